From an optimization exercise on the open Yosys and OpenROAD flow, aimed at small area; shortcuts taken in it are not production practice. Only simulation tests tie the RTL to the original design; equivalence was not proved. Order is by start time. A run may have started before the one above it ended, and the first run may already hold edits. Some runs may be left out. An edit can pass the tests and still lose a function that they never use. Power and IR drop assume default switching activity.

==> flow/design.v <==
module button_debouncer (
    input wire clk_fast,             
    input wire reset,                
    input wire btn_raw_in,           
    output reg btn_debounced_out     
);
    localparam CLK_FREQ_HZ = 25_000_000;  
    localparam DEBOUNCE_TIME_MS = 10;     
    localparam DEBOUNCE_CYCLES_THRESHOLD = (CLK_FREQ_HZ / 1000) * DEBOUNCE_TIME_MS;
    localparam COUNTER_WIDTH = $clog2(DEBOUNCE_CYCLES_THRESHOLD);
    reg [COUNTER_WIDTH-1:0] debounce_counter_reg;  
    reg                     btn_intermediate_reg;  
    reg                     btn_sync1_reg;         
    reg                     btn_sync2_reg;         
    always @(posedge clk_fast) begin
        if (reset) begin
            btn_sync1_reg <= 1'b1;  
            btn_sync2_reg <= 1'b1;  
        end else begin
            btn_sync1_reg <= btn_raw_in;
            btn_sync2_reg <= btn_sync1_reg;
        end
    end
    always @(posedge clk_fast) begin
        if (reset) begin
            btn_intermediate_reg <= 1'b1;  
            debounce_counter_reg <= 0;
            btn_debounced_out    <= 1'b1;  
        end else begin
            if (btn_sync2_reg != btn_intermediate_reg) begin
                btn_intermediate_reg <= btn_sync2_reg;
                debounce_counter_reg <= 0;
            end
            else begin
                if (debounce_counter_reg < (DEBOUNCE_CYCLES_THRESHOLD - 1)) begin
                    debounce_counter_reg <= debounce_counter_reg + 1;
                end
                else begin
                    btn_debounced_out <= btn_intermediate_reg;
                end
            end
        end
    end
endmodule
module input_handler (
    input  wire clk_50Mhz,           
    input  wire game_tick,           
    input  wire reset,               
    input  wire p1_key_left_raw_in,
    input  wire p1_key_right_raw_in,
    input  wire p1_key_attack_raw_in,
    input  wire p1_key_confirm_raw_in,
    output wire p1_move_left_cmd_out,
    output wire p1_move_right_cmd_out,
    output wire p1_attack_cmd_out,
    output reg  p1_confirm_cmd_out
);
    wire p1_left_db_n;
    wire p1_right_db_n;
    wire p1_confirm_db_n;
    button_debouncer db_left (
        .clk_fast        (clk_50Mhz),
        .reset           (reset),
        .btn_raw_in      (p1_key_left_raw_in),
        .btn_debounced_out(p1_left_db_n)
    );
    button_debouncer db_right (
        .clk_fast        (clk_50Mhz),
        .reset           (reset),
        .btn_raw_in      (p1_key_right_raw_in),
        .btn_debounced_out(p1_right_db_n)
    );
    button_debouncer db_confirm (
        .clk_fast        (clk_50Mhz),
        .reset           (reset),
        .btn_raw_in      (p1_key_confirm_raw_in),
        .btn_debounced_out(p1_confirm_db_n)
    );
    reg p1_left_sync1, p1_left_sync2;
    reg p1_right_sync1, p1_right_sync2;
    reg p1_confirm_sync1, p1_confirm_sync2;
    always @(posedge clk_50Mhz) begin
        if (reset) begin
            p1_left_sync1     <= 1'b0;
            p1_left_sync2     <= 1'b0;
            p1_right_sync1    <= 1'b0;
            p1_right_sync2    <= 1'b0;
            p1_confirm_sync1  <= 1'b0;
            p1_confirm_sync2  <= 1'b0;
            p1_confirm_cmd_out<= 1'b0;
        end else if (game_tick) begin
            p1_left_sync1     <= ~p1_left_db_n;
            p1_left_sync2     <= p1_left_sync1;
            p1_right_sync1    <= ~p1_right_db_n;
            p1_right_sync2    <= p1_right_sync1;
            p1_confirm_sync1  <= ~p1_confirm_db_n;
            p1_confirm_sync2  <= p1_confirm_sync1;
            p1_confirm_cmd_out<= p1_confirm_sync2;
        end
    end
    assign p1_move_left_cmd_out   = p1_left_sync1;
    assign p1_move_right_cmd_out  = p1_right_sync1;
    reg p1_attack_sync1;
    always @(posedge clk_50Mhz) begin
        if (reset)
            p1_attack_sync1 <= 1'b0;
        else if (game_tick)
            p1_attack_sync1 <= ~p1_key_attack_raw_in;  
    end
    assign p1_attack_cmd_out = p1_attack_sync1;
endmodule
module game_clocks (
    input  wire clk,             
    input  wire reset_in,        
    input  wire sw1_in,          
    input  wire key_step_in,     
    input  wire frame_sync_in,   
    output wire game_tick_out    
);
    reg key_sync1, key_sync2, key_prev;
    always @(posedge clk) begin
        if (reset_in) begin
            key_sync1 <= 1'b0;
            key_sync2 <= 1'b0;
            key_prev  <= 1'b0;
        end else begin
            key_sync1 <= key_step_in;
            key_sync2 <= key_sync1;
            key_prev  <= key_sync2;
        end
    end
    assign game_tick_out = sw1_in ? (key_sync2 & ~key_prev) : frame_sync_in;
endmodule
module player_logic (
    input  wire        clk,                 
    input  wire        tick,                
    input  wire        reset,              
    input  wire        move_left_cmd_in,
    input  wire        move_right_cmd_in,
    input  wire        p1_attack_cmd_in,
    output reg  [9:0]  char_x_pos_out,      
    output wire [9:0]  char_y_pos_out,      
    output wire [9:0]  char_width_out,      
    output wire [9:0]  char_height_out,     
    output reg  [7:0]  char_color_out_332,  
output wire [1:0] attack_phase_out,
    output wire        attack_active      
);
    localparam P_SCREEN_W   = 10'd640;
    localparam P_SCREEN_H   = 10'd480;
    localparam P_CHAR_W     = 10'd32;
    localparam P_CHAR_H     = 10'd60;
    localparam P_FLOOR_OFF  = 10'd40;
    localparam P_INIT_X     = (P_SCREEN_W - P_CHAR_W) >> 1;
    localparam P_INIT_Y     = P_SCREEN_H - P_CHAR_H - P_FLOOR_OFF;
    localparam P_FWD_SPD    = 10'd3;
    localparam P_BAK_SPD    = 10'd2;
    localparam N_STARTUP = 8'd5, N_ACTIVE = 8'd2,  N_RECOV = 8'd16;
    localparam D_STARTUP = 8'd4, D_ACTIVE = 8'd3,  D_RECOV = 8'd15;
    localparam COL_IDLE    = 8'b11111110;  
    localparam COL_START   = 8'b00011111;  
    localparam COL_ACTIVE  = 8'b11100000;  
    localparam COL_RECOV   = 8'b00111000;  
    localparam S_IDLE     = 2'd0;
    localparam S_STARTUP  = 2'd1;
    localparam S_ACTIVE   = 2'd2;
    localparam S_RECOVERY = 2'd3;
    reg [1:0] state_reg;
    reg [7:0] timer_reg;
    reg       dir_latch;        
    reg       dir_attack;       
    reg       prev_attack;
	 assign attack_phase_out = (state_reg == S_IDLE)     ? 2'b00 :
                          (state_reg == S_STARTUP)  ? 2'b01 :
                          (state_reg == S_ACTIVE)   ? 2'b10 :
                          (state_reg == S_RECOVERY) ? 2'b11 :
                          2'b00; 
    wire attack_trig = p1_attack_cmd_in && !prev_attack;
    assign char_width_out   = P_CHAR_W;
    assign char_height_out  = P_CHAR_H;
    assign char_y_pos_out   = P_INIT_Y;
    assign attack_active    = (state_reg == S_ACTIVE);
    always @(posedge clk) begin
        if (reset) prev_attack <= 1'b0;
        else if (tick) prev_attack <= p1_attack_cmd_in;
    end
    always @(posedge clk) begin
        if (reset) dir_latch <= 1'b0;
        else if (tick && state_reg == S_IDLE)
            dir_latch <= move_left_cmd_in || move_right_cmd_in;
    end
    always @(posedge clk) begin
        if (reset) begin
            char_x_pos_out     <= P_INIT_X;
            char_color_out_332 <= COL_IDLE;
            state_reg          <= S_IDLE;
            timer_reg          <= 8'd0;
            dir_attack         <= 1'b0;
        end else if (tick) begin
            if (attack_trig && state_reg == S_IDLE) begin
                dir_attack         <= dir_latch;
                state_reg          <= S_STARTUP;
                timer_reg          <= dir_latch ? D_STARTUP-1 : N_STARTUP-1;
                char_color_out_332 <= COL_START;
            end else begin
                case (state_reg)
                    S_IDLE: begin
                        char_color_out_332 <= COL_IDLE;
                        if (move_left_cmd_in) begin
                            if (char_x_pos_out >= P_BAK_SPD)
                                char_x_pos_out <= char_x_pos_out - P_BAK_SPD;
                            else
                                char_x_pos_out <= 10'd0;
                        end else if (move_right_cmd_in) begin
                            if (char_x_pos_out <= P_SCREEN_W - P_CHAR_W - P_FWD_SPD)
                                char_x_pos_out <= char_x_pos_out + P_FWD_SPD;
                            else
                                char_x_pos_out <= P_SCREEN_W - P_CHAR_W;
                        end
                    end
                    S_STARTUP: begin
                        char_color_out_332 <= COL_START;
                        if (timer_reg == 0) begin
                            state_reg          <= S_ACTIVE;
                            timer_reg          <= dir_attack ? D_ACTIVE-1 : N_ACTIVE-1;
                            char_color_out_332 <= COL_ACTIVE;
                        end else
                            timer_reg <= timer_reg - 1;
                    end
                    S_ACTIVE: begin
                        char_color_out_332 <= COL_ACTIVE;
                        if (timer_reg == 0) begin
                            state_reg          <= S_RECOVERY;
                            timer_reg          <= dir_attack ? D_RECOV-1 : N_RECOV-1;
                            char_color_out_332 <= COL_RECOV;
                        end else
                            timer_reg <= timer_reg - 1;
                    end
                    S_RECOVERY: begin
                        char_color_out_332 <= COL_RECOV;
                        if (timer_reg == 0) begin
                            state_reg          <= S_IDLE;
                            char_color_out_332 <= COL_IDLE;
                        end else
                            timer_reg <= timer_reg - 1;
                    end
                    default: state_reg <= S_IDLE;
                endcase
            end
        end
    end
endmodule
module background_generator (
    input wire pixel_clk,         
    input wire reset,             
    input wire display_enable,   
    input wire [9:0] pixel_x,    
    input wire [9:0] pixel_y,    
    output reg [7:0] color_out_332 
);
    localparam COLOR_BLACK      = 8'b00000000;
    localparam BACKGROUND_COLOR = 8'b00100101; 
    always @(*) begin  
        if (display_enable) begin
            color_out_332 = BACKGROUND_COLOR;
        end else begin
            color_out_332 = COLOR_BLACK;  
        end
    end
endmodule
module character_renderer (
    input  wire        display_enable,
    input  wire [9:0]  current_pixel_x,
    input  wire [9:0]  current_pixel_y,
    input  wire [9:0]  char_x_pos_in,
    input  wire [9:0]  char_y_pos_in,
    input  wire [9:0]  char_width_in,
    input  wire [9:0]  char_height_in,
    input  wire [7:0]  char_color_in_332,
    input  wire [1:0]  attack_phase_in,
    output reg  [7:0]  char_pixel_color_out_332,
    output reg         char_is_visible_at_pixel_out
);
    wire [9:0] body_right  = char_x_pos_in + char_width_in  - 1;
    wire [9:0] body_bottom = char_y_pos_in + char_height_in - 1;
    wire        in_body_x  = (current_pixel_x >= char_x_pos_in) && (current_pixel_x <= body_right);
    wire        in_body_y  = (current_pixel_y >= char_y_pos_in) && (current_pixel_y <= body_bottom);
    localparam HITBOX_WIDTH  = 32;
    localparam HITBOX_HEIGHT = 8;
    wire [9:0] hitbox_left   = body_right + 1;
    wire [9:0] hitbox_right  = hitbox_left + HITBOX_WIDTH  - 1;
    wire [9:0] hitbox_top    = char_y_pos_in + (char_height_in >> 1) - (HITBOX_HEIGHT >> 1);
    wire [9:0] hitbox_bottom = hitbox_top   + HITBOX_HEIGHT - 1;
    wire        in_hitbox_x  = (current_pixel_x >= hitbox_left)  && (current_pixel_x <= hitbox_right);
    wire        in_hitbox_y  = (current_pixel_y >= hitbox_top)   && (current_pixel_y <= hitbox_bottom);
    always @(*) begin
        char_is_visible_at_pixel_out = 1'b0;
        char_pixel_color_out_332    = 8'b00000000;
        if (display_enable && in_body_x && in_body_y) begin
            char_is_visible_at_pixel_out = 1'b1;
            char_pixel_color_out_332     = char_color_in_332;
        end
        if (display_enable && (attack_phase_in != 2'b00) && in_hitbox_x && in_hitbox_y) begin
            char_is_visible_at_pixel_out = 1'b1;
            case (attack_phase_in)
                2'b01: char_pixel_color_out_332 = 8'b000_000_11;  
                2'b10: char_pixel_color_out_332 = 8'b111_000_00;  
                2'b11: char_pixel_color_out_332 = 8'b000_111_00;  
                default: char_pixel_color_out_332 = 8'b00000000;
            endcase
        end
    end
endmodule
module graphics_mixer (
    input  wire        display_enable,          
    input  wire [9:0]  pixel_x,                 
    input  wire [9:0]  pixel_y,                 
    input  wire [7:0]  background_color_in_332,  
    input  wire [9:0]  char_x_pos,               
    input  wire [9:0]  char_y_pos,               
    input  wire [9:0]  char_width,               
    input  wire [9:0]  char_height,              
    input  wire [7:0]  char_color_in_332,        
    input  wire [1:0]  attack_phase,             
    input  wire [2:0]  current_game_state,       
    input  wire [7:0]  menu_color_in_332,        
    input  wire        menu_pixel_visible,       
    output reg  [7:0]  final_pixel_color_out_332
);
    localparam STATE_MENU      = 3'b000;
    localparam STATE_COUNTDOWN = 3'b001;
    localparam STATE_GAMEPLAY  = 3'b010;
    localparam STATE_GAME_OVER = 3'b011;
    wire gameplay_active = (current_game_state == STATE_GAMEPLAY);
    wire [7:0] sprite_color;
    wire       sprite_visible;
    character_renderer char_inst (
        .display_enable               (display_enable),
        .current_pixel_x              (pixel_x),
        .current_pixel_y              (pixel_y),
        .char_x_pos_in                (char_x_pos),
        .char_y_pos_in                (char_y_pos),
        .char_width_in                (char_width),
        .char_height_in               (char_height),
        .char_color_in_332            (char_color_in_332),
        .attack_phase_in              (attack_phase),
        .char_pixel_color_out_332     (sprite_color),
        .char_is_visible_at_pixel_out (sprite_visible)
    );
    always @(*) begin
        if (!display_enable) begin
            final_pixel_color_out_332 = 8'b00000000;
        end else if (menu_pixel_visible) begin
            final_pixel_color_out_332 = menu_color_in_332;
        end else if (gameplay_active && sprite_visible) begin
            final_pixel_color_out_332 = sprite_color;
        end else begin
            final_pixel_color_out_332 = background_color_in_332;
        end
    end
endmodule
module vga_driver (
    input wire pixel_clk,          
    input wire reset,              
    input wire [7:0] color_in_332,  
    output wire [9:0] pixel_x,     
    output wire [9:0] pixel_y,     
    output wire display_enable,    
    output wire vga_hsync,         
    output wire vga_vsync,         
    output wire [2:0] vga_r_out,       
    output wire [2:0] vga_g_out,       
    output wire [1:0] vga_b_out,        
	 output wire frame_sync,        
    output wire vblank             
);
    localparam [9:0] H_ACTIVE_CYCLES  = 10'd640;
    localparam [9:0] H_FRONT_CYCLES   = 10'd25;
    localparam [9:0] H_PULSE_CYCLES   = 10'd96;
    localparam [9:0] H_BACK_CYCLES    = 10'd39;
    localparam [9:0] H_ACTIVE_PARAM  = H_ACTIVE_CYCLES -1; 
    localparam [9:0] H_FRONT_PARAM   = H_FRONT_CYCLES -1;  
    localparam [9:0] H_PULSE_PARAM   = H_PULSE_CYCLES -1;  
    localparam [9:0] H_BACK_PARAM    = H_BACK_CYCLES -1;   
    localparam [9:0] V_ACTIVE_LINES   = 10'd480;
    localparam [9:0] V_FRONT_LINES    = 10'd10;
    localparam [9:0] V_PULSE_LINES    = 10'd2;
    localparam [9:0] V_BACK_LINES     = 10'd33;
    localparam [9:0] V_ACTIVE_PARAM   = V_ACTIVE_LINES -1;  
    localparam [9:0] V_FRONT_PARAM    = V_FRONT_LINES -1;   
    localparam [9:0] V_PULSE_PARAM    = V_PULSE_LINES -1;   
    localparam [9:0] V_BACK_PARAM     = V_BACK_LINES -1;    
    localparam [1:0] S_H_ACTIVE    = 2'd0; 
    localparam [1:0] S_H_FRONT     = 2'd1;
    localparam [1:0] S_H_PULSE     = 2'd2;
    localparam [1:0] S_H_BACK      = 2'd3;
    localparam [1:0] S_V_ACTIVE    = 2'd0;
    localparam [1:0] S_V_FRONT     = 2'd1;
    localparam [1:0] S_V_PULSE     = 2'd2;
    localparam [1:0] S_V_BACK      = 2'd3;
    reg hsync_reg_internal;  
    reg vsync_reg_internal;  
    reg [2:0] r_reg;
    reg [2:0] g_reg;
    reg [1:0] b_reg;
    reg line_done_tick;
    reg [9:0] h_count;
    reg [9:0] v_count;
    reg [1:0] h_state_reg;
    reg [1:0] v_state_reg;
    assign display_enable = (h_state_reg == S_H_ACTIVE) && (v_state_reg == S_V_ACTIVE);
    assign pixel_x = (h_state_reg == S_H_ACTIVE) ? h_count : 10'd0;  
    assign pixel_y = (v_state_reg == S_V_ACTIVE) ? v_count : 10'd0;  
    always @(posedge pixel_clk) begin
        if (reset) begin
            h_count <= 0; v_count <= 0;
            h_state_reg <= S_H_ACTIVE; v_state_reg <= S_V_ACTIVE;
            hsync_reg_internal <= 1'b1; vsync_reg_internal <= 1'b1;
            line_done_tick <= 1'b0;
            r_reg <= 0; g_reg <= 0; b_reg <= 0;
        end else begin
            line_done_tick <= 1'b0;
            case (h_state_reg)
                S_H_ACTIVE: begin
                    hsync_reg_internal <= 1'b1;  
                    if (h_count == H_ACTIVE_PARAM) begin
                        h_count <= 0;
                        h_state_reg <= S_H_FRONT;
                    end else begin
                        h_count <= h_count + 1;
                    end
                end
                S_H_FRONT: begin
                    hsync_reg_internal <= 1'b1;
                    if (h_count == H_FRONT_PARAM) begin
                        h_count <= 0;
                        h_state_reg <= S_H_PULSE;
                    end else begin
                        h_count <= h_count + 1;
                    end
                end
                S_H_PULSE: begin
                    hsync_reg_internal <= 1'b0;  
                    if (h_count == H_PULSE_PARAM) begin
                        h_count <= 0;
                        h_state_reg <= S_H_BACK;
                    end else begin
                        h_count <= h_count + 1;
                    end
                end
                S_H_BACK: begin
                    hsync_reg_internal <= 1'b1;
                    if (h_count == H_BACK_PARAM) begin
                        h_count <= 0;
                        h_state_reg <= S_H_ACTIVE;
                        line_done_tick <= 1'b1;  
                    end else begin
                        h_count <= h_count + 1;
                    end
                end
                default: begin 
                    h_state_reg <= S_H_ACTIVE;
                    h_count <= 0;
                end
            endcase
            if (line_done_tick) begin
                case (v_state_reg)
                    S_V_ACTIVE: begin
                        vsync_reg_internal <= 1'b1;  
                        if (v_count == V_ACTIVE_PARAM) begin
                            v_count <= 0;
                            v_state_reg <= S_V_FRONT;
                        end else begin
                            v_count <= v_count + 1;
                        end
                    end
                    S_V_FRONT: begin
                        vsync_reg_internal <= 1'b1;
                        if (v_count == V_FRONT_PARAM) begin
                            v_count <= 0;
                            v_state_reg <= S_V_PULSE;
                        end else begin
                            v_count <= v_count + 1;
                        end
                    end
                    S_V_PULSE: begin
                        vsync_reg_internal <= 1'b0;  
                        if (v_count == V_PULSE_PARAM) begin
                            v_count <= 0;
                            v_state_reg <= S_V_BACK;
                        end else begin
                            v_count <= v_count + 1;
                        end
                    end
                    S_V_BACK: begin
                        vsync_reg_internal <= 1'b1;
                        if (v_count == V_BACK_PARAM) begin
                            v_count <= 0;
                            v_state_reg <= S_V_ACTIVE;
                        end else begin
                            v_count <= v_count + 1;
                        end
                    end
                    default: begin  
                        v_state_reg <= S_V_ACTIVE;
                        v_count <= 0;
                    end
                endcase
            end
            if ((h_state_reg == S_H_ACTIVE) && (v_state_reg == S_V_ACTIVE)) begin
                r_reg <= color_in_332[7:5];
                g_reg <= color_in_332[4:2];
                b_reg <= color_in_332[1:0];
            end else begin
                r_reg <= 3'b0;  
                g_reg <= 3'b0;
                b_reg <= 2'b0;
            end
        end
    end
    assign vga_hsync = hsync_reg_internal;
    assign vga_vsync = vsync_reg_internal;
    assign vga_r_out = r_reg;
    assign vga_g_out = g_reg;
    assign vga_b_out = b_reg;
	 reg frame_sync_reg;
    reg prev_vsync;
    always @(posedge pixel_clk) begin
        if (reset) begin
            frame_sync_reg <= 1'b0;
            prev_vsync <= 1'b1;
        end else begin
            prev_vsync <= vsync_reg_internal;
            frame_sync_reg <= (~prev_vsync) & vsync_reg_internal;
        end
    end
    assign frame_sync = frame_sync_reg;
    assign vblank = (v_state_reg != S_V_ACTIVE);  
endmodule
module game_state_controller (
    input wire clk,                          
    input wire tick,                         
    input wire reset,                        
    input wire p1_any_button_pressed,        
    input wire sw0_game_mode,                
    input wire game_over_condition,          
    input wire winner_p1,                    
    input wire winner_p2,
    output reg [2:0] current_game_state,     
    output reg [7:0] countdown_value,        
    output reg game_mode_1p,                 
    output reg start_gameplay,               
    output reg reset_gameplay,                
	 output reg timer_enable,                 
output reg timer_reset                 
);
    localparam STATE_MENU      = 3'b000;
    localparam STATE_COUNTDOWN = 3'b001;
    localparam STATE_GAMEPLAY  = 3'b010;
    localparam STATE_GAME_OVER = 3'b011;
    localparam COUNTDOWN_START = 8'd180;     
    localparam COUNTDOWN_2     = 8'd120;     
    localparam COUNTDOWN_1     = 8'd60;      
    localparam COUNTDOWN_START_TEXT = 8'd0;  
    reg [2:0] state_reg, state_next;
    reg [7:0] countdown_timer;
    reg prev_p1_button;
    wire p1_button_edge = p1_any_button_pressed && !prev_p1_button;
    always @(posedge clk) begin
        if (reset) begin
            state_reg <= STATE_MENU;
            countdown_timer <= 8'd0;
            prev_p1_button <= 1'b0;
            game_mode_1p <= 1'b0;
        end else if (tick) begin
            state_reg <= state_next;
            prev_p1_button <= p1_any_button_pressed;
            game_mode_1p <= sw0_game_mode;
            if (state_reg == STATE_COUNTDOWN) begin
                if (countdown_timer > 0)
                    countdown_timer <= countdown_timer - 1;
            end else if (state_next == STATE_COUNTDOWN) begin
                countdown_timer <= COUNTDOWN_START;
            end
        end
    end
    always @(*) begin
        state_next = state_reg;
        case (state_reg)
            STATE_MENU: begin
                if (p1_button_edge) begin
                    state_next = STATE_COUNTDOWN;
                end
            end
            STATE_COUNTDOWN: begin
                if (countdown_timer == 0) begin
                    state_next = STATE_GAMEPLAY;
                end
            end
            STATE_GAMEPLAY: begin
                if (game_over_condition) begin
                    state_next = STATE_GAME_OVER;
                end
            end
            STATE_GAME_OVER: begin
                if (p1_button_edge) begin
                    state_next = STATE_MENU;
                end
            end
            default: state_next = STATE_MENU;
        endcase
    end
always @(*) begin
    current_game_state = state_reg;
    start_gameplay = (state_reg == STATE_COUNTDOWN && countdown_timer == 0);
    reset_gameplay = (state_reg == STATE_MENU || state_reg == STATE_COUNTDOWN);
    timer_enable = (state_reg == STATE_GAMEPLAY);
    timer_reset = (state_reg == STATE_MENU) || (state_next == STATE_COUNTDOWN && state_reg != STATE_COUNTDOWN);
    if (state_reg == STATE_COUNTDOWN) begin
        if (countdown_timer > COUNTDOWN_2)
            countdown_value = 8'd3;            
        else if (countdown_timer > COUNTDOWN_1)
            countdown_value = 8'd2;            
        else if (countdown_timer > COUNTDOWN_START_TEXT)
            countdown_value = 8'd1;            
        else
            countdown_value = 8'd0;            
    end else begin
        countdown_value = 8'd255;              
    end
end
endmodule
module text_renderer (
    input wire pixel_clk,
    input wire reset,
    input wire display_enable,
    input wire [9:0] pixel_x,
    input wire [9:0] pixel_y,
    input wire text_enable,
    input wire [9:0] text_x_pos,         
    input wire [9:0] text_y_pos,         
    input wire [7:0] text_color_332,     
    input wire [3:0] text_id,            
    output reg [7:0] text_pixel_color_332,
    output reg text_pixel_visible
);
    localparam CHAR_WIDTH = 8;
    localparam CHAR_HEIGHT = 16;
    localparam TEXT_MENU = 4'd0;
    localparam TEXT_1_PLAYER = 4'd1;
    localparam TEXT_2_PLAYER = 4'd2;
    localparam TEXT_PRESS_BUTTON = 4'd3;
    localparam TEXT_COUNT_3 = 4'd4;
    localparam TEXT_COUNT_2 = 4'd5;
    localparam TEXT_COUNT_1 = 4'd6;
    localparam TEXT_START = 4'd7;
    wire [9:0] rel_x = pixel_x - text_x_pos;
    wire [9:0] rel_y = pixel_y - text_y_pos;
    wire [3:0] char_x = rel_x[6:3];   
    wire [2:0] pixel_in_char_x = rel_x[2:0];   
    wire [3:0] pixel_in_char_y = rel_y[3:0];   
    reg [7:0] font_data;
    wire font_pixel = font_data[7 - pixel_in_char_x];
    reg [3:0] text_width;   
    always @(*) begin
        case (text_id)
            TEXT_MENU:        text_width = 4;    
            TEXT_1_PLAYER:    text_width = 3;    
            TEXT_2_PLAYER:    text_width = 3;    
            TEXT_PRESS_BUTTON: text_width = 11;  
            TEXT_COUNT_3:     text_width = 1;    
            TEXT_COUNT_2:     text_width = 1;    
            TEXT_COUNT_1:     text_width = 1;    
            TEXT_START:       text_width = 5;    
            default:          text_width = 0;
        endcase
    end
    wire in_text_bounds = text_enable && display_enable &&
                         (pixel_x >= text_x_pos) && 
                         (pixel_x < text_x_pos + (text_width * CHAR_WIDTH)) &&
                         (pixel_y >= text_y_pos) && 
                         (pixel_y < text_y_pos + CHAR_HEIGHT);
    always @(*) begin
        font_data = 8'h00;   
        if (in_text_bounds) begin
            case (text_id)
                TEXT_START: begin
                    case (char_x)
                        0: begin   
                            case (pixel_in_char_y)
                                0:  font_data = 8'b01111110;
                                1:  font_data = 8'b11000011;
                                2:  font_data = 8'b11000000;
                                3:  font_data = 8'b11000000;
                                4:  font_data = 8'b01111110;
                                5:  font_data = 8'b00000011;
                                6:  font_data = 8'b00000011;
                                7:  font_data = 8'b00000011;
                                8:  font_data = 8'b00000011;
                                9:  font_data = 8'b00000011;
                                10: font_data = 8'b00000011;
                                11: font_data = 8'b11000011;
                                12: font_data = 8'b01111110;
                                13: font_data = 8'b00000000;
                                14: font_data = 8'b00000000;
                                15: font_data = 8'b00000000;
                                default: font_data = 8'h00;
                            endcase
                        end
                        1: begin   
                            case (pixel_in_char_y)
                                0:  font_data = 8'b11111111;
                                1:  font_data = 8'b00011000;
                                2:  font_data = 8'b00011000;
                                3:  font_data = 8'b00011000;
                                4:  font_data = 8'b00011000;
                                5:  font_data = 8'b00011000;
                                6:  font_data = 8'b00011000;
                                7:  font_data = 8'b00011000;
                                8:  font_data = 8'b00011000;
                                9:  font_data = 8'b00011000;
                                10: font_data = 8'b00011000;
                                11: font_data = 8'b00011000;
                                12: font_data = 8'b00011000;
                                13: font_data = 8'b00011000;
                                14: font_data = 8'b00011000;
                                15: font_data = 8'b00000000;
                                default: font_data = 8'h00;
                            endcase
                        end
                        2: begin   
                            case (pixel_in_char_y)
                                0:  font_data = 8'b00111100;
                                1:  font_data = 8'b01100110;
                                2:  font_data = 8'b11000011;
                                3:  font_data = 8'b11000011;
                                4:  font_data = 8'b11000011;
                                5:  font_data = 8'b11111111;
                                6:  font_data = 8'b11000011;
                                7:  font_data = 8'b11000011;
                                8:  font_data = 8'b11000011;
                                9:  font_data = 8'b11000011;
                                10: font_data = 8'b11000011;
                                11: font_data = 8'b11000011;
                                12: font_data = 8'b11000011;
                                13: font_data = 8'b11000011;
                                14: font_data = 8'b11000011;
                                15: font_data = 8'b00000000;
                                default: font_data = 8'h00;
                            endcase
                        end
                        3: begin   
                            case (pixel_in_char_y)
                                0:  font_data = 8'b11111110;
                                1:  font_data = 8'b11000011;
                                2:  font_data = 8'b11000011;
                                3:  font_data = 8'b11000011;
                                4:  font_data = 8'b11111110;
                                5:  font_data = 8'b11111000;
                                6:  font_data = 8'b11001100;
                                7:  font_data = 8'b11000110;
                                8:  font_data = 8'b11000011;
                                9:  font_data = 8'b11000011;
                                10: font_data = 8'b11000011;
                                11: font_data = 8'b11000011;
                                12: font_data = 8'b11000011;
                                13: font_data = 8'b11000011;
                                14: font_data = 8'b11000011;
                                15: font_data = 8'b00000000;
                                default: font_data = 8'h00;
                            endcase
                        end
                        4: begin   
                            case (pixel_in_char_y)
                                0:  font_data = 8'b11111111;
                                1:  font_data = 8'b00011000;
                                2:  font_data = 8'b00011000;
                                3:  font_data = 8'b00011000;
                                4:  font_data = 8'b00011000;
                                5:  font_data = 8'b00011000;
                                6:  font_data = 8'b00011000;
                                7:  font_data = 8'b00011000;
                                8:  font_data = 8'b00011000;
                                9:  font_data = 8'b00011000;
                                10: font_data = 8'b00011000;
                                11: font_data = 8'b00011000;
                                12: font_data = 8'b00011000;
                                13: font_data = 8'b00011000;
                                14: font_data = 8'b00011000;
                                15: font_data = 8'b00000000;
                                default: font_data = 8'h00;
                            endcase
                        end
                        default: font_data = 8'h00;
                    endcase
                end
                TEXT_PRESS_BUTTON: begin
                    case (char_x)
                        0: begin   
                            case (pixel_in_char_y)
                                0:  font_data = 8'b11111110;
                                1:  font_data = 8'b11000011;
                                2:  font_data = 8'b11000011;
                                3:  font_data = 8'b11000011;
                                4:  font_data = 8'b11111110;
                                5:  font_data = 8'b11000000;
                                6:  font_data = 8'b11000000;
                                7:  font_data = 8'b11000000;
                                8:  font_data = 8'b11000000;
                                9:  font_data = 8'b11000000;
                                10: font_data = 8'b11000000;
                                11: font_data = 8'b11000000;
                                12: font_data = 8'b11000000;
                                13: font_data = 8'b11000000;
                                14: font_data = 8'b11000000;
                                15: font_data = 8'b00000000;
                                default: font_data = 8'h00;
                            endcase
                        end
                        1: begin   
                            case (pixel_in_char_y)
                                0:  font_data = 8'b11111110;
                                1:  font_data = 8'b11000011;
                                2:  font_data = 8'b11000011;
                                3:  font_data = 8'b11000011;
                                4:  font_data = 8'b11111110;
                                5:  font_data = 8'b11111000;
                                6:  font_data = 8'b11001100;
                                7:  font_data = 8'b11000110;
                                8:  font_data = 8'b11000011;
                                9:  font_data = 8'b11000011;
                                10: font_data = 8'b11000011;
                                11: font_data = 8'b11000011;
                                12: font_data = 8'b11000011;
                                13: font_data = 8'b11000011;
                                14: font_data = 8'b11000011;
                                15: font_data = 8'b00000000;
                                default: font_data = 8'h00;
                            endcase
                        end
                        2: begin   
                            case (pixel_in_char_y)
                                0:  font_data = 8'b11111111;
                                1:  font_data = 8'b11000000;
                                2:  font_data = 8'b11000000;
                                3:  font_data = 8'b11000000;
                                4:  font_data = 8'b11111110;
                                5:  font_data = 8'b11000000;
                                6:  font_data = 8'b11000000;
                                7:  font_data = 8'b11000000;
                                8:  font_data = 8'b11000000;
                                9:  font_data = 8'b11000000;
                                10: font_data = 8'b11000000;
                                11: font_data = 8'b11000000;
                                12: font_data = 8'b11000000;
                                13: font_data = 8'b11000000;
                                14: font_data = 8'b11111111;
                                15: font_data = 8'b00000000;
                                default: font_data = 8'h00;
                            endcase
                        end
                        3: begin   
                            case (pixel_in_char_y)
                                0:  font_data = 8'b01111110;
                                1:  font_data = 8'b11000011;
                                2:  font_data = 8'b11000000;
                                3:  font_data = 8'b11000000;
                                4:  font_data = 8'b01111110;
                                5:  font_data = 8'b00000011;
                                6:  font_data = 8'b00000011;
                                7:  font_data = 8'b00000011;
                                8:  font_data = 8'b00000011;
                                9:  font_data = 8'b00000011;
                                10: font_data = 8'b00000011;
                                11: font_data = 8'b11000011;
                                12: font_data = 8'b01111110;
                                13: font_data = 8'b00000000;
                                14: font_data = 8'b00000000;
                                15: font_data = 8'b00000000;
                                default: font_data = 8'h00;
                            endcase
                        end
                        4: begin   
                            case (pixel_in_char_y)
                                0:  font_data = 8'b01111110;
                                1:  font_data = 8'b11000011;
                                2:  font_data = 8'b11000000;
                                3:  font_data = 8'b11000000;
                                4:  font_data = 8'b01111110;
                                5:  font_data = 8'b00000011;
                                6:  font_data = 8'b00000011;
                                7:  font_data = 8'b00000011;
                                8:  font_data = 8'b00000011;
                                9:  font_data = 8'b00000011;
                                10: font_data = 8'b00000011;
                                11: font_data = 8'b11000011;
                                12: font_data = 8'b01111110;
                                13: font_data = 8'b00000000;
                                14: font_data = 8'b00000000;
                                15: font_data = 8'b00000000;
                                default: font_data = 8'h00;
                            endcase
                        end
                        5: begin   
                            font_data = 8'h00;
                        end
                        6: begin   
                            case (pixel_in_char_y)
                                0:  font_data = 8'b01111110;
                                1:  font_data = 8'b11000011;
                                2:  font_data = 8'b11000000;
                                3:  font_data = 8'b11000000;
                                4:  font_data = 8'b01111110;
                                5:  font_data = 8'b00000011;
                                6:  font_data = 8'b00000011;
                                7:  font_data = 8'b00000011;
                                8:  font_data = 8'b00000011;
                                9:  font_data = 8'b00000011;
                                10: font_data = 8'b00000011;
                                11: font_data = 8'b11000011;
                                12: font_data = 8'b01111110;
                                13: font_data = 8'b00000000;
                                14: font_data = 8'b00000000;
                                15: font_data = 8'b00000000;
                                default: font_data = 8'h00;
                            endcase
                        end
                        7: begin   
                            case (pixel_in_char_y)
                                0:  font_data = 8'b11111111;
                                1:  font_data = 8'b00011000;
                                2:  font_data = 8'b00011000;
                                3:  font_data = 8'b00011000;
                                4:  font_data = 8'b00011000;
                                5:  font_data = 8'b00011000;
                                6:  font_data = 8'b00011000;
                                7:  font_data = 8'b00011000;
                                8:  font_data = 8'b00011000;
                                9:  font_data = 8'b00011000;
                                10: font_data = 8'b00011000;
                                11: font_data = 8'b00011000;
                                12: font_data = 8'b00011000;
                                13: font_data = 8'b00011000;
                                14: font_data = 8'b00011000;
                                15: font_data = 8'b00000000;
                                default: font_data = 8'h00;
                            endcase
                        end
                        8: begin   
                            case (pixel_in_char_y)
                                0:  font_data = 8'b00111100;
                                1:  font_data = 8'b01100110;
                                2:  font_data = 8'b11000011;
                                3:  font_data = 8'b11000011;
                                4:  font_data = 8'b11000011;
                                5:  font_data = 8'b11111111;
                                6:  font_data = 8'b11000011;
                                7:  font_data = 8'b11000011;
                                8:  font_data = 8'b11000011;
                                9:  font_data = 8'b11000011;
                                10: font_data = 8'b11000011;
                                11: font_data = 8'b11000011;
                                12: font_data = 8'b11000011;
                                13: font_data = 8'b11000011;
                                14: font_data = 8'b11000011;
                                15: font_data = 8'b00000000;
                                default: font_data = 8'h00;
                            endcase
                        end
                        9: begin   
                            case (pixel_in_char_y)
                                0:  font_data = 8'b11111110;
                                1:  font_data = 8'b11000011;
                                2:  font_data = 8'b11000011;
                                3:  font_data = 8'b11000011;
                                4:  font_data = 8'b11111110;
                                5:  font_data = 8'b11111000;
                                6:  font_data = 8'b11001100;
                                7:  font_data = 8'b11000110;
                                8:  font_data = 8'b11000011;
                                9:  font_data = 8'b11000011;
                                10: font_data = 8'b11000011;
                                11: font_data = 8'b11000011;
                                12: font_data = 8'b11000011;
                                13: font_data = 8'b11000011;
                                14: font_data = 8'b11000011;
                                15: font_data = 8'b00000000;
                                default: font_data = 8'h00;
                            endcase
                        end
                        10: begin   
                            case (pixel_in_char_y)
                                0:  font_data = 8'b11111111;
                                1:  font_data = 8'b00011000;
                                2:  font_data = 8'b00011000;
                                3:  font_data = 8'b00011000;
                                4:  font_data = 8'b00011000;
                                5:  font_data = 8'b00011000;
                                6:  font_data = 8'b00011000;
                                7:  font_data = 8'b00011000;
                                8:  font_data = 8'b00011000;
                                9:  font_data = 8'b00011000;
                                10: font_data = 8'b00011000;
                                11: font_data = 8'b00011000;
                                12: font_data = 8'b00011000;
                                13: font_data = 8'b00011000;
                                14: font_data = 8'b00011000;
                                15: font_data = 8'b00000000;
                                default: font_data = 8'h00;
                            endcase
                        end
                        default: font_data = 8'h00;
                    endcase
                end
                TEXT_MENU: begin
                    case (char_x)
                        0: begin   
                            case (pixel_in_char_y)
                                0:  font_data = 8'b11000011;
                                1:  font_data = 8'b11100111;
                                2:  font_data = 8'b11111111;
                                3:  font_data = 8'b11011011;
                                4:  font_data = 8'b11000011;
                                5:  font_data = 8'b11000011;
                                6:  font_data = 8'b11000011;
                                7:  font_data = 8'b11000011;
                                8:  font_data = 8'b11000011;
                                9:  font_data = 8'b11000011;
                                10: font_data = 8'b11000011;
                                11: font_data = 8'b11000011;
                                12: font_data = 8'b11000011;
                                13: font_data = 8'b11000011;
                                14: font_data = 8'b11000011;
                                15: font_data = 8'b00000000;
                                default: font_data = 8'h00;
                            endcase
                        end
                        1: begin   
                            case (pixel_in_char_y)
                                0:  font_data = 8'b11111111;
                                1:  font_data = 8'b11000000;
                                2:  font_data = 8'b11000000;
                                3:  font_data = 8'b11000000;
                                4:  font_data = 8'b11111110;
                                5:  font_data = 8'b11000000;
                                6:  font_data = 8'b11000000;
                                7:  font_data = 8'b11000000;
                                8:  font_data = 8'b11000000;
                                9:  font_data = 8'b11000000;
                                10: font_data = 8'b11000000;
                                11: font_data = 8'b11000000;
                                12: font_data = 8'b11000000;
                                13: font_data = 8'b11000000;
                                14: font_data = 8'b11111111;
                                15: font_data = 8'b00000000;
                                default: font_data = 8'h00;
                            endcase
                        end
                        2: begin   
                            case (pixel_in_char_y)
                                0:  font_data = 8'b11000011;
                                1:  font_data = 8'b11100011;
                                2:  font_data = 8'b11110011;
                                3:  font_data = 8'b11111011;
                                4:  font_data = 8'b11011111;
                                5:  font_data = 8'b11001111;
                                6:  font_data = 8'b11000111;
                                7:  font_data = 8'b11000011;
                                8:  font_data = 8'b11000011;
                                9:  font_data = 8'b11000011;
                                10: font_data = 8'b11000011;
                                11: font_data = 8'b11000011;
                                12: font_data = 8'b11000011;
                                13: font_data = 8'b11000011;
                                14: font_data = 8'b11000011;
                                15: font_data = 8'b00000000;
                                default: font_data = 8'h00;
                            endcase
                        end
                        3: begin   
                            case (pixel_in_char_y)
                                0:  font_data = 8'b11000011;
                                1:  font_data = 8'b11000011;
                                2:  font_data = 8'b11000011;
                                3:  font_data = 8'b11000011;
                                4:  font_data = 8'b11000011;
                                5:  font_data = 8'b11000011;
                                6:  font_data = 8'b11000011;
                                7:  font_data = 8'b11000011;
                                8:  font_data = 8'b11000011;
                                9:  font_data = 8'b11000011;
                                10: font_data = 8'b11000011;
                                11: font_data = 8'b11000011;
                                12: font_data = 8'b01100110;
                                13: font_data = 8'b00111100;
                                14: font_data = 8'b00011000;
                                15: font_data = 8'b00000000;
                                default: font_data = 8'h00;
                            endcase
                        end
                        default: font_data = 8'h00;
                    endcase
                end
                TEXT_1_PLAYER: begin
                    case (char_x)
                        0: begin   
                            case (pixel_in_char_y)
                                0:  font_data = 8'b00011000;
                                1:  font_data = 8'b00111000;
                                2:  font_data = 8'b00011000;
                                3:  font_data = 8'b00011000;
                                4:  font_data = 8'b00011000;
                                5:  font_data = 8'b00011000;
                                6:  font_data = 8'b00011000;
                                7:  font_data = 8'b00011000;
                                8:  font_data = 8'b00011000;
                                9:  font_data = 8'b00011000;
                                10: font_data = 8'b00011000;
                                11: font_data = 8'b00011000;
                                12: font_data = 8'b00011000;
                                13: font_data = 8'b00011000;
                                14: font_data = 8'b01111110;
                                15: font_data = 8'b00000000;
                                default: font_data = 8'h00;
                            endcase
                        end
                        1: begin   
                            case (pixel_in_char_y)
                                7:  font_data = 8'b11111111;
                                8:  font_data = 8'b11111111;
                                default: font_data = 8'h00;
                            endcase
                        end
                        2: begin   
                            case (pixel_in_char_y)
                                0:  font_data = 8'b11111110;
                                1:  font_data = 8'b11000011;
                                2:  font_data = 8'b11000011;
                                3:  font_data = 8'b11000011;
                                4:  font_data = 8'b11111110;
                                5:  font_data = 8'b11000000;
                                6:  font_data = 8'b11000000;
                                7:  font_data = 8'b11000000;
                                8:  font_data = 8'b11000000;
                                9:  font_data = 8'b11000000;
                                10: font_data = 8'b11000000;
                                11: font_data = 8'b11000000;
                                12: font_data = 8'b11000000;
                                13: font_data = 8'b11000000;
                                14: font_data = 8'b11000000;
                                15: font_data = 8'b00000000;
                                default: font_data = 8'h00;
                            endcase
                        end
                        default: font_data = 8'h00;
                    endcase
                end
                TEXT_2_PLAYER: begin
                    case (char_x)
                        0: begin   
                            case (pixel_in_char_y)
                                0:  font_data = 8'b01111110;
                                1:  font_data = 8'b11000011;
                                2:  font_data = 8'b00000011;
                                3:  font_data = 8'b00000011;
                                4:  font_data = 8'b00000110;
                                5:  font_data = 8'b00001100;
                                6:  font_data = 8'b00011000;
                                7:  font_data = 8'b00110000;
                                8:  font_data = 8'b01100000;
                                9:  font_data = 8'b11000000;
                                10: font_data = 8'b11000000;
                                11: font_data = 8'b11000000;
                                12: font_data = 8'b11000011;
                                13: font_data = 8'b11000011;
                                14: font_data = 8'b11111111;
                                15: font_data = 8'b00000000;
                                default: font_data = 8'h00;
                            endcase
                        end
                        1: begin   
                            case (pixel_in_char_y)
                                7:  font_data = 8'b11111111;
                                8:  font_data = 8'b11111111;
                                default: font_data = 8'h00;
                            endcase
                        end
                        2: begin   
                            case (pixel_in_char_y)
                                0:  font_data = 8'b11111110;
                                1:  font_data = 8'b11000011;
                                2:  font_data = 8'b11000011;
                                3:  font_data = 8'b11000011;
                                4:  font_data = 8'b11111110;
                                5:  font_data = 8'b11000000;
                                6:  font_data = 8'b11000000;
                                7:  font_data = 8'b11000000;
                                8:  font_data = 8'b11000000;
                                9:  font_data = 8'b11000000;
                                10: font_data = 8'b11000000;
                                11: font_data = 8'b11000000;
                                12: font_data = 8'b11000000;
                                13: font_data = 8'b11000000;
                                14: font_data = 8'b11000000;
                                15: font_data = 8'b00000000;
                                default: font_data = 8'h00;
                            endcase
                        end
                        default: font_data = 8'h00;
                    endcase
                end
                TEXT_COUNT_3: begin
                    case (pixel_in_char_y)
                        1:  font_data = 8'b01111110;
                        2:  font_data = 8'b11000011;
                        3:  font_data = 8'b00000011;
                        4:  font_data = 8'b00000011;
                        5:  font_data = 8'b00111110;
                        6:  font_data = 8'b00000011;
                        7:  font_data = 8'b00000011;
                        8:  font_data = 8'b00000011;
                        9:  font_data = 8'b00000011;
                        10: font_data = 8'b00000011;
                        11: font_data = 8'b11000011;
                        12: font_data = 8'b01111110;
                        default: font_data = 8'h00;
                    endcase
                end
                TEXT_COUNT_2: begin
                    case (pixel_in_char_y)
                        1:  font_data = 8'b01111110;
                        2:  font_data = 8'b11000011;
                        3:  font_data = 8'b00000011;
                        4:  font_data = 8'b00000110;
                        5:  font_data = 8'b00001100;
                        6:  font_data = 8'b00011000;
                        7:  font_data = 8'b00110000;
                        8:  font_data = 8'b01100000;
                        9:  font_data = 8'b11000000;
                        10: font_data = 8'b11000011;
                        11: font_data = 8'b11111111;
                        default: font_data = 8'h00;
                    endcase
                end
                TEXT_COUNT_1: begin
                    case (pixel_in_char_y)
                        1:  font_data = 8'b00011000;
                        2:  font_data = 8'b00111000;
                        3:  font_data = 8'b00011000;
                        4:  font_data = 8'b00011000;
                        5:  font_data = 8'b00011000;
                        6:  font_data = 8'b00011000;
                        7:  font_data = 8'b00011000;
                        8:  font_data = 8'b00011000;
                        9:  font_data = 8'b00011000;
                        10: font_data = 8'b00011000;
                        11: font_data = 8'b01111110;
                        default: font_data = 8'h00;
                    endcase
                end
                default: font_data = 8'h00;
            endcase
        end
    end
    always @(*) begin
        if (in_text_bounds && font_pixel) begin
            text_pixel_visible = 1'b1;
            text_pixel_color_332 = text_color_332;
        end else begin
            text_pixel_visible = 1'b0;
            text_pixel_color_332 = 8'b00000000;
        end
    end
endmodule
module menu_controller (
    input wire pixel_clk,                    
    input wire reset,
    input wire display_enable,               
    input wire [9:0] pixel_x,
    input wire [9:0] pixel_y,
    input wire menu_active,                  
    input wire countdown_active,             
    input wire [7:0] countdown_value,        
    input wire game_mode_1p,                 
    output reg [7:0] menu_color_out_332,     
    output reg menu_pixel_visible            
);
    localparam SCREEN_WIDTH = 640;
    localparam SCREEN_HEIGHT = 480;
    localparam MENU_TITLE_X = 296;           
    localparam MENU_TITLE_Y = 150;
    localparam MODE_TEXT_X = 276;            
    localparam MODE_TEXT_Y = 220;
    localparam INSTRUCTION_X = 264;          
    localparam INSTRUCTION_Y = 280;
    localparam COUNTDOWN_X = 316;            
    localparam COUNTDOWN_Y = 200;
    localparam COLOR_MENU_BG = 8'b001_001_01;       
    localparam COLOR_TITLE = 8'b111_111_11;         
    localparam COLOR_MODE_1P = 8'b000_111_00;       
    localparam COLOR_MODE_2P = 8'b111_100_00;       
    localparam COLOR_INSTRUCTION = 8'b110_110_10;    
    localparam COLOR_COUNTDOWN = 8'b111_000_00;      
    wire [7:0] title_color, mode_color, instruction_color, countdown_color;
    wire title_visible, mode_visible, instruction_visible, countdown_visible;
    text_renderer title_renderer (
        .pixel_clk(pixel_clk),
        .reset(reset),
        .display_enable(display_enable),
        .pixel_x(pixel_x),
        .pixel_y(pixel_y),
        .text_enable(menu_active),
        .text_x_pos(MENU_TITLE_X),
        .text_y_pos(MENU_TITLE_Y),
        .text_color_332(COLOR_TITLE),
        .text_id(4'd0),   
        .text_pixel_color_332(title_color),
        .text_pixel_visible(title_visible)
    );
    text_renderer mode_renderer (
        .pixel_clk(pixel_clk),
        .reset(reset),
        .display_enable(display_enable),
        .pixel_x(pixel_x),
        .pixel_y(pixel_y),
        .text_enable(menu_active),
        .text_x_pos(MODE_TEXT_X),
        .text_y_pos(MODE_TEXT_Y),
        .text_color_332(game_mode_1p ? COLOR_MODE_1P : COLOR_MODE_2P),
        .text_id(game_mode_1p ? 4'd1 : 4'd2),   
        .text_pixel_color_332(mode_color),
        .text_pixel_visible(mode_visible)
    );
    text_renderer instruction_renderer (
        .pixel_clk(pixel_clk),
        .reset(reset),
        .display_enable(display_enable),
        .pixel_x(pixel_x),
        .pixel_y(pixel_y),
        .text_enable(menu_active),
        .text_x_pos(INSTRUCTION_X),
        .text_y_pos(INSTRUCTION_Y),
        .text_color_332(COLOR_INSTRUCTION),
        .text_id(4'd3),   
        .text_pixel_color_332(instruction_color),
        .text_pixel_visible(instruction_visible)
    );
    reg [3:0] countdown_text_id;
    always @(*) begin
        case (countdown_value)
            8'd3: countdown_text_id = 4'd4;     
            8'd2: countdown_text_id = 4'd5;     
            8'd1: countdown_text_id = 4'd6;     
            8'd0: countdown_text_id = 4'd7;     
            default: countdown_text_id = 4'd4;
        endcase
    end
    text_renderer countdown_renderer (
        .pixel_clk(pixel_clk),
        .reset(reset),
        .display_enable(display_enable),
        .pixel_x(pixel_x),
        .pixel_y(pixel_y),
        .text_enable(countdown_active),
        .text_x_pos(COUNTDOWN_X),
        .text_y_pos(COUNTDOWN_Y),
        .text_color_332(COLOR_COUNTDOWN),
        .text_id(countdown_text_id),
        .text_pixel_color_332(countdown_color),
        .text_pixel_visible(countdown_visible)
    );
    always @(*) begin
        menu_pixel_visible = 1'b0;
        menu_color_out_332 = COLOR_MENU_BG;
        if (display_enable && (menu_active || countdown_active)) begin
            menu_pixel_visible = 1'b1;
            if (countdown_visible) begin
                menu_color_out_332 = countdown_color;
            end else if (title_visible) begin
                menu_color_out_332 = title_color;
            end else if (mode_visible) begin
                menu_color_out_332 = mode_color;
            end else if (instruction_visible) begin
                menu_color_out_332 = instruction_color;
            end else begin
                menu_color_out_332 = COLOR_MENU_BG;   
            end
        end
    end
endmodule
module game_timer (
    input wire clk,                          
    input wire tick,                         
    input wire reset,                        
    input wire timer_enable,                 
    input wire timer_reset,                  
    output reg [7:0] seconds_count           
);
    reg [5:0] tick_counter;   
    always @(posedge clk) begin
        if (reset) begin
            seconds_count <= 8'd0;
            tick_counter <= 6'd0;
        end else if (tick && timer_reset) begin
            seconds_count <= 8'd0;
            tick_counter <= 6'd0;
        end else if (tick && timer_enable) begin
            if (tick_counter == 6'd59) begin
                tick_counter <= 6'd0;
                if (seconds_count < 8'd99) begin
                    seconds_count <= seconds_count + 1;
                end
            end else begin
                tick_counter <= tick_counter + 1;
            end
        end
    end
endmodule
module seven_segment_controller (
    input wire clk,                          
    input wire tick,                         
    input wire reset,                        
    input wire [2:0] current_game_state,     
    input wire game_mode_1p,                 
    input wire [7:0] game_time_seconds,      
    input wire winner_p1,                    
    input wire winner_p2,                    
    input wire game_is_draw,                 
    output reg [6:0] hex0_out,               
    output reg [6:0] hex1_out,
    output reg [6:0] hex2_out,
    output reg [6:0] hex3_out,
    output reg [6:0] hex4_out,
    output reg [6:0] hex5_out                
);
    localparam STATE_MENU      = 3'b000;
    localparam STATE_COUNTDOWN = 3'b001;
    localparam STATE_GAMEPLAY  = 3'b010;
    localparam STATE_GAME_OVER = 3'b011;
    localparam SEG_0 = 7'b1000000;   
    localparam SEG_1 = 7'b1111001;   
    localparam SEG_2 = 7'b0100100;   
    localparam SEG_3 = 7'b0110000;   
    localparam SEG_4 = 7'b0011001;   
    localparam SEG_5 = 7'b0010010;   
    localparam SEG_6 = 7'b0000010;   
    localparam SEG_7 = 7'b1111000;   
    localparam SEG_8 = 7'b0000000;   
    localparam SEG_9 = 7'b0010000;   
    localparam SEG_A = 7'b0001000;   
    localparam SEG_b = 7'b0000011;   
    localparam SEG_C = 7'b1000110;   
    localparam SEG_d = 7'b0100001;   
    localparam SEG_E = 7'b0000110;   
    localparam SEG_F = 7'b0001110;   
    localparam SEG_G = 7'b1000010;   
    localparam SEG_H = 7'b0001001;   
    localparam SEG_I = 7'b1111001;   
    localparam SEG_J = 7'b1100001;   
    localparam SEG_L = 7'b1000111;   
    localparam SEG_n = 7'b0101011;   
    localparam SEG_o = 7'b0100011;   
    localparam SEG_P = 7'b0001100;   
    localparam SEG_q = 7'b0011000;   
    localparam SEG_r = 7'b0101111;   
    localparam SEG_S = 7'b0010010;   
    localparam SEG_t = 7'b0000111;   
    localparam SEG_U = 7'b1000001;   
    localparam SEG_y = 7'b0010001;   
    localparam SEG_DASH = 7'b0111111;   
    localparam SEG_BLANK = 7'b1111111;  
    function [6:0] digit_to_7seg;
        input [3:0] digit;
        begin
            case (digit)
                4'd0: digit_to_7seg = SEG_0;
                4'd1: digit_to_7seg = SEG_1;
                4'd2: digit_to_7seg = SEG_2;
                4'd3: digit_to_7seg = SEG_3;
                4'd4: digit_to_7seg = SEG_4;
                4'd5: digit_to_7seg = SEG_5;
                4'd6: digit_to_7seg = SEG_6;
                4'd7: digit_to_7seg = SEG_7;
                4'd8: digit_to_7seg = SEG_8;
                4'd9: digit_to_7seg = SEG_9;
                default: digit_to_7seg = SEG_BLANK;
            endcase
        end
    endfunction
    wire [3:0] time_tens = (game_time_seconds >= 8'd10) ? (game_time_seconds / 8'd10) : 4'd0;
    wire [3:0] time_units = game_time_seconds % 8'd10;
    always @(posedge clk) begin
        if (reset) begin
            hex0_out <= SEG_BLANK;
            hex1_out <= SEG_BLANK;
            hex2_out <= SEG_BLANK;
            hex3_out <= SEG_BLANK;
            hex4_out <= SEG_BLANK;
            hex5_out <= SEG_BLANK;
        end else if (tick) begin
            case (current_game_state)
                STATE_MENU: begin
                    if (game_mode_1p) begin
                        hex5_out <= SEG_BLANK;
                        hex4_out <= SEG_BLANK;
                        hex3_out <= SEG_BLANK;
                        hex2_out <= SEG_1;         
                        hex1_out <= SEG_P;         
                        hex0_out <= SEG_BLANK;
                    end else begin
                        hex5_out <= SEG_BLANK;
                        hex4_out <= SEG_BLANK;
                        hex3_out <= SEG_BLANK;
                        hex2_out <= SEG_2;         
                        hex1_out <= SEG_P;         
                        hex0_out <= SEG_BLANK;
                    end
                end
                STATE_COUNTDOWN, STATE_GAMEPLAY: begin
                    hex5_out <= SEG_F;             
                    hex4_out <= SEG_I;             
                    hex3_out <= SEG_G;             
                    hex2_out <= SEG_H;             
                    hex1_out <= SEG_t;             
                    hex0_out <= SEG_BLANK;
                end
                STATE_GAME_OVER: begin
                    if (game_is_draw) begin
                        hex5_out <= SEG_E;                     
                        hex4_out <= SEG_q;                     
                        hex3_out <= SEG_DASH;                  
                        hex2_out <= digit_to_7seg(time_tens);  
                        hex1_out <= digit_to_7seg(time_units); 
                        hex0_out <= SEG_DASH;                  
                    end else if (winner_p1) begin
                        hex5_out <= SEG_P;                     
                        hex4_out <= SEG_1;                     
                        hex3_out <= SEG_DASH;                  
                        hex2_out <= digit_to_7seg(time_tens);  
                        hex1_out <= digit_to_7seg(time_units); 
                        hex0_out <= SEG_DASH;                  
                    end else if (winner_p2) begin
                        hex5_out <= SEG_P;                     
                        hex4_out <= SEG_2;                     
                        hex3_out <= SEG_DASH;                  
                        hex2_out <= digit_to_7seg(time_tens);  
                        hex1_out <= digit_to_7seg(time_units); 
                        hex0_out <= SEG_DASH;                  
                    end else begin
                        hex5_out <= SEG_E;                     
                        hex4_out <= SEG_r;                     
                        hex3_out <= SEG_r;                     
                        hex2_out <= SEG_o;                     
                        hex1_out <= SEG_r;                     
                        hex0_out <= SEG_BLANK;
                    end
                end
                default: begin
                    hex5_out <= SEG_E;         
                    hex4_out <= SEG_r;         
                    hex3_out <= SEG_r;         
                    hex2_out <= SEG_BLANK;
                    hex1_out <= SEG_BLANK;
                    hex0_out <= SEG_BLANK;
                end
            endcase
        end
    end
endmodule
module EE314_GROUP38(
    input              clk,         
    input              rst,         
    output     [6:0]   HEX0,
    output     [6:0]   HEX1,
    output     [6:0]   HEX2,
    output     [6:0]   HEX3,
    output     [6:0]   HEX4,
    output     [6:0]   HEX5,
    input      [3:0]   KEY,
    input      [1:0]   SW,
    output             VGA_BLANK_N,
    output     [7:0]   VGA_B,
    output             VGA_HS,
    output     [7:0]   VGA_R,
    output     [7:0]   VGA_G,
    output             VGA_SYNC_N,
    output             VGA_VS
);
    wire [2:0] vga_r_3bit_internal;
    wire [2:0] vga_g_3bit_internal;
    wire [1:0] vga_b_2bit_internal;
    wire timer_enable;
    wire timer_reset;
    wire [7:0] game_time_seconds;
    wire winner_p1, winner_p2, game_is_draw;
    wire p1_move_left_cmd;
    wire p1_move_right_cmd;
    wire p1_attack_cmd;
    wire p1_confirm_cmd;
    wire game_tick;
    wire [9:0] current_pixel_x;
    wire [9:0] current_pixel_y;
    wire current_display_enable;
    wire [9:0] char_x_pos;
    wire [9:0] char_y_pos;
    wire [9:0] char_width;
    wire [9:0] char_height;
    wire [7:0] char_color_332;
    wire [7:0] background_pixel_color_332;
    wire [7:0] final_pixel_color_to_vga_332;
    wire [1:0] attack_phase;
    wire frame_sync;
    wire vblank;
    wire [2:0] current_game_state;
    wire [7:0] countdown_value;
    wire game_mode_1p;
    wire start_gameplay;
    wire reset_gameplay;
    wire p1_any_button_pressed;
    wire menu_active;
    wire countdown_active;
    wire [7:0] menu_color_332;
    wire menu_pixel_visible;
    game_clocks clocks_inst (
        .clk          (clk),
        .reset_in     (rst),
        .sw1_in       (SW[1]),
        .key_step_in  (KEY[0]),
        .frame_sync_in(frame_sync),
        .game_tick_out(game_tick)
    );
    input_handler player1_input_inst (
        .clk_50Mhz(clk),
        .game_tick(game_tick),
        .reset(rst),
        .p1_key_left_raw_in(KEY[1]),
        .p1_key_right_raw_in(KEY[2]),
        .p1_key_attack_raw_in(KEY[3]),
        .p1_key_confirm_raw_in(1'b0),
        .p1_move_left_cmd_out(p1_move_left_cmd),
        .p1_move_right_cmd_out(p1_move_right_cmd),
        .p1_attack_cmd_out(p1_attack_cmd),
        .p1_confirm_cmd_out(p1_confirm_cmd)
    );
    player_logic player1_logic_inst (
        .clk(clk),
        .tick(game_tick),
        .reset(rst || reset_gameplay),
        .move_left_cmd_in(p1_move_left_cmd && (current_game_state == 3'b010)),
        .move_right_cmd_in(p1_move_right_cmd && (current_game_state == 3'b010)),
        .p1_attack_cmd_in(p1_attack_cmd && (current_game_state == 3'b010)),
        .char_x_pos_out(char_x_pos),
        .char_y_pos_out(char_y_pos),
        .char_width_out(char_width),
        .char_height_out(char_height),
        .char_color_out_332(char_color_332),
        .attack_phase_out(attack_phase),
        .attack_active()
    );
    background_generator background_gen_inst (
        .pixel_clk(clk),
        .reset(rst),
        .display_enable(current_display_enable),
        .pixel_x(current_pixel_x),
        .pixel_y(current_pixel_y),
        .color_out_332(background_pixel_color_332)
    );
    graphics_mixer mixer_inst (
        .display_enable(current_display_enable),
        .pixel_x(current_pixel_x),
        .pixel_y(current_pixel_y),
        .background_color_in_332(background_pixel_color_332),
        .char_x_pos(char_x_pos),
        .char_y_pos(char_y_pos),
        .char_width(char_width),
        .char_height(char_height),
        .char_color_in_332(char_color_332),
        .attack_phase(attack_phase),
        .current_game_state(current_game_state),
        .menu_color_in_332(menu_color_332),
        .menu_pixel_visible(menu_pixel_visible),
        .final_pixel_color_out_332(final_pixel_color_to_vga_332)
    );
    vga_driver vga_controller_inst (
        .pixel_clk(clk),
        .reset(rst),
        .color_in_332(final_pixel_color_to_vga_332),
        .pixel_x(current_pixel_x),
        .pixel_y(current_pixel_y),
        .display_enable(current_display_enable),
        .vga_hsync(VGA_HS),
        .vga_vsync(VGA_VS),
        .vga_r_out(vga_r_3bit_internal),
        .vga_g_out(vga_g_3bit_internal),
        .vga_b_out(vga_b_2bit_internal),
        .frame_sync(frame_sync),
        .vblank(vblank)
    );
    assign menu_active = (current_game_state == 3'b000);       
    assign countdown_active = (current_game_state == 3'b001);  
    assign p1_any_button_pressed = p1_move_left_cmd || p1_move_right_cmd || p1_attack_cmd;
    game_state_controller game_state_ctrl (
        .clk(clk),
        .tick(game_tick),
        .reset(rst),
        .p1_any_button_pressed(p1_any_button_pressed),
        .sw0_game_mode(SW[0]),
        .game_over_condition(1'b0),
        .winner_p1(1'b0),
        .winner_p2(1'b0),
        .current_game_state(current_game_state),
        .countdown_value(countdown_value),
        .game_mode_1p(game_mode_1p),
        .start_gameplay(start_gameplay),
        .reset_gameplay(reset_gameplay),
        .timer_enable(timer_enable),
        .timer_reset(timer_reset)
    );
    menu_controller menu_ctrl (
        .pixel_clk(clk),
        .reset(rst),
        .display_enable(current_display_enable),
        .pixel_x(current_pixel_x),
        .pixel_y(current_pixel_y),
        .menu_active(menu_active),
        .countdown_active(countdown_active),
        .countdown_value(countdown_value),
        .game_mode_1p(game_mode_1p),
        .menu_color_out_332(menu_color_332),
        .menu_pixel_visible(menu_pixel_visible)
    );
    game_timer timer_inst (
        .clk(clk),
        .tick(game_tick),
        .reset(rst),
        .timer_enable(timer_enable),
        .timer_reset(timer_reset),
        .seconds_count(game_time_seconds)
    );
    seven_segment_controller seg7_ctrl (
        .clk(clk),
        .tick(game_tick),
        .reset(rst),
        .current_game_state(current_game_state),
        .game_mode_1p(game_mode_1p),
        .game_time_seconds(game_time_seconds),
        .winner_p1(winner_p1),
        .winner_p2(winner_p2),
        .game_is_draw(game_is_draw),
        .hex0_out(HEX0),
        .hex1_out(HEX1),
        .hex2_out(HEX2),
        .hex3_out(HEX3),
        .hex4_out(HEX4),
        .hex5_out(HEX5)
    );
    assign winner_p1 = 1'b0;
    assign winner_p2 = 1'b0;
    assign game_is_draw = 1'b0;
    assign VGA_BLANK_N = current_display_enable;
    assign VGA_SYNC_N  = 1'b1;
    assign VGA_R = {vga_r_3bit_internal, vga_r_3bit_internal[2:1], vga_r_3bit_internal[2:0]};
    assign VGA_G = {vga_g_3bit_internal, vga_g_3bit_internal[2:1], vga_g_3bit_internal[2:0]};
    assign VGA_B = {vga_b_2bit_internal, vga_b_2bit_internal, vga_b_2bit_internal, vga_b_2bit_internal};
endmodule
==> flow/run.sh <==
#!/bin/bash
# synth_recipe.tcl (not shown) runs the flow's synth.tcl, then flattens the netlist and writes it again
# the make line also repeats each setting of config.mk as NAME=value (left out here)
make -C /OpenROAD-flow-scripts/flow DESIGN_CONFIG=/design/flow/config.mk WORK_HOME=/design/flow/orfs CLKGATE_MAP_FILE= SYNTH_SCRIPT=/design/flow/synth_recipe.tcl finish
==> flow/config.mk <==
export PLATFORM = sky130hd
export DESIGN_NAME = EE314_GROUP38
export DESIGN_NICKNAME = EE314_GROUP38
export VERILOG_FILES = /design/flow/design.v
export SDC_FILE = /design/flow/constraint.sdc
export NUM_CORES = 4
export LEC_CHECK = 0
export CAP_MARGIN = 20
export CORE_MARGIN = 2
export CORE_UTILIZATION = 40
export PLACE_DENSITY = 0.6
export SLEW_MARGIN = 20
==> flow/constraint.sdc <==
create_clock -name core_clock -period 40.0 [get_ports {clk}]
set_input_delay 8.0000 -clock core_clock [delete_from_list [all_inputs] [get_ports {clk}]]
set_output_delay 8.0000 -clock core_clock [all_outputs]
set_load 0.01 [all_outputs]
==> implementation parameters, run 1 <==
Parameter                              Value

Run status
  Result of the run ... finished clean

Setup path
  Crit Path Class ... register to output pin
  Reg-to-reg critical path startpoint ... player1_logic_inst.char_x_pos_out[2]
  Crit. End Element ... output pin
  CP Max Fanout ... 38
  Category of the worst setup path launch point ... register
  Cell breakdown of the critical path ... inv_1 > ha_1 > buf_4 > nand2_1 > inv_1 > clkdlybuf4s50_1
  Launch point of the worst path ... vga_controller_inst.v_state_reg[0]
  Cell type with the highest occurrence count on the critical path ... inv_1
  Longest individual stage delay on the worst path ... between 0.5 and 0.6 ns
  Required time of the worst setup path ... ~32 ns
  CP Data Arrival Time ... around 2.4 ns
  Library cell contributing the largest single delay on the critical path ... clkdlybuf4s50_1

Clock tree
  Setup fix buffers added after clock tree synthesis ... 0
  Clock transition at the register clock pins on the worst setup and hold paths after CTS ... approximately 0.070 ns
  Largest buffer count on any clock path ... 2
  Clock latency reported for the late side of the worst-skew pair ... about 0.43 ns
  Sink Count ... around 140
  PostCTS Resize Cnt ... 0
  Max H-tree Level ... 4
  CTS tree ... built
  Quantity of hold-fixing buffers added after cts ... 0
  Clock root buffer ... clkbuf_16
  Clock buffer count from CTS ... 17

Die
  Die height ... approximately 170 µm
  Starting density of the core ... between 40 and 50%
  Die ar. ... roughly 30000 µm²
  X dimension of the die ... 175 µm
  Number of top-level pins ... between 70 and 80
  Floorplan row count ... between 60 and 70
  Core region area ... between 20000 and 30000 µm²

Route
  Detailed-route via count ... 11.1k
  Number of DRC violations after detailed routing ... 0
  Routed via count divided by cell count ... 5.79
  WL final ... between 30 and 40 mm
  Met2 wire length ... ~15 mm
  Top Layer Used ... met4
  Number of design-rule violations left by the first detailed-router iteration ... approximately 960
  Length of routed wiring on met1 ... approximately 16 mm
  Routed wire length on met3 ... about 2.3 mm
  DRT Pass-1 Iters ... 5
  Final ANT Viol Nets ... 0
  Wirelength per Cell ... approximately 17 µm

Synth
  Leading cell types by total area after synthesis ... dfxtp_1 24%, ha_1 11%, nor2_1 5.6%
  Number of flops mapped to enable cells by yosys ... 0
  Async set-reset flop share out of synthesis ... 0%
  Post-synthesis cell type with the largest combined area ... dfxtp_1
  Proportion of netlist area held by the largest area contributor ... about a quarter
  Number of distinct library cell variants in the gate-level netlist after synthesis ... 90
  Average cell area after synthesis ... between 7 and 8 µm²
  Seq cells post-synth ... 138
  Syn Inst Count ... between 1.5k and 2k
  Sequential cell area fraction in the yosys report ... between 20% and 30%
  Post-synth top flop ... dfxtp_1
  Yosys warning count ... 21
  Cell area after synthesis ... about 12000 µm²

Timing
  Max frequency ... approximately 96 MHz
  Max-slew violation total from the final report ... 0
  Slew at the pin closest to its max-slew limit ... ~1.2 ns
  Total count of hold-check failures in the final report ... 0
  Setup Skew ... roughly 0.012 ns
  Final sum of negative setup slack ... 0 ns
  Setup slack after layout ... between 20 and 30 ns
  Tmin final ... 10.41 ns
  Final worst-path cycle share ... between 20% and 30%
  Final number of setup-violating endpoints ... 0
  Worst hold-check slack ... just over 0.4 ns
  RSZ-0062 raised after global routing ... no
  Relative slew slack ... 20.7%

Layout
  Filler cells ... ~3k
  Total Nets Final ... 1634
  Post-route standard cell area excluding fillers ... ~13000 µm²
  Number of antenna diodes ... 0
  Relative area change from synthesis to final layout ... 9.06%
  Most common cell after layout, fill and taps aside ... nor2_1
  Most used cells in the layout excluding fill and tap cells ... 175 x nor2_1, 138 x dfxtp_1, 127 x nand2_1
  Filler-free cell count of the finished design ... about 1.9k
  Layout cell share with drive strength beyond 1 ... between 5 and 6%

GRT
  Total global routing track utilization ... 21.5%
  Number of global-route vias before repair ... ~10k
  First-pass GRT wire length ... 54.1 mm
  Remaining global-route overflow ... 0
  Largest net degree at the start of global routing ... 62
  Antenna violations before repair ... 1

Pwr
  Net switching fraction of the power ... 30.0%
  Pwr/cell area ... slightly below 30 nW/µm²
  Power share of the combinational group ... between 10% and 20%
  Share of power burned in registers ... 39.5%
  Int Pwr ... between 0.2 and 0.3 mW
  Total leakage power ... 4.75 nW
  Peak supply drop ... about 0.021 mV
  Part of the power in the clock network ... roughly 46%
  NetSw ... around 0.11 mW

Placed design
  Gp weighted congestion ... 0.931
  Post-detailed-placement cell area ... about 12000 µm²
  Post-detailed-placement half-perimeter wirelength ... approximately 24 mm
  IO Port Bufs ... 62
  Setup slack at placement ... 29.69 ns
  Cell count after placement ... 1890

Hold path
  Path class of the lowest-slack min-delay path ... register to register
  Hold Path Origin ... player1_input_inst.db_left.btn_sync1_reg

Run
  Max_cap viols ... 0
kinds of logic after synthesis:
| logic type | synth area share [%] |
|---|---|
| and+or+nand+nor | 26.1 |
| AOI/OAI and AO/OA | 23.1 |
| buffers and inverters | 9.18 |
| DFF | 23.8 |
| adders and majority gates | 10.9 |
| xor gates and xnor gates | 5.51 |
| muxes | 1.48 |
| other | 0.0322 |
critical path: cells and delay by family, from the launching register on:
kind | cells | cell delay [ns]
fa+ha+maj | 1 | 0.17
simple gates | 1 | 0.30
flops | 1 | 0.35
buf+inv | 4 | 1.15
layout make-up:
type	count	area [µm²]	share of cell area (%)
clock buffer	18	439	3.46
multi-input combinational	1221	7860	61.9
sequential	138	2760	21.8
timing repair buffer	71	683	5.39
clock inverter	14	175	1.38
tap	384	480	3.79
inverter	76	287	2.26
routing by layer:
metal / GRT usage [%] / vias to the layer above
met4: 5.03 / 0
met3: 3.59 / 40
met5: 0 / -
li1: - / 5468
met2: 34.4 / 396
met1: 30.1 / 5218
path summary, 6_finish.rpt:
path / endpoint / slack, ns / cells after the start
setup / recovery: VGA_BLANK_N / 29.59 / 6
hold / removal: player1_input_inst.db_left.btn_sync2_reg / 0.41 / 1
setup reg to reg: vga_controller_inst.g_reg[0] / 34.51 / 20
hold reg to reg: player1_input_inst.db_left.btn_sync2_reg / 0.41 / 1
cell usage after synthesis (all sizes together), types with 7 or more instances:
| library cell | count |
|---|---|
| nand2b | 36 |
| buf | 88 |
| nand3 | 46 |
| o21a | 9 |
| o221ai | 9 |
| o21ai | 88 |
| nor2b | 14 |
| a211oi | 31 |
| o211ai | 9 |
| o31ai | 8 |
| a31oi | 20 |
| and2 | 10 |
| dfxtp | 138 |
| mux2i | 15 |
| o22ai | 11 |
| o21bai | 13 |
| nor3 | 67 |
| or3 | 18 |
| a21oi | 106 |
| a22oi | 9 |
| a221oi | 7 |
| ha | 101 |
| nor4 | 22 |
| and3 | 14 |
| nand3b | 9 |
| a21o | 13 |
| xnor2 | 47 |
| nand4 | 17 |
| clkbuf | 52 |
| or2 | 15 |
| xor2 | 24 |
| nand2 | 128 |
| inv | 74 |
| a311oi | 13 |
| nor2 | 176 |
power by group through the flow:
stage / clock network [mW] / logic (mW) / registers (mW)
after floorplan: 0 / 0.0382 / 0.146
final: 0.169 / 0.0525 / 0.145
after CTS: 0.172 / 0.0518 / 0.145
after global placement: 0 / 0.0514 / 0.148
after detailed placement: 0 / 0.0516 / 0.148
after global routing: 0.178 / 0.0571 / 0.145
per-stage QoR:
step,util [%],total power [mW]
2_1_floorplan,-,0.184
3_3_place_gp,42.0,0.199
3_5_place_dp,42.0,0.199
4_1_cts,44.2,0.369
5_1_grt,44.2,0.380
6_report,44.2,0.366
==> run 2, diff against run 1 <==
==> flow/design.v (replaced) <==
module button_debouncer (
    input  wire clk,
    input  wire rst,
    input  wire btn_raw_in,
    output reg  btn_debounced_out
);
    localparam [17:0] DB_TERM = 18'h0de83;
    reg        s1, s2;
    reg [17:0] c;
    always @(posedge clk) begin
        if (rst) begin
            s1 <= 1'b1;
            s2 <= 1'b1;
            c  <= 18'd1;
            btn_debounced_out <= 1'b1;
        end else begin
            s1 <= btn_raw_in;
            s2 <= s1;
            c  <= (s1 != s2) ? 18'd0 : {c[16:0], ~(c[17] ^ c[10])};
            if (c == DB_TERM)
                btn_debounced_out <= s2;
        end
    end
endmodule
module input_handler (
    input  wire clk,
    input  wire rst,
    input  wire tick,
    input  wire key_left,
    input  wire key_right,
    input  wire key_attack,
    output reg  mv_l,
    output reg  mv_r,
    output reg  atk
);
    wire db_l, db_r;
    button_debouncer db_left  (.clk(clk), .rst(rst), .btn_raw_in(key_left),  .btn_debounced_out(db_l));
    button_debouncer db_right (.clk(clk), .rst(rst), .btn_raw_in(key_right), .btn_debounced_out(db_r));
    always @(posedge clk) begin
        if (rst) begin
            mv_l <= 1'b0; mv_r <= 1'b0; atk <= 1'b0;
        end else if (tick) begin
            mv_l <= ~db_l;
            mv_r <= ~db_r;
            atk  <= ~key_attack;
        end
    end
endmodule
module game_clocks (
    input  wire clk,
    input  wire rst,
    input  wire sw1,
    input  wire key_step,
    input  wire frame_sync,
    output wire tick
);
    reg k1, k2, kp;
    always @(posedge clk) begin
        if (rst) begin
            k1 <= 1'b0; k2 <= 1'b0; kp <= 1'b0;
        end else begin
            k1 <= key_step; k2 <= k1; kp <= k2;
        end
    end
    assign tick = sw1 ? (k2 & ~kp) : frame_sync;
endmodule
module player_logic (
    input  wire       clk,
    input  wire       rst,
    input  wire       tick,
    input  wire       mv_l,
    input  wire       mv_r,
    input  wire       atk,
    output reg  [9:0] px,
    output wire [1:0] ps
);
    reg [4:0] k;
    reg       dir_latch, dir_attack, prev_attack;
    wire idle = (k == 5'd0);
    wire k_end = (k == {4'b1011, ~dir_attack});
    assign ps = idle ? 2'd0 :
                (k <= {4'b0010, ~dir_attack}) ? 2'd1 :
                (k <= 5'd7) ? 2'd2 : 2'd3;
    wire [9:0] px_step = px + (mv_l ? 10'h3fe : 10'd3);
    wire low_clamp  = (px[9:1] == 9'd0);         
    wire high_clamp = (px > 10'd605);
    always @(posedge clk) begin
        if (rst) begin
            px <= 10'd304; k <= 5'd0;
            dir_latch <= 1'b0; dir_attack <= 1'b0; prev_attack <= 1'b0;
        end else if (tick) begin
            prev_attack <= atk;
            if (idle)
                dir_latch <= mv_l | mv_r;
            if (idle) begin
                if (atk && !prev_attack) begin
                    dir_attack <= dir_latch;
                    k <= 5'd1;
                end else if (mv_l)
                    px <= low_clamp ? 10'd0 : px_step;
                else if (mv_r)
                    px <= high_clamp ? 10'd608 : px_step;
            end else
                k <= k_end ? 5'd0 : k + 5'd1;
        end
    end
endmodule
module character_renderer (
    input  wire [9:0] H,
    input  wire [9:0] V,
    input  wire [9:0] px,
    input  wire [1:0] ps,
    output wire       body,
    output wire       hitbox
);
    wire [10:0] dx = {1'b0, H} - {1'b0, px};
    wire near_x = (dx[10:6] == 5'd0);
    assign body   = near_x && !dx[5] && (V >= 10'd380) && (V <= 10'd439);
    assign hitbox = near_x &&  dx[5] && (V >= 10'd406) && (V <= 10'd413) && (ps != 2'd0);
endmodule
module graphics_mixer (
    input  wire       st_menu,
    input  wire       st_cd,
    input  wire       mode_1p,
    input  wire       lit,
    input  wire       y_title,
    input  wire       y_mode,
    input  wire       body,
    input  wire       hitbox,
    input  wire [1:0] ps,
    output reg  [3:0] code
);
    localparam [3:0] C_BG = 4'b1001, C_WHITE = 4'b0011, C_GREEN = 4'b0010, C_ORANGE = 4'b0101, C_LGRAY = 4'b1110, C_RED = 4'b0001, C_CREAM = 4'b0111, C_START = 4'b1010, C_RECOV = 4'b1111, C_BLUE = 4'b1000;
    always @(*) begin
        code = C_BG;
        if (st_menu) begin
            if (lit) begin
                if (y_title)     code = C_WHITE;
                else if (y_mode) code = mode_1p ? C_GREEN : C_ORANGE;
                else             code = C_LGRAY;
            end
        end else if (st_cd) begin
            if (lit) code = C_RED;
        end else if (hitbox) begin
            case (ps)
                2'd1: code = C_BLUE;
                2'd2: code = C_RED;
                default: code = C_GREEN;
            endcase
        end else if (body) begin
            case (ps)
                2'd0: code = C_CREAM;
                2'd1: code = C_START;
                2'd2: code = C_RED;
                default: code = C_RECOV;
            endcase
        end
    end
endmodule
module vga_driver (
    input  wire       clk,
    input  wire       rst,
    output reg  [9:0] H,
    output reg  [9:0] V,
    output wire       de,
    output wire       hs,
    output wire       vs,
    output wire       frame_sync
);
    reg ldt;
    wire h_end = (H == 10'd799);
    always @(posedge clk) begin
        if (rst) begin
            H   <= 10'd0;
            V   <= 10'd0;
            ldt <= 1'b0;
        end else begin
            H   <= h_end ? 10'd0 : H + 10'd1;
            ldt <= h_end;
            V   <= (ldt && V == 10'd524) ? 10'd0 : V + {9'd0, ldt};
        end
    end
    assign de = (H < 10'd640) && (V < 10'd480);
    assign hs = !((H >= 10'd666) && (H <= 10'd761));
    assign vs = !((V == 10'd491) || (V == 10'd492));
    assign frame_sync = (V == 10'd493) && (H == 10'd2);
endmodule
module game_state_controller (
    input  wire       clk,
    input  wire       rst,
    input  wire       tick,
    input  wire       any_btn,
    input  wire       sw0,
    output reg  [2:0] st,
    output reg        mode_1p
);
    reg [5:0] cr;
    reg       prev_btn;
    always @(posedge clk) begin
        if (rst) begin
            st <= 3'b000; cr <= 6'd0; prev_btn <= 1'b0; mode_1p <= 1'b0;
        end else if (tick) begin
            prev_btn <= any_btn;
            mode_1p  <= sw0;
            if (st == 3'b000) begin
                if (any_btn && !prev_btn) begin
                    st <= 3'b111;
                    cr <= 6'd59;
                end
            end else if (st[2]) begin
                if (st[1:0] == 2'd0)
                    st <= 3'b001;
                else if (cr == 6'd0) begin
                    st[1:0] <= st[1:0] - 2'd1;
                    cr <= 6'd59;
                end else
                    cr <= cr - 6'd1;
            end
        end
    end
endmodule
module text_renderer (
    input  wire [9:0] H,
    input  wire [9:0] V,
    input  wire st_menu,
    input  wire st_cd,
    input  wire [1:0] cdp,
    input  wire mode_1p,
    output wire lit,
    output wire y_title,
    output wire y_mode
);
  wire new_n29, new_n30, new_n31, new_n32, new_n33, new_n34, new_n35,
    new_n36, new_n37, new_n38, new_n39, new_n40, new_n41, new_n42, new_n43,
    new_n44, new_n45, new_n46, new_n47, new_n48, new_n49, new_n51, new_n52,
    new_n53, new_n54, new_n55, new_n57, new_n58, new_n59, new_n60, new_n61,
    new_n62, new_n63, new_n64, new_n65, new_n66, new_n67, new_n68, new_n69,
    new_n70, new_n71, new_n72, new_n73, new_n74, new_n75, new_n76, new_n77,
    new_n78, new_n79, new_n80, new_n81, new_n82, new_n83, new_n84, new_n85,
    new_n86, new_n87, new_n88, new_n89, new_n90, new_n91, new_n92, new_n93,
    new_n94, new_n95, new_n96, new_n97, new_n98, new_n99, new_n100,
    new_n101, new_n102, new_n103, new_n104, new_n105, new_n106, new_n107,
    new_n108, new_n109, new_n110, new_n111, new_n112, new_n113, new_n114,
    new_n115, new_n116, new_n117, new_n118, new_n119, new_n120, new_n121,
    new_n122, new_n123, new_n124, new_n125, new_n126, new_n127, new_n128,
    new_n129, new_n130, new_n131, new_n132, new_n133, new_n134, new_n135,
    new_n136, new_n137, new_n138, new_n139, new_n140, new_n141, new_n142,
    new_n143, new_n144, new_n145, new_n146, new_n147, new_n148, new_n149,
    new_n150, new_n151, new_n152, new_n153, new_n154, new_n155, new_n156,
    new_n157, new_n158, new_n159, new_n160, new_n161, new_n162, new_n163,
    new_n164, new_n165, new_n166, new_n167, new_n168, new_n169, new_n170,
    new_n171, new_n172, new_n173, new_n174, new_n175, new_n176, new_n177,
    new_n178, new_n179, new_n180, new_n181, new_n182, new_n183, new_n184,
    new_n185, new_n186, new_n187, new_n188, new_n189, new_n190, new_n191,
    new_n192, new_n193, new_n194, new_n195, new_n196, new_n197, new_n198,
    new_n199, new_n200, new_n201, new_n202, new_n203, new_n204, new_n205,
    new_n206, new_n207, new_n208, new_n209, new_n210, new_n211, new_n212,
    new_n213, new_n214, new_n215, new_n216, new_n217, new_n218, new_n219,
    new_n220, new_n221, new_n222, new_n223, new_n224, new_n225, new_n226,
    new_n227, new_n228, new_n229, new_n230, new_n231, new_n232, new_n233,
    new_n234, new_n235, new_n236, new_n237, new_n238, new_n239, new_n240,
    new_n241, new_n242, new_n243, new_n244, new_n245, new_n246, new_n247,
    new_n248, new_n249, new_n250, new_n251, new_n252, new_n253, new_n254,
    new_n255, new_n256, new_n257, new_n258, new_n259, new_n260, new_n261,
    new_n262, new_n263, new_n264, new_n265, new_n266, new_n267, new_n268,
    new_n269, new_n270, new_n271, new_n272, new_n273, new_n274, new_n275,
    new_n276, new_n277, new_n278, new_n279, new_n280, new_n281, new_n282,
    new_n283, new_n284, new_n285, new_n286, new_n287, new_n288, new_n289,
    new_n290, new_n291, new_n292, new_n293, new_n294, new_n295, new_n296,
    new_n297, new_n298, new_n299, new_n300, new_n301, new_n302, new_n303,
    new_n304, new_n305, new_n306, new_n307, new_n308, new_n309, new_n310,
    new_n311, new_n312, new_n313, new_n314, new_n315, new_n316, new_n317,
    new_n318, new_n319, new_n320, new_n321, new_n322, new_n323, new_n324,
    new_n325, new_n326, new_n327, new_n328, new_n329, new_n330, new_n331,
    new_n332, new_n333, new_n334, new_n335, new_n336, new_n337, new_n338,
    new_n339, new_n340, new_n341, new_n342, new_n343, new_n344, new_n345,
    new_n346, new_n347, new_n348, new_n349, new_n350, new_n351;
  assign new_n29 = ~H[7] & H[8];
  assign new_n30 = ~H[9] & new_n29;
  assign new_n31 = st_cd & new_n30;
  assign new_n32 = V[4] & ~V[5];
  assign new_n33 = V[3] & new_n32;
  assign new_n34 = V[6] & V[7];
  assign new_n35 = ~V[8] & new_n34;
  assign new_n36 = V[3] & ~V[5];
  assign new_n37 = ~new_n32 & ~new_n36;
  assign new_n38 = new_n35 & ~new_n37;
  assign new_n39 = ~new_n33 & new_n38;
  assign new_n40 = new_n31 & new_n39;
  assign new_n41 = cdp[0] & new_n40;
  assign new_n42 = V[1] & V[2];
  assign new_n43 = ~V[3] & ~new_n42;
  assign new_n44 = ~new_n32 & ~new_n43;
  assign new_n45 = ~V[4] & V[5];
  assign new_n46 = new_n43 & ~new_n45;
  assign new_n47 = ~V[6] & ~V[8];
  assign new_n48 = V[7] & new_n47;
  assign new_n49 = ~new_n46 & new_n48;
  assign y_title = ~new_n44 & new_n49;
  assign new_n51 = ~new_n41 & ~y_title;
  assign new_n52 = V[2] & V[3];
  assign new_n53 = ~new_n45 & ~new_n52;
  assign new_n54 = ~new_n32 & new_n52;
  assign new_n55 = ~new_n53 & ~new_n54;
  assign y_mode = new_n35 & new_n55;
  assign new_n57 = V[1] & new_n47;
  assign new_n58 = ~y_mode & ~new_n57;
  assign new_n59 = ~V[2] & ~new_n58;
  assign new_n60 = V[2] & new_n58;
  assign new_n61 = ~new_n59 & ~new_n60;
  assign new_n62 = ~V[3] & ~new_n57;
  assign new_n63 = V[3] & new_n57;
  assign new_n64 = ~new_n62 & ~new_n63;
  assign new_n65 = V[2] & ~new_n64;
  assign new_n66 = ~V[3] & V[5];
  assign new_n67 = V[6] & new_n66;
  assign new_n68 = ~new_n36 & ~new_n67;
  assign new_n69 = ~V[2] & new_n68;
  assign new_n70 = ~new_n65 & ~new_n69;
  assign new_n71 = new_n61 & new_n70;
  assign new_n72 = ~H[2] & ~V[6];
  assign new_n73 = H[2] & V[6];
  assign new_n74 = ~new_n72 & ~new_n73;
  assign new_n75 = ~H[1] & ~new_n74;
  assign new_n76 = H[1] & new_n74;
  assign new_n77 = ~new_n75 & ~new_n76;
  assign new_n78 = ~H[0] & ~H[1];
  assign new_n79 = H[0] & H[1];
  assign new_n80 = ~new_n78 & ~new_n79;
  assign new_n81 = ~new_n77 & ~new_n80;
  assign new_n82 = V[0] & ~new_n81;
  assign new_n83 = ~V[1] & ~new_n47;
  assign new_n84 = ~new_n57 & ~new_n83;
  assign new_n85 = ~V[2] & ~new_n84;
  assign new_n86 = ~new_n82 & new_n85;
  assign new_n87 = V[0] & new_n77;
  assign new_n88 = V[2] & new_n87;
  assign new_n89 = ~V[0] & ~V[2];
  assign new_n90 = H[2] & ~new_n89;
  assign new_n91 = ~new_n77 & ~new_n90;
  assign new_n92 = new_n84 & ~new_n91;
  assign new_n93 = ~new_n88 & ~new_n92;
  assign new_n94 = ~new_n86 & new_n93;
  assign new_n95 = new_n71 & ~new_n94;
  assign new_n96 = st_menu & new_n30;
  assign new_n97 = y_title & new_n96;
  assign new_n98 = ~H[3] & H[4];
  assign new_n99 = H[3] & H[6];
  assign new_n100 = ~new_n98 & ~new_n99;
  assign new_n101 = ~new_n97 & new_n100;
  assign new_n102 = new_n97 & ~new_n100;
  assign new_n103 = ~new_n101 & ~new_n102;
  assign new_n104 = ~H[5] & ~H[6];
  assign new_n105 = y_mode & new_n96;
  assign new_n106 = new_n104 & new_n105;
  assign new_n107 = ~H[3] & ~H[5];
  assign new_n108 = H[6] & ~new_n107;
  assign new_n109 = H[3] & H[5];
  assign new_n110 = H[4] & ~new_n109;
  assign new_n111 = ~new_n108 & ~new_n110;
  assign new_n112 = new_n41 & new_n111;
  assign new_n113 = ~new_n106 & ~new_n112;
  assign new_n114 = ~new_n75 & new_n113;
  assign new_n115 = ~new_n103 & new_n114;
  assign new_n116 = ~V[0] & ~new_n84;
  assign new_n117 = new_n71 & ~new_n116;
  assign new_n118 = ~new_n115 & new_n117;
  assign new_n119 = V[1] & new_n117;
  assign new_n120 = ~V[0] & ~V[1];
  assign new_n121 = new_n76 & ~new_n120;
  assign new_n122 = ~new_n119 & new_n121;
  assign new_n123 = ~new_n118 & ~new_n122;
  assign new_n124 = ~new_n80 & ~new_n84;
  assign new_n125 = ~new_n123 & ~new_n124;
  assign new_n126 = ~V[0] & ~new_n77;
  assign new_n127 = ~new_n87 & ~new_n126;
  assign new_n128 = H[2] & ~V[0];
  assign new_n129 = ~new_n84 & ~new_n128;
  assign new_n130 = ~new_n127 & new_n129;
  assign new_n131 = new_n70 & ~new_n130;
  assign new_n132 = ~new_n125 & new_n131;
  assign new_n133 = ~new_n95 & ~new_n132;
  assign new_n134 = ~new_n51 & ~new_n133;
  assign new_n135 = ~new_n61 & new_n68;
  assign new_n136 = new_n51 & new_n70;
  assign new_n137 = new_n123 & new_n136;
  assign new_n138 = ~new_n135 & ~new_n137;
  assign new_n139 = V[0] & V[1];
  assign new_n140 = new_n75 & new_n139;
  assign new_n141 = ~V[3] & ~new_n76;
  assign new_n142 = ~new_n140 & new_n141;
  assign new_n143 = new_n138 & new_n142;
  assign new_n144 = ~cdp[0] & new_n40;
  assign new_n145 = cdp[1] & new_n144;
  assign new_n146 = H[2] & H[3];
  assign new_n147 = ~H[2] & ~H[3];
  assign new_n148 = ~new_n146 & ~new_n147;
  assign new_n149 = new_n40 & ~new_n148;
  assign new_n150 = new_n98 & new_n149;
  assign new_n151 = H[5] & ~new_n146;
  assign new_n152 = mode_1p & ~new_n146;
  assign new_n153 = H[4] & ~new_n147;
  assign new_n154 = ~new_n152 & new_n153;
  assign new_n155 = ~new_n151 & ~new_n154;
  assign new_n156 = new_n105 & ~new_n155;
  assign new_n157 = ~new_n150 & ~new_n156;
  assign new_n158 = ~new_n145 & new_n157;
  assign new_n159 = ~V[3] & new_n45;
  assign new_n160 = ~new_n33 & ~new_n159;
  assign new_n161 = ~V[6] & ~V[7];
  assign new_n162 = V[8] & new_n161;
  assign new_n163 = new_n96 & new_n162;
  assign new_n164 = ~new_n160 & new_n163;
  assign new_n165 = new_n40 & ~new_n147;
  assign new_n166 = ~new_n164 & ~new_n165;
  assign new_n167 = H[5] & ~new_n166;
  assign new_n168 = ~H[5] & new_n166;
  assign new_n169 = ~new_n167 & ~new_n168;
  assign new_n170 = new_n158 & ~new_n169;
  assign new_n171 = ~new_n81 & new_n116;
  assign new_n172 = ~new_n138 & ~new_n171;
  assign new_n173 = new_n170 & ~new_n172;
  assign new_n174 = ~new_n143 & new_n173;
  assign new_n175 = ~new_n134 & new_n174;
  assign new_n176 = V[0] & ~V[1];
  assign new_n177 = ~new_n89 & ~new_n176;
  assign new_n178 = new_n43 & new_n177;
  assign new_n179 = new_n156 & new_n178;
  assign new_n180 = new_n84 & new_n135;
  assign new_n181 = V[0] & new_n180;
  assign new_n182 = ~cdp[1] & new_n144;
  assign new_n183 = new_n113 & ~new_n182;
  assign new_n184 = H[2] & ~new_n183;
  assign new_n185 = ~new_n104 & new_n164;
  assign new_n186 = ~new_n184 & ~new_n185;
  assign new_n187 = ~new_n113 & new_n186;
  assign new_n188 = new_n97 & new_n107;
  assign new_n189 = H[6] & ~new_n164;
  assign new_n190 = ~new_n182 & new_n189;
  assign new_n191 = H[6] & new_n109;
  assign new_n192 = ~new_n98 & ~new_n191;
  assign new_n193 = ~new_n190 & new_n192;
  assign new_n194 = ~new_n188 & ~new_n193;
  assign new_n195 = ~new_n187 & new_n194;
  assign new_n196 = ~H[4] & new_n108;
  assign new_n197 = ~new_n186 & ~new_n196;
  assign new_n198 = ~H[4] & new_n186;
  assign new_n199 = ~new_n194 & ~new_n198;
  assign new_n200 = ~new_n197 & new_n199;
  assign new_n201 = ~new_n195 & ~new_n200;
  assign new_n202 = ~new_n156 & ~new_n164;
  assign new_n203 = H[6] & ~new_n147;
  assign new_n204 = new_n202 & ~new_n203;
  assign new_n205 = H[5] & ~V[6];
  assign new_n206 = ~new_n147 & ~new_n205;
  assign new_n207 = new_n111 & ~new_n206;
  assign new_n208 = ~H[6] & ~V[6];
  assign new_n209 = H[4] & ~new_n208;
  assign new_n210 = H[3] & ~new_n209;
  assign new_n211 = ~H[5] & ~new_n210;
  assign new_n212 = ~new_n207 & ~new_n211;
  assign new_n213 = ~new_n190 & ~new_n212;
  assign new_n214 = ~new_n204 & new_n213;
  assign new_n215 = ~H[4] & ~H[6];
  assign new_n216 = new_n40 & ~new_n215;
  assign new_n217 = cdp[0] & ~cdp[1];
  assign new_n218 = new_n216 & ~new_n217;
  assign new_n219 = ~new_n214 & ~new_n218;
  assign new_n220 = new_n71 & new_n116;
  assign new_n221 = new_n77 & ~new_n80;
  assign new_n222 = ~new_n220 & ~new_n221;
  assign new_n223 = H[6] & ~new_n170;
  assign new_n224 = ~new_n222 & new_n223;
  assign new_n225 = ~new_n219 & ~new_n224;
  assign new_n226 = new_n201 & new_n225;
  assign new_n227 = ~new_n181 & ~new_n226;
  assign new_n228 = ~new_n179 & ~new_n227;
  assign new_n229 = ~new_n175 & new_n228;
  assign new_n230 = new_n70 & new_n171;
  assign new_n231 = new_n115 & ~new_n230;
  assign new_n232 = ~new_n220 & new_n231;
  assign new_n233 = ~new_n84 & new_n95;
  assign new_n234 = ~H[0] & new_n233;
  assign new_n235 = new_n80 & new_n170;
  assign new_n236 = ~new_n234 & new_n235;
  assign new_n237 = ~new_n232 & ~new_n236;
  assign new_n238 = ~new_n180 & ~new_n237;
  assign new_n239 = ~new_n81 & new_n106;
  assign new_n240 = ~new_n77 & ~new_n233;
  assign new_n241 = V[0] & new_n80;
  assign new_n242 = new_n94 & ~new_n241;
  assign new_n243 = V[3] & ~new_n84;
  assign new_n244 = new_n77 & new_n243;
  assign new_n245 = ~new_n242 & new_n244;
  assign new_n246 = H[6] & ~new_n245;
  assign new_n247 = ~new_n240 & new_n246;
  assign new_n248 = H[5] & ~new_n97;
  assign new_n249 = new_n104 & ~new_n164;
  assign new_n250 = ~new_n248 & ~new_n249;
  assign new_n251 = ~new_n190 & new_n250;
  assign new_n252 = ~new_n247 & new_n251;
  assign new_n253 = ~new_n239 & ~new_n252;
  assign new_n254 = ~new_n238 & ~new_n253;
  assign new_n255 = ~new_n97 & ~new_n149;
  assign new_n256 = new_n111 & ~new_n255;
  assign new_n257 = ~new_n214 & ~new_n256;
  assign new_n258 = ~new_n254 & new_n257;
  assign new_n259 = ~V[0] & ~new_n76;
  assign new_n260 = new_n84 & ~new_n259;
  assign new_n261 = ~V[5] & ~new_n260;
  assign new_n262 = ~V[2] & ~new_n261;
  assign new_n263 = H[2] & new_n78;
  assign new_n264 = new_n120 & new_n263;
  assign new_n265 = ~H[2] & ~V[3];
  assign new_n266 = ~H[0] & new_n120;
  assign new_n267 = H[2] & V[3];
  assign new_n268 = H[1] & ~new_n267;
  assign new_n269 = ~new_n266 & new_n268;
  assign new_n270 = ~new_n265 & ~new_n269;
  assign new_n271 = ~new_n264 & new_n270;
  assign new_n272 = ~new_n262 & ~new_n271;
  assign new_n273 = ~V[2] & V[3];
  assign new_n274 = new_n84 & new_n221;
  assign new_n275 = new_n80 & new_n116;
  assign new_n276 = ~new_n87 & ~new_n275;
  assign new_n277 = ~new_n274 & new_n276;
  assign new_n278 = H[2] & ~V[1];
  assign new_n279 = ~H[2] & new_n139;
  assign new_n280 = ~new_n278 & ~new_n279;
  assign new_n281 = ~new_n277 & new_n280;
  assign new_n282 = ~new_n273 & ~new_n281;
  assign new_n283 = ~new_n58 & new_n244;
  assign new_n284 = ~new_n282 & ~new_n283;
  assign new_n285 = ~new_n61 & ~new_n284;
  assign new_n286 = ~new_n272 & ~new_n285;
  assign new_n287 = ~new_n117 & ~new_n286;
  assign new_n288 = ~new_n95 & ~new_n158;
  assign new_n289 = ~new_n287 & new_n288;
  assign new_n290 = ~H[2] & ~V[1];
  assign new_n291 = H[0] & ~new_n290;
  assign new_n292 = H[2] & ~new_n176;
  assign new_n293 = ~new_n291 & ~new_n292;
  assign new_n294 = ~new_n51 & new_n293;
  assign new_n295 = new_n117 & ~new_n294;
  assign new_n296 = new_n70 & ~new_n295;
  assign new_n297 = new_n77 & ~new_n296;
  assign new_n298 = ~new_n51 & new_n77;
  assign new_n299 = H[2] & ~new_n84;
  assign new_n300 = ~new_n116 & ~new_n128;
  assign new_n301 = H[0] & ~new_n300;
  assign new_n302 = ~new_n299 & ~new_n301;
  assign new_n303 = ~new_n61 & ~new_n302;
  assign new_n304 = new_n298 & ~new_n303;
  assign new_n305 = ~V[1] & ~new_n74;
  assign new_n306 = ~new_n75 & ~new_n266;
  assign new_n307 = ~new_n305 & new_n306;
  assign new_n308 = ~H[0] & new_n139;
  assign new_n309 = H[0] & new_n176;
  assign new_n310 = ~H[1] & ~new_n309;
  assign new_n311 = ~new_n308 & new_n310;
  assign new_n312 = new_n76 & new_n308;
  assign new_n313 = ~new_n311 & ~new_n312;
  assign new_n314 = new_n307 & new_n313;
  assign new_n315 = new_n136 & new_n314;
  assign new_n316 = ~new_n304 & ~new_n315;
  assign new_n317 = ~new_n117 & ~new_n316;
  assign new_n318 = new_n158 & ~new_n317;
  assign new_n319 = ~new_n297 & new_n318;
  assign new_n320 = ~new_n257 & ~new_n319;
  assign new_n321 = ~new_n289 & new_n320;
  assign new_n322 = ~new_n258 & ~new_n321;
  assign new_n323 = ~new_n201 & ~new_n322;
  assign new_n324 = ~new_n77 & new_n117;
  assign new_n325 = new_n231 & ~new_n324;
  assign new_n326 = new_n97 & new_n109;
  assign new_n327 = new_n202 & ~new_n326;
  assign new_n328 = new_n84 & new_n241;
  assign new_n329 = ~new_n124 & ~new_n328;
  assign new_n330 = new_n117 & new_n329;
  assign new_n331 = new_n298 & ~new_n330;
  assign new_n332 = ~new_n327 & ~new_n331;
  assign new_n333 = ~new_n325 & new_n332;
  assign new_n334 = new_n80 & ~new_n178;
  assign new_n335 = ~new_n81 & ~new_n334;
  assign new_n336 = H[1] & new_n128;
  assign new_n337 = new_n71 & new_n336;
  assign new_n338 = ~new_n335 & ~new_n337;
  assign new_n339 = ~new_n135 & new_n216;
  assign new_n340 = ~new_n220 & new_n339;
  assign new_n341 = ~new_n338 & new_n340;
  assign new_n342 = new_n77 & ~new_n135;
  assign new_n343 = new_n135 & new_n277;
  assign new_n344 = H[6] & ~new_n40;
  assign new_n345 = ~new_n343 & new_n344;
  assign new_n346 = ~new_n342 & new_n345;
  assign new_n347 = new_n219 & ~new_n346;
  assign new_n348 = ~new_n341 & new_n347;
  assign new_n349 = ~new_n333 & new_n348;
  assign new_n350 = new_n201 & new_n349;
  assign new_n351 = ~new_n323 & ~new_n350;
  assign lit = ~new_n229 & new_n351;
endmodule
module seven_segment_controller (
    input  wire       clk,
    input  wire       rst,
    input  wire       tick,
    input  wire       st_menu,
    input  wire       mode_1p,
    output wire [6:0] hex0,
    output wire [6:0] hex1,
    output wire [6:0] hex2,
    output wire [6:0] hex3,
    output wire [6:0] hex4,
    output wire [6:0] hex5
);
    reg hx, hy;
    always @(posedge clk) begin
        if (rst) begin
            hx <= 1'b0; hy <= 1'b0;
        end else if (tick) begin
            hx <= !st_menu | !mode_1p;
            hy <= !st_menu |  mode_1p;
        end
    end
    wire f  = hx & hy;
    wire m2 = hx & ~hy;
    wire m1 = ~hx & hy;
    assign hex5 = f ? 7'b0001110 : 7'b1111111;
    assign hex4 = f ? 7'b1111001 : 7'b1111111;
    assign hex3 = f ? 7'b1000010 : 7'b1111111;
    assign hex2 = f ? 7'b0001001 : m1 ? 7'b1111001 : m2 ? 7'b0100100 : 7'b1111111;
    assign hex1 = f ? 7'b0000111 : (m1 | m2) ? 7'b0001100 : 7'b1111111;
    assign hex0 = 7'b1111111;
endmodule
module EE314_GROUP38(
    input              clk,         
    input              rst,         
    output     [6:0]   HEX0,
    output     [6:0]   HEX1,
    output     [6:0]   HEX2,
    output     [6:0]   HEX3,
    output     [6:0]   HEX4,
    output     [6:0]   HEX5,
    input      [3:0]   KEY,
    input      [1:0]   SW,
    output             VGA_BLANK_N,
    output     [7:0]   VGA_B,
    output             VGA_HS,
    output     [7:0]   VGA_R,
    output     [7:0]   VGA_G,
    output             VGA_SYNC_N,
    output             VGA_VS
);
    wire [9:0] H, V;
    wire de, frame_sync, tick;
    wire mv_l, mv_r, atk;
    wire [2:0] st;
    wire mode_1p;
    wire [9:0] px;
    wire [1:0] ps;
    wire lit, y_title, y_mode, body, hitbox;
    wire [3:0] code;
    wire st_menu = (st == 3'b000);
    wire st_gp   = (st == 3'b001);
    wire st_cd   = st[2];
    vga_driver vga (.clk(clk), .rst(rst), .H(H), .V(V), .de(de), .hs(VGA_HS), .vs(VGA_VS),
                    .frame_sync(frame_sync));
    game_clocks clocks (.clk(clk), .rst(rst), .sw1(SW[1]), .key_step(KEY[0]),
                        .frame_sync(frame_sync), .tick(tick));
    input_handler inputs (.clk(clk), .rst(rst), .tick(tick), .key_left(KEY[1]), .key_right(KEY[2]),
                          .key_attack(KEY[3]), .mv_l(mv_l), .mv_r(mv_r), .atk(atk));
    game_state_controller game (.clk(clk), .rst(rst), .tick(tick), .any_btn(mv_l | mv_r | atk),
                                .sw0(SW[0]), .st(st), .mode_1p(mode_1p));
    player_logic player (.clk(clk), .rst(rst | ~st_gp), .tick(tick), .mv_l(mv_l), .mv_r(mv_r),
                         .atk(atk), .px(px), .ps(ps));
    text_renderer text (.H(H), .V(V), .st_menu(st_menu), .st_cd(st_cd), .cdp(st[1:0]),
                        .mode_1p(mode_1p), .lit(lit), .y_title(y_title), .y_mode(y_mode));
    character_renderer sprite (.H(H), .V(V), .px(px), .ps(ps), .body(body), .hitbox(hitbox));
    graphics_mixer mixer (.st_menu(st_menu), .st_cd(st_cd), .mode_1p(mode_1p), .lit(lit),
                          .y_title(y_title), .y_mode(y_mode), .body(body), .hitbox(hitbox),
                          .ps(ps), .code(code));
    reg [3:0] cc;
    always @(posedge clk) begin
        if (rst || !de) begin
            cc <= 4'd0;
        end else begin
            cc <= code;
        end
    end
    reg [7:0] rgb;
    always @(*) begin
        case (cc)
            4'b1001: rgb = 8'b001_001_01;   
            4'b0011: rgb = 8'b111_111_11;   
            4'b0010: rgb = 8'b000_111_00;   
            4'b0101: rgb = 8'b111_100_00;   
            4'b1110: rgb = 8'b110_110_10;   
            4'b0001: rgb = 8'b111_000_00;   
            4'b0111: rgb = 8'b111_111_10;   
            4'b1010: rgb = 8'b000_111_11;   
            4'b1111: rgb = 8'b001_110_00;   
            4'b1000: rgb = 8'b000_000_11;   
            default: rgb = 8'b000_000_00;
        endcase
    end
    assign VGA_R = {rgb[7:5], rgb[7:6], rgb[7:5]};
    assign VGA_G = {rgb[4:2], rgb[4:3], rgb[4:2]};
    assign VGA_B = {rgb[1:0], rgb[1:0], rgb[1:0], rgb[1:0]};
    assign VGA_BLANK_N = de;
    assign VGA_SYNC_N  = 1'b1;
    seven_segment_controller seg7 (.clk(clk), .rst(rst), .tick(tick), .st_menu(st_menu),
                                   .mode_1p(mode_1p), .hex0(HEX0), .hex1(HEX1), .hex2(HEX2),
                                   .hex3(HEX3), .hex4(HEX4), .hex5(HEX5));
endmodule
==> flow/flow/run.sh (new file) <==
#!/bin/bash
# Own layout flow: the standard flow (standard.sh) unchanged for
# synthesis, with three layout changes:
#  - after floorplanning, OpenROAD's restructure re-maps the combinational
#    logic for area (registers are not touched);
#  - ports are buffered with 1x buffers;
#  - the clock tree uses the small clock buffers listed in config.mk.
# Each make step's full output goes to a log file in the work folder.
set -euo pipefail
here=$(cd "$(dirname "${BASH_SOURCE[0]}")" && pwd)
export POST_FLOORPLAN_TCL="$here/restructure.tcl"
export BUFFER_PORTS_ARGS="-buffer_cell sky130_fd_sc_hd__buf_1"
bash standard.sh synth > synth.log 2>&1
bash standard.sh floorplan > floorplan.log 2>&1
bash standard.sh finish > layout.log 2>&1
==> flow/flow/restructure.tcl (new file) <==
# Area-oriented resynthesis of the combinational logic (registers are kept).
# restructure hands ABC a liberty file, and ABC does not know the platform's
# don't-use list, so it gets a copy of the library without those cells.
proc write_filtered_lib { src dst patterns } {
  set in [open $src r]
  set out [open $dst w]
  set skip 0
  while { [gets $in line] >= 0 } {
    if { !$skip && [regexp {^    cell \("([^"]+)"\)} $line -> name] } {
      foreach p $patterns {
        if { [string match $p $name] } { set skip 1; break }
      }
    }
    if { !$skip } {
      puts $out $line
    } elseif { $line eq "    \}" } {
      set skip 0
    }
  }
  close $in
  close $out
}

remove_buffers
set rmp_dir $::env(RESULTS_DIR)/rmp
file mkdir $rmp_dir
set rmp_lib $rmp_dir/rmp.lib
write_filtered_lib [lindex $::env(LIB_FILES) 0] $rmp_lib $::env(DONT_USE_CELLS)
restructure -target area -liberty_file $rmp_lib \
  -tielo_port sky130_fd_sc_hd__conb_1/LO -tiehi_port sky130_fd_sc_hd__conb_1/HI \
  -work_dir $rmp_dir/
file delete $rmp_lib
==> flow/standard.sh (new file) <==
#!/bin/bash
# synth_recipe.tcl (not shown) runs the flow's synth.tcl, then flattens the netlist and writes it again
# the make line also repeats each setting of config.mk as NAME=value (left out here)
make -C /OpenROAD-flow-scripts/flow DESIGN_CONFIG=/design/flow/config.mk WORK_HOME=/design/flow/orfs CLKGATE_MAP_FILE= SYNTH_SCRIPT=/design/flow/synth_recipe.tcl "${@:-finish}"
--- a/flow/config.mk
+++ b/flow/config.mk
@@ -8,5 +8,6 @@
 export CAP_MARGIN = 20
 export CORE_MARGIN = 2
 export CORE_UTILIZATION = 40
+export CTS_BUF_LIST = sky130_fd_sc_hd__clkbuf_8
 export PLACE_DENSITY = 0.6
 export SLEW_MARGIN = 20
removed: flow/run.sh
==> run 2 against run 1 <==
Effect of this change:
- synthesized cell count down 42%
- clock power decreased by about 60%
- setup slack got worse by 0.61 ns
- critical path type is now primary input to register
- count of clock-buffer cells in the layout decreased by 8
- critical endpoint is now player.px[7]
- worst hold slack improved by 0.019 ns
- largest cell class unchanged
- critical path depth up 8
- sequential power fell by 24%
- final area decreased by 50%
- core utilization fell by 9.3 points
==> implementation parameters, run 2 <==
Parameter                              Value

Run status
  Result of the run ... finished clean

Clock tree
  Clock buffer count from CTS ... 9
  Clock transition at the register clock pins on the worst setup and hold paths after CTS ... 0.11 ns
  Max H-tree Level ... 3
  Quantity of hold-fixing buffers added after cts ... 0
  Clock root buffer ... clkbuf_8
  Setup fix buffers added after clock tree synthesis ... 0
  Largest buffer count on any clock path ... 2
  PostCTS Resize Cnt ... 0
  Sink Count ... 107
  Clock latency reported for the late side of the worst-skew pair ... around 0.39 ns
  CTS tree ... built

Route
  WL final ... around 15 mm
  Wirelength per Cell ... between 10 and 15 µm
  Number of design-rule violations left by the first detailed-router iteration ... around 430
  Final ANT Viol Nets ... 0
  DRT Pass-1 Iters ... 7
  Routed via count divided by cell count ... around 5.4
  Number of DRC violations after detailed routing ... 0
  Detailed-route via count ... 5758

Synth
  Yosys warning count ... 9
  Post-synthesis cell type with the largest combined area ... dfxtp_1
  Sequential cell area fraction in the yosys report ... ~29%
  Average cell area after synthesis ... approximately 8.2 µm²
  Cell area after synthesis ... between 7000 and 8000 µm²
  Post-synth top flop ... dfxtp_1
  Syn Inst Count ... 904
  Proportion of netlist area held by the largest area contributor ... between 20 and 30%
  Number of distinct library cell variants in the gate-level netlist after synthesis ... 94
  Async set-reset flop share out of synthesis ... 0%
  Number of flops mapped to enable cells by yosys ... 0
  Most frequent cell after synthesis ... dfxtp_1
  Leading cell types by total area after synthesis ... dfxtp_1 29%, ha_1 8.0%, buf_4 5.9%
  Post-synth top cells ... 107 x dfxtp_1, 91 x nor2_1, 58 x buf_4
  Seq cells post-synth ... 107

Placed design
  Cell count after placement ... roughly 1.0k
  Post-detailed-placement cell area ... around 6000 µm²
  Post-detailed-placement half-perimeter wirelength ... approximately 11 mm
  Gp weighted congestion ... ~0.93
  IO Port Bufs ... 58

Layout
  Relative area change from synthesis to final layout ... -14.7%
  Post-route standard cell area excluding fillers ... roughly 6300 µm²
  Layout cell share with drive strength beyond 1 ... roughly 2.4%
  Most used cells in the layout excluding fill and tap cells ... 129 x nor2_1, 108 x clkinv_1, 107 x dfxtp_1
  Total Nets Final ... between 800 and 900
  Most common cell after layout, fill and taps aside ... nor2_1
  Filler-free cell count of the finished design ... between 1k and 1.5k
  Number of antenna diodes ... 0
  Core utilization of the finished layout ... 34.9%
  Filler cells ... just under 2k

Die
  Die ar. ... slightly below 20000 µm²
  Core region area ... between 15000 and 20000 µm²
  Starting density of the core ... around two fifths
  Die height ... ~140 µm
  Floorplan row count ... between 40 and 50
  X dimension of the die ... 140 µm
  Number of top-level pins ... about 80

Timing
  Final sum of negative setup slack ... 0 ns
  RSZ-0062 raised after global routing ... no
  Final worst-path cycle share ... between 20% and 30%
  Setup Skew ... roughly 0.0084 ns
  Max-slew violation total from the final report ... 0
  Final number of setup-violating endpoints ... 0
  Worst hold-check slack ... around 0.43 ns
  Max frequency ... 90.7 MHz
  Slew at the pin closest to its max-slew limit ... 0.870 ns
  Total count of hold-check failures in the final report ... 0
  Tmin final ... between 10 and 15 ns
  Relative slew slack ... between 40% and 50%

Setup path
  Largest delay share family, worst path ... simple AND/OR/NAND/NOR gates
  CP Data Arrival Time ... roughly 11 ns
  Stages on worst setup path ... 14
  Required time of the worst setup path ... ~40 ns
  Longest individual stage delay on the worst path ... 0.61 ns
  Cell breakdown of the critical path ... buf_1 > nor4_1 > nand4_1 > o22ai_1 > buf_4 > clkinv_1 > nor2_1 > clkinv_1 > nor3_1 > clkinv_1 > nor2_1 > nand2_1 > o32a_1 > nor2_1
  Category of the worst setup path launch point ... primary input
  CP Max Fanout ... 15
  Count of buffer and inverter cells on the critical path ... 5
  Library cell contributing the largest single delay on the critical path ... nor3_1
  Crit Path Class ... primary input to register
  Number of cells on the worst reg-to-reg path ... 19
  Crit. End Element ... register

Hold path
  Worst hold path cell count ... 2
  Path class of the lowest-slack min-delay path ... register to register

GRT
  Antenna violations before repair ... 0
  Number of global-route vias before repair ... about 4.9k
  First-pass GRT wire length ... approximately 25 mm
  Remaining global-route overflow ... 0
  Largest net degree at the start of global routing ... 21
  Total global routing track utilization ... between 15 and 20%

Run
  Max_cap viols ... 0

Pwr
  Pwr/cell area ... between 30 and 40 nW/µm²
  Peak supply drop ... approximately 0.025 mV
  Total leakage power ... ~2.0 nW
## run 2: cell count changes after synthesis, moves of 31 or more
cell / change
nor2_1: -84
nand2_1: -76
ha_1: -54
a21oi_1: -53
o21ai_0: -50
nor3_1: -44
dfxtp_1: -31
## run 2: worst paths after layout
check / startpoint / end / slack [ns]
max reg2reg: vga.H[2] / rgb[0] / 34.24
max: SW[1] / player.px[7] / 28.97
min: inputs.db_left.c[14] / inputs.db_left.c[15] / 0.43
min reg2reg: inputs.db_left.c[14] / inputs.db_left.c[15] / 0.43
## run 2: worst min-delay path, stage by stage, from the launching register on
cell,delay (ns)
dfxtp_1,0.32
clkinv_1,0.05
nor2_1,0.03
## run 2: layout make-up
| class | instances | area (µm²) | area share (%) |
|---|---|---|---|
| Tap cell | 229 | 287 | 4.56 |
| Clock buffer | 10 | 138 | 2.19 |
| Inverter | 108 | 405 | 6.45 |
| Clock inverter | 6 | 62.6 | 0.995 |
| Timing Repair Buffer | 62 | 248 | 3.94 |
| Multi-Input combinational cell | 536 | 3010 | 47.8 |
| Sequential cell | 107 | 2140 | 34.1 |
## run 2: cell families (layout without fill, tap and decap cells)
| kind of cell | count (synthesis) | count (layout) | share of synthesized area, % |
|---|---|---|---|
| multiplexers | 16 | 2 | 2.27 |
| XOR/XNOR | 30 | 2 | 3.67 |
| adder cells (fa/ha/maj) | 48 | 0 | 8.11 |
| AND/OR/NAND/NOR | 347 | 274 | 25.3 |
| flip-flops | 107 | 107 | 29.1 |
| other | 1 | 19 | 0.0509 |
| buffers and inverters | 147 | 186 | 11.0 |
| AO/OA/AOI/OAI | 208 | 239 | 20.5 |
## run 2: through the flow
| step | total power, mW | worst slack [ns] |
|---|---|---|
| after CTS | 0.193 | 28.99 |
| after global routing | 0.200 | 28.68 |
| after floorplan | 0.128 | 30.23 |
| final | 0.191 | 28.97 |
| after detailed placement | 0.126 | 28.57 |
| after global placement | 0.126 | 28.67 |
## run 2: report_power, final
| part | switching (mW) | internal [mW] | leakage [nW] |
|---|---|---|---|
| Sequential | 0.00169 | 0.108 | 0.868 |
| Combinational | 0.00989 | 0.00409 | 0.995 |
| Clock | 0.0414 | 0.0261 | 0.103 |
## run 2: layer usage
metal,vias to the layer above,wire length (µm),track usage (%)
met5,-,0,0
met4,0,324,5.58
met3,31,1110,3.34
met2,240,6870,24.2
met1,2635,7120,20.4
li1,2852,-,-
==> run 3, diff against run 2 <==
--- a/flow/design.v
+++ b/flow/design.v
@@ -64,47 +64,6 @@
     end
     assign tick = sw1 ? (k2 & ~kp) : frame_sync;
 endmodule
-module player_logic (
-    input  wire       clk,
-    input  wire       rst,
-    input  wire       tick,
-    input  wire       mv_l,
-    input  wire       mv_r,
-    input  wire       atk,
-    output reg  [9:0] px,
-    output wire [1:0] ps
-);
-    reg [4:0] k;
-    reg       dir_latch, dir_attack, prev_attack;
-    wire idle = (k == 5'd0);
-    wire k_end = (k == {4'b1011, ~dir_attack});
-    assign ps = idle ? 2'd0 :
-                (k <= {4'b0010, ~dir_attack}) ? 2'd1 :
-                (k <= 5'd7) ? 2'd2 : 2'd3;
-    wire [9:0] px_step = px + (mv_l ? 10'h3fe : 10'd3);
-    wire low_clamp  = (px[9:1] == 9'd0);         
-    wire high_clamp = (px > 10'd605);
-    always @(posedge clk) begin
-        if (rst) begin
-            px <= 10'd304; k <= 5'd0;
-            dir_latch <= 1'b0; dir_attack <= 1'b0; prev_attack <= 1'b0;
-        end else if (tick) begin
-            prev_attack <= atk;
-            if (idle)
-                dir_latch <= mv_l | mv_r;
-            if (idle) begin
-                if (atk && !prev_attack) begin
-                    dir_attack <= dir_latch;
-                    k <= 5'd1;
-                end else if (mv_l)
-                    px <= low_clamp ? 10'd0 : px_step;
-                else if (mv_r)
-                    px <= high_clamp ? 10'd608 : px_step;
-            end else
-                k <= k_end ? 5'd0 : k + 5'd1;
-        end
-    end
-endmodule
 module character_renderer (
     input  wire [9:0] H,
     input  wire [9:0] V,
@@ -189,35 +148,74 @@
     input  wire       clk,
     input  wire       rst,
     input  wire       tick,
-    input  wire       any_btn,
+    input  wire       mv_l,
+    input  wire       mv_r,
+    input  wire       atk,
     input  wire       sw0,
-    output reg  [2:0] st,
-    output reg        mode_1p
+    output reg  [1:0] st,
+    output reg        mode_1p,
+    output reg  [9:0] px,
+    output wire [1:0] ps,
+    output wire [1:0] cdp
 );
-    reg [5:0] cr;
+    localparam [1:0] S_MENU = 2'b00, S_CD = 2'b01, S_GP = 2'b10;
     reg       prev_btn;
+    reg [4:0] k;
+    reg       dir_latch, dir_attack, prev_attack;
+    wire any_btn = mv_l | mv_r | atk;
+    wire cd_done = (px == 10'd304);
+    assign cdp = (px < 10'd184) ? 2'd3 : (px < 10'd244) ? 2'd2 : cd_done ? 2'd0 : 2'd1;
+    wire idle  = (k == 5'd0);
+    wire k_end = (k == {4'b1011, ~dir_attack});
+    assign ps = idle ? 2'd0 :
+                (k <= {4'b0010, ~dir_attack}) ? 2'd1 :
+                (k <= 5'd7) ? 2'd2 : 2'd3;
+    wire [9:0] px_step = px + ((st == S_CD) ? 10'd1 : mv_l ? 10'h3fe : 10'd3);
+    wire low_clamp  = (px[9:1] == 9'd0);         
+    wire high_clamp = (px > 10'd605);
     always @(posedge clk) begin
         if (rst) begin
-            st <= 3'b000; cr <= 6'd0; prev_btn <= 1'b0; mode_1p <= 1'b0;
+            st <= S_MENU; prev_btn <= 1'b0; mode_1p <= 1'b0;
         end else if (tick) begin
             prev_btn <= any_btn;
             mode_1p  <= sw0;
-            if (st == 3'b000) begin
-                if (any_btn && !prev_btn) begin
-                    st <= 3'b111;
-                    cr <= 6'd59;
-                end
-            end else if (st[2]) begin
-                if (st[1:0] == 2'd0)
-                    st <= 3'b001;
-                else if (cr == 6'd0) begin
-                    st[1:0] <= st[1:0] - 2'd1;
-                    cr <= 6'd59;
-                end else
-                    cr <= cr - 6'd1;
+            if (st == S_MENU) begin
+                if (any_btn && !prev_btn) st <= S_CD;
+            end else if (st == S_CD) begin
+                if (cd_done) st <= S_GP;
             end
         end
     end
+    always @(posedge clk) begin
+        if (rst || st == S_MENU) begin
+            px <= (!rst && tick && any_btn && !prev_btn) ? 10'd124 : 10'd304;
+        end else if (tick) begin
+            if (st == S_CD) begin
+                if (!cd_done) px <= px_step;
+            end else if (idle && !(atk && !prev_attack)) begin
+                if (mv_l)
+                    px <= low_clamp ? 10'd0 : px_step;
+                else if (mv_r)
+                    px <= high_clamp ? 10'd608 : px_step;
+            end
+        end
+    end
+    always @(posedge clk) begin
+        if (rst || st != S_GP) begin
+            k <= 5'd0; dir_latch <= 1'b0; dir_attack <= 1'b0; prev_attack <= 1'b0;
+        end else if (tick) begin
+            prev_attack <= atk;
+            if (idle)
+                dir_latch <= mv_l | mv_r;
+            if (idle) begin
+                if (atk && !prev_attack) begin
+                    dir_attack <= dir_latch;
+                    k <= 5'd1;
+                end
+            end else
+                k <= k_end ? 5'd0 : k + 5'd1;
+        end
+    end
 endmodule
 module text_renderer (
     input  wire [9:0] H,
@@ -654,26 +652,25 @@
     wire [9:0] H, V;
     wire de, frame_sync, tick;
     wire mv_l, mv_r, atk;
-    wire [2:0] st;
+    wire [1:0] st;
+    wire [1:0] cdp;
     wire mode_1p;
     wire [9:0] px;
     wire [1:0] ps;
     wire lit, y_title, y_mode, body, hitbox;
     wire [3:0] code;
-    wire st_menu = (st == 3'b000);
-    wire st_gp   = (st == 3'b001);
-    wire st_cd   = st[2];
+    wire st_menu = (st == 2'b00);
+    wire st_cd   = (st == 2'b01);
     vga_driver vga (.clk(clk), .rst(rst), .H(H), .V(V), .de(de), .hs(VGA_HS), .vs(VGA_VS),
                     .frame_sync(frame_sync));
     game_clocks clocks (.clk(clk), .rst(rst), .sw1(SW[1]), .key_step(KEY[0]),
                         .frame_sync(frame_sync), .tick(tick));
     input_handler inputs (.clk(clk), .rst(rst), .tick(tick), .key_left(KEY[1]), .key_right(KEY[2]),
                           .key_attack(KEY[3]), .mv_l(mv_l), .mv_r(mv_r), .atk(atk));
-    game_state_controller game (.clk(clk), .rst(rst), .tick(tick), .any_btn(mv_l | mv_r | atk),
-                                .sw0(SW[0]), .st(st), .mode_1p(mode_1p));
-    player_logic player (.clk(clk), .rst(rst | ~st_gp), .tick(tick), .mv_l(mv_l), .mv_r(mv_r),
-                         .atk(atk), .px(px), .ps(ps));
-    text_renderer text (.H(H), .V(V), .st_menu(st_menu), .st_cd(st_cd), .cdp(st[1:0]),
+    game_state_controller game (.clk(clk), .rst(rst), .tick(tick), .mv_l(mv_l), .mv_r(mv_r),
+                                .atk(atk), .sw0(SW[0]), .st(st), .mode_1p(mode_1p), .px(px),
+                                .ps(ps), .cdp(cdp));
+    text_renderer text (.H(H), .V(V), .st_menu(st_menu), .st_cd(st_cd), .cdp(cdp),
                         .mode_1p(mode_1p), .lit(lit), .y_title(y_title), .y_mode(y_mode));
     character_renderer sprite (.H(H), .V(V), .px(px), .ps(ps), .body(body), .hitbox(hitbox));
     graphics_mixer mixer (.st_menu(st_menu), .st_cd(st_cd), .mode_1p(mode_1p), .lit(lit),
@@ -687,22 +684,15 @@
             cc <= code;
         end
     end
-    reg [7:0] rgb;
-    always @(*) begin
-        case (cc)
-            4'b1001: rgb = 8'b001_001_01;   
-            4'b0011: rgb = 8'b111_111_11;   
-            4'b0010: rgb = 8'b000_111_00;   
-            4'b0101: rgb = 8'b111_100_00;   
-            4'b1110: rgb = 8'b110_110_10;   
-            4'b0001: rgb = 8'b111_000_00;   
-            4'b0111: rgb = 8'b111_111_10;   
-            4'b1010: rgb = 8'b000_111_11;   
-            4'b1111: rgb = 8'b001_110_00;   
-            4'b1000: rgb = 8'b000_000_11;   
-            default: rgb = 8'b000_000_00;
-        endcase
-    end
+    wire [7:0] rgb;
+    assign rgb[0] = (cc == 4'b1001) | (cc == 4'b0011) | (cc == 4'b1010) | (cc == 4'b1000);
+    assign rgb[1] = (cc == 4'b0011) | (cc == 4'b1110) | (cc == 4'b0111) | (cc == 4'b1010) | (cc == 4'b1000);
+    assign rgb[2] = (cc == 4'b1001) | (cc == 4'b0011) | (cc == 4'b0010) | (cc == 4'b0111) | (cc == 4'b1010);
+    assign rgb[3] = (cc == 4'b0011) | (cc == 4'b0010) | (cc == 4'b1110) | (cc == 4'b0111) | (cc == 4'b1010) | (cc == 4'b1111);
+    assign rgb[4] = (cc == 4'b0011) | (cc == 4'b0010) | (cc == 4'b0101) | (cc == 4'b1110) | (cc == 4'b0111) | (cc == 4'b1010) | (cc == 4'b1111);
+    assign rgb[5] = (cc == 4'b1001) | (cc == 4'b0011) | (cc == 4'b0101) | (cc == 4'b0001) | (cc == 4'b0111) | (cc == 4'b1111);
+    assign rgb[6] = (cc == 4'b0011) | (cc == 4'b0101) | (cc == 4'b1110) | (cc == 4'b0001) | (cc == 4'b0111);
+    assign rgb[7] = (cc == 4'b0011) | (cc == 4'b0101) | (cc == 4'b1110) | (cc == 4'b0001) | (cc == 4'b0111);
     assign VGA_R = {rgb[7:5], rgb[7:6], rgb[7:5]};
     assign VGA_G = {rgb[4:2], rgb[4:3], rgb[4:2]};
     assign VGA_B = {rgb[1:0], rgb[1:0], rgb[1:0], rgb[1:0]};
==> flow/flow/run.sh (replaced) <==
#!/bin/bash
set -euo pipefail
here=$(cd "$(dirname "${BASH_SOURCE[0]}")" && pwd)
work=$(pwd)
res=$work/orfs/results/${FLOW_PLATFORM}/EE314_GROUP38/base
export BUFFER_PORTS_ARGS="-buffer_cell sky130_fd_sc_hd__buf_1"

bash standard.sh synth > synth.log 2>&1

export REMAP_DIR=$work/remap
mkdir -p "$REMAP_DIR"
export REMAP_LIB=$FLOW_HOME/platforms/${FLOW_PLATFORM}/lib/sky130_fd_sc_hd__tt_025C_1v80.lib
export REMAP_CELLS=$REMAP_DIR/cells.v
export REMAP_IN=$REMAP_DIR/1_2_yosys.standard.v
cp "$res/1_2_yosys.v" "$REMAP_IN"
python3 "$here/cells.py" "$REMAP_LIB" "$REMAP_CELLS" > cells.log 2>&1
pids=()
for s in 1 2 3; do
  echo "strash; &get -n; &deepsyn -T 300 -S $s; &put; dch; amap; topo" > "$REMAP_DIR/s$s.abc"
  REMAP_SCRIPT=$REMAP_DIR/s$s.abc REMAP_OUT=$REMAP_DIR/out$s.v REMAP_STAT=$REMAP_DIR/stat$s.txt \
    yosys -c "$here/remap.tcl" > "remap$s.log" 2>&1 &
  pids+=($!)
done
for p in "${pids[@]}"; do wait "$p" || true; done
best=""; best_area=""
for s in 1 2 3; do
  [[ -s $REMAP_DIR/out$s.v && -s $REMAP_DIR/stat$s.txt ]] || continue
  a=$(awk '/Chip area/ {print $NF}' "$REMAP_DIR/stat$s.txt")
  if [[ -z $best_area ]] || awk -v a="$a" -v b="$best_area" 'BEGIN {exit !(a < b)}'; then
    best=$s; best_area=$a
  fi
done
[[ -n $best ]] || { echo "remap failed" >&2; exit 1; }
echo "remap: kept run $best, area $best_area" > remap.log
cp "$REMAP_DIR/out$best.v" "$res/1_2_yosys.v"
rm -f "$res/1_synth.odb" "$res/1_synth.sdc"
bash standard.sh synth > synth_odb.log 2>&1

bash standard.sh finish > layout.log 2>&1
==> flow/flow/cells.py (new file) <==
#!/usr/bin/env python3
# Writes a Verilog model of every cell in a liberty file: combinational cells
# as assign statements from their liberty functions, sequential and
# tri-state cells as black boxes. usage: cells.py lib out.v
import re, sys
lib = open(sys.argv[1]).read()
out = []
for m in re.finditer(r'\n    cell \("(\w+)"\) \{(.*?)\n    \}', lib, re.S):
    name, body = m.group(1), m.group(2)
    parts = re.split(r'\n        pin \("', body)[1:]
    pins = []
    for p in parts:
        pn = p.split('"')[0]
        d = re.search(r'direction : "(\w+)"', p)
        f = re.search(r'\n            function : "(.*?)"', p)
        tri = 'three_state' in p
        pins.append((pn, d.group(1) if d else 'input', f.group(1) if f else None, tri))
    seq = re.search(r'\n        (ff|latch|statetable) ?\(', body) is not None
    comb = not seq and all(f is not None and not t for pn, d, f, t in pins if d == 'output') \
        and any(d == 'output' for pn, d, f, t in pins)
    ports = ', '.join(('input ' if d == 'input' else 'output ') + pn for pn, d, f, t in pins
                      if d in ('input', 'output'))
    if comb:
        out.append('module %s(%s);' % (name, ports))
        for pn, d, f, t in pins:
            if d == 'output':
                e = f.replace('!', '~').replace('+', '|').replace('*', '&')
                e = re.sub(r'\)\s*\(', ')&(', e)
                out.append('  assign %s = %s;' % (pn, e))
        out.append('endmodule')
    else:
        out.append('(* blackbox *)\nmodule %s(%s);\nendmodule' % (name, ports))
open(sys.argv[2], 'w').write('\n'.join(out) + '\n')
==> flow/flow/remap.tcl (new file) <==
# Re-map the combinational logic of the standard synthesis for area.
# The flip-flops stay as the standard synthesis made them (same instances,
# names and cells): they are black boxes here, and only the logic between
# them and the ports is re-synthesised (ABC deepsyn, then area mapping).
yosys read_verilog $::env(REMAP_CELLS)
yosys read_verilog $::env(REMAP_IN)
yosys hierarchy -top $::env(FLOW_TOP)
yosys flatten
yosys techmap
yosys opt_clean -purge
set dont_use {}
foreach c {sky130_fd_sc_hd__probe_p_8 sky130_fd_sc_hd__probec_p_8 sky130_fd_sc_hd__lpflow_*} {
  lappend dont_use -dont_use $c
}
yosys abc -liberty $::env(REMAP_LIB) {*}$dont_use -script $::env(REMAP_SCRIPT)
yosys opt_clean -purge
# the cells ABC chose, as black boxes, for the checks below
yosys read_liberty -lib -ignore_redef $::env(REMAP_LIB)
yosys hilomap -singleton -hicell sky130_fd_sc_hd__conb_1 HI -locell sky130_fd_sc_hd__conb_1 LO
yosys insbuf -buf sky130_fd_sc_hd__buf_4 A X
yosys splitnets
yosys opt_clean -purge
yosys tee -o $::env(REMAP_STAT) stat -liberty $::env(REMAP_LIB)
yosys check -assert -mapped
yosys write_verilog -noattr -nohex -nodec $::env(REMAP_OUT)
removed: flow/flow/restructure.tcl
==> run 3 against run 2 <==
Effect of this change:
- routed wire length shrank 4.1%
- sequential share of layout area is 0.92 points higher
- non-clock buffer count fell by 2
- core utilization rose by 8.8 points
- sequential power decreased by 9%
- synthesized area shrank 26%
- largest power group unchanged
- still clean on timing, DRC and antenna
- critical endpoint is now VGA_HS
- critical path depth down 8
- critical path type is now register to output pin
- clock skew increased by 0.0040 ns
- maximum frequency grew 7.4%
- register-to-register slack better by 0.84 ns
==> implementation parameters, run 3 <==
Parameter                              Value

Setup path
  Reg-to-reg critical path startpoint ... vga.V[3]
  Largest delay share family, worst path ... flip-flops
  Longest individual stage delay on the worst path ... approximately 0.61 ns
  Cell breakdown of the critical path ... clkinv_1 > nor2_1 > o21ai_0 > a21oi_1 > nand4_1 > buf_1
  Count of buffer and inverter cells on the critical path ... 2
  CP Max Fanout ... 13
  Stages on worst setup path ... 6
  CP Data Arrival Time ... approximately 2.3 ns
  Reg-to-reg setup timing slack ... 35.08 ns
  Crit Path Class ... register to output pin
  Library cell contributing the largest single delay on the critical path ... dfxtp_1
  Critical Path Sink ... VGA_HS
  Crit. End Element ... output pin
  Launch point of the worst path ... vga.H[2]
  Number of cells on the worst reg-to-reg path ... 16
  Category of the worst setup path launch point ... register
  Required time of the worst setup path ... 32.00 ns
  RR Endpoint ... cc[1]

Die
  Floorplan row count ... 42
  Core region area ... around 13000 µm²
  X dimension of the die ... roughly 120 µm
  Number of top-level pins ... 78
  Die ar. ... ~15000 µm²
  Die height ... 121 µm
  Starting density of the core ... around two fifths

Clock tree
  Clock root buffer ... clkbuf_8
  CTS tree ... built
  Clock latency reported for the late side of the worst-skew pair ... ~0.37 ns
  Setup fix buffers added after clock tree synthesis ... 0
  Quantity of hold-fixing buffers added after cts ... 0
  Clock transition at the register clock pins on the worst setup and hold paths after CTS ... ~0.10 ns
  PostCTS Resize Cnt ... 0
  Clock buffer count from CTS ... 9
  Sink Count ... 97
  Largest buffer count on any clock path ... 2
  Max H-tree Level ... 3

Timing
  Relative slew slack ... between 30% and 40%
  RSZ-0062 raised after global routing ... no
  Tmin final ... slightly above 10 ns
  Max frequency ... around 97 MHz
  Total count of hold-check failures in the final report ... 0
  Max-slew violation total from the final report ... 0
  Final sum of negative setup slack ... 0 ns
  Setup slack after layout ... slightly below 30 ns
  Slew at the pin closest to its max-slew limit ... 0.980 ns
  Setup Skew ... 0.0125 ns
  Final worst-path cycle share ... between 20% and 30%
  Final number of setup-violating endpoints ... 0

Route
  Detailed-route via count ... ~5.4k
  DRT Pass-1 Iters ... 7
  Wirelength per Cell ... between 15 and 20 µm
  WL final ... between 10 and 15 mm
  Routed via count divided by cell count ... 5.57
  Number of DRC violations after detailed routing ... 0
  Final ANT Viol Nets ... 0
  Number of design-rule violations left by the first detailed-router iteration ... around 540

GRT
  Total global routing track utilization ... between 20% and 30%
  First-pass GRT wire length ... ~24 mm
  Number of global-route vias before repair ... approximately 5.0k
  Largest net degree at the start of global routing ... 20
  Remaining global-route overflow ... 0
  Antenna violations before repair ... 0

Synth
  Average cell area after synthesis ... ~7.2 µm²
  Yosys warning count ... 8
  Cell area after synthesis ... around 5500 µm²
  Syn Inst Count ... 760

Layout
  Total Nets Final ... 803
  Most common cell after layout, fill and taps aside ... nor2_1
  Layout cell share with drive strength beyond 1 ... roughly 2.4%
  Relative area change from synthesis to final layout ... 6.27%
  Number of antenna diodes ... 0
  Filler cells ... approximately 1.4k
  Most used cells in the layout excluding fill and tap cells ... 137 x nor2_1, 109 x clkinv_1, 87 x dfxtp_1

Pwr
  Part of the power in the clock network ... between 30% and 40%
  Int Pwr ... approximately 0.14 mW
  Total power after layout ... 0.183 mW
  Share of power burned in registers ... between 50% and 60%
  Total leakage power ... 1.89 nW
  NetSw ... between 0.04 and 0.05 mW
  Peak supply drop ... roughly 0.019 mV
  Net switching fraction of the power ... approximately a quarter
  Pwr/cell area ... 31.3 nW/µm²
  Power share of the combinational group ... under 10%

Run
  Max_cap viols ... 0

Placed design
  Post-detailed-placement half-perimeter wirelength ... between 10 and 15 mm
  Setup slack at placement ... between 20 and 30 ns
  IO Port Bufs ... 58
  Gp weighted congestion ... about 0.95

Run status
  Result of the run ... finished clean

Hold path
  Path class of the lowest-slack min-delay path ... register to register
[run 3: layer usage]
layer / wire [µm] / share of wire, % / GRT usage [%] / vias to the layer above
met3: 1040 / 7.0 / 3.71 / 53
li1: - / - / - / 2654
met1: 6380 / 43 / 26.2 / 2453
met5: 0 / 0 / 0 / -
met2: 6770 / 46 / 33.4 / 281
met4: 597 / 4.0 / 8.76 / 0
[run 3: layout make-up]
class                           count  area [µm²]  area share [%]
Multi-Input combinational cell    518        2710            46.4
Sequential cell                    97        2040            35.0
Inverter                          109         409            7.01
Timing Repair Buffer               60         233            3.99
Tap cell                          176         220            3.77
Clock buffer                        9         124            2.12
Clock inverter                      7        98.8            1.69
[run 3: worst min path at each step]
stage,start,to,slack [ns],cells after the start
final,inputs.db_right.c[4],inputs.db_right.c[5],0.42,2
after global routing,inputs.db_left.c[12],inputs.db_left.c[13],0.44,2
after CTS,inputs.db_right.c[4],inputs.db_right.c[5],0.42,2
after detailed placement,clocks.k2,clocks.kp,0.41,2
after global placement,inputs.db_left.c[12],inputs.db_left.c[13],0.41,2
after floorplan,clocks.k2,clocks.kp,0.40,2
[run 3: tightest hold or removal path, stage by stage (launching register included)]
cell and delay, ns:
dfxtp_1 0.31, clkinv_1 0.05, nor2_1 0.04
[run 3: per-stage QoR]
| stage | area (µm²) | utilization, % | hold slack, ns | instances |
|---|---|---|---|---|
| final | 5840 | 43.7 | 0.417 | 976 |
| after global placement | 5610 | 42.0 | 0.409 | 960 |
| after floorplan | 5560 | - | 0.398 | 778 |
| after CTS | 5830 | 43.7 | 0.424 | 976 |
| after global routing | 5840 | 43.7 | 0.440 | 976 |
| after detailed placement | 5610 | 42.0 | 0.412 | 960 |
[run 3: power groups by stage]
stage | clock (mW) | sequential [mW] | combinational [mW]
final | 0.0706 | 0.100 | 0.0118
after global routing | 0.0764 | 0.100 | 0.0132
after CTS | 0.0726 | 0.100 | 0.0116
after detailed placement | 0 | 0.102 | 0.0115
after global placement | 0 | 0.102 | 0.0117
after floorplan | 0 | 0.102 | 0.0106
==> run 4, diff against run 3 <==
--- a/flow/design.v
+++ b/flow/design.v
@@ -4,20 +4,21 @@
     input  wire btn_raw_in,
     output reg  btn_debounced_out
 );
-    localparam [17:0] DB_TERM = 18'h0de83;
+    localparam [17:0] DB_CLR = 18'h2e51f;
+    localparam [17:0] DB_RST = 18'h1ca3e;
     reg        s1, s2;
     reg [17:0] c;
     always @(posedge clk) begin
         if (rst) begin
             s1 <= 1'b1;
             s2 <= 1'b1;
-            c  <= 18'd1;
+            c  <= DB_RST;
             btn_debounced_out <= 1'b1;
         end else begin
             s1 <= btn_raw_in;
             s2 <= s1;
-            c  <= (s1 != s2) ? 18'd0 : {c[16:0], ~(c[17] ^ c[10])};
-            if (c == DB_TERM)
+            c  <= (s1 != s2) ? DB_CLR : {c[16:0], c[17] ^ c[10]};
+            if (&c)
                 btn_debounced_out <= s2;
         end
     end
--- a/flow/flow/run.sh
+++ b/flow/flow/run.sh
@@ -4,6 +4,7 @@
 work=$(pwd)
 res=$work/orfs/results/${FLOW_PLATFORM}/EE314_GROUP38/base
 export BUFFER_PORTS_ARGS="-buffer_cell sky130_fd_sc_hd__buf_1"
+export SKIP_REPAIR_TIE_FANOUT=1
 
 bash standard.sh synth > synth.log 2>&1
 
==> run 4 against run 3 <==
Effect of this change:
- still clean
- synthesized cell count decreased by 0.39%
- synthesized area decreased by 0.16%
- non-clock buffer count grew 2
- combinational power is 23% higher
- worst hold slack gained 0.0043 ns
- total power down 0.98%
- routed wire length rose by 3.1%
- register-to-register slack improved by 0.07 ns
- critical path depth decreased by 1
- die area fell by 0.16%
- final cell count shrank 2.0%
- sequential power rose by 4%
- critical path type unchanged
- highest routed layer unchanged
==> implementation parameters, run 4 <==
Parameter                              Value

Pwr
  Share of power burned in registers ... 57.3%
  Net switching fraction of the power ... 25.5%
  Part of the power in the clock network ... between 30% and 40%
  NetSw ... between 0.04 and 0.05 mW
  Power share of the combinational group ... 8.0%
  Total power after layout ... ~0.18 mW
  Pwr/cell area ... 31.5 nW/µm²
  Total leakage power ... between 1.5 and 2 nW
  Int Pwr ... around 0.13 mW
  Peak supply drop ... between 0.02 and 0.025 mV

Setup path
  CP Max Fanout ... 15
  Required time of the worst setup path ... between 30 and 40 ns
  Crit Path Class ... register to output pin
  CP Data Arrival Time ... 2.23 ns
  Crit. End Element ... output pin
  Category of the worst setup path launch point ... register
  Reg-to-reg setup timing slack ... 35.15 ns

Timing
  Final worst-path cycle share ... between 20% and 30%
  Max frequency ... about 98 MHz
  Setup slack after layout ... 29.77 ns
  Setup Skew ... around 0.015 ns
  RSZ-0062 raised after global routing ... no
  Worst hold-check slack ... between 0.4 and 0.5 ns
  Relative slew slack ... 44.9%
  Final sum of negative setup slack ... 0 ns
  Total count of hold-check failures in the final report ... 0
  Tmin final ... 10.23 ns
  Final number of setup-violating endpoints ... 0
  Max-slew violation total from the final report ... 0
  Slew at the pin closest to its max-slew limit ... just over 0.8 ns

Clock tree
  Setup fix buffers added after clock tree synthesis ... 0
  Max H-tree Level ... 3
  Quantity of hold-fixing buffers added after cts ... 0
  Clock transition at the register clock pins on the worst setup and hold paths after CTS ... about 0.10 ns
  CTS tree ... built
  Clock root buffer ... clkbuf_8
  Clock buffer count from CTS ... 9
  Clock latency reported for the late side of the worst-skew pair ... around 0.37 ns
  PostCTS Resize Cnt ... 0
  Sink Count ... 97
  Largest buffer count on any clock path ... 2

Die
  Die ar. ... ~15000 µm²
  Floorplan row count ... 42
  X dimension of the die ... around 120 µm
  Starting density of the core ... between 40% and 50%
  Core region area ... between 10000 and 15000 µm²
  Number of top-level pins ... just under 80
  Die height ... 121 µm

GRT
  Total global routing track utilization ... around a fifth
  Antenna violations before repair ... 0
  Number of global-route vias before repair ... around 5k
  Largest net degree at the start of global routing ... between 40 and 50
  GR Layer Usage met1 ... 27.9%
  Met3 global-route usage ... between 2 and 3%
  Remaining global-route overflow ... 0
  GRT met2 Usage ... between 30% and 40%
  First-pass GRT wire length ... between 20 and 25 mm
  Busiest grt layer ... met2

Run
  Max_cap viols ... 0

Layout
  Most used cells in the layout excluding fill and tap cells ... 142 x nor2_1, 90 x clkinv_1, 87 x dfxtp_1
  Core utilization of the finished layout ... a little over two fifths
  Filler-free cell count of the finished design ... roughly 960
  Post-route standard cell area excluding fillers ... ~5700 µm²
  Number of antenna diodes ... 0
  Total Nets Final ... 784
  Relative area change from synthesis to final layout ... 4.68%
  Most common cell after layout, fill and taps aside ... nor2_1
  Layout cell share with drive strength beyond 1 ... around 2.4%

Synth
  Cell area after synthesis ... roughly 5500 µm²
  Average cell area after synthesis ... 7.24 µm²
  Yosys warning count ... 8
  Syn Inst Count ... approximately 760

Route
  WL final ... roughly 15 mm
  Detailed-route via count ... between 5k and 6k
  Number of design-rule violations left by the first detailed-router iteration ... 546
  DRT Pass-1 Iters ... 7
  Wirelength per Cell ... 16.0 µm
  Routed via count divided by cell count ... about 5.7
  Number of DRC violations after detailed routing ... 0
  Final ANT Viol Nets ... 0

Run status
  Result of the run ... finished clean

Placed design
  Setup slack at placement ... approximately 30 ns
  Cell count after placement ... roughly 940
  Gp weighted congestion ... between 0.9 and 1
  IO Port Bufs ... a little under 60
  Post-detailed-placement half-perimeter wirelength ... approximately 12 mm
  Post-detailed-placement cell area ... between 5000 and 6000 µm²

Hold path
  Path class of the lowest-slack min-delay path ... register to register
run 4: path summary, 6_finish.rpt:
kind / from / end / depth (start not counted)
hold / removal: clocks.k2 / clocks.kp / 2
hold reg to reg: clocks.k2 / clocks.kp / 2
setup / recovery: vga.V[1] / VGA_VS / 5
setup reg to reg: vga.V[3] / cc[1] / 20
run 4: power by group through the flow:
| stage | Sequential, mW | Clock (mW) | Combinational, mW |
|---|---|---|---|
| 6_report | 0.104 | 0.0628 | 0.0145 |
| 5_1_grt | 0.104 | 0.0688 | 0.0163 |
| 4_1_cts | 0.104 | 0.0649 | 0.0144 |
| 3_5_place_dp | 0.106 | 0 | 0.0144 |
| 3_3_place_gp | 0.106 | 0 | 0.0144 |
| 2_1_floorplan | 0.105 | 0 | 0.0124 |
run 4: cell type report:
type	instances	area, µm²
timing repair buffer	62	249
inverter	90	338
fill	1377	7560
tap	176	220
multi-input combinational	516	2700
sequential	97	2040
clock buffer	9	124
clock inverter	6	68.8
run 4: metal layers:
layer | wire, µm | share of wire, %
met3 | 1010 | 6.6
met5 | 0 | 0
met2 | 7320 | 48
met1 | 6600 | 43
met4 | 318 | 2.1
run 4: worst max-delay path: stages, from the launching register on:
cell and delay, ns:
dfxtp_1 0.51, clkinv_1 0.43, nor2_1 0.45, nor3_1 0.16, nand4_1 0.15, buf_1 0.16
==> run 5, diff against run 4 <==
--- a/flow/design.v
+++ b/flow/design.v
@@ -153,17 +153,22 @@
     input  wire       mv_r,
     input  wire       atk,
     input  wire       sw0,
-    output reg  [1:0] st,
+    output wire [1:0] st,
     output reg        mode_1p,
     output reg  [9:0] px,
     output wire [1:0] ps,
     output wire [1:0] cdp
 );
-    localparam [1:0] S_MENU = 2'b00, S_CD = 2'b01, S_GP = 2'b10;
-    reg       prev_btn;
+    localparam [4:0] K_MENU = 5'd24, K_CD = 5'd25;
     reg [4:0] k;
-    reg       dir_latch, dir_attack, prev_attack;
+    reg       pv;
+    reg       dir_latch, dir_attack;
+    wire menu = (k == K_MENU);
+    wire cd   = (k == K_CD);
+    wire gp   = !(k[4] & k[3]);
+    assign st = menu ? 2'b00 : cd ? 2'b01 : 2'b10;
     wire any_btn = mv_l | mv_r | atk;
+    wire start   = tick && any_btn && !pv;
     wire cd_done = (px == 10'd304);
     assign cdp = (px < 10'd184) ? 2'd3 : (px < 10'd244) ? 2'd2 : cd_done ? 2'd0 : 2'd1;
     wire idle  = (k == 5'd0);
@@ -171,48 +176,41 @@
     assign ps = idle ? 2'd0 :
                 (k <= {4'b0010, ~dir_attack}) ? 2'd1 :
                 (k <= 5'd7) ? 2'd2 : 2'd3;
-    wire [9:0] px_step = px + ((st == S_CD) ? 10'd1 : mv_l ? 10'h3fe : 10'd3);
+    wire [9:0] px_step = px + (cd ? 10'd1 : mv_l ? 10'h3fe : 10'd3);
     wire low_clamp  = (px[9:1] == 9'd0);         
     wire high_clamp = (px > 10'd605);
     always @(posedge clk) begin
         if (rst) begin
-            st <= S_MENU; prev_btn <= 1'b0; mode_1p <= 1'b0;
+            mode_1p <= 1'b0;
         end else if (tick) begin
-            prev_btn <= any_btn;
-            mode_1p  <= sw0;
-            if (st == S_MENU) begin
-                if (any_btn && !prev_btn) st <= S_CD;
-            end else if (st == S_CD) begin
-                if (cd_done) st <= S_GP;
-            end
+            mode_1p <= sw0;
         end
     end
     always @(posedge clk) begin
-        if (rst || st == S_MENU) begin
-            px <= (!rst && tick && any_btn && !prev_btn) ? 10'd124 : 10'd304;
-        end else if (tick) begin
-            if (st == S_CD) begin
-                if (!cd_done) px <= px_step;
-            end else if (idle && !(atk && !prev_attack)) begin
-                if (mv_l)
-                    px <= low_clamp ? 10'd0 : px_step;
-                else if (mv_r)
-                    px <= high_clamp ? 10'd608 : px_step;
+        if (rst) begin
+            k <= K_MENU; pv <= 1'b0; px <= 10'd304;
+            dir_latch <= 1'b0; dir_attack <= 1'b0;
+        end else if (menu) begin
+            px <= start ? 10'd124 : 10'd304;
+            if (tick) pv <= any_btn;
+            if (start) k <= K_CD;
+        end else if (cd) begin
+            pv <= 1'b0;
+            if (tick) begin
+                if (cd_done) k <= 5'd0;
+                else px <= px_step;
             end
-        end
-    end
-    always @(posedge clk) begin
-        if (rst || st != S_GP) begin
-            k <= 5'd0; dir_latch <= 1'b0; dir_attack <= 1'b0; prev_attack <= 1'b0;
         end else if (tick) begin
-            prev_attack <= atk;
-            if (idle)
-                dir_latch <= mv_l | mv_r;
+            pv <= atk;
             if (idle) begin
-                if (atk && !prev_attack) begin
+                dir_latch <= mv_l | mv_r;
+                if (atk && !pv) begin
                     dir_attack <= dir_latch;
                     k <= 5'd1;
-                end
+                end else if (mv_l)
+                    px <= low_clamp ? 10'd0 : px_step;
+                else if (mv_r)
+                    px <= high_clamp ? 10'd608 : px_step;
             end else
                 k <= k_end ? 5'd0 : k + 5'd1;
         end
--- a/flow/flow/run.sh
+++ b/flow/flow/run.sh
@@ -1,10 +1,21 @@
 #!/bin/bash
+# Own layout flow: the standard flow (standard.sh), with two changes:
+#  - after the standard synthesis, the combinational logic between the
+#    flip-flops and ports is re-synthesised for area with Yosys and ABC
+#    (flow/remap.tcl; three ABC deepsyn runs with different seeds, the
+#    smallest result is kept); the flip-flops are left exactly as the
+#    standard synthesis made them;
+#  - ports are buffered with 1x buffers;
+#  - the constant outputs share one tie cell (no repair_tie_fanout).
+# The clock tree uses 8x clock buffers and no dummy loads (CTS_ARGS).
+# Each tool's full output goes to a log file of its own in the work folder.
 set -euo pipefail
 here=$(cd "$(dirname "${BASH_SOURCE[0]}")" && pwd)
 work=$(pwd)
 res=$work/orfs/results/${FLOW_PLATFORM}/EE314_GROUP38/base
 export BUFFER_PORTS_ARGS="-buffer_cell sky130_fd_sc_hd__buf_1"
 export SKIP_REPAIR_TIE_FANOUT=1
+export CTS_ARGS="-sink_clustering_enable -repair_clock_nets -buf_list sky130_fd_sc_hd__clkbuf_8 -dont_use_dummy_load"
 
 bash standard.sh synth > synth.log 2>&1
 
==> run 5 against run 4 <==
Effect of this change:
- final area down 3.9%
- critical path type is now primary input to register
- sequential cell count fell by 3
- synthesized area down 2.9%
- synthesized cell count decreased by 0.53%
- non-clock buffer count did not move
- die area is 2.8% lower
- via count decreased by 1.8%
- final cell count decreased by 1.0%
- still clean
- total power shrank 9.7%
==> implementation parameters, run 5 <==
Parameter                              Value

Timing
  Relative slew slack ... 49.1%
  Max frequency ... ~84 MHz
  Total count of hold-check failures in the final report ... 0
  RSZ-0062 raised after global routing ... no
  Slew at the pin closest to its max-slew limit ... 0.754 ns
  Final sum of negative setup slack ... 0 ns
  Tmin final ... approximately 12 ns
  Setup Skew ... 0.0287 ns
  Final number of setup-violating endpoints ... 0
  Max-slew violation total from the final report ... 0
  Worst hold-check slack ... around 0.43 ns
  Final worst-path cycle share ... 29.7%

Run
  Max_cap viols ... 0

Clock tree
  CTS tree ... built
  Clock buffer count from CTS ... 9
  Setup fix buffers added after clock tree synthesis ... 0
  Sink Count ... 94
  PostCTS Resize Cnt ... 0
  Clock latency reported for the late side of the worst-skew pair ... about 0.36 ns
  Clock transition at the register clock pins on the worst setup and hold paths after CTS ... 0.08 ns
  Largest buffer count on any clock path ... 2
  Quantity of hold-fixing buffers added after cts ... 0
  Max H-tree Level ... 3
  Clock root buffer ... clkbuf_8

Layout
  Number of antenna diodes ... 0
  Filler cells ... around 1.4k
  Most common cell after layout, fill and taps aside ... nor2_1
  Layout cell share with drive strength beyond 1 ... 1.82%
  Most used cells in the layout excluding fill and tap cells ... 156 x nor2_1, 94 x dfxtp_1, 89 x clkinv_1
  Relative area change from synthesis to final layout ... 3.52%
  Total Nets Final ... just under 800

Setup path
  Category of the worst setup path launch point ... primary input
  RR Endpoint ... game.px[2]
  CP Data Arrival Time ... ~12 ns
  Required time of the worst setup path ... about 40 ns
  Reg-to-reg setup timing slack ... about 35 ns
  Crit. End Element ... register
  CP Max Fanout ... 5
  Launch point of the worst path ... SW[1]
  Crit Path Class ... primary input to register
  Reg-to-reg critical path startpoint ... vga.V[1]
  Number of cells on the worst reg-to-reg path ... 18

Route
  Met2 wire length ... approximately 6.8 mm
  Length of routed wiring on met1 ... ~6.5 mm
  Routed via count divided by cell count ... between 5 and 6
  Final ANT Viol Nets ... 0
  Wirelength per Cell ... between 15 and 20 µm
  Detailed-route via count ... about 5.4k
  Number of design-rule violations left by the first detailed-router iteration ... just over 600
  Number of DRC violations after detailed routing ... 0
  Top Layer Used ... met4
  Routed wire length on met3 ... about 950 µm
  DRT Pass-1 Iters ... 5
  WL final ... 14.9 mm

Hold path
  Path class of the lowest-slack min-delay path ... register to register
  Hold endpoint ... clocks.kp
  Worst hold path cell count ... 2
  Hold Path Origin ... clocks.k2

Die
  X dimension of the die ... about 120 µm
  Core region area ... between 10000 and 15000 µm²
  Die ar. ... around 14000 µm²
  Starting density of the core ... 40.5%
  Number of top-level pins ... 78
  Floorplan row count ... between 40 and 50
  Die height ... about 120 µm

Synth
  Syn Inst Count ... ~750
  Yosys warning count ... 8
  Average cell area after synthesis ... 7.07 µm²
  Cell area after synthesis ... around 5300 µm²

GRT
  Number of global-route vias before repair ... between 4k and 5k
  Total global routing track utilization ... a little over a fifth
  Antenna violations before repair ... 0
  First-pass GRT wire length ... 24.4 mm
  Largest net degree at the start of global routing ... 50
  Remaining global-route overflow ... 0

Pwr
  Peak supply drop ... about 0.025 mV
  Total leakage power ... around 1.8 nW
  Pwr/cell area ... 29.6 nW/µm²

Placed design
  Gp weighted congestion ... 0.957
  IO Port Bufs ... 58
  Post-detailed-placement half-perimeter wirelength ... approximately 11 mm

Run status
  Result of the run ... finished clean
## run 5: layout make-up
cell class / instances / area (µm²) / area share (%)
clock buffer: 9 / 124 / 2.25
tap: 176 / 220 / 3.99
multi-input combinational: 516 / 2710 / 49.1
timing repair buffer: 62 / 249 / 4.52
inverter: 89 / 334 / 6.06
sequential: 94 / 1880 / 34.1
## run 5: per-stage QoR
step	utilization, %	area, µm²	instances	power (mW)	setup WS, ns
after detailed placement	41.0	5390	937	0.116	27.92
after floorplan	-	5330	753	0.113	28.74
final	42.0	5510	946	0.163	28.12
after global routing	42.0	5510	946	0.171	27.92
after CTS	42.0	5510	946	0.165	28.27
after global placement	41.0	5390	937	0.116	28.02
## run 5: worst max-delay path, cell delays in order
cell	delay, ns
buf_1	0.11
or3_1	0.34
or4_1	0.49
o21ai_0	0.58
o211ai_1	0.35
a21oi_1	0.25
clkinv_1	0.11
a211oi_1	0.36
o221ai_1	0.24
nand2_1	0.14
a211oi_1	0.10
o41ai_1	0.64
or3_1	0.28
o21ai_0	0.10
## run 5: how the worst max path moves through the flow
stage                     depth (start not counted)         end  slack (ns)
after detailed placement                         14  game.px[2]       27.92
after global routing                             15  game.px[9]       27.92
after floorplan                                  13  game.px[2]       28.74
after CTS                                        14  game.px[2]       28.27
final                                            14  game.px[2]       28.12
after global placement                           14  game.px[3]       28.02
## run 5: where the power goes
group / switching (mW) / internal (mW) / total (mW)
registers: 0.00245 / 0.0968 / 0.0993
logic: 0.0102 / 0.00473 / 0.0150
clock network: 0.0289 / 0.0202 / 0.0491
## run 5: routing by layer
layer | track usage [%] | vias to the layer above
li1 | - | 2638
met1 | 27.5 | 2424
met2 | 33.8 | 239
met3 | 3.45 | 50
met4 | 11.3 | 0
met5 | 0 | -
==> run 6, diff against run 5 <==
--- a/flow/flow/run.sh
+++ b/flow/flow/run.sh
@@ -2,9 +2,9 @@
 # Own layout flow: the standard flow (standard.sh), with two changes:
 #  - after the standard synthesis, the combinational logic between the
 #    flip-flops and ports is re-synthesised for area with Yosys and ABC
-#    (flow/remap.tcl; three ABC deepsyn runs with different seeds, the
-#    smallest result is kept); the flip-flops are left exactly as the
-#    standard synthesis made them;
+#    (flow/remap.tcl; four ABC deepsyn runs with different seeds and
+#    starting points, the smallest result is kept); the flip-flops are
+#    left exactly as the standard synthesis made them;
 #  - ports are buffered with 1x buffers;
 #  - the constant outputs share one tie cell (no repair_tie_fanout).
 # The clock tree uses 8x clock buffers and no dummy loads (CTS_ARGS).
@@ -27,15 +27,19 @@
 cp "$res/1_2_yosys.v" "$REMAP_IN"
 python3 "$here/cells.py" "$REMAP_LIB" "$REMAP_CELLS" > cells.log 2>&1
 pids=()
-for s in 1 2 3; do
-  echo "strash; &get -n; &deepsyn -T 300 -S $s; &put; dch; amap; topo" > "$REMAP_DIR/s$s.abc"
+pre="dc2; balance; rewrite; refactor; balance; rewrite; rewrite -z; balance; refactor -z; rewrite -z; balance"
+echo "strash; &get -n; &deepsyn -T 300 -S 1; &put; dch; amap; topo" > "$REMAP_DIR/s1.abc"
+echo "strash; $pre; &get -n; &deepsyn -T 300 -S 1; &put; dch; amap; topo" > "$REMAP_DIR/s2.abc"
+echo "strash; $pre; &get -n; &deepsyn -T 300 -S 2; &put; dch; amap; topo" > "$REMAP_DIR/s3.abc"
+echo "strash; &get -n; &deepsyn -T 300 -S 3; &put; dch; amap; topo" > "$REMAP_DIR/s4.abc"
+for s in 1 2 3 4; do
   REMAP_SCRIPT=$REMAP_DIR/s$s.abc REMAP_OUT=$REMAP_DIR/out$s.v REMAP_STAT=$REMAP_DIR/stat$s.txt \
     yosys -c "$here/remap.tcl" > "remap$s.log" 2>&1 &
   pids+=($!)
 done
 for p in "${pids[@]}"; do wait "$p" || true; done
 best=""; best_area=""
-for s in 1 2 3; do
+for s in 1 2 3 4; do
   [[ -s $REMAP_DIR/out$s.v && -s $REMAP_DIR/stat$s.txt ]] || continue
   a=$(awk '/Chip area/ {print $NF}' "$REMAP_DIR/stat$s.txt")
   if [[ -z $best_area ]] || awk -v a="$a" -v b="$best_area" 'BEGIN {exit !(a < b)}'; then
==> run 6 against run 5 <==
Effect of this change:
- non-clock buffer count shrank 1
- critical path depth up 3
- synthesized cell count grew 1.6%
- via count rose by 3.0%
- setup slack lost 0.043 ns
- final area rose by 0.70%
- final cell count is 1.2% higher
- die area is 0.84% higher
- first-iteration DRC count decreased by 31%
- highest routed layer unchanged
- critical path type unchanged
- clock power up 0.8%
- core utilization up 0.13 points
- worst hold slack improved by 0.0016 ns
==> implementation parameters, run 6 <==
Parameter                              Value

Run status
  Result of the run ... finished clean

Layout
  Core utilization of the finished layout ... a little over two fifths
  Total Nets Final ... between 700 and 800
  Layout cell share with drive strength beyond 1 ... 1.66%
  Relative area change from synthesis to final layout ... 3.35%
  Most used cells in the layout excluding fill and tap cells ... 165 x nor2_1, 94 x dfxtp_1, 90 x clkinv_1
  Area of the multi-input gates ... 2750 µm²
  Reg area ... 1880 µm²
  Filler-free cell count of the finished design ... 957
  Filler cells ... between 1k and 1.5k
  Most common cell after layout, fill and taps aside ... nor2_1
  Number of antenna diodes ... 0
  Post-route standard cell area excluding fillers ... between 5000 and 6000 µm²

GRT
  Number of global-route vias before repair ... roughly 5.0k
  Antenna violations before repair ... 0
  Largest net degree at the start of global routing ... 50
  First-pass GRT wire length ... ~25 mm
  Total global routing track utilization ... between 20% and 30%
  Remaining global-route overflow ... 0

Synth
  Average cell area after synthesis ... ~7 µm²
  Cell area after synthesis ... approximately 5400 µm²
  Syn Inst Count ... between 700 and 800
  Yosys warning count ... 8

Timing
  Final number of setup-violating endpoints ... 0
  Final worst-path cycle share ... 29.8%
  Setup Skew ... about 0.031 ns
  Slew at the pin closest to its max-slew limit ... 0.985 ns
  Tmin final ... between 10 and 15 ns
  RSZ-0062 raised after global routing ... no
  Setup slack after layout ... 28.07 ns
  Relative slew slack ... roughly a third
  Max-slew violation total from the final report ... 0
  Max frequency ... about 84 MHz
  Worst hold-check slack ... between 0.4 and 0.5 ns
  Total count of hold-check failures in the final report ... 0
  Final sum of negative setup slack ... 0 ns

Route
  Detailed-route via count ... 5514
  Wirelength per Cell ... between 15 and 20 µm
  DRT Pass-1 Iters ... 5
  Number of DRC violations after detailed routing ... 0
  Routed via count divided by cell count ... ~5.8
  Number of design-rule violations left by the first detailed-router iteration ... between 400 and 500
  WL final ... 15.4 mm
  Final ANT Viol Nets ... 0

Placed design
  Gp weighted congestion ... between 0.9 and 1
  Cell count after placement ... ~950
  Post-detailed-placement cell area ... 5430 µm²
  IO Port Bufs ... 58
  Setup slack at placement ... between 20 and 30 ns
  Post-detailed-placement half-perimeter wirelength ... roughly 12 mm

Clock tree
  CTS tree ... built
  Largest buffer count on any clock path ... 2
  Clock buffer count from CTS ... 9
  Clock latency reported for the late side of the worst-skew pair ... around 0.37 ns
  Setup fix buffers added after clock tree synthesis ... 0
  PostCTS Resize Cnt ... 0
  Clock transition at the register clock pins on the worst setup and hold paths after CTS ... 0.08 ns
  Max H-tree Level ... 3
  Sink Count ... 94
  Quantity of hold-fixing buffers added after cts ... 0
  Clock root buffer ... clkbuf_8

Die
  Die ar. ... between 10000 and 15000 µm²
  Die height ... 120 µm
  Number of top-level pins ... between 70 and 80
  Starting density of the core ... roughly 41%
  Core region area ... about 13000 µm²
  X dimension of the die ... around 120 µm
  Floorplan row count ... 42

Hold path
  Path class of the lowest-slack min-delay path ... register to register

Setup path
  Crit. End Element ... register
  Required time of the worst setup path ... roughly 40 ns
  Crit Path Class ... primary input to register
  CP Data Arrival Time ... roughly 12 ns
  Category of the worst setup path launch point ... primary input
  CP Max Fanout ... 9

Run
  Max_cap viols ... 0

Pwr
  Total power after layout ... 0.169 mW
  Power share of the combinational group ... roughly an eighth
  Pwr/cell area ... slightly above 30 nW/µm²
  Total leakage power ... about 1.8 nW
  Share of power burned in registers ... approximately 59%
  Net switching fraction of the power ... between 20% and 30%
  Peak supply drop ... about 0.023 mV
  Int Pwr ... ~0.12 mW
  NetSw ... between 0.04 and 0.05 mW
  Part of the power in the clock network ... between 20% and 30%
run 6: final timing paths:
path	from	slack, ns	endpoint	depth (start not counted)
hold / removal	clocks.k2	0.43	clocks.kp	2
setup / recovery	SW[1]	28.07	game.px[6]	17
hold reg to reg	clocks.k2	0.43	clocks.kp	2
setup reg to reg	game.k[3]	33.43	cc[2]	21
run 6: layout make-up:
cell class | count | area share [%]
Timing Repair Buffer | 61 | 4.35
Sequential cell | 94 | 33.9
Clock buffer | 9 | 2.23
Tap cell | 176 | 3.97
Multi-Input combinational cell | 527 | 49.5
Inverter | 90 | 6.08
run 6: metal layers:
layer / up-vias / wire, µm / track usage, %
met1: 2549 / 6930 / 28.2
met5: - / 0 / 0
met4: 0 / 521 / 8.90
met3: 40 / 1090 / 3.61
met2: 235 / 6880 / 34.7
li1: 2690 / - / -
run 6: power by group through the flow:
stage / sequential (mW) / clock, mW / combinational (mW)
4_1_cts: 0.0997 / 0.0508 / 0.0199
5_1_grt: 0.100 / 0.0542 / 0.0222
2_1_floorplan: 0.101 / 0 / 0.0165
3_5_place_dp: 0.102 / 0 / 0.0198
6_report: 0.0998 / 0.0495 / 0.0202
3_3_place_gp: 0.102 / 0 / 0.0198
run 6: worst max-delay path, stage by stage:
cell,delay [ns]
buf_1,0.11
nor3_1,0.14
nand3_1,0.09
nor4_1,0.23
a32oi_1,0.38
clkinv_1,0.22
o21ai_0,0.24
a31oi_1,0.27
clkinv_1,0.11
a211oi_1,0.36
o21ai_0,0.20
clkinv_1,0.11
nand2_1,0.07
o32a_1,0.18
o21ai_0,0.77
o21ai_0,0.37
o22a_1,0.29
==> run 7, diff against run 6 <==
--- a/flow/flow/run.sh
+++ b/flow/flow/run.sh
@@ -3,7 +3,8 @@
 #  - after the standard synthesis, the combinational logic between the
 #    flip-flops and ports is re-synthesised for area with Yosys and ABC
 #    (flow/remap.tcl; four ABC deepsyn runs with different seeds and
-#    starting points, the smallest result is kept); the flip-flops are
+#    starting points, each followed by a don't-care resubstitution pass
+#    (mfs2) and remapping; the smallest result is kept); the flip-flops are
 #    left exactly as the standard synthesis made them;
 #  - ports are buffered with 1x buffers;
 #  - the constant outputs share one tie cell (no repair_tie_fanout).
@@ -28,10 +29,10 @@
 python3 "$here/cells.py" "$REMAP_LIB" "$REMAP_CELLS" > cells.log 2>&1
 pids=()
 pre="dc2; balance; rewrite; refactor; balance; rewrite; rewrite -z; balance; refactor -z; rewrite -z; balance"
-echo "strash; &get -n; &deepsyn -T 300 -S 1; &put; dch; amap; topo" > "$REMAP_DIR/s1.abc"
-echo "strash; $pre; &get -n; &deepsyn -T 300 -S 1; &put; dch; amap; topo" > "$REMAP_DIR/s2.abc"
-echo "strash; $pre; &get -n; &deepsyn -T 300 -S 2; &put; dch; amap; topo" > "$REMAP_DIR/s3.abc"
-echo "strash; &get -n; &deepsyn -T 300 -S 3; &put; dch; amap; topo" > "$REMAP_DIR/s4.abc"
+echo "strash; &get -n; &deepsyn -T 300 -S 1; &put; dch; amap; mfs2 -W 4 -M 500; strash; dch; amap; topo" > "$REMAP_DIR/s1.abc"
+echo "strash; $pre; &get -n; &deepsyn -T 300 -S 1; &put; dch; amap; mfs2 -W 4 -M 500; strash; dch; amap; topo" > "$REMAP_DIR/s2.abc"
+echo "strash; $pre; &get -n; &deepsyn -T 300 -S 2; &put; dch; amap; mfs2 -W 4 -M 500; strash; dch; amap; topo" > "$REMAP_DIR/s3.abc"
+echo "strash; &get -n; &deepsyn -T 300 -S 3; &put; dch; amap; mfs2 -W 4 -M 500; strash; dch; amap; topo" > "$REMAP_DIR/s4.abc"
 for s in 1 2 3 4; do
   REMAP_SCRIPT=$REMAP_DIR/s$s.abc REMAP_OUT=$REMAP_DIR/out$s.v REMAP_STAT=$REMAP_DIR/stat$s.txt \
     yosys -c "$here/remap.tcl" > "remap$s.log" 2>&1 &
==> run 7 against run 6 <==
Effect of this change:
- sequential cell count unchanged
- critical path depth increased by 1
- non-clock buffer count decreased by 2
- synthesized area decreased by 0.44%
- total power decreased by 3.2%
- count of clock-buffer cells in the layout unchanged
- clock power increased by 2%
- critical path type unchanged
==> implementation parameters, run 7 <==
Parameter                              Value

Run status
  Result of the run ... finished clean

Run
  Max_cap viols ... 0

Timing
  Slew at the pin closest to its max-slew limit ... about 0.96 ns
  Total count of hold-check failures in the final report ... 0
  Final number of setup-violating endpoints ... 0
  Setup Skew ... 0.0262 ns
  RSZ-0062 raised after global routing ... no
  Relative slew slack ... 36.1%
  Max-slew violation total from the final report ... 0
  Setup slack after layout ... ~29 ns
  Tmin final ... around 11 ns
  Max frequency ... approximately 90 MHz
  Final sum of negative setup slack ... 0 ns
  Final worst-path cycle share ... 28.6%

Synth
  Average cell area after synthesis ... about 7 µm²
  Cell area after synthesis ... between 5000 and 6000 µm²
  Syn Inst Count ... 764
  Yosys warning count ... 8

Pwr
  Pwr/cell area ... roughly 30 nW/µm²
  Total power after layout ... 0.164 mW
  Peak supply drop ... around 0.027 mV
  Total leakage power ... about 1.7 nW

Setup path
  Crit Path Class ... primary input to register
  Required time of the worst setup path ... between 40 and 50 ns
  Reg-to-reg setup timing slack ... roughly 35 ns
  Cell breakdown of the critical path ... buf_1 > or3_1 > nor4_1 > a22oi_1 > clkinv_1 > o211ai_1 > clkinv_1 > o21ai_0 > a211oi_1 > o221ai_1 > nand2_1 > a211oi_1 > nor4_1 > a41o_1 > a2111oi_0 > nor2_1 > a21oi_1 > nor2_1
  Category of the worst setup path launch point ... primary input
  Crit. End Element ... register
  Longest individual stage delay on the worst path ... between 0.6 and 0.7 ns
  Number of cells on the worst reg-to-reg path ... 21
  Reg-to-reg critical path startpoint ... vga.V[1]
  CP Max Fanout ... 9
  CP Data Arrival Time ... 11.68 ns
  RR Endpoint ... game.px[9]
  Library cell contributing the largest single delay on the critical path ... a22oi_1

Layout
  Most used cells in the layout excluding fill and tap cells ... 150 x nor2_1, 96 x clkinv_1, 94 x dfxtp_1
  Most common cell after layout, fill and taps aside ... nor2_1
  Filler cells ... 1442
  Total Nets Final ... roughly 800
  Relative area change from synthesis to final layout ... 3.09%
  Number of antenna diodes ... 0
  Layout cell share with drive strength beyond 1 ... around 1.4%
  Filler-free cell count of the finished design ... 954

Hold path
  Worst hold path cell count ... 2
  Hold endpoint ... clocks.kp
  Path class of the lowest-slack min-delay path ... register to register
  Hold Path Origin ... clocks.k2

Clock tree
  Clock transition at the register clock pins on the worst setup and hold paths after CTS ... 0.08 ns
  Sink Count ... 94
  Clock root buffer ... clkbuf_8
  CTS tree ... built
  Largest buffer count on any clock path ... 2
  PostCTS Resize Cnt ... 0
  Clock latency reported for the late side of the worst-skew pair ... ~0.38 ns
  Max H-tree Level ... 3
  Quantity of hold-fixing buffers added after cts ... 0
  Setup fix buffers added after clock tree synthesis ... 0
  Clock buffer count from CTS ... 9

Route
  Routed via count divided by cell count ... 5.58
  Final ANT Viol Nets ... 0
  Wirelength per Cell ... 15.9 µm
  DRT Pass-1 Iters ... 5
  Detailed-route via count ... roughly 5.3k
  Number of DRC violations after detailed routing ... 0
  WL final ... around 15 mm
  Number of design-rule violations left by the first detailed-router iteration ... between 400 and 500

Die
  Number of top-level pins ... 78
  Floorplan row count ... 42
  Die height ... around 120 µm
  Starting density of the core ... between 40% and 50%
  Die ar. ... between 10000 and 15000 µm²
  Core region area ... around 13000 µm²
  X dimension of the die ... 120 µm

GRT
  Remaining global-route overflow ... 0
  Antenna violations before repair ... 0
  Total global routing track utilization ... between 20% and 30%
  Number of global-route vias before repair ... slightly above 5k
  First-pass GRT wire length ... between 20 and 30 mm
  Largest net degree at the start of global routing ... between 40 and 50

Placed design
  Cell count after placement ... roughly 950
  IO Port Bufs ... 58
  Post-detailed-placement half-perimeter wirelength ... between 10 and 15 mm
  Gp weighted congestion ... ~0.96
  Setup slack at placement ... between 20 and 30 ns
==> run 7: final cells by class <==
cell class                 instances  area, µm²  area share (%)
tap                              176        220            3.99
clock buffer                       9        124            2.25
inverter                          96        360            6.54
sequential                        94       1880            34.1
multi-input combinational        520       2700            49.0
timing repair buffer              59        226            4.11
==> run 7: power by group <==
group	internal (mW)	switching, mW
Sequential	0.0967	0.00249
Combinational	0.00436	0.00999
Clock	0.0202	0.0302
Total	0.121	0.0427
==> run 7: how the worst max path moves through the flow <==
stage          startpoint    endpoint  slack (ns)  depth (start not counted)
5_1_grt             SW[1]  game.px[9]       28.15                         18
2_1_floorplan       SW[1]  game.px[9]       29.05                         16
4_1_cts             SW[1]  game.px[9]       28.64                         18
3_3_place_gp        SW[1]  game.px[9]       28.46                         18
3_5_place_dp        SW[1]  game.px[9]       28.27                         18
6_report            SW[1]  game.px[9]       28.58                         18
==> run 7: per-layer routing <==
| metal | GRT usage [%] | share of wire [%] | vias to the layer above |
|---|---|---|---|
| met5 | 0 | 0 | - |
| met2 | 35.9 | 47 | 162 |
| li1 | - | - | 2663 |
| met3 | 2.76 | 5.2 | 34 |
| met1 | 28.4 | 45 | 2464 |
| met4 | 10.5 | 3.3 | 0 |
==> run 7: through the flow <==
step | cell area (µm²) | utilization (%) | hold WS (ns)
CTS | 5510 | 42.0 | 0.432
global route | 5510 | 42.0 | 0.447
floorplan | 5350 | - | 0.398
finish | 5510 | 42.0 | 0.427
detailed placement | 5390 | 41.0 | 0.419
global placement | 5390 | 41.0 | 0.407
==> run 7: critical path: cells and delay by family <==
family	cells	cell delay [ns]
compound gates	9	2.52
buf+inv	3	0.57
simple gates	6	0.58
==> run 8, diff against run 7 <==
--- a/flow/flow/run.sh
+++ b/flow/flow/run.sh
@@ -2,7 +2,7 @@
 # Own layout flow: the standard flow (standard.sh), with two changes:
 #  - after the standard synthesis, the combinational logic between the
 #    flip-flops and ports is re-synthesised for area with Yosys and ABC
-#    (flow/remap.tcl; four ABC deepsyn runs with different seeds and
+#    (flow/remap.tcl; eight ABC deepsyn runs with different seeds and
 #    starting points, each followed by a don't-care resubstitution pass
 #    (mfs2) and remapping; the smallest result is kept); the flip-flops are
 #    left exactly as the standard synthesis made them;
@@ -27,20 +27,27 @@
 export REMAP_IN=$REMAP_DIR/1_2_yosys.standard.v
 cp "$res/1_2_yosys.v" "$REMAP_IN"
 python3 "$here/cells.py" "$REMAP_LIB" "$REMAP_CELLS" > cells.log 2>&1
-pids=()
 pre="dc2; balance; rewrite; refactor; balance; rewrite; rewrite -z; balance; refactor -z; rewrite -z; balance"
-echo "strash; &get -n; &deepsyn -T 300 -S 1; &put; dch; amap; mfs2 -W 4 -M 500; strash; dch; amap; topo" > "$REMAP_DIR/s1.abc"
-echo "strash; $pre; &get -n; &deepsyn -T 300 -S 1; &put; dch; amap; mfs2 -W 4 -M 500; strash; dch; amap; topo" > "$REMAP_DIR/s2.abc"
-echo "strash; $pre; &get -n; &deepsyn -T 300 -S 2; &put; dch; amap; mfs2 -W 4 -M 500; strash; dch; amap; topo" > "$REMAP_DIR/s3.abc"
-echo "strash; &get -n; &deepsyn -T 300 -S 3; &put; dch; amap; mfs2 -W 4 -M 500; strash; dch; amap; topo" > "$REMAP_DIR/s4.abc"
-for s in 1 2 3 4; do
-  REMAP_SCRIPT=$REMAP_DIR/s$s.abc REMAP_OUT=$REMAP_DIR/out$s.v REMAP_STAT=$REMAP_DIR/stat$s.txt \
-    yosys -c "$here/remap.tcl" > "remap$s.log" 2>&1 &
-  pids+=($!)
+post="dch; amap; mfs2 -W 4 -M 500; strash; dch; amap; topo"
+run_remap() {  # $1: run number, $2: deepsyn seed, $3: 1 to start from a rewritten graph
+  local p=""
+  [[ $3 == 1 ]] && p="$pre; "
+  echo "strash; $p&get -n; &deepsyn -T 240 -S $2; &put; $post" > "$REMAP_DIR/s$1.abc"
+  REMAP_SCRIPT=$REMAP_DIR/s$1.abc REMAP_OUT=$REMAP_DIR/out$1.v REMAP_STAT=$REMAP_DIR/stat$1.txt \
+    yosys -c "$here/remap.tcl" > "remap$1.log" 2>&1
+}
+# two rounds of four runs in parallel (NUM_CORES is 4)
+for round in 0 1; do
+  pids=()
+  for i in 1 2 3 4; do
+    n=$((round * 4 + i))
+    run_remap "$n" "$n" $((i % 2)) &
+    pids+=($!)
+  done
+  for p in "${pids[@]}"; do wait "$p" || true; done
 done
-for p in "${pids[@]}"; do wait "$p" || true; done
 best=""; best_area=""
-for s in 1 2 3 4; do
+for s in 1 2 3 4 5 6 7 8; do
   [[ -s $REMAP_DIR/out$s.v && -s $REMAP_DIR/stat$s.txt ]] || continue
   a=$(awk '/Chip area/ {print $NF}' "$REMAP_DIR/stat$s.txt")
   if [[ -z $best_area ]] || awk -v a="$a" -v b="$best_area" 'BEGIN {exit !(a < b)}'; then
==> run 8 against run 7 <==
Effect of this change:
- still clean
- setup slack improved by 0.28 ns
- combinational power increased by 8%
- routed wire length decreased by 6.1%
- sequential cell count unchanged
- worst hold slack improved by 0.012 ns
- clock skew decreased by 0.0085 ns
- global-route usage decreased by 1.3 points
- clock power increased by 1%
- count of clock-buffer cells in the layout unchanged
- die area increased by 0.15%
- critical path type unchanged
- critical endpoint is now game.px[6]
- largest cell class unchanged
- largest power group unchanged
==> implementation parameters, run 8 <==
Parameter                              Value

Route
  Wirelength per Cell ... 14.8 µm
  Number of design-rule violations left by the first detailed-router iteration ... 370
  WL final ... roughly 14 mm
  Detailed-route via count ... between 5k and 6k
  Final ANT Viol Nets ... 0
  DRT Pass-1 Iters ... 5
  Routed via count divided by cell count ... 5.40
  Number of DRC violations after detailed routing ... 0

Clock tree
  CTS tree ... built
  Sink Count ... between 90 and 100
  Clock latency reported for the late side of the worst-skew pair ... between 0.3 and 0.4 ns
  Quantity of hold-fixing buffers added after cts ... 0
  Largest buffer count on any clock path ... 2
  Clock root buffer ... clkbuf_8
  Max H-tree Level ... 3
  Clock transition at the register clock pins on the worst setup and hold paths after CTS ... around 0.080 ns
  Clock buffer count from CTS ... 9
  Setup fix buffers added after clock tree synthesis ... 0
  PostCTS Resize Cnt ... 0

Run
  Max_cap viols ... 0

Setup path
  CP Data Arrival Time ... 11.41 ns
  CP Max Fanout ... 7
  Crit Path Class ... primary input to register
  Category of the worst setup path launch point ... primary input
  Crit. End Element ... register
  Required time of the worst setup path ... 40.26 ns

Layout
  Most used cells in the layout excluding fill and tap cells ... 186 x nor2_1, 100 x clkinv_1, 94 x dfxtp_1
  Layout cell share with drive strength beyond 1 ... ~1.6%
  Filler cells ... 1463
  Total Nets Final ... 800
  Post-route standard cell area excluding fillers ... roughly 5500 µm²
  Most common cell after layout, fill and taps aside ... nor2_1
  Core utilization of the finished layout ... between 40 and 50%
  Number of antenna diodes ... 0
  Relative area change from synthesis to final layout ... 3.36%
  Filler-free cell count of the finished design ... approximately 970

Run status
  Result of the run ... finished clean

Placed design
  Setup slack at placement ... 28.52 ns
  Post-detailed-placement half-perimeter wirelength ... between 10 and 15 mm
  Cell count after placement ... roughly 960
  IO Port Bufs ... just under 60
  Gp weighted congestion ... 0.963
  Post-detailed-placement cell area ... approximately 5400 µm²

GRT
  Antenna violations before repair ... 0
  First-pass GRT wire length ... between 20 and 25 mm
  Largest net degree at the start of global routing ... around 50
  Total global routing track utilization ... 20.5%
  Remaining global-route overflow ... 0
  Number of global-route vias before repair ... around 4.7k

Pwr
  Int Pwr ... between 0.1 and 0.15 mW
  Power share of the combinational group ... a little under a tenth
  NetSw ... approximately 0.044 mW
  Peak supply drop ... between 0.03 and 0.04 mV
  Share of power burned in registers ... 59.9%
  Net switching fraction of the power ... roughly a quarter
  Total leakage power ... roughly 1.8 nW
  Part of the power in the clock network ... 30.8%
  Total power after layout ... ~0.17 mW
  Pwr/cell area ... 29.9 nW/µm²

Timing
  Max frequency ... between 80 and 90 MHz
  Setup Skew ... roughly 0.018 ns
  Worst hold-check slack ... ~0.44 ns
  Max-slew violation total from the final report ... 0
  Total count of hold-check failures in the final report ... 0
  RSZ-0062 raised after global routing ... no
  Setup slack after layout ... ~29 ns
  Final worst-path cycle share ... between 20% and 30%
  Final number of setup-violating endpoints ... 0
  Tmin final ... 11.15 ns
  Final sum of negative setup slack ... 0 ns
  Slew at the pin closest to its max-slew limit ... 1.05 ns
  Relative slew slack ... a little under a third

Die
  Die height ... ~120 µm
  Core region area ... approximately 13000 µm²
  Die ar. ... 14300 µm²
  X dimension of the die ... between 100 and 150 µm
  Floorplan row count ... 42
  Starting density of the core ... just over 40%
  Number of top-level pins ... between 70 and 80

Synth
  Yosys warning count ... 8
  Average cell area after synthesis ... approximately 7 µm²
  Cell area after synthesis ... about 5400 µm²
  Syn Inst Count ... about 770

Hold path
  Path class of the lowest-slack min-delay path ... register to register
run 8: layer usage:
layer | global-route usage [%] | wire (µm) | vias up
met5 | 0 | 0 | -
met4 | 7.06 | 258 | 0
met3 | 4.56 | 1030 | 25
met2 | 31.4 | 6350 | 207
met1 | 28.5 | 6630 | 2314
li1 | - | - | 2666
run 8: final cells by class:
| type | instances | area, µm² | area share, % |
|---|---|---|---|
| Inverter | 100 | 375 | 6.78 |
| Sequential cell | 94 | 1880 | 34.0 |
| Tap cell | 176 | 220 | 3.98 |
| Timing Repair Buffer | 61 | 241 | 4.36 |
| Multi-Input combinational cell | 526 | 2700 | 48.7 |
| Clock buffer | 9 | 124 | 2.24 |
run 8: power groups by stage:
stage | Combinational (mW) | Clock [mW] | Sequential (mW)
finish | 0.0154 | 0.0510 | 0.0991
global route | 0.0174 | 0.0557 | 0.0996
CTS | 0.0153 | 0.0530 | 0.0992
detailed placement | 0.0152 | 0 | 0.101
global placement | 0.0153 | 0 | 0.101
floorplan | 0.0134 | 0 | 0.100
run 8: worst paths after layout:
kind,from,to,slack [ns],cells past startpoint
min reg2reg,inputs.db_right.c[2],inputs.db_right.c[3],0.44,1
max,SW[1],game.px[6],28.85,14
min,inputs.db_right.c[2],inputs.db_right.c[3],0.44,1
max reg2reg,game.k[3],cc[1],34.71,18
run 8: critical path, stage by stage:
cell and delay [ns]:
buf_1 0.08, nor2_1 0.09, nand4b_1 0.10, o32ai_1 0.75, clkinv_1 0.42, nor2_1 0.35
o211ai_1 0.22, nor2_1 0.22, clkinv_1 0.17, o21ai_0 0.27, nor2_1 0.07, nor2_1 0.19
nor2_1 0.13, o32a_1 0.35
==> run 9, diff against run 8 <==
==> flow/design.v (replaced) <==
module button_debouncer (
    input  wire clk,
    input  wire rst,
    input  wire btn_raw_in,
    output reg  btn_debounced_out
);
    localparam [17:0] DB_CLR = 18'h2e51f;
    localparam [17:0] DB_RST = 18'h1ca3e;
    reg        s1, s2;
    reg [17:0] c;
    always @(posedge clk) begin
        if (rst) begin
            s1 <= 1'b1;
            s2 <= 1'b1;
            c  <= DB_RST;
            btn_debounced_out <= 1'b1;
        end else begin
            s1 <= btn_raw_in;
            s2 <= s1;
            c  <= (s1 != s2) ? DB_CLR : {c[16:0], c[17] ^ c[10]};
            if (&c)
                btn_debounced_out <= s2;
        end
    end
endmodule
module input_handler (
    input  wire clk,
    input  wire rst,
    input  wire tick,
    input  wire key_left,
    input  wire key_right,
    input  wire key_attack,
    output reg  mv_l,
    output reg  mv_r,
    output reg  atk
);
    wire db_l, db_r;
    button_debouncer db_left  (.clk(clk), .rst(rst), .btn_raw_in(key_left),  .btn_debounced_out(db_l));
    button_debouncer db_right (.clk(clk), .rst(rst), .btn_raw_in(key_right), .btn_debounced_out(db_r));
    always @(posedge clk) begin
        if (rst) begin
            mv_l <= 1'b0; mv_r <= 1'b0; atk <= 1'b0;
        end else if (tick) begin
            mv_l <= ~db_l;
            mv_r <= ~db_r;
            atk  <= ~key_attack;
        end
    end
endmodule
module game_clocks (
    input  wire clk,
    input  wire rst,
    input  wire sw1,
    input  wire key_step,
    input  wire frame_sync,
    output wire tick
);
    reg k1, k2, kp;
    always @(posedge clk) begin
        if (rst) begin
            k1 <= 1'b0; k2 <= 1'b0; kp <= 1'b0;
        end else begin
            k1 <= key_step; k2 <= k1; kp <= k2;
        end
    end
    assign tick = sw1 ? (k2 & ~kp) : frame_sync;
endmodule
module character_renderer (
    input  wire [9:0] H,
    input  wire [9:0] V,
    input  wire [9:0] px,
    input  wire [1:0] ps,
    output wire       body,
    output wire       hitbox
);
    wire [10:0] dx = {1'b0, H} - {1'b0, px};
    wire near_x = (dx[10:6] == 5'd0);
    assign body   = near_x && !dx[5] && (V[8:0] >= 9'd380) && (V[8:0] <= 9'd439);
    assign hitbox = near_x &&  dx[5] && (V[8:0] >= 9'd406) && (V[8:0] <= 9'd413) && (ps != 2'd0);
endmodule
module graphics_mixer (
    input  wire       st_menu,
    input  wire       st_cd,
    input  wire       mode_1p,
    input  wire       lit,
    input  wire       y_title,
    input  wire       y_mode,
    input  wire       body,
    input  wire       hitbox,
    input  wire [1:0] ps,
    output reg  [3:0] code
);
    localparam [3:0] C_BG = 4'b1001, C_WHITE = 4'b0011, C_GREEN = 4'b0010, C_ORANGE = 4'b0101, C_LGRAY = 4'b1110, C_RED = 4'b0001, C_CREAM = 4'b0111, C_START = 4'b1010, C_RECOV = 4'b1111, C_BLUE = 4'b1000;
    always @(*) begin
        code = C_BG;
        if (st_menu) begin
            if (lit) begin
                if (y_title)     code = C_WHITE;
                else if (y_mode) code = mode_1p ? C_GREEN : C_ORANGE;
                else             code = C_LGRAY;
            end
        end else if (st_cd) begin
            if (lit) code = C_RED;
        end else if (hitbox) begin
            case (ps)
                2'd1: code = C_BLUE;
                2'd2: code = C_RED;
                default: code = C_GREEN;
            endcase
        end else if (body) begin
            case (ps)
                2'd0: code = C_CREAM;
                2'd1: code = C_START;
                2'd2: code = C_RED;
                default: code = C_RECOV;
            endcase
        end
    end
endmodule
module vga_driver (
    input  wire       clk,
    input  wire       rst,
    output reg  [9:0] H,
    output reg  [9:0] V,
    output wire       de,
    output wire       hs,
    output wire       vs,
    output wire       frame_sync
);
    reg ldt;
    wire h_end = H[9] & H[8] & (&H[4:0]);         
    wire v_end = V[9] & V[3] & V[2];               
    always @(posedge clk) begin
        if (rst) begin
            H   <= 10'd0;
            V   <= 10'd0;
            ldt <= 1'b0;
        end else begin
            H   <= h_end ? 10'd0 : H + 10'd1;
            ldt <= h_end;
            V   <= (ldt && v_end) ? 10'd0 : V + {9'd0, ldt};
        end
    end
    assign de = (H < 10'd640) && (V < 10'd480);
    assign hs = !((H >= 10'd666) && (H <= 10'd761));
    assign vs = !((V == 10'd491) || (V == 10'd492));
    assign frame_sync = (V == 10'd493) && (H == 10'd2);
endmodule
module game_state_controller (
    input  wire       clk,
    input  wire       rst,
    input  wire       tick,
    input  wire       mv_l,
    input  wire       mv_r,
    input  wire       atk,
    input  wire       sw0,
    output wire [1:0] st,
    output reg        mode_1p,
    output reg  [9:0] px,
    output wire [1:0] ps,
    output wire [1:0] cdp
);
    localparam [4:0] K_MENU = 5'd24, K_CD = 5'd25;
    reg [4:0] k;
    reg       pv;
    reg       dir_latch, dir_attack;
    wire menu = (k == K_MENU);
    wire cd   = (k == K_CD);
    wire gp   = !(k[4] & k[3]);
    assign st = menu ? 2'b00 : cd ? 2'b01 : 2'b10;
    wire any_btn = mv_l | mv_r | atk;
    wire start   = tick && any_btn && !pv;
    wire cd_done = (px == 10'd304);
    assign cdp = (px[8:0] < 9'd184) ? 2'd3 : (px[8:0] < 9'd244) ? 2'd2 : cd_done ? 2'd0 : 2'd1;
    wire idle  = (k == 5'd0);
    wire k_end = (k == {4'b1011, ~dir_attack});
    assign ps = idle ? 2'd0 :
                (k <= {4'b0010, ~dir_attack}) ? 2'd1 :
                (k <= 5'd7) ? 2'd2 : 2'd3;
    wire [9:0] px_step = px + (cd ? 10'd1 : mv_l ? 10'h3fe : 10'd3);
    wire low_clamp  = (px[9:1] == 9'd0);         
    wire high_clamp = (px > 10'd605);
    always @(posedge clk) begin
        if (rst) begin
            mode_1p <= 1'b0;
        end else if (tick) begin
            mode_1p <= sw0;
        end
    end
    always @(posedge clk) begin
        if (rst) begin
            k <= K_MENU; pv <= 1'b0; px <= 10'd304;
            dir_latch <= 1'b0; dir_attack <= 1'b0;
        end else if (menu) begin
            px <= start ? 10'd124 : 10'd304;
            if (tick) pv <= any_btn;
            if (start) k <= K_CD;
        end else if (cd) begin
            pv <= 1'b0;
            if (tick) begin
                if (cd_done) k <= 5'd0;
                else px <= px_step;
            end
        end else if (tick) begin
            pv <= atk;
            if (idle) begin
                dir_latch <= mv_l | mv_r;
                if (atk && !pv) begin
                    dir_attack <= dir_latch;
                    k <= 5'd1;
                end else if (mv_l)
                    px <= low_clamp ? 10'd0 : px_step;
                else if (mv_r)
                    px <= high_clamp ? 10'd608 : px_step;
            end else
                k <= k_end ? 5'd0 : k + 5'd1;
        end
    end
endmodule
module text_renderer (
    input  wire [9:0] H,
    input  wire [9:0] V,
    input  wire st_menu,
    input  wire st_cd,
    input  wire [1:0] cdp,
    input  wire mode_1p,
    output wire lit,
    output wire y_title,
    output wire y_mode
);
  wire new_n29, new_n30, new_n31, new_n32, new_n33, new_n34, new_n35,
    new_n36, new_n37, new_n38, new_n39, new_n40, new_n41, new_n42, new_n43,
    new_n44, new_n45, new_n46, new_n47, new_n48, new_n49, new_n50, new_n51,
    new_n52, new_n53, new_n54, new_n55, new_n56, new_n57, new_n58, new_n59,
    new_n60, new_n61, new_n62, new_n63, new_n64, new_n65, new_n66, new_n67,
    new_n68, new_n69, new_n70, new_n71, new_n72, new_n73, new_n74, new_n75,
    new_n76, new_n77, new_n78, new_n79, new_n80, new_n82, new_n83, new_n84,
    new_n85, new_n86, new_n87, new_n88, new_n89, new_n90, new_n91, new_n92,
    new_n93, new_n94, new_n95, new_n96, new_n97, new_n98, new_n99,
    new_n100, new_n102, new_n103, new_n104, new_n105, new_n106, new_n107,
    new_n108, new_n109, new_n110, new_n111, new_n112, new_n113, new_n114,
    new_n115, new_n116, new_n117, new_n118, new_n119, new_n120, new_n121,
    new_n122, new_n123, new_n124, new_n125, new_n126, new_n127, new_n128,
    new_n129, new_n130, new_n131, new_n132, new_n133, new_n134, new_n135,
    new_n136, new_n137, new_n138, new_n139, new_n140, new_n141, new_n142,
    new_n143, new_n144, new_n145, new_n146, new_n147, new_n148, new_n149,
    new_n150, new_n151, new_n152, new_n153, new_n154, new_n155, new_n156,
    new_n157, new_n158, new_n159, new_n160, new_n161, new_n162, new_n163,
    new_n164, new_n165, new_n166, new_n167, new_n168, new_n169, new_n170,
    new_n171, new_n172, new_n173, new_n174, new_n175, new_n176, new_n177,
    new_n178, new_n179, new_n180, new_n181, new_n182, new_n183, new_n184,
    new_n185, new_n186, new_n187, new_n188, new_n189, new_n190, new_n191,
    new_n192, new_n193, new_n194, new_n195, new_n196, new_n197, new_n198,
    new_n199, new_n200, new_n201, new_n202, new_n203, new_n204, new_n205,
    new_n206, new_n207, new_n208, new_n209, new_n210, new_n211, new_n212,
    new_n213, new_n214, new_n215, new_n216, new_n217, new_n218, new_n219,
    new_n220, new_n221, new_n222, new_n223, new_n224, new_n225, new_n226,
    new_n227, new_n228, new_n229, new_n230, new_n231, new_n232, new_n233,
    new_n234, new_n235, new_n236, new_n237, new_n238, new_n239, new_n240,
    new_n241, new_n242, new_n243, new_n244, new_n245, new_n246, new_n247,
    new_n248, new_n249, new_n250, new_n251, new_n252, new_n253, new_n254,
    new_n255, new_n256, new_n257, new_n258, new_n259, new_n260, new_n261,
    new_n262, new_n263, new_n264, new_n265, new_n266, new_n267, new_n268,
    new_n269, new_n270, new_n271, new_n272, new_n273, new_n274, new_n275,
    new_n276, new_n277, new_n278, new_n279, new_n280, new_n281, new_n282,
    new_n283, new_n284, new_n285, new_n286, new_n287, new_n288, new_n289,
    new_n290, new_n291, new_n292, new_n293, new_n294, new_n295, new_n296,
    new_n297, new_n298, new_n299, new_n300, new_n301, new_n302, new_n303,
    new_n304, new_n305, new_n306, new_n307, new_n308, new_n309, new_n310,
    new_n311, new_n312, new_n313, new_n314, new_n315, new_n316, new_n317,
    new_n318, new_n319, new_n320, new_n321, new_n322, new_n323, new_n324,
    new_n325, new_n326, new_n327, new_n328, new_n329, new_n330, new_n331,
    new_n332, new_n333, new_n334, new_n335, new_n336, new_n337, new_n338,
    new_n339, new_n340, new_n341;
  assign new_n29 = cdp[0] & ~cdp[1];
  assign new_n30 = H[4] & ~H[6];
  assign new_n31 = ~H[4] & H[6];
  assign new_n32 = ~new_n30 & ~new_n31;
  assign new_n33 = V[6] & V[7];
  assign new_n34 = ~V[8] & new_n33;
  assign new_n35 = ~V[5] & st_cd;
  assign new_n36 = new_n34 & new_n35;
  assign new_n37 = ~H[7] & H[8];
  assign new_n38 = ~H[9] & new_n37;
  assign new_n39 = ~V[3] & ~V[4];
  assign new_n40 = V[3] & V[4];
  assign new_n41 = ~new_n39 & ~new_n40;
  assign new_n42 = new_n38 & new_n41;
  assign new_n43 = new_n36 & new_n42;
  assign new_n44 = ~new_n32 & new_n43;
  assign new_n45 = ~H[3] & H[4];
  assign new_n46 = H[3] & ~H[4];
  assign new_n47 = H[6] & new_n46;
  assign new_n48 = ~new_n45 & ~new_n47;
  assign new_n49 = ~H[5] & ~H[6];
  assign new_n50 = ~new_n46 & new_n49;
  assign new_n51 = H[5] & H[6];
  assign new_n52 = ~new_n50 & ~new_n51;
  assign new_n53 = new_n48 & new_n52;
  assign new_n54 = ~H[2] & ~H[3];
  assign new_n55 = H[2] & H[3];
  assign new_n56 = ~new_n54 & ~new_n55;
  assign new_n57 = new_n53 & ~new_n56;
  assign new_n58 = new_n44 & new_n57;
  assign new_n59 = ~new_n29 & new_n58;
  assign new_n60 = H[6] & ~cdp[0];
  assign new_n61 = ~cdp[1] & new_n60;
  assign new_n62 = new_n43 & new_n61;
  assign new_n63 = ~H[4] & H[5];
  assign new_n64 = new_n54 & ~new_n63;
  assign new_n65 = H[4] & ~H[5];
  assign new_n66 = ~new_n54 & ~new_n65;
  assign new_n67 = ~new_n64 & ~new_n66;
  assign new_n68 = new_n62 & new_n67;
  assign new_n69 = ~new_n59 & ~new_n68;
  assign new_n70 = ~H[5] & new_n62;
  assign new_n71 = new_n56 & new_n70;
  assign new_n72 = new_n69 & new_n71;
  assign new_n73 = st_menu & new_n38;
  assign new_n74 = ~H[6] & new_n73;
  assign new_n75 = V[2] & V[3];
  assign new_n76 = V[4] & ~V[5];
  assign new_n77 = new_n75 & ~new_n76;
  assign new_n78 = ~V[4] & V[5];
  assign new_n79 = ~new_n75 & ~new_n78;
  assign new_n80 = new_n34 & ~new_n79;
  assign y_mode = ~new_n77 & new_n80;
  assign new_n82 = new_n74 & y_mode;
  assign new_n83 = new_n69 & ~new_n82;
  assign new_n84 = ~new_n55 & ~new_n63;
  assign new_n85 = new_n55 & ~new_n65;
  assign new_n86 = ~new_n84 & ~new_n85;
  assign new_n87 = ~new_n83 & new_n86;
  assign new_n88 = ~new_n72 & ~new_n87;
  assign new_n89 = H[5] & new_n74;
  assign new_n90 = ~new_n45 & ~new_n46;
  assign new_n91 = new_n89 & ~new_n90;
  assign new_n92 = new_n31 & new_n73;
  assign new_n93 = ~new_n91 & ~new_n92;
  assign new_n94 = V[1] & V[2];
  assign new_n95 = ~V[3] & ~new_n94;
  assign new_n96 = ~new_n78 & new_n95;
  assign new_n97 = ~new_n76 & ~new_n95;
  assign new_n98 = ~V[6] & ~V[8];
  assign new_n99 = V[7] & new_n98;
  assign new_n100 = ~new_n97 & new_n99;
  assign y_title = ~new_n96 & new_n100;
  assign new_n102 = ~new_n93 & y_title;
  assign new_n103 = ~cdp[0] & cdp[1];
  assign new_n104 = new_n44 & ~new_n103;
  assign new_n105 = ~new_n76 & ~new_n78;
  assign new_n106 = ~V[6] & ~V[7];
  assign new_n107 = V[8] & new_n106;
  assign new_n108 = ~new_n41 & new_n107;
  assign new_n109 = ~new_n105 & new_n108;
  assign new_n110 = new_n73 & new_n109;
  assign new_n111 = ~new_n104 & ~new_n110;
  assign new_n112 = ~new_n102 & new_n111;
  assign new_n113 = new_n53 & ~new_n112;
  assign new_n114 = new_n88 & ~new_n113;
  assign new_n115 = V[1] & y_title;
  assign new_n116 = ~y_mode & ~new_n115;
  assign new_n117 = V[2] & ~new_n116;
  assign new_n118 = ~V[2] & new_n116;
  assign new_n119 = ~new_n117 & ~new_n118;
  assign new_n120 = ~V[2] & V[5];
  assign new_n121 = V[1] & new_n98;
  assign new_n122 = V[2] & new_n121;
  assign new_n123 = ~new_n120 & ~new_n122;
  assign new_n124 = V[3] & ~new_n123;
  assign new_n125 = V[6] & new_n120;
  assign new_n126 = ~V[3] & ~new_n125;
  assign new_n127 = ~new_n122 & new_n126;
  assign new_n128 = ~new_n124 & ~new_n127;
  assign new_n129 = ~new_n119 & new_n128;
  assign new_n130 = ~V[1] & ~new_n98;
  assign new_n131 = ~new_n121 & ~new_n130;
  assign new_n132 = ~V[0] & ~new_n131;
  assign new_n133 = ~H[2] & ~V[6];
  assign new_n134 = H[2] & V[6];
  assign new_n135 = ~new_n133 & ~new_n134;
  assign new_n136 = ~H[1] & ~new_n135;
  assign new_n137 = H[1] & new_n135;
  assign new_n138 = ~new_n136 & ~new_n137;
  assign new_n139 = ~new_n132 & ~new_n138;
  assign new_n140 = new_n129 & new_n139;
  assign new_n141 = cdp[0] & new_n58;
  assign new_n142 = ~V[7] & ~new_n48;
  assign new_n143 = new_n32 & new_n55;
  assign new_n144 = new_n31 & ~new_n55;
  assign new_n145 = H[5] & ~new_n54;
  assign new_n146 = V[6] & ~new_n145;
  assign new_n147 = ~new_n144 & new_n146;
  assign new_n148 = ~new_n143 & new_n147;
  assign new_n149 = ~new_n142 & ~new_n148;
  assign new_n150 = ~new_n141 & new_n149;
  assign new_n151 = ~H[0] & ~H[1];
  assign new_n152 = H[0] & H[1];
  assign new_n153 = ~new_n151 & ~new_n152;
  assign new_n154 = ~new_n138 & ~new_n153;
  assign new_n155 = new_n132 & ~new_n154;
  assign new_n156 = new_n128 & new_n155;
  assign new_n157 = ~new_n136 & ~new_n156;
  assign new_n158 = ~new_n150 & new_n157;
  assign new_n159 = ~new_n140 & new_n158;
  assign new_n160 = V[0] & ~new_n131;
  assign new_n161 = V[2] & ~new_n155;
  assign new_n162 = new_n136 & new_n161;
  assign new_n163 = ~new_n160 & new_n162;
  assign new_n164 = new_n129 & ~new_n163;
  assign new_n165 = ~new_n159 & new_n164;
  assign new_n166 = ~H[0] & ~V[0];
  assign new_n167 = new_n129 & new_n166;
  assign new_n168 = V[0] & new_n153;
  assign new_n169 = V[1] & V[4];
  assign new_n170 = new_n168 & new_n169;
  assign new_n171 = new_n138 & ~new_n153;
  assign new_n172 = ~new_n170 & ~new_n171;
  assign new_n173 = ~new_n167 & new_n172;
  assign new_n174 = H[3] & y_title;
  assign new_n175 = new_n150 & ~new_n174;
  assign new_n176 = new_n119 & ~new_n128;
  assign new_n177 = ~new_n175 & ~new_n176;
  assign new_n178 = ~new_n173 & new_n177;
  assign new_n179 = ~new_n165 & new_n178;
  assign new_n180 = V[7] & new_n69;
  assign new_n181 = ~V[0] & new_n131;
  assign new_n182 = new_n171 & new_n181;
  assign new_n183 = new_n138 & new_n160;
  assign new_n184 = new_n132 & new_n153;
  assign new_n185 = ~new_n183 & ~new_n184;
  assign new_n186 = ~new_n182 & new_n185;
  assign new_n187 = new_n176 & new_n186;
  assign new_n188 = new_n138 & ~new_n176;
  assign new_n189 = ~V[6] & ~new_n188;
  assign new_n190 = ~new_n187 & new_n189;
  assign new_n191 = new_n180 & ~new_n190;
  assign new_n192 = ~new_n179 & new_n191;
  assign new_n193 = H[1] & V[1];
  assign new_n194 = ~new_n119 & new_n193;
  assign new_n195 = new_n139 & ~new_n194;
  assign new_n196 = new_n150 & ~new_n155;
  assign new_n197 = ~new_n195 & new_n196;
  assign new_n198 = ~new_n131 & ~new_n168;
  assign new_n199 = ~new_n138 & ~new_n198;
  assign new_n200 = ~new_n183 & ~new_n199;
  assign new_n201 = V[0] & new_n131;
  assign new_n202 = H[2] & new_n201;
  assign new_n203 = ~new_n200 & ~new_n202;
  assign new_n204 = H[1] & ~H[2];
  assign new_n205 = ~V[0] & V[2];
  assign new_n206 = new_n204 & new_n205;
  assign new_n207 = ~new_n203 & ~new_n206;
  assign new_n208 = ~new_n150 & new_n207;
  assign new_n209 = new_n128 & ~new_n162;
  assign new_n210 = ~new_n208 & new_n209;
  assign new_n211 = ~new_n197 & new_n210;
  assign new_n212 = new_n136 & new_n201;
  assign new_n213 = ~V[2] & ~new_n137;
  assign new_n214 = ~new_n212 & new_n213;
  assign new_n215 = ~new_n128 & ~new_n214;
  assign new_n216 = ~new_n161 & new_n215;
  assign new_n217 = ~new_n180 & ~new_n216;
  assign new_n218 = ~new_n211 & new_n217;
  assign new_n219 = new_n67 & new_n82;
  assign new_n220 = ~mode_1p & new_n219;
  assign new_n221 = new_n88 & ~new_n220;
  assign new_n222 = new_n91 & y_title;
  assign new_n223 = new_n58 & new_n103;
  assign new_n224 = ~H[5] & new_n110;
  assign new_n225 = ~H[3] & ~new_n31;
  assign new_n226 = new_n224 & ~new_n225;
  assign new_n227 = ~new_n223 & ~new_n226;
  assign new_n228 = ~new_n222 & new_n227;
  assign new_n229 = new_n221 & new_n228;
  assign new_n230 = ~new_n218 & new_n229;
  assign new_n231 = ~new_n192 & new_n230;
  assign new_n232 = new_n67 & ~new_n221;
  assign new_n233 = new_n69 & ~new_n232;
  assign new_n234 = ~H[6] & new_n233;
  assign new_n235 = new_n176 & new_n201;
  assign new_n236 = ~new_n138 & ~new_n235;
  assign new_n237 = new_n153 & new_n201;
  assign new_n238 = ~new_n198 & ~new_n237;
  assign new_n239 = new_n129 & new_n238;
  assign new_n240 = ~new_n236 & ~new_n239;
  assign new_n241 = ~new_n175 & ~new_n240;
  assign new_n242 = ~new_n157 & ~new_n235;
  assign new_n243 = new_n175 & new_n242;
  assign new_n244 = ~new_n140 & ~new_n243;
  assign new_n245 = ~new_n241 & new_n244;
  assign new_n246 = new_n234 & new_n245;
  assign new_n247 = ~new_n119 & new_n132;
  assign new_n248 = new_n128 & new_n201;
  assign new_n249 = ~new_n247 & ~new_n248;
  assign new_n250 = ~new_n129 & ~new_n249;
  assign new_n251 = ~new_n175 & ~new_n250;
  assign new_n252 = new_n171 & ~new_n235;
  assign new_n253 = new_n128 & new_n247;
  assign new_n254 = new_n175 & ~new_n253;
  assign new_n255 = ~new_n252 & new_n254;
  assign new_n256 = ~new_n251 & ~new_n255;
  assign new_n257 = ~new_n234 & ~new_n256;
  assign new_n258 = ~new_n229 & ~new_n257;
  assign new_n259 = ~new_n246 & new_n258;
  assign new_n260 = ~new_n231 & ~new_n259;
  assign new_n261 = ~new_n114 & ~new_n260;
  assign new_n262 = new_n45 & new_n224;
  assign new_n263 = new_n89 & new_n174;
  assign new_n264 = ~new_n262 & ~new_n263;
  assign new_n265 = new_n233 & new_n264;
  assign new_n266 = new_n128 & new_n203;
  assign new_n267 = ~new_n236 & ~new_n266;
  assign new_n268 = ~V[2] & new_n198;
  assign new_n269 = new_n128 & new_n268;
  assign new_n270 = new_n267 & new_n269;
  assign new_n271 = ~new_n267 & ~new_n269;
  assign new_n272 = H[6] & ~new_n271;
  assign new_n273 = ~new_n270 & new_n272;
  assign new_n274 = new_n176 & new_n181;
  assign new_n275 = new_n254 & ~new_n274;
  assign new_n276 = ~new_n242 & new_n275;
  assign new_n277 = ~new_n273 & ~new_n276;
  assign new_n278 = new_n265 & ~new_n277;
  assign new_n279 = ~V[2] & ~new_n203;
  assign new_n280 = new_n165 & ~new_n279;
  assign new_n281 = ~new_n131 & new_n138;
  assign new_n282 = new_n219 & ~new_n281;
  assign new_n283 = new_n176 & ~new_n282;
  assign new_n284 = ~V[0] & ~new_n204;
  assign new_n285 = new_n169 & ~new_n284;
  assign new_n286 = H[1] & ~V[1];
  assign new_n287 = ~H[1] & V[1];
  assign new_n288 = ~new_n286 & ~new_n287;
  assign new_n289 = new_n166 & new_n288;
  assign new_n290 = H[1] & ~new_n166;
  assign new_n291 = H[2] & ~new_n290;
  assign new_n292 = ~new_n289 & new_n291;
  assign new_n293 = ~new_n285 & ~new_n292;
  assign new_n294 = ~new_n119 & new_n293;
  assign new_n295 = H[2] & V[0];
  assign new_n296 = new_n186 & ~new_n295;
  assign new_n297 = ~new_n183 & new_n293;
  assign new_n298 = H[2] & ~new_n297;
  assign new_n299 = ~new_n296 & ~new_n298;
  assign new_n300 = new_n128 & ~new_n299;
  assign new_n301 = ~new_n294 & ~new_n300;
  assign new_n302 = ~new_n235 & new_n301;
  assign new_n303 = ~new_n283 & new_n302;
  assign new_n304 = ~new_n280 & ~new_n303;
  assign new_n305 = ~new_n265 & new_n304;
  assign new_n306 = ~new_n70 & new_n229;
  assign new_n307 = ~new_n71 & ~new_n306;
  assign new_n308 = new_n153 & new_n274;
  assign new_n309 = H[1] & H[2];
  assign new_n310 = new_n160 & new_n309;
  assign new_n311 = new_n129 & new_n310;
  assign new_n312 = ~new_n252 & ~new_n311;
  assign new_n313 = ~new_n308 & new_n312;
  assign new_n314 = new_n219 & ~new_n313;
  assign new_n315 = ~new_n307 & ~new_n314;
  assign new_n316 = ~new_n305 & ~new_n315;
  assign new_n317 = ~new_n278 & new_n316;
  assign new_n318 = ~H[0] & V[0];
  assign new_n319 = ~new_n286 & ~new_n318;
  assign new_n320 = new_n135 & ~new_n319;
  assign new_n321 = ~new_n288 & ~new_n320;
  assign new_n322 = new_n288 & new_n320;
  assign new_n323 = ~new_n321 & ~new_n322;
  assign new_n324 = new_n128 & new_n323;
  assign new_n325 = ~new_n129 & ~new_n324;
  assign new_n326 = new_n159 & ~new_n325;
  assign new_n327 = ~new_n287 & ~new_n319;
  assign new_n328 = ~new_n119 & new_n327;
  assign new_n329 = H[0] & ~V[0];
  assign new_n330 = ~new_n287 & ~new_n329;
  assign new_n331 = ~new_n286 & ~new_n330;
  assign new_n332 = new_n119 & new_n331;
  assign new_n333 = new_n150 & ~new_n332;
  assign new_n334 = ~new_n328 & new_n333;
  assign new_n335 = new_n128 & ~new_n334;
  assign new_n336 = ~new_n236 & ~new_n335;
  assign new_n337 = ~new_n326 & ~new_n336;
  assign new_n338 = ~new_n265 & new_n337;
  assign new_n339 = new_n315 & new_n338;
  assign new_n340 = ~new_n317 & ~new_n339;
  assign new_n341 = new_n114 & ~new_n340;
  assign lit = new_n261 | new_n341;
endmodule
module seven_segment_controller (
    input  wire       clk,
    input  wire       rst,
    input  wire       tick,
    input  wire       st_menu,
    input  wire       mode_1p,
    output wire [6:0] hex0,
    output wire [6:0] hex1,
    output wire [6:0] hex2,
    output wire [6:0] hex3,
    output wire [6:0] hex4,
    output wire [6:0] hex5
);
    reg hx, hy;
    always @(posedge clk) begin
        if (rst) begin
            hx <= 1'b0; hy <= 1'b0;
        end else if (tick) begin
            hx <= !st_menu | !mode_1p;
            hy <= !st_menu |  mode_1p;
        end
    end
    wire f  = hx & hy;
    wire m2 = hx & ~hy;
    wire m1 = ~hx & hy;
    assign hex5 = f ? 7'b0001110 : 7'b1111111;
    assign hex4 = f ? 7'b1111001 : 7'b1111111;
    assign hex3 = f ? 7'b1000010 : 7'b1111111;
    assign hex2 = f ? 7'b0001001 : m1 ? 7'b1111001 : m2 ? 7'b0100100 : 7'b1111111;
    assign hex1 = f ? 7'b0000111 : (m1 | m2) ? 7'b0001100 : 7'b1111111;
    assign hex0 = 7'b1111111;
endmodule
module EE314_GROUP38(
    input              clk,         
    input              rst,         
    output     [6:0]   HEX0,
    output     [6:0]   HEX1,
    output     [6:0]   HEX2,
    output     [6:0]   HEX3,
    output     [6:0]   HEX4,
    output     [6:0]   HEX5,
    input      [3:0]   KEY,
    input      [1:0]   SW,
    output             VGA_BLANK_N,
    output     [7:0]   VGA_B,
    output             VGA_HS,
    output     [7:0]   VGA_R,
    output     [7:0]   VGA_G,
    output             VGA_SYNC_N,
    output             VGA_VS
);
    wire [9:0] H, V;
    wire de, frame_sync, tick;
    wire mv_l, mv_r, atk;
    wire [1:0] st;
    wire [1:0] cdp;
    wire mode_1p;
    wire [9:0] px;
    wire [1:0] ps;
    wire lit, y_title, y_mode, body, hitbox;
    wire [3:0] code;
    wire st_menu = (st == 2'b00);
    wire st_cd   = (st == 2'b01);
    vga_driver vga (.clk(clk), .rst(rst), .H(H), .V(V), .de(de), .hs(VGA_HS), .vs(VGA_VS),
                    .frame_sync(frame_sync));
    game_clocks clocks (.clk(clk), .rst(rst), .sw1(SW[1]), .key_step(KEY[0]),
                        .frame_sync(frame_sync), .tick(tick));
    input_handler inputs (.clk(clk), .rst(rst), .tick(tick), .key_left(KEY[1]), .key_right(KEY[2]),
                          .key_attack(KEY[3]), .mv_l(mv_l), .mv_r(mv_r), .atk(atk));
    game_state_controller game (.clk(clk), .rst(rst), .tick(tick), .mv_l(mv_l), .mv_r(mv_r),
                                .atk(atk), .sw0(SW[0]), .st(st), .mode_1p(mode_1p), .px(px),
                                .ps(ps), .cdp(cdp));
    text_renderer text (.H(H), .V(V), .st_menu(st_menu), .st_cd(st_cd), .cdp(cdp),
                        .mode_1p(mode_1p), .lit(lit), .y_title(y_title), .y_mode(y_mode));
    character_renderer sprite (.H(H), .V(V), .px(px), .ps(ps), .body(body), .hitbox(hitbox));
    graphics_mixer mixer (.st_menu(st_menu), .st_cd(st_cd), .mode_1p(mode_1p), .lit(lit),
                          .y_title(y_title), .y_mode(y_mode), .body(body), .hitbox(hitbox),
                          .ps(ps), .code(code));
    reg [3:0] cc;
    always @(posedge clk) begin
        if (rst || !de) begin
            cc <= 4'd0;
        end else begin
            cc <= code;
        end
    end
    wire [7:0] rgb;
    assign rgb[0] = (cc == 4'b1001) | (cc == 4'b0011) | (cc == 4'b1010) | (cc == 4'b1000);
    assign rgb[1] = (cc == 4'b0011) | (cc == 4'b1110) | (cc == 4'b0111) | (cc == 4'b1010) | (cc == 4'b1000);
    assign rgb[2] = (cc == 4'b1001) | (cc == 4'b0011) | (cc == 4'b0010) | (cc == 4'b0111) | (cc == 4'b1010);
    assign rgb[3] = (cc == 4'b0011) | (cc == 4'b0010) | (cc == 4'b1110) | (cc == 4'b0111) | (cc == 4'b1010) | (cc == 4'b1111);
    assign rgb[4] = (cc == 4'b0011) | (cc == 4'b0010) | (cc == 4'b0101) | (cc == 4'b1110) | (cc == 4'b0111) | (cc == 4'b1010) | (cc == 4'b1111);
    assign rgb[5] = (cc == 4'b1001) | (cc == 4'b0011) | (cc == 4'b0101) | (cc == 4'b0001) | (cc == 4'b0111) | (cc == 4'b1111);
    assign rgb[6] = (cc == 4'b0011) | (cc == 4'b0101) | (cc == 4'b1110) | (cc == 4'b0001) | (cc == 4'b0111);
    assign rgb[7] = (cc == 4'b0011) | (cc == 4'b0101) | (cc == 4'b1110) | (cc == 4'b0001) | (cc == 4'b0111);
    assign VGA_R = {rgb[7:5], rgb[7:6], rgb[7:5]};
    assign VGA_G = {rgb[4:2], rgb[4:3], rgb[4:2]};
    assign VGA_B = {rgb[1:0], rgb[1:0], rgb[1:0], rgb[1:0]};
    assign VGA_BLANK_N = de;
    assign VGA_SYNC_N  = 1'b1;
    seven_segment_controller seg7 (.clk(clk), .rst(rst), .tick(tick), .st_menu(st_menu),
                                   .mode_1p(mode_1p), .hex0(HEX0), .hex1(HEX1), .hex2(HEX2),
                                   .hex3(HEX3), .hex4(HEX4), .hex5(HEX5));
endmodule
--- a/flow/flow/run.sh
+++ b/flow/flow/run.sh
@@ -32,7 +32,7 @@
 run_remap() {  # $1: run number, $2: deepsyn seed, $3: 1 to start from a rewritten graph
   local p=""
   [[ $3 == 1 ]] && p="$pre; "
-  echo "strash; $p&get -n; &deepsyn -T 240 -S $2; &put; $post" > "$REMAP_DIR/s$1.abc"
+  echo "strash; $p&get -n; &deepsyn -T 300 -S $2; &put; $post" > "$REMAP_DIR/s$1.abc"
   REMAP_SCRIPT=$REMAP_DIR/s$1.abc REMAP_OUT=$REMAP_DIR/out$1.v REMAP_STAT=$REMAP_DIR/stat$1.txt \
     yosys -c "$here/remap.tcl" > "remap$1.log" 2>&1
 }
==> run 9 against run 8 <==
Effect of this change:
- still clean on timing, DRC and antenna
- non-clock buffer count is 1 lower
- routed wire length decreased by 1.9%
- first-iteration DRC count decreased by 11%
- combinational power is 4% lower
- global-route usage down 0.73 points
- sequential power about the same
- critical path type is now register to output pin
- largest cell class unchanged
- largest power group unchanged
==> implementation parameters, run 9 <==
Parameter                              Value

Placed design
  Setup slack at placement ... approximately 29 ns
  Gp weighted congestion ... around 0.92
  Post-detailed-placement half-perimeter wirelength ... roughly 11 mm
  IO Port Bufs ... 58

Clock tree
  Setup fix buffers added after clock tree synthesis ... 0
  Clock root buffer ... clkbuf_8
  Sink Count ... 94
  Quantity of hold-fixing buffers added after cts ... 0
  Clock buffer count from CTS ... 9
  CTS tree ... built
  Clock transition at the register clock pins on the worst setup and hold paths after CTS ... about 0.09 ns
  PostCTS Resize Cnt ... 0
  Largest buffer count on any clock path ... 2
  Clock latency reported for the late side of the worst-skew pair ... 0.35 ns
  Max H-tree Level ... 3

Route
  WL final ... 14.0 mm
  Number of DRC violations after detailed routing ... 0
  Length of routed wiring on met1 ... roughly 6 mm
  Met2 wire length ... around 6.8 mm
  Wirelength per Cell ... about 15 µm
  Routed wire length on met3 ... around 600 µm
  Routed via count divided by cell count ... 5.49
  Detailed-route via count ... just over 5k
  DRT Pass-1 Iters ... 5
  Top Layer Used ... met4
  Number of design-rule violations left by the first detailed-router iteration ... between 300 and 400
  Final ANT Viol Nets ... 0

Layout
  Layout cell share with drive strength beyond 1 ... about 1.7%
  Relative area change from synthesis to final layout ... 3.29%
  Most common cell after layout, fill and taps aside ... nor2_1
  Number of antenna diodes ... 0
  Total Nets Final ... 779
  Most used cells in the layout excluding fill and tap cells ... 175 x nor2_1, 94 x dfxtp_1, 92 x clkinv_1

Timing
  Relative slew slack ... roughly 35%
  Final number of setup-violating endpoints ... 0
  Slew at the pin closest to its max-slew limit ... about 0.97 ns
  Total count of hold-check failures in the final report ... 0
  Setup slack after layout ... approximately 30 ns
  Tmin final ... about 10 ns
  Max frequency ... 96.0 MHz
  Setup Skew ... between 0.02 and 0.025 ns
  Final worst-path cycle share ... 26.0%
  RSZ-0062 raised after global routing ... no
  Max-slew violation total from the final report ... 0
  Final sum of negative setup slack ... 0 ns

GRT
  Remaining global-route overflow ... 0
  Number of global-route vias before repair ... just under 5k
  First-pass GRT wire length ... between 20 and 25 mm
  Total global routing track utilization ... just under 20%
  Largest net degree at the start of global routing ... 51
  Antenna violations before repair ... 0

Pwr
  Peak supply drop ... around 0.024 mV
  NetSw ... 0.0407 mW
  Share of power burned in registers ... approximately 61%
  Pwr/cell area ... between 20 and 30 nW/µm²
  Power share of the combinational group ... about 9%
  Total leakage power ... between 1.5 and 2 nW
  Int Pwr ... between 0.1 and 0.15 mW
  Part of the power in the clock network ... between 20% and 30%
  Net switching fraction of the power ... 25.1%

Die
  Core region area ... around 13000 µm²
  Floorplan row count ... 41
  Die ar. ... around 14000 µm²
  Starting density of the core ... between 40% and 50%
  X dimension of the die ... around 120 µm
  Die height ... approximately 120 µm
  Number of top-level pins ... between 70 and 80

Run
  Max_cap viols ... 0

Setup path
  Reg-to-reg setup timing slack ... 34.86 ns
  Crit. End Element ... output pin
  Category of the worst setup path launch point ... register
  Required time of the worst setup path ... approximately 32 ns
  Number of cells on the worst reg-to-reg path ... 17
  Crit Path Class ... register to output pin
  CP Data Arrival Time ... between 2 and 2.5 ns
  CP Max Fanout ... 8
  Reg-to-reg critical path startpoint ... vga.H[1]
  RR Endpoint ... cc[0]

Synth
  Yosys warning count ... 8
  Syn Inst Count ... between 700 and 800
  Average cell area after synthesis ... 6.96 µm²
  Cell area after synthesis ... around 5200 µm²

Hold path
  Hold Path Origin ... clocks.k2
  Hold endpoint ... clocks.kp
  Worst hold path cell count ... 2
  Path class of the lowest-slack min-delay path ... register to register

Run status
  Result of the run ... finished clean
[run 9: how the worst max path moves through the flow]
stage	depth (start not counted)	start	slack [ns]	endpoint
4_1_cts	7	vga.H[2]	29.59	VGA_HS
2_1_floorplan	14	SW[1]	29.87	game.px[9]
6_report	7	vga.H[2]	29.58	VGA_HS
3_3_place_gp	16	SW[1]	29.54	game.px[6]
3_5_place_dp	16	SW[1]	29.38	game.px[6]
5_1_grt	15	SW[1]	29.28	game.px[9]
[run 9: worst max-delay path: stages, from the launching register on]
cell	delay, ns
dfxtp_1	0.50
clkinv_1	0.33
nand2_1	0.18
nand3_1	0.12
nand2_1	0.10
o32ai_1	0.11
or4_1	0.59
buf_1	0.15
[run 9: stage by stage]
stage	total power, mW	utilization (%)	std cells	instance area, µm²	hold WS (ns)
final	0.162	42.6	941	5420	0.420
after global routing	0.170	42.6	941	5420	0.437
after CTS	0.164	42.6	941	5420	0.427
after detailed placement	0.116	41.6	932	5290	0.412
after global placement	0.116	41.6	932	5290	0.408
after floorplan	0.113	-	754	5250	0.398
[run 9: per-layer routing]
metal  GRT usage, %  vias up
met2           33.9      154
met4           9.08        0
li1               -     2596
met3           3.23       43
met5              0        -
met1           24.2     2369
[run 9: power by group through the flow]
stage	combinational (mW)	sequential, mW	clock [mW]
4_1_cts	0.0147	0.0990	0.0501
3_5_place_dp	0.0146	0.101	0
2_1_floorplan	0.0127	0.100	0
6_report	0.0148	0.0990	0.0486
5_1_grt	0.0166	0.0994	0.0539
3_3_place_gp	0.0145	0.101	0
[run 9: layout make-up]
cell class                 count  area, µm²
fill                        1402       7300
multi-input combinational    514       2620
sequential                    94       1880
inverter                      92        345
clock buffer                   9        124
timing repair buffer          60        234
tap                          172        215
==> run 10, diff against run 9 <==
--- a/flow/design.v
+++ b/flow/design.v
@@ -143,8 +143,8 @@
     end
     assign de = (H < 10'd640) && (V < 10'd480);
     assign hs = !((H >= 10'd666) && (H <= 10'd761));
-    assign vs = !((V == 10'd491) || (V == 10'd492));
-    assign frame_sync = (V == 10'd493) && (H == 10'd2);
+    assign vs = !((V[8:0] == 9'd491) || (V[8:0] == 9'd492));
+    assign frame_sync = (V[8:0] == 9'd493) && (H == 10'd2);
 endmodule
 module game_state_controller (
     input  wire       clk,
@@ -164,13 +164,13 @@
     reg [4:0] k;
     reg       pv;
     reg       dir_latch, dir_attack;
-    wire menu = (k == K_MENU);
-    wire cd   = (k == K_CD);
+    wire menu = k[4] & k[3] & ~k[0];      
+    wire cd   = k[4] & k[3] &  k[0];      
     wire gp   = !(k[4] & k[3]);
     assign st = menu ? 2'b00 : cd ? 2'b01 : 2'b10;
     wire any_btn = mv_l | mv_r | atk;
     wire start   = tick && any_btn && !pv;
-    wire cd_done = (px == 10'd304);
+    wire cd_done = px[8] & px[5] & px[4];
     assign cdp = (px[8:0] < 9'd184) ? 2'd3 : (px[8:0] < 9'd244) ? 2'd2 : cd_done ? 2'd0 : 2'd1;
     wire idle  = (k == 5'd0);
     wire k_end = (k == {4'b1011, ~dir_attack});
@@ -179,7 +179,7 @@
                 (k <= 5'd7) ? 2'd2 : 2'd3;
     wire [9:0] px_step = px + (cd ? 10'd1 : mv_l ? 10'h3fe : 10'd3);
     wire low_clamp  = (px[9:1] == 9'd0);         
-    wire high_clamp = (px > 10'd605);
+    wire high_clamp = px[9] & px[6] & (px[5] | (&px[4:1]));
     always @(posedge clk) begin
         if (rst) begin
             mode_1p <= 1'b0;
==> run 10 against run 9 <==
Effect of this change:
- still clean on timing, DRC and antenna
- final cell count decreased by 1.7%
- sequential power increased by 0.4%
- clock power about the same
- die area decreased by 0.80%
- maximum frequency increased by 1.3%
- synthesized cell count decreased by 2.0%
- count of clock-buffer cells in the layout unchanged
- register-to-register slack improved by 0.15 ns
- largest cell class unchanged
==> implementation parameters, run 10 <==
Parameter                              Value

Run status
  Result of the run ... finished clean

Clock tree
  Setup fix buffers added after clock tree synthesis ... 0
  Clock latency reported for the late side of the worst-skew pair ... ~0.37 ns
  Largest buffer count on any clock path ... 2
  Clock root buffer ... clkbuf_8
  Clock transition at the register clock pins on the worst setup and hold paths after CTS ... 0.09 ns
  CTS tree ... built
  Clock buffer count from CTS ... 9
  PostCTS Resize Cnt ... 0
  Sink Count ... 94
  Quantity of hold-fixing buffers added after cts ... 0
  Max H-tree Level ... 3

Layout
  Filler cells ... around 1.4k
  Most used cells in the layout excluding fill and tap cells ... 161 x nor2_1, 94 x dfxtp_1, 85 x clkinv_1
  Layout cell share with drive strength beyond 1 ... under 10%
  Relative area change from synthesis to final layout ... 3.08%
  Total Nets Final ... 763
  Most common cell after layout, fill and taps aside ... nor2_1
  Post-route standard cell area excluding fillers ... between 5000 and 6000 µm²
  Number of antenna diodes ... 0
  Filler-free cell count of the finished design ... approximately 900

Timing
  Tmin final ... approximately 10 ns
  Relative slew slack ... 39.1%
  Final number of setup-violating endpoints ... 0
  Max-slew violation total from the final report ... 0
  Final sum of negative setup slack ... 0 ns
  RSZ-0062 raised after global routing ... no
  Setup Skew ... approximately 0.023 ns
  Setup slack after layout ... 29.71 ns
  Slew at the pin closest to its max-slew limit ... a little over 0.9 ns
  Final worst-path cycle share ... between 20% and 30%
  Max frequency ... around 97 MHz
  Total count of hold-check failures in the final report ... 0

Pwr
  Power share of the combinational group ... under 10%
  Share of power burned in registers ... 61.3%
  Peak supply drop ... about 0.033 mV
  Total power after layout ... between 0.15 and 0.2 mW
  Total leakage power ... 1.72 nW
  Part of the power in the clock network ... 30.1%
  Int Pwr ... about 0.12 mW
  NetSw ... just over 0.04 mW
  Pwr/cell area ... between 30 and 40 nW/µm²
  Net switching fraction of the power ... between 20% and 30%

Hold path
  Path class of the lowest-slack min-delay path ... register to register

Placed design
  Post-detailed-placement cell area ... 5240 µm²
  Post-detailed-placement half-perimeter wirelength ... between 10 and 15 mm
  Gp weighted congestion ... ~0.95
  Cell count after placement ... approximately 900
  IO Port Bufs ... 58
  Setup slack at placement ... 29.46 ns

Die
  Core region area ... ~13000 µm²
  Die height ... around 120 µm
  X dimension of the die ... between 100 and 150 µm
  Number of top-level pins ... slightly below 80
  Floorplan row count ... just over 40
  Starting density of the core ... just over 40%
  Die ar. ... 13900 µm²

Synth
  Syn Inst Count ... 739
  Yosys warning count ... 8
  Cell area after synthesis ... approximately 5200 µm²
  Average cell area after synthesis ... 7.04 µm²

Route
  WL final ... 14.6 mm
  DRT Pass-1 Iters ... 5
  Detailed-route via count ... slightly above 5k
  Number of DRC violations after detailed routing ... 0
  Number of design-rule violations left by the first detailed-router iteration ... just under 500
  Final ANT Viol Nets ... 0
  Wirelength per Cell ... ~16 µm
  Routed via count divided by cell count ... roughly 5.6

Setup path
  CP Max Fanout ... 11
  Longest individual stage delay on the worst path ... 0.35 ns
  Cell breakdown of the critical path ... buf_1 > nor4_1 > nor4b_1 > a21oi_1 > nor2_1 > clkinv_1 > nor3_1 > o21ai_0 > clkinv_1 > nor2_1 > o311ai_0
  Crit. End Element ... register
  Required time of the worst setup path ... between 40 and 50 ns
  Count of buffer and inverter cells on the critical path ... 3
  Largest delay share family, worst path ... simple AND/OR/NAND/NOR gates
  Crit Path Class ... primary input to register
  Reg-to-reg setup timing slack ... 35.01 ns
  Category of the worst setup path launch point ... primary input
  Library cell contributing the largest single delay on the critical path ... nor4b_1
  CP Data Arrival Time ... 10.54 ns

GRT
  GRT met2 Usage ... between 30% and 40%
  Remaining global-route overflow ... 0
  Met3 global-route usage ... around 2.2%
  Total global routing track utilization ... 20.9%
  First-pass GRT wire length ... approximately 24 mm
  GR Layer Usage met1 ... a little over a quarter
  Number of global-route vias before repair ... 4906
  Busiest grt layer ... met2
  Antenna violations before repair ... 0
  Largest net degree at the start of global routing ... 46

Run
  Max_cap viols ... 0
==> run 10: path summary, 6_finish.rpt <==
| path | startpoint | end | cells past startpoint |
|---|---|---|---|
| worst max-delay path | SW[1] | game.px[4] | 11 |
| worst min-delay path | clocks.k2 | clocks.kp | 2 |
| worst max register to register | vga.H[2] | cc[2] | 18 |
| worst min register to register | clocks.k2 | clocks.kp | 2 |
==> run 10: area by class of cell <==
| class | count | area (µm²) | share of cell area (%) |
|---|---|---|---|
| Multi-Input combinational cell | 506 | 2600 | 48.4 |
| Sequential cell | 94 | 1880 | 35.1 |
| Inverter | 85 | 319 | 5.95 |
| Timing Repair Buffer | 59 | 226 | 4.22 |
| Tap cell | 172 | 215 | 4.01 |
| Clock buffer | 9 | 124 | 2.31 |
==> run 10: metrics by stage <==
stage,hold WS [ns],util (%)
floorplan,0.398,-
global placement,0.408,41.4
detailed placement,0.409,41.4
CTS,0.405,42.3
global route,0.423,42.3
finish,0.396,42.3
==> run 10: power by group through the flow <==
stage	clock (mW)	combinational, mW	sequential [mW]
global placement	0	0.0138	0.101
CTS	0.0507	0.0139	0.0993
global route	0.0542	0.0158	0.0997
floorplan	0	0.0123	0.100
finish	0.0488	0.0139	0.0994
detailed placement	0	0.0138	0.101
==> run 10: per-layer routing <==
layer | vias up | part of all wire, %
met2 | 199 | 47
li1 | 2568 | -
met5 | - | 0
met3 | 59 | 4.4
met1 | 2363 | 44
met4 | 0 | 4.7
==> run 10: tightest hold or removal path: stages (launching register included) <==
cell	delay [ns]
dfxtp_1	0.30
clkinv_1	0.05
nor2_1	0.03

==> separate check: timing with driven ports <==
In the flow no input, the clock included, has a driving cell. The finished layouts below were timed again as built, in two steps.
Step 1 (the two cells are an assumption about what drives the block):
set clk [get_ports {clk}]
set_driving_cell -lib_cell sky130_fd_sc_hd__clkbuf_16 $clk
set_driving_cell -lib_cell sky130_fd_sc_hd__buf_2 [delete_from_list [all_inputs] $clk]
Step 2 also shifts input and output timing later by t, the mid clock arrival at the registers, as if the neighbouring blocks saw the same clock.
Slacks: no drivers / after step 1 / after step 2; pairs: no drivers / after step 1.
run | t, ns | slack for setup (ns) | latest minus earliest clock arrival (ns) | worst register clock-pin slew, ns | worst slew at a driven data input, ns
run 1 | 0.474 | 29.588 / 29.542 / 29.648 | 0.013 / 0.014 | 0.07 / 0.07 | 0.04
run 2 | 0.424 | 28.974 / 28.979 / 28.555 | 0.010 / 0.010 | 0.11 / 0.11 | 0.03
run 3 | 0.394 | 29.729 / 29.696 / 29.963 | 0.013 / 0.013 | 0.10 / 0.10 | 0.03
run 4 | 0.391 | 29.773 / 29.742 / 29.690 | 0.015 / 0.015 | 0.10 / 0.10 | 0.05
run 5 | 0.381 | 28.116 / 28.128 / 27.748 | 0.029 / 0.029 | 0.09 / 0.09 | 0.03
run 6 | 0.389 | 28.073 / 28.087 / 27.698 | 0.032 / 0.033 | 0.11 / 0.11 | 0.03
run 7 | 0.396 | 28.577 / 28.578 / 28.181 | 0.027 / 0.027 | 0.10 / 0.10 | 0.03
run 8 | 0.398 | 28.852 / 28.853 / 28.455 | 0.018 / 0.018 | 0.09 / 0.09 | 0.04
run 9 | 0.374 | 29.583 / 29.551 / 29.282 | 0.022 / 0.022 | 0.09 / 0.09 | 0.05
run 10 | 0.382 | 29.715 / 29.704 / 29.339 | 0.023 / 0.023 | 0.09 / 0.09 | 0.03
After both steps every run listed still meets setup and hold. The setup slack of run 2, which loses most, moves by +0.005 ns with the drivers and by -0.419 ns with both steps.
